Background: an optimization exercise with open tools, aiming at small area and a short achievable clock period. Do not read the settings as production practice. At most, simulation tests tie the RTL to the original design; equivalence was not proved. Order is by start time. A run may have started before the one above it ended, and the first run may already hold edits. Not every run is shown, and edits may drop behaviour that the tests do not exercise. Function not checked in runs 3, 8, 10 to 15 and 20: the RTL went through the layout flow alone. The flow treats the clock pin as an ideal source. Dropping or thinning the clock tree relies on that and would not hold on a real chip.

==> design/flow/design.v <==
module fifo_sync(clk,rst,wen,ren,data_in,data_out,full,empty);
  input clk;
  input rst;
  input wen;
  input ren;
  input [31 : 0] data_in;
  output reg [31 : 0] data_out;
  output full, empty;
  reg [31:0] mem [7:0];
  reg [3:0] wptr;  
  reg [3:0] rptr;  
  always @(posedge clk) begin
    if(rst)
      wptr <= 0;
    else if(wen && ~full) begin
      mem[wptr[2:0]] <= data_in;
      wptr <= wptr + 1;
    end 
  end
  always @(posedge clk) begin
    if(rst) begin
      rptr <= 0;
      data_out <= 0;
    end
    else if(ren && ~empty) begin
      data_out <= mem[rptr[2:0]];
      rptr <= rptr + 1;
    end
  end
  assign full  = ({~wptr[3], wptr[2:0]} == rptr);
  assign empty = (wptr == rptr);
endmodule
==> design/flow/run.sh <==
#!/bin/bash
# synth_recipe.tcl (not shown) runs the flow's synth.tcl, then flattens the netlist and writes it again
# the make line also repeats each setting of config.mk as NAME=value (left out here)
make -C /OpenROAD-flow-scripts/flow DESIGN_CONFIG=/design/flow/config.mk WORK_HOME=/design/flow/orfs CLKGATE_MAP_FILE= SYNTH_SCRIPT=/design/flow/synth_recipe.tcl finish
==> design/flow/config.mk <==
export PLATFORM = sky130hd
export DESIGN_NAME = fifo_sync
export DESIGN_NICKNAME = fifo_sync
export VERILOG_FILES = /design/flow/design.v
export SDC_FILE = /design/flow/constraint.sdc
export NUM_CORES = 4
export LEC_CHECK = 0
export CAP_MARGIN = 20
export CORE_MARGIN = 2
export CORE_UTILIZATION = 40
export SLEW_MARGIN = 20
==> design/flow/constraint.sdc <==
create_clock -name core_clock -period 2.0 [get_ports {clk}]
set_input_delay 0.4000 -clock core_clock [delete_from_list [all_inputs] [get_ports {clk}]]
set_output_delay 0.4000 -clock core_clock [all_outputs]
set_load 0.01 [all_outputs]
==> results of run 1 <==
## layout make-up
type,instances,area (µm²),share of cell area (%)
sequential,296,8500,60.5
multi-input combinational,210,2720,19.4
timing repair buffer,111,1290,9.21
clock buffer,38,832,5.93
tap,378,473,3.37
clock inverter,18,216,1.54
inverter,1,3.75,0.0267
## per-stage QoR
stage | instances | hold slack [ns] | worst slack (ns) | setup TNS [ns]
final | 1052 | 0.326 | 0.0459 | 0
after global routing | 1052 | 0.326 | -0.0151 | -0.0606
after CTS | 1050 | 0.297 | -0.00831 | -0.0139
after detailed placement | 993 | 0.505 | -0.224 | -38.03
after global placement | 993 | 0.492 | -0.177 | -31.22
after floorplan | 542 | 0.495 | -0.541 | -57.57
## what timing repair did
action,in CTS,in global routing
endpoints found under the setup margin,17,135
cloned,0,2
pin swaps,2,1
gates resized for setup,17,10
hold buffers,0,0
buffers inserted,1,0
## sequential cells by signal, summed over array words and instances, names as in the netlist
signal	count
rptr	4
wptr	4
mem	256
data_out	32
## tightest hold or removal path: cells and delay by family
family          cells  cell delay (ns)
compound gates      1             0.04
buf+inv             2             0.38
## synth_stat cells (3+ instances only)
library cell / number / share of area (%)
buf_2: 12 / 0.53
a21oi_1: 4 / 0.18
nor3_1: 4 / 0.18
nand2_1: 4 / 0.13
buf_4: 7 / 0.47
xor2_1: 4 / 0.31
dfxtp_1: 40 / 7.1
edfxtp_1: 256 / 68
xnor2_1: 3 / 0.23
mux2i_1: 33 / 2.9
nor2_1: 43 / 1.4
nand2b_1: 3 / 0.17
mux4_2: 64 / 13
clkbuf_1: 11 / 0.37
buf_6: 3 / 0.30
a211oi_2: 30 / 3.3
## per-layer routing
| metal | vias up | track usage, % | share of wire (%) |
|---|---|---|---|
| li1 | 2425 | - | - |
| met1 | 2900 | 22.4 | 45 |
| met2 | 104 | 26.2 | 49 |
| met3 | 32 | 2.22 | 3.7 |
| met4 | 0 | 4.60 | 2.1 |
| met5 | - | 0 | 0 |
## cells by family after synthesis
logic type / after synthesis / synth area share [%]
mux: 98 / 15.8
fa+ha+maj: 2 / 0.222
buf+inv: 36 / 1.76
simple gates: 61 / 2.30
xor+xnor: 7 / 0.544
flops: 296 / 75.3
compound gates: 42 / 4.08
## path summary, 6_finish.rpt
check / from / end
min reg2reg: data_out[5] / data_out[5]
min: rst / data_out[20]
max reg2reg: rptr[1] / mem[6][12]
max: rptr[1] / empty
==> summary.txt, run 1 <==
Fillers - 2247
relative slew slack - 50.8%
DR vias - 5461
final core occ - 50.5%
Initial DRC Count - 446
placed inst area - 12900 µm²
IO buf count - 69
WP depth - 4
Die X - 172 µm
synth warn - 1
Avg Cell Area, Syn - 20.8 µm²
critical path fanouts, max - 2
final antenna-violating net count - 0
area delta synth->final - 24.5%
run status - finished clean
Worst-Margin Slew - 0.738 ns
crit-path leading delay family - simple AND/OR/NAND/NOR gates
TritonCTS Sinks - 296
Site Rows - 61
Initial Utilization - 40.6%
Top Ports - 70
cell area after synthesis - 11300 µm²
WP data arrival - 1.55 ns
post-synthesis cell count - 542
number of setup violations in the final report - 0
Reg2Reg Depth - 7
post-route cell area - 14000 µm²
first-pass GRT wire length - 34.9 mm
Worst Setup Start Kind - flop
total gr overflow - 0
Final Hold Vio Count - 0
WL per Instance - 22.0 µm
CP Class - flop to output port
CTS tree - built
Yosys reg bits - 296
ys async rst share - 0%
number of flops mapped to enable cells by yosys - 256
TritonCTS buffer count - 30
Tmin final - 1.95 ns
share of cells above drive strength 1 - 31.9%
clk root buf - clkbuf_16
Max clock buf depth - 3
Clk pin slew, worst setup/hold paths - 0.06 ns
commonest non-fill, non-tap cells in the layout - edfxtp_1 (256), clkdlybuf4s50_1 (66), mux4_2 (64)
ant diodes - 0
fin crit share - 97.7%
Hold Crit Depth - 3
number of max-cap violations - 0
crit path cell chain - xor2_2 > or2_4 > nor3_2 > buf_2
drt drc - 0
register area share after synthesis - 75.3%
Die Area - 29500 µm²
Final Skew - 0.0105 ns
CP max-delay cell - dfxtp_2
Buf/Inv on CP - 1
htree depth - 1
min-delay worst type - input port to flop
syn nets - 580
Yosys cell types - 31
Critical Path RT - 1.60 ns
count of final max-slew check failures - 0
chip height - 172 µm
clock latency (worst-skew pair) - 0.55 ns
crit-path max cell delay - 0.33 ns
Core Region - 27800 µm²
internal reg-to-reg setup slack - 0.06 ns
largest net degree at the start of global routing - 68
most common cell after layout, fill and taps aside - edfxtp_1
unrepaired setup endpoints after global routing - yes
dominant synthesized flop cell - edfxtp_1
crit path capture type - output port
routed vias/inst - 5.19
gr usage total - 15.9%
highest achievable clock rate - 512 MHz
drt total wl - 23.2 mm
routability cong. - 0.746
final net count - 688
initial antenna violation count - 0
vias in the first global route - 5715
dpl hpwl - 14.5 mm
drt pass-1 iters - 4
Power of run 1 is not shown: the default activity estimate is doubtful for this run.
==> run 2, diff against run 1 <==
==> design/flow/design.v (replaced) <==
module fifo_sync(clk,rst,wen,ren,data_in,data_out,full,empty);
  input clk;
  input rst;
  input wen;
  input ren;
  input [31 : 0] data_in;
  output reg [31 : 0] data_out;
  output reg full, empty;
  reg [31:0] mem [7:0];
  reg [3:0] wj;      
  reg [3:0] rj;      
  reg nfull;         
  reg nempty;        
  function automatic [7:0] jdec(input [3:0] j);
    begin
      jdec[0] = ~j[3] & ~j[0];
      jdec[1] =  j[0] & ~j[1];
      jdec[2] =  j[1] & ~j[2];
      jdec[3] =  j[2] & ~j[3];
      jdec[4] =  j[3] &  j[0];
      jdec[5] = ~j[0] &  j[1];
      jdec[6] = ~j[1] &  j[2];
      jdec[7] = ~j[2] &  j[3];
    end
  endfunction
  function automatic [3:0] jinc(input [3:0] j);
    jinc = {j[2:0], ~j[3]};
  endfunction
  wire [7:0] wsel = jdec(wj);
  wire [7:0] rsel = jdec(rj);
  wire wr = wen & nfull;
  wire rd = ren & nempty;
  integer i;
  always @(posedge clk)
    for (i = 0; i < 8; i = i + 1)
      if (nfull & wsel[i])
        mem[i] <= data_in;
  wire take = rd & ~rst;
  wire hold = ~rd & ~rst;
  reg [31:0] rdata;
  always @* begin
    rdata = {32{hold}} & data_out;
    for (i = 0; i < 8; i = i + 1)
      rdata = rdata | ({32{take & rsel[i]}} & mem[i]);
  end
  always @(posedge clk)
    data_out <= rdata;
  wire almost_full  = (jinc(wj) == rj);    
  wire almost_empty = (jinc(rj) == wj);    
  reg full_n, empty_n;
  always @* begin
    full_n  = ~nfull;
    empty_n = ~nempty;
    if (wr & ~rd) begin
      empty_n = 1'b0;
      full_n  = almost_full;
    end
    if (rd & ~wr) begin
      full_n  = 1'b0;
      empty_n = almost_empty;
    end
  end
  always @(posedge clk) begin
    if (rst) begin
      wj     <= 4'd0;
      rj     <= 4'd0;
      full   <= 1'b0;
      empty  <= 1'b1;
      nfull  <= 1'b1;
      nempty <= 1'b0;
    end else begin
      if (wr) wj <= jinc(wj);
      if (rd) rj <= jinc(rj);
      full   <= full_n;
      empty  <= empty_n;
      nfull  <= ~full_n;
      nempty <= ~empty_n;
    end
  end
endmodule
--- a/design/flow/config.mk
+++ b/design/flow/config.mk
@@ -9,3 +9,3 @@
 export CORE_MARGIN = 2
-export CORE_UTILIZATION = 40
+export CORE_UTILIZATION = 65
 export SLEW_MARGIN = 20
==> summary.txt, run 2 <==
run status - finished clean
final antenna-violating net count - 0 (unchanged)
CTS Hold Buffers Added - 0 (unchanged)
Synth area leaders - edfxtp_1 (69%), dfxtp_1 (7.9%), a22o_1 (2.8%), nand2_1 (2.8%), a222oi_1 (2.3%)
commonest non-fill, non-tap cells in the layout - edfxtp_1 (256), nand2_1 (84), clkdlybuf4s50_1 (69)
drt total wl - 26.5 mm (+14%)
post-route setup slack - 0.129 ns (+0.0833 ns)
CP Class - flop to output port
largest net degree at the start of global routing - 33 (-51%)
number of setup violations in the final report - 0 (unchanged)
dominant synthesized flop cell - edfxtp_1
Final Skew - 0.0231 ns (+0.0126 ns)
min-delay worst type - flop to flop
Worst-Margin Slew - 0.831 ns (+0.0925 ns)
crit-path max cell delay - 0.56 ns (+0.23 ns)
setup bufs post-CTS - 0 (-1)
placed inst area - 12400 µm² (-3.6%)
post-route cell area - 13300 µm² (-5.0%)
Yosys reg bits - 300 (+1.4%)
Commonest cells post-synth - edfxtp_1 (256), nand2_1 (84), dfxtp_1 (44)
first-pass GRT wire length - 40.1 mm (+15%)
synth warn - 2 (+1)
internal reg-to-reg setup slack - 0.16 ns (+0.10 ns)
gr usage total - 30.0% (+14 points)
TritonCTS Sinks - 300 (+1.4%)
cell area after synthesis - 11100 µm² (-1.7%)
crit-path leading delay family - buffers and inverters
routability cong. - 0.763 (+2.3%)
post-synth top area share - 69.3% (+1.1 points)
Die Area - 18100 µm² (-39%)
Clk pin slew, worst setup/hold paths - 0.06 ns (about the same)
Site Rows - 47 (-23%)
drt pass-1 iters - 6 (+2)
Hold Crit Depth - 2 (-1)
WP depth - 1 (-3)
leading area contributor after synthesis - edfxtp_1
count of final max-slew check failures - 0 (unchanged)
IO buf count - 69 (unchanged)
vias in the first global route - 6932 (+21%)
crit path cell chain - clkdlybuf4s50_1
area delta synth->final - 20.3%
post-synthesis cell count - 710 (+31%)
Largest register FFs - 256 (unchanged)
drt drc - 0 (unchanged)
WP data arrival - 1.47 ns (-0.08 ns)
Buf/Inv on CP - 1 (unchanged)
Yosys cell types - 38 (+23%)
Max clock buf depth - 3 (unchanged)
share of cells above drive strength 1 - 12.6% (-19 points)
Reg2Reg Depth - 4 (-3)
routed vias/inst - 6.58 (+27%)
fin crit share - 93.5% (-4.2 points)
Initial Utilization - 66.6% (+26 points)
highest achievable clock rate - 535 MHz (+4.5%)
CTS tree - built
Worst Setup Start Kind - flop
unrepaired setup endpoints after global routing - no
final net count - 842 (+22%)
number of flops mapped to enable cells by yosys - 256 (unchanged)
CTS resizes - 0 (-17)
ys async rst share - 0% (unchanged)
relative slew slack - 44.5% (-6.3 points)
DR vias - 6896 (+26%)
ant diodes - 0 (unchanged)
initial antenna violation count - 0 (unchanged)
chip height - 135 µm (-22%)
WL per Instance - 25.3 µm (+15%)
placed cell count - 996 (+0.30%)
hold worst-path end - data_out[5]
critical path fanouts, max - 2 (unchanged)
TritonCTS buffer count - 28 (-6.7%)
total gr overflow - 0 (unchanged)
Core Region - 16600 µm² (-40%)
worst r2r src - nempty
Initial DRC Count - 735 (+65%)
worst slack at placement - -0.231 ns (-0.00726 ns)
clk root buf - clkbuf_16
register area share after synthesis - 77.3% (+2.0 points)
final non-filler cell total - 1048 (-0.38%)
clock latency (worst-skew pair) - 0.55 ns (about the same)
most frequent cell after synthesis - edfxtp_1
Critical Path RT - 1.60 ns (about the same)
Top Ports - 70 (unchanged)
syn nets - 746 (+29%)
Final Hold Vio Count - 0 (unchanged)
htree depth - 1 (unchanged)
dpl hpwl - 14.2 mm (-1.8%)
number of max-cap violations - 0 (unchanged)
CP max-delay cell - clkdlybuf4s50_1
crit path capture type - output port
most common cell after layout, fill and taps aside - edfxtp_1
Die X - 135 µm (-22%)
RR Endpoint - data_out[0]
Tmin final - 1.87 ns (-0.0833 ns)
Avg Cell Area, Syn - 15.6 µm² (-25%)
HP Start - mem[7][5]
run 2: kinds of logic after synthesis:
group	count (synthesis)	share of synthesized area (%)
xor gates and xnor gates	8	0.632
AOI/OAI and AO/OA	162	11.3
DFF	300	77.3
buffers and inverters	50	1.88
and+or+nand+nor	190	8.88
run 2: worst max path at each step:
stage                 startpoint  slack [ns]      endpoint
CTS                 data_out[29]        0.12  data_out[29]
detailed placement           ren       -0.23  data_out[16]
global placement             ren       -0.16  data_out[16]
floorplan                  nfull       -0.45     mem[2][0]
finish              data_out[29]        0.13  data_out[29]
global route        data_out[27]        0.09  data_out[27]
run 2: final cells by class:
cell class	count	area [µm²]
multi-input cells	360	2350
clock buffers	37	774
inverters	3	11.3
repair buffers	113	1180
clock inverters	15	169
flip-flops and latches	300	8570
well taps	220	275
fillers	904	3310
run 2: per-layer routing:
layer,vias up,track usage [%],wire [µm],part of all wire (%)
met2,371,50.6,13400,51
met5,-,0,0,0
li1,2978,-,-,-
met4,0,10.4,689,2.6
met3,57,4.20,2190,8.3
met1,3490,40.8,10200,39
run 2: per-stage QoR:
stage / hold WS [ns] / util, % / TNS, ns
3_3_place_gp: 0.422 / 74.5 / -1.91
6_report: 0.455 / 80.1 / 0
4_1_cts: 0.457 / 80.1 / 0
2_1_floorplan: 0.421 / - / -39.45
5_1_grt: 0.470 / 80.1 / 0
3_5_place_dp: 0.429 / 74.5 / -3.76
Power of run 2 is not shown: the default activity estimate is doubtful for this run.
==> run 3, diff against run 2 <==
--- a/design/flow/design.v
+++ b/design/flow/design.v
@@ -37,12 +37,11 @@
         mem[i] <= data_in;
-  wire take = rd & ~rst;
-  wire hold = ~rd & ~rst;
   reg [31:0] rdata;
   always @* begin
-    rdata = {32{hold}} & data_out;
+    rdata = 32'd0;
     for (i = 0; i < 8; i = i + 1)
-      rdata = rdata | ({32{take & rsel[i]}} & mem[i]);
+      rdata = rdata | ({32{~rst & rsel[i]}} & mem[i]);
   end
   always @(posedge clk)
-    data_out <= rdata;
+    if (rd | rst)
+      data_out <= rdata;
   wire almost_full  = (jinc(wj) == rj);    
==> summary.txt, run 3 <==
run status - finished clean
Worst Setup Start Kind - flop
fin crit share - 94.8% (+1.2 points)
total gr overflow - 0 (unchanged)
drt drc - 0 (unchanged)
TritonCTS Sinks - 300 (unchanged)
initial antenna violation count - 2 (+2)
Core Region - 16500 µm² (-0.71%)
crit-path max cell delay - 0.58 ns (+0.02 ns)
Critical Path RT - 2.28 ns (+0.68 ns)
IO buf count - 69 (unchanged)
Site Rows - 47 (unchanged)
Top Ports - 70 (unchanged)
multi-input combinational cell area - 1890 µm² (-20%)
Initial Utilization - 66.2% (-0.43 points)
Fillers - 887 (-1.9%)
Commonest cells post-synth - edfxtp_1 (288), a22oi_1 (81), a21oi_1 (20)
Yosys reg bits - 300 (unchanged)
CP Class - flop to flop
Hold Crit Depth - 3 (+1)
drt pass-1 iters - 8 (+2)
relative slew slack - 50.2% (+5.7 points)
number of setup violations in the final report - 0 (unchanged)
register area share after synthesis - 81.2% (+4.0 points)
share of cells above drive strength 1 - 13.4% (+0.88 points)
syn nets - 643 (-14%)
worst slack at placement - 0.0415 ns (+0.273 ns)
leading area contributor after synthesis - edfxtp_1
CP max-delay cell - dfxtp_1
htree depth - 1 (unchanged)
TritonCTS buffer count - 29 (+3.6%)
Final Skew - 0.0133 ns (-0.00980 ns)
Clk pin slew, worst setup/hold paths - 0.06 ns (about the same)
final antenna-violating net count - 0 (unchanged)
chip height - 134 µm (-0.65%)
vias in the first global route - 6464 (-6.8%)
final non-filler cell total - 950 (-9.4%)
crit path cell chain - nor2b_1 > buf_4 > a222oi_1 > a31oi_1 > a21o_1
most frequent cell after synthesis - edfxtp_1
highest achievable clock rate - 528 MHz (-1.3%)
WP data arrival - 2.18 ns (+0.71 ns)
drt total wl - 24.5 mm (-7.5%)
Max clock buf depth - 3 (unchanged)
Yosys cell types - 41 (+7.9%)
clk root buf - clkbuf_16
area delta synth->final - 20.1%
cell area after synthesis - 10900 µm² (-1.3%)
routed vias/inst - 6.58 (about the same)
register area - 8890 µm² (+3.7%)
post-route setup slack - 0.105 ns (-0.0243 ns)
synth warn - 2 (unchanged)
Die X - 134 µm (-0.65%)
ys async rst share - 0% (unchanged)
Worst-Margin Slew - 0.746 ns (-0.0843 ns)
Largest register FFs - 256 (unchanged)
WL per Instance - 25.8 µm (+2.1%)
Die Area - 17900 µm² (-1.3%)
crit path capture type - flop
final net count - 745 (-12%)
Tmin final - 1.90 ns (+0.0243 ns)
dominant synthesized flop cell - edfxtp_1
number of flops mapped to enable cells by yosys - 288 (+13%)
Final Hold Vio Count - 0 (unchanged)
count of final max-slew check failures - 0 (unchanged)
Reg2Reg Depth - 5 (+1)
unrepaired setup endpoints after global routing - no
post-synth top area share - 79.0% (+9.7 points)
CTS tree - built
routability cong. - 0.751 (-1.5%)
first-pass GRT wire length - 37.0 mm (-7.8%)
CTS Hold Buffers Added - 0 (unchanged)
Initial DRC Count - 622 (-15%)
commonest non-fill, non-tap cells in the layout - edfxtp_1 (288), a22oi_1 (81), clkdlybuf4s50_1 (68)
number of max-cap violations - 0 (unchanged)
setup bufs post-CTS - 0 (unchanged)
placed cell count - 898 (-9.8%)
dpl hpwl - 13.7 mm (-4.1%)
DR vias - 6255 (-9.3%)
Synth area leaders - edfxtp_1 (79%), a22oi_1 (5.6%), dfxtp_1 (2.2%), a22o_1 (1.2%), a222oi_1 (1.0%)
min-delay worst type - input port to flop
gr usage total - 28.0% (-2.0 points)
clock latency (worst-skew pair) - 0.53 ns (-0.02 ns)
most common cell after layout, fill and taps aside - edfxtp_1
critical path fanouts, max - 14 (+12)
post-synthesis cell count - 607 (-15%)
Avg Cell Area, Syn - 18.0 µm² (+15%)
largest net degree at the start of global routing - 33 (unchanged)
-- run 3: through the flow --
stage	cell area [µm²]	TNS, ns	util, %	hold slack (ns)
final	13100	0	79.5	0.398
after global routing	13100	0	79.5	0.414
after CTS	13100	0	79.5	0.367
after detailed placement	12200	0	73.8	0.510
after global placement	12200	0	73.8	0.499
after floorplan	10900	-38.66	-	0.456
-- run 3: path summary, 6_finish.rpt --
| kind | start | slack, ns | to |
|---|---|---|---|
| worst min register to register | mem[2][1] | 0.52 | data_out[1] |
| worst max-delay path | rj[1] | 0.10 | data_out[5] |
| worst min-delay path | rst | 0.40 | rj[0] |
| worst max register to register | rj[1] | 0.10 | data_out[5] |
-- run 3: area by class of cell --
cell class	count	area share (%)
inverter	5	0.143
antenna	1	0.0190
sequential	300	67.6
multi-input combinational	262	14.4
timing repair buffer	111	8.60
clock buffer	34	5.67
tap	220	2.09
clock inverter	17	1.45
-- run 3: cell families (layout without fill, tap and decap cells) --
group / after synthesis / count (layout) / share of synthesized area [%]
AO/OA/AOI/OAI: 189 / 189 / 13.2
XOR/XNOR: 8 / 8 / 0.640
buffers and inverters: 45 / 167 / 1.82
flip-flops: 300 / 300 / 81.2
other: 0 / 1 / 0
AND/OR/NAND/NOR: 65 / 65 / 3.10
-- run 3: critical path, delay by kind of cell (launching register included) --
family,cells,cell delay (ns)
flops,1,0.58
simple gates,1,0.13
compound gates,3,0.70
buf+inv,1,0.23
-- run 3: routing by layer --
metal  vias up  track usage [%]  share of wire (%)
met2       304             47.3                 51
li1       2724                -                  -
met4         2             9.28                2.3
met1      3185             38.1                 39
met3        40             4.11                7.3
met5         -                0              0.053
-- run 3: timing repair --
action	4_1_cts	5_1_grt
setup endpoints to repair	1	12
resized for setup	1	2
endpoints found under the hold margin	0	0
Power of run 3 is not shown: the default activity estimate is doubtful for this run.
==> run 4, diff against run 3 <==
--- a/design/flow/design.v
+++ b/design/flow/design.v
@@ -37,11 +37,12 @@
         mem[i] <= data_in;
+  wire take = rd & ~rst;
+  wire hold = ~rd & ~rst;
   reg [31:0] rdata;
   always @* begin
-    rdata = 32'd0;
+    rdata = {32{hold}} & data_out;
     for (i = 0; i < 8; i = i + 1)
-      rdata = rdata | ({32{~rst & rsel[i]}} & mem[i]);
+      rdata = rdata | ({32{take & rsel[i]}} & mem[i]);
   end
   always @(posedge clk)
-    if (rd | rst)
-      data_out <= rdata;
+    data_out <= rdata;
   wire almost_full  = (jinc(wj) == rj);    
==> design/flow/flow/run.sh (new file) <==
#!/bin/bash
# Standard layout, with the output-port buffers made ordinary buffers after
# global placement (the standard port buffering picks a slow delay cell).
set -uo pipefail
here=$(pwd)
bash standard.sh finish POST_GLOBAL_PLACE_TCL="$here/flow/outbuf.tcl" > "$here/standard.log" 2>&1
==> design/flow/flow/outbuf.tcl (new file) <==
# Output-port buffers become buf_2.
foreach inst [get_cells output*] {
  replace_cell $inst sky130_fd_sc_hd__buf_2
}
puts "outbuf.tcl: resized [llength [get_cells output*]] output buffers"
==> design/flow/standard.sh (new file) <==
#!/bin/bash
# synth_recipe.tcl (not shown) runs the flow's synth.tcl, then flattens the netlist and writes it again
# the make line also repeats each setting of config.mk as NAME=value (left out here)
make -C /OpenROAD-flow-scripts/flow DESIGN_CONFIG=/design/flow/config.mk WORK_HOME=/design/flow/orfs CLKGATE_MAP_FILE= SYNTH_SCRIPT=/design/flow/synth_recipe.tcl "${@:-finish}"
removed: design/flow/run.sh
==> summary.txt, run 4 <==
run status - finished clean
total gr overflow - 0 (unchanged)
final net count - 844 (+13%)
syn nets - 746 (+16%)
Worst Setup Start Kind - flop
Buf/Inv on CP - 0 (-1)
multi-input combinational cell area - 2350 µm² (+24%)
post-synth top area share - 69.3% (-9.7 points)
CP max-delay cell - nor3_2
drt drc - 0 (unchanged)
Synth area leaders - edfxtp_1 (69%), dfxtp_1 (7.9%), a22o_1 (2.8%), nand2_1 (2.8%), a222oi_1 (2.3%)
Die Area - 18100 µm² (+1.3%)
DR vias - 6773 (+8.3%)
Tmin final - 1.79 ns (-0.106 ns)
crit path cell chain - nand3b_4 > nor3_2 > a222oi_1 > nand4_1
routed vias/inst - 6.44 (-2.1%)
critical path fanouts, max - 10 (-4)
Site Rows - 47 (unchanged)
Top Ports - 70 (unchanged)
CTS tree - built
count of final max-slew check failures - 0 (unchanged)
placed cell count - 996 (+11%)
Max clock buf depth - 3 (unchanged)
Clk pin slew, worst setup/hold paths - 0.06 ns (about the same)
number of flops mapped to enable cells by yosys - 256 (-11%)
WL per Instance - 24.2 µm (-6.2%)
most common cell after layout, fill and taps aside - edfxtp_1
drt pass-1 iters - 5 (-3)
TritonCTS buffer count - 30 (+3.4%)
Core Region - 16600 µm² (+0.71%)
IO buf count - 69 (unchanged)
Commonest cells post-synth - edfxtp_1 (256), nand2_1 (84), dfxtp_1 (44)
dominant synthesized flop cell - edfxtp_1
leading area contributor after synthesis - edfxtp_1
Fillers - 930 (+4.8%)
share of cells above drive strength 1 - 16.5% (+3.0 points)
highest achievable clock rate - 559 MHz (+5.9%)
final antenna-violating net count - 0 (unchanged)
number of setup violations in the final report - 0 (unchanged)
vias in the first global route - 6783 (+4.9%)
gr usage total - 28.5% (+0.57 points)
CTS Hold Buffers Added - 0 (unchanged)
Largest register FFs - 256 (unchanged)
min-delay worst type - flop to flop
unrepaired setup endpoints after global routing - no
commonest non-fill, non-tap cells in the layout - edfxtp_1 (256), nand2_1 (84), dfxtp_1 (44)
relative slew slack - 41.9% (-8.3 points)
register area - 8570 µm² (-3.6%)
CTS resizes - 0 (-1)
CP Class - flop to flop
TritonCTS Sinks - 300 (unchanged)
ant diodes - 0 (-1)
first-pass GRT wire length - 38.6 mm (+4.2%)
final non-filler cell total - 1051 (+11%)
most frequent cell after synthesis - edfxtp_1
register area share after synthesis - 77.3% (-4.0 points)
initial antenna violation count - 0 (-2)
number of max-cap violations - 0 (unchanged)
cell area after synthesis - 11100 µm² (+1.4%)
crit-path max cell delay - 0.59 ns (about the same)
synth warn - 2 (unchanged)
Initial DRC Count - 746 (+20%)
Yosys reg bits - 300 (unchanged)
clock latency (worst-skew pair) - 0.54 ns (about the same)
ys async rst share - 0% (unchanged)
htree depth - 1 (unchanged)
clk root buf - clkbuf_16
WP data arrival - 2.27 ns (+0.09 ns)
Worst-Margin Slew - 0.870 ns (+0.124 ns)
Final Hold Vio Count - 0 (unchanged)
crit-path leading delay family - simple AND/OR/NAND/NOR gates
post-synthesis cell count - 710 (+17%)
drt total wl - 25.4 mm (+3.8%)
Final Skew - 0.00839 ns (-0.00490 ns)
largest net degree at the start of global routing - 33 (unchanged)
Fin Hold WS - 0.451 ns (+0.0534 ns)
Critical Path RT - 2.48 ns (+0.20 ns)
Avg Cell Area, Syn - 15.6 µm² (-13%)
fin crit share - 89.5% (-5.3 points)
Yosys cell types - 38 (-7.3%)
Die X - 135 µm (+0.66%)
crit path capture type - flop
area delta synth->final - 19.6%
chip height - 135 µm (+0.66%)
setup bufs post-CTS - 0 (unchanged)
dpl hpwl - 14.1 mm (+3.2%)
Initial Utilization - 66.6% (+0.43 points)
-- run 4: cell types whose count changed after synthesis, moves of 12 or more --
cell,before,now
dfxtp_1,12,44
a21o_1,6,18
o21ai_0,0,25
a222oi_1,11,26
a22oi_1,81,15
nand2_1,15,84
nor2b_1,6,39
a31oi_1,13,0
edfxtp_1,288,256
a22o_1,15,36
nand4_1,0,22
-- run 4: worst paths after layout --
path	slack [ns]	to	startpoint	cells past startpoint
setup reg to reg	0.21	data_out[17]	nempty	4
hold / removal	0.45	data_out[24]	mem[7][24]	2
setup / recovery	0.21	data_out[17]	nempty	4
hold reg to reg	0.45	data_out[24]	mem[7][24]	2
-- run 4: layout make-up --
type,instances,area share (%)
clock inverters,19,1.74
flip-flops and latches,300,64.6
well taps,220,2.07
clock buffers,36,6.14
inverters,3,0.0849
repair buffers,113,7.64
multi-input cells,360,17.7
-- run 4: per-layer routing --
| metal | routed length [µm] | vias up | global-route usage (%) |
|---|---|---|---|
| met1 | 10000 | 3395 | 40.3 |
| li1 | - | 2980 | - |
| met5 | 0 | - | 0 |
| met2 | 12900 | 351 | 48.1 |
| met4 | 453 | 0 | 7.49 |
| met3 | 2090 | 47 | 3.57 |
-- run 4: through the flow --
step                      area (µm²)  setup TNS, ns  util [%]  setup slack, ns
final                          13300              0      79.7            0.211
after global routing           13300              0      79.7            0.111
after CTS                      13300              0      79.7            0.209
after global placement         12400          -1.91      74.5           -0.159
after detailed placement       12200          -3.70      73.4           -0.225
after floorplan                11100         -39.45         -           -0.449
-- run 4: kinds of logic after synthesis --
kind of cell	Yosys count	synth area share (%)
buffers and inverters	50	1.88
xor gates and xnor gates	8	0.632
and+or+nand+nor	190	8.88
AOI/OAI and AO/OA	162	11.3
DFF	300	77.3
-- run 4: worst reg2reg max path: cells and delay by family, from the launching register on --
kind            cells  cell delay, ns
simple gates        3            0.93
flops               1            0.57
compound gates      1            0.23
Power of run 4 is not shown: the default activity estimate is doubtful for this run.
==> run 5, diff against run 4 <==
--- a/design/flow/config.mk
+++ b/design/flow/config.mk
@@ -10,2 +10,3 @@
 export CORE_UTILIZATION = 65
+export SETUP_SLACK_MARGIN = 0.8
 export SLEW_MARGIN = 20
==> summary.txt, run 5 <==
relative slew slack - 31.0% (-11 points)
Tmin final - 2.13 ns (+0.337 ns)
Avg Cell Area, Syn - 15.6 µm² (unchanged)
CTS Hold Buffers Added - 0 (unchanged)
worst slack at placement - -0.0523 ns (+0.173 ns)
fin crit share - 106% (+17 points)
Yosys reg bits - 300 (unchanged)
CTS tree - built
htree depth - 1 (unchanged)
final core occ - 92.3% (+13 points)
simple logic cell fraction of the synthesized area - 8.88% (unchanged)
TritonCTS buffer count - 29 (-3.3%)
number of setup violations in the final report - 2 (+2)
DR vias - 8457 (+25%)
dpl hpwl - 14.3 mm (+1.8%)
IO buf count - 69 (unchanged)
Worst-Margin Slew - 1.04 ns (+0.165 ns)
unrepaired setup endpoints after global routing - yes
final antenna-violating net count - 0 (unchanged)
clock latency (worst-skew pair) - 0.56 ns (+0.02 ns)
Critical Path RT - 2.39 ns (-0.09 ns)
Max clock buf depth - 3 (unchanged)
post-synthesis mux area share - 0% (unchanged)
final net count - 946 (+12%)
largest net degree at the start of global routing - 35 (+6.1%)
CP max-delay cell - a222oi_1
Core Region - 16600 µm² (unchanged)
crit path capture type - flop
routed vias/inst - 7.33 (+14%)
Worst Setup Start Kind - flop
Yosys cell types - 38 (unchanged)
Metal-1 WL - 12.3 mm (+23%)
Top Ports - 70 (unchanged)
met3 WL - 6.44 mm (+210%)
chip height - 135 µm (unchanged)
Synth Area in Compound Gates - 11.3% (unchanged)
setup_tns - -0.149 ns (-0.149 ns)
worst r2r src - rj[1]
most common cell after layout, fill and taps aside - edfxtp_1
register area - 8650 µm² (+0.96%)
Die X - 135 µm (unchanged)
Initial DRC Count - 1637 (+120%)
syn nets - 746 (unchanged)
crit path cell chain - inv_8 > buf_16 > a22o_1 > a222oi_1 > o21ai_1
ys async rst share - 0% (unchanged)
post-route setup slack - -0.127 ns (-0.337 ns)
Site Rows - 47 (unchanged)
drt pass-1 iters - 9 (+4)
post-synthesis cell count - 710 (unchanged)
critical path fanouts, max - 7 (-3)
Commonest cells post-synth - edfxtp_1 (256), nand2_1 (84), dfxtp_1 (44)
commonest non-fill, non-tap cells in the layout - edfxtp_1 (256), nand2_1 (78), buf_6 (63)
highest achievable clock rate - 470 MHz (-16%)
cell area after synthesis - 11100 µm² (unchanged)
WP data arrival - 2.51 ns (+0.24 ns)
first-pass GRT wire length - 49.9 mm (+29%)
number of max-cap violations - 0 (unchanged)
drt drc - 0 (unchanged)
Largest register FFs - 256 (unchanged)
run status - finished with violations
post-synthesis xor/xnor area fraction - 0.632% (unchanged)
synth warn - 2 (unchanged)
WL per Instance - 35.1 µm (+45%)
Worst Setup SP - rj[1]
most frequent cell after synthesis - edfxtp_1
gr usage total - 38.3% (+9.8 points)
post-synth top area share - 69.3% (unchanged)
total gr overflow - 0 (unchanged)
clk root buf - clkbuf_16
number of flops mapped to enable cells by yosys - 256 (unchanged)
register area share after synthesis - 77.3% (unchanged)
initial antenna violation count - 3 (+3)
Adder-Cell Fraction of Synth Area - 0% (unchanged)
vias in the first global route - 7913 (+17%)
share of cells above drive strength 1 - 34.9% (+18 points)
drt total wl - 40.5 mm (+59%)
leading area contributor after synthesis - edfxtp_1
met2 WL post-DR - 18.7 mm (+45%)
HP Start - mem[7][22]
Fillers - 492 (-47%)
Initial Utilization - 66.6% (unchanged)
crit-path max cell delay - 0.86 ns (+0.27 ns)
count of final max-slew check failures - 0 (unchanged)
top layer in use - met5
area delta synth->final - 38.6%
Fin Hold WS - 0.459 ns (+0.00843 ns)
Synth area leaders - edfxtp_1 (69%), dfxtp_1 (7.9%), a22o_1 (2.8%), nand2_1 (2.8%), a222oi_1 (2.3%)
dominant synthesized flop cell - edfxtp_1
Final Hold Vio Count - 0 (unchanged)
CP Class - flop to flop
Clk pin slew, worst setup/hold paths - 0.08 ns (+0.02 ns)
main combinational cell family by area after synthesis - compound AO/OA/AOI/OAI gates
Failed Checks - negative setup slack
multi-input combinational cell area - 2620 µm² (+11%)
min-delay worst type - flop to flop
TritonCTS Sinks - 300 (unchanged)
Final Skew - 0.0188 ns (+0.0104 ns)
Die Area - 18100 µm² (unchanged)
==> run 5: cell counts after synthesis <==
No cell type changed its count.
==> run 5: cells by family after synthesis <==
group	after synthesis
DFF	300
and+or+nand+nor	190
AOI/OAI and AO/OA	162
buffers and inverters	50
xor gates and xnor gates	8
==> run 5: timing repair <==
item	4_1_cts	5_1_grt
gates cloned	15	6
pin swaps	31	34
setup buffers	52	22
setup endpoints to repair	330	313
gates resized for setup	176	57
==> run 5: final cells by class <==
class                           instances  area share, %
Sequential cell                       300           56.3
Antenna cell                            1         0.0163
Multi-Input combinational cell        361           17.1
Clock buffer                           39           5.23
Inverter                                3          0.204
Clock inverter                         15           1.35
Tap cell                              220           1.79
Timing Repair Buffer                  215           18.1
==> run 5: worst max-delay path, delay by kind of cell (launching register included) <==
family	cells	cell delay, ns
buf+inv	2	0.21
compound gates	3	1.31
flops	1	0.43
==> run 5: layer usage <==
metal | vias to the layer above | global-route usage [%]
li1 | 3199 | -
met1 | 4008 | 50.9
met2 | 960 | 61.1
met3 | 286 | 9.27
met4 | 4 | 17.5
met5 | - | 0
==> run 5: stage by stage <==
stage	area [µm²]	instances
floorplan	11300	710
global placement	12500	1004
detailed placement	12300	1004
CTS	14800	1125
global route	15400	1153
finish	15400	1154
==> run 5: path summary, 6_finish.rpt <==
path	endpoint	cells after the start	slack (ns)
hold / removal	data_out[22]	2	0.46
setup reg to reg	data_out[25]	5	-0.13
hold reg to reg	data_out[22]	2	0.46
setup / recovery	data_out[25]	5	-0.13
Power of run 5 is not shown: the default activity estimate is doubtful for this run.
==> run 6, diff against run 5 <==
==> design/flow/flow/run.sh (replaced) <==
#!/bin/bash
# The standard layout, with three changes:
#  - output-port buffers become buf_2 after global placement (outbuf.tcl);
#  - CTS without dummy loads, in clusters of at most 20 sinks;
#  - after CTS the clock port drives four branch buffers directly instead of
#    a root buffer and two branch buffers (post_cts.tcl, retree.tcl).
set -uo pipefail
here=$(pwd)
bash standard.sh finish \
  POST_GLOBAL_PLACE_TCL="$here/flow/outbuf.tcl" \
  POST_CTS_TCL="$here/flow/post_cts.tcl" \
  CTS_ARGS="-sink_clustering_enable -repair_clock_nets -sink_clustering_size 20 -sink_clustering_max_diameter 60 -dont_use_dummy_load" \
  > "$here/standard.log" 2>&1
==> design/flow/flow/post_cts.tcl (new file) <==
# After CTS: rebuild the top of the clock tree (retree.tcl), legalize, and
# repair timing again with the new clock arrival times.
source [file join [file dirname [info script]] retree.tcl]
detailed_placement
estimate_parasitics -placement
repair_timing -setup_margin $::env(SETUP_SLACK_MARGIN) -hold_margin $::env(HOLD_SLACK_MARGIN) -repair_tns 100 -verbose
detailed_placement
check_placement -verbose
estimate_parasitics -placement
report_clock_latency -clock core_clock
==> design/flow/flow/retree.tcl (new file) <==
# Rebuild the top of the clock tree: the clock port drives up to four
# clkbuf_16 branch buffers (one per quadrant of the leaf buffers), each placed
# at the centre of its leaves; CTS's root and branch buffers are removed.
set blk [ord::get_db_block]
set master [[ord::get_db] findMaster sky130_fd_sc_hd__clkbuf_16]
set clknet [$blk findNet clk]
set leaves {}
set old {}
foreach inst [$blk getInsts] {
  set n [$inst getName]
  if {[string match clkbuf_leaf_* $n]} { lappend leaves $inst }
  if {[string match clkbuf_0_* $n] || [string match clkbuf_1_* $n]} { lappend old $inst }
}
# centre of the leaves
set sx 0; set sy 0
foreach l $leaves { set b [$l getBBox]; set sx [expr {$sx + (([$b xMin]+[$b xMax])/2)}]; set sy [expr {$sy + (([$b yMin]+[$b yMax])/2)}] }
set cx [expr {$sx / [llength $leaves]}]
set cy [expr {$sy / [llength $leaves]}]
array set grp {0 {} 1 {} 2 {} 3 {}}
foreach l $leaves {
  set b [$l getBBox]
  set q [expr {((([$b xMin]+[$b xMax])/2) >= $cx ? 1 : 0) + ((([$b yMin]+[$b yMax])/2) >= $cy ? 2 : 0)}]
  lappend grp($q) $l
}
# remove old top of tree
foreach inst $old {
  set xn [[$inst findITerm X] getNet]
  [$inst findITerm A] disconnect
  [$inst findITerm X] disconnect
  odb::dbInst_destroy $inst
  if {$xn ne "NULL" && [llength [$xn getITerms]] == 0} { odb::dbNet_destroy $xn }
}
set k 0
foreach q {0 1 2 3} {
  if {[llength $grp($q)] == 0} continue
  set bx 0; set by 0
  foreach l $grp($q) { set b [$l getBBox]; set bx [expr {$bx + (([$b xMin]+[$b xMax])/2)}]; set by [expr {$by + (([$b yMin]+[$b yMax])/2)}] }
  set bx [expr {$bx / [llength $grp($q)]}]
  set by [expr {$by / [llength $grp($q)]}]
  set buf [odb::dbInst_create $blk $master clkbuf_top_$k]
  $buf setLocation $bx $by
  $buf setPlacementStatus PLACED
  set net [odb::dbNet_create $blk clknet_top_$k]
  $net setSigType CLOCK
  [$buf findITerm A] connect $clknet
  [$buf findITerm X] connect $net
  foreach l $grp($q) {
    set a [$l findITerm A]
    $a disconnect
    $a connect $net
  }
  incr k
}
puts "retree.tcl: clock port drives $k branch buffers over [llength $leaves] leaf buffers"
--- a/design/flow/config.mk
+++ b/design/flow/config.mk
@@ -10,3 +10,3 @@
 export CORE_UTILIZATION = 65
-export SETUP_SLACK_MARGIN = 0.8
+export SETUP_SLACK_MARGIN = 0.7
 export SLEW_MARGIN = 20
==> summary.txt, run 6 <==
run status - finished clean
area delta synth->final - 27.6%
number of setup violations in the final report - 0 (-2)
cell area after synthesis - 11100 µm² (unchanged)
most frequent cell after synthesis - edfxtp_1
final antenna-violating net count - 0 (unchanged)
post-synth top area share - 69.3% (unchanged)
share of cells above drive strength 1 - 30.0% (-5.0 points)
Core Region - 16600 µm² (unchanged)
Avg Cell Area, Syn - 15.6 µm² (unchanged)
Final Skew - 0.0234 ns (+0.00459 ns)
IO buf count - 69 (unchanged)
WP data arrival - 1.85 ns (-0.66 ns)
drt drc - 0 (unchanged)
ys async rst share - 0% (unchanged)
Die Area - 18100 µm² (unchanged)
Initial Utilization - 66.6% (unchanged)
crit path capture type - flop
syn nets - 746 (unchanged)
Fin Hold WS - 0.442 ns (-0.0170 ns)
Worst Setup Start Kind - flop
Initial DRC Count - 905 (-45%)
Synth area leaders - edfxtp_1 (69%), dfxtp_1 (7.9%), a22o_1 (2.8%), nand2_1 (2.8%), a222oi_1 (2.3%)
final non-filler cell total - 1078 (-6.6%)
Commonest cells post-synth - edfxtp_1 (256), nand2_1 (84), dfxtp_1 (44)
Largest register FFs - 256 (unchanged)
leading area contributor after synthesis - edfxtp_1
dpl hpwl - 14.4 mm (+0.35%)
Tmin final - 1.67 ns (-0.457 ns)
Top Ports - 70 (unchanged)
total gr overflow - 0 (unchanged)
routed vias/inst - 6.90 (-5.8%)
final net count - 899 (-5.0%)
number of flops mapped to enable cells by yosys - 256 (unchanged)
commonest non-fill, non-tap cells in the layout - edfxtp_1 (256), nand2_1 (70), buf_6 (56)
Fillers - 763 (+55%)
crit-path max cell delay - 0.46 ns (-0.40 ns)
placed cell count - 998 (-0.60%)
initial antenna violation count - 0 (-3)
synth warn - 2 (unchanged)
final core occ - 85.0% (-7.3 points)
gr usage total - 32.7% (-5.6 points)
number of max-cap violations - 0 (unchanged)
unrepaired setup endpoints after global routing - yes
register area share after synthesis - 77.3% (unchanged)
Clk pin slew, worst setup/hold paths - 0.08 ns (about the same)
clock latency (worst-skew pair) - 0.31 ns (-0.25 ns)
TritonCTS Sinks - 300 (unchanged)
Critical Path RT - 2.18 ns (-0.21 ns)
fin crit share - 83.5% (-23 points)
ant diodes - 0 (-1)
CP Class - flop to flop
most common cell after layout, fill and taps aside - edfxtp_1
relative slew slack - 66.2% (+35 points)
Worst-Margin Slew - 0.507 ns (-0.528 ns)
Yosys reg bits - 300 (unchanged)
Die X - 135 µm (unchanged)
drt total wl - 31.2 mm (-23%)
DR vias - 7439 (-12%)
CP max-delay cell - a222oi_1
crit path cell chain - buf_4 > clkbuf_16 > a22o_1 > a222oi_1 > o21ai_1
largest net degree at the start of global routing - 35 (unchanged)
WL per Instance - 29.0 µm (-17%)
drt pass-1 iters - 5 (-4)
first-pass GRT wire length - 43.2 mm (-13%)
min-delay worst type - flop to flop
critical path fanouts, max - 11 (+4)
Final Hold Vio Count - 0 (unchanged)
vias in the first global route - 7312 (-7.6%)
dominant synthesized flop cell - edfxtp_1
Site Rows - 47 (unchanged)
post-synthesis cell count - 710 (unchanged)
highest achievable clock rate - 599 MHz (+27%)
count of final max-slew check failures - 0 (unchanged)
Yosys cell types - 38 (unchanged)
chip height - 135 µm (unchanged)
-- run 6: changes by cell type in the layout (fill, tap and decap cells not counted), moves of 8 or more --
cell	change
buf_4	-17
buf_16	-12
buf_12	-9
a22oi_1	+8
a22oi_2	-8
nand2_1	-8
nand2_2	+8
-- run 6: final timing paths --
path              from           end  slack (ns)  depth (start not counted)
min reg2reg  mem[7][5]   data_out[5]        0.44                          2
max reg2reg      rj[3]  data_out[25]        0.33                          5
min          mem[7][5]   data_out[5]        0.44                          2
max              rj[3]  data_out[25]        0.33                          5
-- run 6: worst max-delay path: cells and delay by family, from the launching register on --
| family | cells | cell delay, ns |
|---|---|---|
| AOI/OAI and AO/OA | 3 | 0.81 |
| DFF | 1 | 0.41 |
| buffers and inverters | 2 | 0.33 |
-- run 6: layout make-up, clock buffers not listed --
cell class,count,area (µm²),share of cell area (%)
flip-flops and latches,300,8640,61.1
inverters,3,36.3,0.257
multi-input cells,360,2600,18.4
repair buffers,175,2090,14.8
plain buffers,4,100,0.708
well taps,220,275,1.95
-- run 6: logic make-up after synthesis --
group	Yosys count	share of synthesized area [%]
flip-flops	300	77.3
XOR/XNOR	8	0.632
AND/OR/NAND/NOR	190	8.88
AO/OA/AOI/OAI	162	11.3
buffers and inverters	50	1.88
-- run 6: layer usage --
metal  wire (µm)  track usage (%)  vias up
li1            -                -     3064
met1       11400             44.2     3768
met2       15300             53.5      524
met3        3290             6.04       83
met4        1190             13.5        0
met5           0                0        -
-- run 6: per-stage QoR --
| stage | setup slack [ns] | setup TNS (ns) | area [µm²] |
|---|---|---|---|
| 6_report | 0.331 | 0 | 14100 |
| 5_1_grt | 0.387 | 0 | 14100 |
| 3_5_place_dp | -0.0957 | -0.841 | 12300 |
| 3_3_place_gp | -0.0238 | -0.139 | 12500 |
| 2_1_floorplan | 0.241 | 0 | 11300 |
Power of run 6 is not shown: the default activity estimate is doubtful for this run.
==> run 7, diff against run 6 <==
==> design/flow/flow/run.sh (replaced) <==
#!/bin/bash
# Standard layout, with the output-port buffers made ordinary buffers after
# global placement (the standard port buffering picks a slow delay cell).
set -uo pipefail
here=$(pwd)
bash standard.sh finish POST_GLOBAL_PLACE_TCL="$here/flow/outbuf.tcl" > "$here/standard.log" 2>&1
--- a/design/flow/config.mk
+++ b/design/flow/config.mk
@@ -10,3 +10,3 @@
 export CORE_UTILIZATION = 65
-export SETUP_SLACK_MARGIN = 0.7
+export SETUP_SLACK_MARGIN = 0.5
 export SLEW_MARGIN = 20
removed: design/flow/flow/post_cts.tcl
removed: design/flow/flow/retree.tcl
==> summary.txt, run 7 <==
Critical Path RT - 2.40 ns (+0.22 ns)
crit path cell chain - clkinvlp_4 > buf_6 > a22o_1 > a222oi_1 > nand4_1
CTS tree - built
IO buf count - 69 (unchanged)
clk root buf - clkbuf_16
ant diodes - 0 (unchanged)
Yosys cell types - 38 (unchanged)
Synth Area in Compound Gates - 11.3% (unchanged)
clock latency (worst-skew pair) - 0.54 ns (+0.23 ns)
post-synthesis cell count - 710 (unchanged)
vias in the first global route - 6792 (-7.1%)
Worst Setup Start Kind - flop
commonest non-fill, non-tap cells in the layout - edfxtp_1 (256), nand2_1 (84), buf_4 (39)
largest net degree at the start of global routing - 35 (unchanged)
Yosys reg bits - 300 (unchanged)
number of setup violations in the final report - 0 (unchanged)
critical path fanouts, max - 14 (+3)
htree depth - 1
post-synthesis xor/xnor area fraction - 0.632% (unchanged)
area delta synth->final - 20.2%
highest achievable clock rate - 663 MHz (+11%)
post-synth top area share - 69.3% (unchanged)
number of flops mapped to enable cells by yosys - 256 (unchanged)
most frequent cell after synthesis - edfxtp_1
simple logic cell fraction of the synthesized area - 8.88% (unchanged)
DR vias - 6736 (-9.5%)
relative slew slack - 73.5% (+7.3 points)
initial antenna violation count - 0 (unchanged)
leading area contributor after synthesis - edfxtp_1
Avg Cell Area, Syn - 15.6 µm² (unchanged)
TritonCTS buffer count - 29
count of final max-slew check failures - 0 (unchanged)
register area share after synthesis - 77.3% (unchanged)
drt pass-1 iters - 6 (+1)
routed vias/inst - 6.34 (-8.2%)
Initial Utilization - 66.6% (unchanged)
Adder-Cell Fraction of Synth Area - 0% (unchanged)
Top Ports - 70 (unchanged)
Clk pin slew, worst setup/hold paths - 0.06 ns (-0.02 ns)
total gr overflow - 0 (unchanged)
dominant synthesized flop cell - edfxtp_1
Site Rows - 47 (unchanged)
dpl hpwl - 14.4 mm (+0.31%)
Final Skew - 0.0120 ns (-0.0114 ns)
final net count - 858 (-4.6%)
main combinational cell family by area after synthesis - compound AO/OA/AOI/OAI gates
post-route setup slack - 0.493 ns (+0.162 ns)
Initial DRC Count - 681 (-25%)
crit-path max cell delay - 0.37 ns (-0.09 ns)
crit-path leading delay family - compound AO/OA/AOI/OAI gates
Die X - 135 µm (unchanged)
WP data arrival - 1.91 ns (+0.06 ns)
CP Class - flop to flop
CTS Hold Buffers Added - 0
Die Area - 18100 µm² (unchanged)
Commonest cells post-synth - edfxtp_1 (256), nand2_1 (84), dfxtp_1 (44)
gr usage total - 27.8% (-5.0 points)
WL per Instance - 23.5 µm (-19%)
Buf/Inv on CP - 2 (unchanged)
most common cell after layout, fill and taps aside - edfxtp_1
run status - finished clean
synth warn - 2 (unchanged)
unrepaired setup endpoints after global routing - yes
Final Hold Vio Count - 0 (unchanged)
Max clock buf depth - 3
Synth area leaders - edfxtp_1 (69%), dfxtp_1 (7.9%), a22o_1 (2.8%), nand2_1 (2.8%), a222oi_1 (2.3%)
share of cells above drive strength 1 - 19.6% (-10 points)
number of max-cap violations - 0 (unchanged)
post-synthesis mux area share - 0% (unchanged)
chip height - 135 µm (unchanged)
syn nets - 746 (unchanged)
Core Region - 16600 µm² (unchanged)
TritonCTS Sinks - 300 (unchanged)
Fin Hold WS - 0.413 ns (-0.0298 ns)
drt total wl - 25.0 mm (-20%)
crit path capture type - flop
Largest register FFs - 256 (unchanged)
cell area after synthesis - 11100 µm² (unchanged)
drt drc - 0 (unchanged)
first-pass GRT wire length - 37.6 mm (-13%)
final antenna-violating net count - 0 (unchanged)
ys async rst share - 0% (unchanged)
fin crit share - 75.4% (-8.1 points)
min-delay worst type - input port to flop
Tmin final - 1.51 ns (-0.162 ns)
CP max-delay cell - dfxtp_4
worst slack at placement - -0.139 ns (-0.0433 ns)
Worst-Margin Slew - 0.393 ns (-0.115 ns)
[run 7: cell counts after synthesis]
Identical to the previous run, type by type.
[run 7: worst reg2reg max path, delay by kind of cell (launching register included)]
| kind | cells | cell delay, ns |
|---|---|---|
| buffers and inverters | 2 | 0.32 |
| and+or+nand+nor | 1 | 0.16 |
| DFF | 1 | 0.37 |
| AOI/OAI and AO/OA | 2 | 0.52 |
[run 7: worst paths after layout]
| kind | from | end | slack, ns | depth (start not counted) |
|---|---|---|---|---|
| worst min-delay path | rst | nempty | 0.41 | 3 |
| worst max register to register | rj[1] | data_out[29] | 0.49 | 5 |
| worst min register to register | mem[7][20] | data_out[20] | 0.44 | 2 |
| worst max-delay path | rj[1] | data_out[29] | 0.49 | 5 |
[run 7: per-layer routing]
metal	global-route usage, %	part of all wire, %	vias to the layer above
met3	3.83	7.4	54
met2	47.7	51	286
li1	-	-	3004
met5	0	0	-
met4	8.77	2.2	0
met1	37.5	39	3392
[run 7: cells by family (layout without fill, tap and decap cells)]
group                     Yosys count  in the layout
buffers and inverters              50            183
and+or+nand+nor                   190            190
AOI/OAI and AO/OA                 162            162
DFF                               300            300
xor gates and xnor gates            8              8
[run 7: repair_timing]
| action | CTS | global route |
|---|---|---|
| pin swaps | 3 | 4 |
| setup endpoints to repair | 124 | 31 |
| gates resized for setup | 32 | 16 |
| cloned | 0 | 1 |
| setup buffers | 5 | 2 |
[run 7: cell type report]
cell class	count	area, µm²
Clock inverter	8	70.1
Inverter	3	26.3
Multi-Input combinational cell	360	2410
Tap cell	220	275
Fill cell	936	3310
Timing Repair Buffer	128	1160
Sequential cell	300	8590
Clock buffer	44	802
[run 7: through the flow]
step           instance area (µm²)  instances  utilization (%)  TNS [ns]
3_3_place_gp                 12400       1003             74.6    -0.249
6_report                     13300       1063             80.1         0
5_1_grt                      13300       1063             80.1         0
2_1_floorplan                11200        710                -         0
3_5_place_dp                 12200       1003             73.6     -1.68
4_1_cts                      13200       1060             79.6         0
Power of run 7 is not shown: the default activity estimate is doubtful for this run.
==> run 8, diff against run 7 <==
--- a/design/flow/design.v
+++ b/design/flow/design.v
@@ -37,12 +37,11 @@
         mem[i] <= data_in;
-  wire take = rd & ~rst;
-  wire hold = ~rd & ~rst;
   reg [31:0] rdata;
   always @* begin
-    rdata = {32{hold}} & data_out;
+    rdata = 32'd0;
     for (i = 0; i < 8; i = i + 1)
-      rdata = rdata | ({32{take & rsel[i]}} & mem[i]);
+      rdata = rdata | ({32{~rst & rsel[i]}} & mem[i]);
   end
   always @(posedge clk)
-    data_out <= rdata;
+    if (rd | rst)
+      data_out <= rdata;
   wire almost_full  = (jinc(wj) == rj);    
==> design/flow/flow/run.sh (replaced) <==
#!/bin/bash
# The standard layout, with three changes:
#  - output-port buffers become buf_2 after global placement (outbuf.tcl);
#  - CTS without dummy loads, in clusters of at most 20 sinks;
#  - after CTS the clock port drives four branch buffers directly instead of
#    a root buffer and two branch buffers (post_cts.tcl, retree.tcl).
set -uo pipefail
here=$(pwd)
bash standard.sh finish \
  POST_GLOBAL_PLACE_TCL="$here/flow/outbuf.tcl" \
  POST_CTS_TCL="$here/flow/post_cts.tcl" \
  CTS_ARGS="-sink_clustering_enable -repair_clock_nets -sink_clustering_size 20 -sink_clustering_max_diameter 60 -dont_use_dummy_load" \
  > "$here/standard.log" 2>&1
==> design/flow/flow/post_cts.tcl (new file) <==
# After CTS: rebuild the top of the clock tree (retree.tcl), legalize, and
# repair timing again with the new clock arrival times.
source [file join [file dirname [info script]] retree.tcl]
detailed_placement
estimate_parasitics -placement
repair_timing -setup_margin $::env(SETUP_SLACK_MARGIN) -hold_margin $::env(HOLD_SLACK_MARGIN) -repair_tns 100 -verbose
detailed_placement
check_placement -verbose
estimate_parasitics -placement
report_clock_latency -clock core_clock
==> design/flow/flow/retree.tcl (new file) <==
# Rebuild the top of the clock tree: the clock port drives up to four
# clkbuf_16 branch buffers (one per quadrant of the leaf buffers), each placed
# at the centre of its leaves; CTS's root and branch buffers are removed.
set blk [ord::get_db_block]
set master [[ord::get_db] findMaster sky130_fd_sc_hd__clkbuf_16]
set clknet [$blk findNet clk]
set leaves {}
set old {}
foreach inst [$blk getInsts] {
  set n [$inst getName]
  if {[string match clkbuf_leaf_* $n]} { lappend leaves $inst }
  if {[string match clkbuf_0_* $n] || [string match clkbuf_1_* $n]} { lappend old $inst }
}
# centre of the leaves
set sx 0; set sy 0
foreach l $leaves { set b [$l getBBox]; set sx [expr {$sx + (([$b xMin]+[$b xMax])/2)}]; set sy [expr {$sy + (([$b yMin]+[$b yMax])/2)}] }
set cx [expr {$sx / [llength $leaves]}]
set cy [expr {$sy / [llength $leaves]}]
array set grp {0 {} 1 {} 2 {} 3 {}}
foreach l $leaves {
  set b [$l getBBox]
  set q [expr {((([$b xMin]+[$b xMax])/2) >= $cx ? 1 : 0) + ((([$b yMin]+[$b yMax])/2) >= $cy ? 2 : 0)}]
  lappend grp($q) $l
}
# remove old top of tree
foreach inst $old {
  set xn [[$inst findITerm X] getNet]
  [$inst findITerm A] disconnect
  [$inst findITerm X] disconnect
  odb::dbInst_destroy $inst
  if {$xn ne "NULL" && [llength [$xn getITerms]] == 0} { odb::dbNet_destroy $xn }
}
set k 0
foreach q {0 1 2 3} {
  if {[llength $grp($q)] == 0} continue
  set bx 0; set by 0
  foreach l $grp($q) { set b [$l getBBox]; set bx [expr {$bx + (([$b xMin]+[$b xMax])/2)}]; set by [expr {$by + (([$b yMin]+[$b yMax])/2)}] }
  set bx [expr {$bx / [llength $grp($q)]}]
  set by [expr {$by / [llength $grp($q)]}]
  set buf [odb::dbInst_create $blk $master clkbuf_top_$k]
  $buf setLocation $bx $by
  $buf setPlacementStatus PLACED
  set net [odb::dbNet_create $blk clknet_top_$k]
  $net setSigType CLOCK
  [$buf findITerm A] connect $clknet
  [$buf findITerm X] connect $net
  foreach l $grp($q) {
    set a [$l findITerm A]
    $a disconnect
    $a connect $net
  }
  incr k
}
puts "retree.tcl: clock port drives $k branch buffers over [llength $leaves] leaf buffers"
--- a/design/flow/config.mk
+++ b/design/flow/config.mk
@@ -7,2 +7,3 @@
 export LEC_CHECK = 0
+export ABC_CLOCK_PERIOD_IN_PS = 800
 export CAP_MARGIN = 20
@@ -10,3 +11,3 @@
 export CORE_UTILIZATION = 65
-export SETUP_SLACK_MARGIN = 0.5
+export SETUP_SLACK_MARGIN = 0.7
 export SLEW_MARGIN = 20
==> summary.txt, run 8 <==
drt total wl - 29.0 mm (+16%)
syn nets - 643 (-14%)
relative slew slack - 69.9% (-3.5 points)
leading area contributor after synthesis - edfxtp_1
Reg2Reg Depth - 9 (+4)
cell area after synthesis - 10900 µm² (-1.3%)
fin crit share - 85.8% (+10 points)
Yosys cell types - 41 (+7.9%)
ys async rst share - 0% (unchanged)
IO buf count - 69 (unchanged)
final net count - 827 (-3.6%)
register area share after synthesis - 81.2% (+4.0 points)
register area - 8920 µm² (+3.9%)
Avg Cell Area, Syn - 18.0 µm² (+15%)
Die Area - 17900 µm² (-1.3%)
Final Skew - 0.0264 ns (+0.0144 ns)
synth warn - 2 (unchanged)
Worst-Margin Slew - 0.449 ns (+0.0564 ns)
RR Endpoint - data_out[19]
Largest register FFs - 256 (unchanged)
first-pass GRT wire length - 41.1 mm (+9.3%)
clock latency (worst-skew pair) - 0.31 ns (-0.23 ns)
worst r2r src - rj[1]
DR vias - 6895 (+2.4%)
Yosys reg bits - 300 (unchanged)
post-synth top area share - 79.0% (+9.7 points)
Fin Hold WS - 0.524 ns (+0.112 ns)
Core Region - 16500 µm² (-0.71%)
Clk pin slew, worst setup/hold paths - 0.08 ns (+0.02 ns)
drt drc - 0 (unchanged)
hold worst-path end - data_out[17]
min-delay worst type - flop to flop
final antenna-violating net count - 0 (unchanged)
Tmin final - 1.72 ns (+0.209 ns)
share of cells above drive strength 1 - 37.7% (+18 points)
WL per Instance - 28.9 µm (+23%)
Commonest cells post-synth - edfxtp_1 (288), a22oi_1 (81), a21oi_1 (20)
Initial Utilization - 66.2% (-0.43 points)
multi-input combinational cell area - 2390 µm² (-0.83%)
Final Hold Vio Count - 0 (unchanged)
number of setup violations in the final report - 0 (unchanged)
Hold Crit Depth - 1 (-2)
HP Start - mem[2][17]
most common cell after layout, fill and taps aside - edfxtp_1
unrepaired setup endpoints after global routing - yes
ant diodes - 0 (unchanged)
chip height - 134 µm (-0.65%)
Critical Path RT - 2.03 ns (-0.37 ns)
dominant synthesized flop cell - edfxtp_1
crit path capture type - flop
dpl hpwl - 13.2 mm (-8.7%)
TritonCTS Sinks - 300 (unchanged)
post-synthesis cell count - 607 (-15%)
area delta synth->final - 31.0%
largest net degree at the start of global routing - 33 (-5.7%)
Site Rows - 47 (unchanged)
number of flops mapped to enable cells by yosys - 288 (+13%)
critical path fanouts, max - 6 (-8)
Worst Setup Start Kind - flop
number of max-cap violations - 0 (unchanged)
CP Class - flop to flop
setup_tns - 0 ns (unchanged)
total gr overflow - 0 (unchanged)
initial antenna violation count - 0 (unchanged)
Die X - 134 µm (-0.65%)
gr usage total - 31.7% (+4.0 points)
drt pass-1 iters - 8 (+2)
routed vias/inst - 6.85 (+8.2%)
highest achievable clock rate - 583 MHz (-12%)
Fillers - 679 (-27%)
commonest non-fill, non-tap cells in the layout - edfxtp_1 (288), buf_4 (54), a22oi_2 (43)
Top Ports - 70 (unchanged)
Initial DRC Count - 932 (+37%)
most frequent cell after synthesis - edfxtp_1
vias in the first global route - 6772 (-0.29%)
Synth area leaders - edfxtp_1 (79%), a22oi_1 (5.6%), dfxtp_1 (2.2%), a22o_1 (1.2%), a222oi_1 (1.0%)
run status - finished clean
WP data arrival - 1.75 ns (-0.16 ns)
internal reg-to-reg setup slack - 0.28 ns (-0.21 ns)
count of final max-slew check failures - 0 (unchanged)
final core occ - 86.7% (+6.6 points)
run 8: cell count changes after synthesis, moves of 22 or more:
| cell | previous run | this run |
|---|---|---|
| o21ai_0 | 25 | 0 |
| edfxtp_1 | 256 | 288 |
| nor2b_1 | 39 | 6 |
| nand2_1 | 84 | 15 |
| nand4_1 | 22 | 0 |
| a22oi_1 | 15 | 81 |
| dfxtp_1 | 44 | 12 |
run 8: per-stage QoR:
stage | std cells | worst slack (ns) | cell area [µm²]
3_3_place_gp | 888 | -0.00548 | 12300
6_report | 1006 | 0.283 | 14300
3_5_place_dp | 888 | 0.154 | 12100
2_1_floorplan | 607 | 0.242 | 11300
5_1_grt | 1006 | 0.272 | 14300
run 8: area by class of cell, clock buffers not listed:
type	count	share of cell area [%]
Sequential cell	300	62.3
Buffer	4	0.699
Tap cell	220	1.92
Multi-Input combinational cell	262	16.7
Inverter	5	0.332
Timing Repair Buffer	199	15.3
run 8: routing by layer:
metal	track usage (%)	share of wire (%)
met2	54.6	51
met4	10.6	3.7
met3	5.75	9.9
met1	41.5	36
met5	0	0
run 8: logic make-up after synthesis:
group                     Yosys count  share of synthesized area [%]
xor gates and xnor gates            8                          0.640
AOI/OAI and AO/OA                 189                           13.2
buffers and inverters              45                           1.82
DFF                               300                           81.2
and+or+nand+nor                    65                           3.10
run 8: how the worst max path moves through the flow:
stage               depth (start not counted)  startpoint            to  slack [ns]
floorplan                                   2       nfull     mem[0][0]        0.24
global placement                            4         rst   data_out[6]      -0.005
detailed placement                          4         ren  data_out[17]        0.15
global route                                7       rj[1]   data_out[7]        0.27
finish                                      9       rj[1]  data_out[19]        0.28
run 8: critical path, cell delays in order (launching register included):
cell	delay, ns
dfxtp_4	0.36
buf_6	0.09
buf_6	0.10
inv_8	0.04
buf_16	0.13
buf_4	0.13
buf_6	0.11
a22oi_2	0.21
a2bb2oi_2	0.16
nand3_1	0.11
Power of run 8 is not shown: the default activity estimate is doubtful for this run.
==> run 9, diff against run 8 <==
--- a/design/flow/design.v
+++ b/design/flow/design.v
@@ -37,11 +37,12 @@
         mem[i] <= data_in;
+  wire take = rd & ~rst;
+  wire hold = ~rd & ~rst;
   reg [31:0] rdata;
   always @* begin
-    rdata = 32'd0;
+    rdata = {32{hold}} & data_out;
     for (i = 0; i < 8; i = i + 1)
-      rdata = rdata | ({32{~rst & rsel[i]}} & mem[i]);
+      rdata = rdata | ({32{take & rsel[i]}} & mem[i]);
   end
   always @(posedge clk)
-    if (rd | rst)
-      data_out <= rdata;
+    data_out <= rdata;
   wire almost_full  = (jinc(wj) == rj);    
==> summary.txt, run 9 <==
routed vias/inst - 6.90 (+0.68%)
register area share after synthesis - 77.3% (-4.0 points)
Buf/Inv on CP - 2 (-4)
unrepaired setup endpoints after global routing - yes
relative slew slack - 66.2% (-3.8 points)
multi-input combinational cell area - 2600 µm² (+8.5%)
DR vias - 7439 (+7.9%)
Avg Cell Area, Syn - 15.6 µm² (-13%)
drt pass-1 iters - 5 (-3)
Clk pin slew, worst setup/hold paths - 0.08 ns (about the same)
syn nets - 746 (+16%)
gr usage total - 32.7% (+1.0 points)
post-synthesis cell count - 710 (+17%)
Fillers - 763 (+12%)
ys async rst share - 0% (unchanged)
drt total wl - 31.2 mm (+7.5%)
Worst Setup Start Kind - flop
Top Ports - 70 (unchanged)
initial antenna violation count - 0 (unchanged)
Fin Hold WS - 0.442 ns (-0.0820 ns)
Initial DRC Count - 905 (-2.9%)
worst slack at placement - -0.0957 ns (-0.250 ns)
Commonest cells post-synth - edfxtp_1 (256), nand2_1 (84), dfxtp_1 (44)
Site Rows - 47 (unchanged)
post-synth top area share - 69.3% (-9.7 points)
run status - finished clean
Initial Utilization - 66.6% (+0.43 points)
crit-path max cell delay - 0.46 ns (+0.10 ns)
area delta synth->final - 27.6%
Final Hold Vio Count - 0 (unchanged)
chip height - 135 µm (+0.66%)
synth warn - 2 (unchanged)
count of final max-slew check failures - 0 (unchanged)
Synth area leaders - edfxtp_1 (69%), dfxtp_1 (7.9%), a22o_1 (2.8%), nand2_1 (2.8%), a222oi_1 (2.3%)
HP Start - mem[7][5]
Final Skew - 0.0234 ns (-0.00303 ns)
ant diodes - 0 (unchanged)
worst r2r src - rj[3]
crit-path leading delay family - compound AO/OA/AOI/OAI gates
CP max-delay cell - a222oi_1
drt drc - 0 (unchanged)
total gr overflow - 0 (unchanged)
leading area contributor after synthesis - edfxtp_1
clock latency (worst-skew pair) - 0.31 ns (about the same)
Core Region - 16600 µm² (+0.71%)
crit path cell chain - buf_4 > clkbuf_16 > a22o_1 > a222oi_1 > o21ai_1
CP Class - flop to flop
highest achievable clock rate - 599 MHz (+2.8%)
vias in the first global route - 7312 (+8.0%)
commonest non-fill, non-tap cells in the layout - edfxtp_1 (256), nand2_1 (70), buf_6 (56)
WP data arrival - 1.85 ns (+0.10 ns)
dominant synthesized flop cell - edfxtp_1
WL per Instance - 29.0 µm (+0.36%)
TritonCTS Sinks - 300 (unchanged)
number of flops mapped to enable cells by yosys - 256 (-11%)
most frequent cell after synthesis - edfxtp_1
Worst Setup SP - rj[3]
Worst-Margin Slew - 0.507 ns (+0.0581 ns)
final antenna-violating net count - 0 (unchanged)
Yosys cell types - 38 (-7.3%)
crit path capture type - flop
number of max-cap violations - 0 (unchanged)
min-delay worst type - flop to flop
Die Area - 18100 µm² (+1.3%)
post-route setup slack - 0.331 ns (+0.0473 ns)
Largest register FFs - 256 (unchanged)
dpl hpwl - 14.4 mm (+9.2%)
register area - 8640 µm² (-3.2%)
Yosys reg bits - 300 (unchanged)
final net count - 899 (+8.7%)
most common cell after layout, fill and taps aside - edfxtp_1
number of setup violations in the final report - 0 (unchanged)
largest net degree at the start of global routing - 35 (+6.1%)
fin crit share - 83.5% (-2.4 points)
critical path fanouts, max - 11 (+5)
share of cells above drive strength 1 - 30.0% (-7.7 points)
Critical Path RT - 2.18 ns (+0.15 ns)
cell area after synthesis - 11100 µm² (+1.4%)
IO buf count - 69 (unchanged)
Tmin final - 1.67 ns (-0.0473 ns)
Die X - 135 µm (+0.66%)
first-pass GRT wire length - 43.2 mm (+5.1%)
-- run 9: changes by cell type in the layout (fill, tap and decap cells not counted), sizes merged, moves of 27 or more --
cell	change
nand2	+69
a22oi	-66
nor2b	+33
dfxtp	+32
edfxtp	-32
buf	-27
o21ai	+27
-- run 9: final timing paths --
path,end,slack (ns),cells after the start
min reg2reg,data_out[5],0.44,2
max reg2reg,data_out[25],0.33,5
max,data_out[25],0.33,5
min,data_out[5],0.44,2
-- run 9: cell type report, clock buffers not listed --
| cell class | instances | area share (%) |
|---|---|---|
| Inverter | 3 | 0.257 |
| Timing Repair Buffer | 175 | 14.8 |
| Sequential cell | 300 | 61.1 |
| Tap cell | 220 | 1.95 |
| Buffer | 4 | 0.708 |
| Multi-Input combinational cell | 360 | 18.4 |
-- run 9: stage by stage --
step	setup TNS (ns)	instance area, µm²	util (%)	cells
finish	0	14100	85.0	1078
global route	0	14100	85.0	1078
global placement	-0.139	12500	75.1	998
detailed placement	-0.841	12300	74.1	998
floorplan	0	11300	-	710
-- run 9: per-layer routing --
layer  wire length [µm]  global-route usage [%]  up-vias
li1                   -                       -     3064
met3               3290                    6.04       83
met2              15300                    53.5      524
met4               1190                    13.5        0
met5                  0                       0        -
met1              11400                    44.2     3768
-- run 9: cell families after synthesis --
| family | Yosys count | share of synthesized area, % |
|---|---|---|
| compound gates | 162 | 11.3 |
| xor+xnor | 8 | 0.632 |
| buf+inv | 50 | 1.88 |
| flops | 300 | 77.3 |
| simple gates | 190 | 8.88 |
-- run 9: worst register-to-register path: stages (launching register included) --
cell       delay, ns
dfxtp_4         0.41
buf_4           0.16
clkbuf_16       0.17
a22o_1          0.21
a222oi_1        0.46
o21ai_1         0.14
Power of run 9 is not shown: the default activity estimate is doubtful for this run.
==> run 10, diff against run 9 <==
--- a/design/flow/design.v
+++ b/design/flow/design.v
@@ -10,3 +10,3 @@
   reg [3:0] wj;      
-  reg [3:0] rj;      
+  reg [7:0] rsel;    
   reg nfull;         
@@ -29,3 +29,2 @@
   wire [7:0] wsel = jdec(wj);
-  wire [7:0] rsel = jdec(rj);
   wire wr = wen & nfull;
@@ -47,4 +46,6 @@
     data_out <= rdata;
-  wire almost_full  = (jinc(wj) == rj);    
-  wire almost_empty = (jinc(rj) == wj);    
+  wire [7:0] rnext = {rsel[6:0], rsel[7]};
+  wire [7:0] wnext = jdec(jinc(wj));
+  wire almost_full  = |(wnext & rsel);     
+  wire almost_empty = |(rnext & wsel);     
   reg full_n, empty_n;
@@ -65,3 +66,3 @@
       wj     <= 4'd0;
-      rj     <= 4'd0;
+      rsel   <= 8'd1;
       full   <= 1'b0;
@@ -72,3 +73,3 @@
       if (wr) wj <= jinc(wj);
-      if (rd) rj <= jinc(rj);
+      if (rd) rsel <= rnext;
       full   <= full_n;
--- a/design/flow/config.mk
+++ b/design/flow/config.mk
@@ -7,3 +7,2 @@
 export LEC_CHECK = 0
-export ABC_CLOCK_PERIOD_IN_PS = 800
 export CAP_MARGIN = 20
==> summary.txt, run 10 <==
run status - finished clean
relative slew slack - 68.8% (+2.6 points)
Critical Path RT - 2.17 ns (about the same)
TritonCTS Sinks - 304 (+1.3%)
IO buf count - 69 (unchanged)
Yosys reg bits - 304 (+1.3%)
internal reg-to-reg setup slack - 0.27 ns (-0.07 ns)
Synth Area in Compound Gates - 12.4% (+1.1 points)
WL per Instance - 36.1 µm (+24%)
ant diodes - 0 (unchanged)
drt pass-1 iters - 8 (+3)
crit path capture type - flop
initial antenna violation count - 0 (unchanged)
hold worst-path end - data_out[15]
CP Class - flop to flop
Tmin final - 1.73 ns (+0.0650 ns)
dpl hpwl - 13.4 mm (-6.9%)
area delta synth->final - 39.1%
main combinational cell family by area after synthesis - compound AO/OA/AOI/OAI gates
highest achievable clock rate - 577 MHz (-3.7%)
syn nets - 669 (-10%)
number of flops mapped to enable cells by yosys - 256 (unchanged)
fin crit share - 86.7% (+3.3 points)
Commonest cells post-synth - edfxtp_1 (256), dfxtp_1 (48), a221oi_1 (43)
Synth area leaders - edfxtp_1 (71%), dfxtp_1 (8.9%), a221oi_1 (3.5%), a222oi_1 (2.8%), a22o_1 (1.8%)
routed vias/inst - 7.47 (+8.3%)
dominant synthesized flop cell - edfxtp_1
WP data arrival - 1.90 ns (+0.05 ns)
most frequent cell after synthesis - edfxtp_1
drt total wl - 37.9 mm (+21%)
worst r2r src - rsel[0]
number of max-cap violations - 0 (unchanged)
clock latency (worst-skew pair) - 0.34 ns (+0.03 ns)
min-delay worst type - flop to flop
chip height - 133 µm (-1.2%)
DR vias - 7861 (+5.7%)
leading area contributor after synthesis - edfxtp_1
first-pass GRT wire length - 47.6 mm (+10%)
largest net degree at the start of global routing - 33 (-5.7%)
share of cells above drive strength 1 - 40.9% (+11 points)
Clk pin slew, worst setup/hold paths - 0.10 ns (+0.02 ns)
Reg2Reg Depth - 5 (unchanged)
Worst Setup Start Kind - flop
unrepaired setup endpoints after global routing - yes
Avg Cell Area, Syn - 17.1 µm² (+9.4%)
most common cell after layout, fill and taps aside - edfxtp_1
critical path fanouts, max - 3 (-8)
Die Area - 17700 µm² (-2.4%)
count of final max-slew check failures - 0 (unchanged)
Adder-Cell Fraction of Synth Area - 0% (unchanged)
setup_tns - 0 ns (unchanged)
post-synthesis mux area share - 0% (unchanged)
gr usage total - 37.6% (+4.8 points)
Final Hold Vio Count - 0 (unchanged)
Hold Crit Depth - 2 (unchanged)
Initial DRC Count - 1281 (+42%)
final antenna-violating net count - 0 (unchanged)
Final Skew - 0.0610 ns (+0.0376 ns)
synth warn - 2 (unchanged)
Fillers - 488 (-36%)
RR Endpoint - nempty
Initial Utilization - 65.9% (-0.73 points)
drt drc - 0 (unchanged)
cell area after synthesis - 10800 µm² (-2.5%)
Worst-Margin Slew - 0.465 ns (-0.0427 ns)
post-synth top area share - 71.1% (+1.8 points)
Core Region - 16400 µm² (-1.4%)
HP Start - mem[3][15]
register area share after synthesis - 80.0% (+2.7 points)
ys async rst share - 0% (unchanged)
post-synthesis cell count - 633 (-11%)
Die X - 133 µm (-1.2%)
Largest register FFs - 256 (unchanged)
vias in the first global route - 7569 (+3.5%)
post-synthesis xor/xnor area fraction - 0% (-0.63 points)
final net count - 873 (-2.9%)
Site Rows - 47 (unchanged)
number of setup violations in the final report - 0 (unchanged)
total gr overflow - 0 (unchanged)
commonest non-fill, non-tap cells in the layout - edfxtp_1 (256), buf_6 (71), buf_4 (44)
Yosys cell types - 35 (-7.9%)
simple logic cell fraction of the synthesized area - 5.45% (-3.4 points)
Top Ports - 70 (unchanged)
## run 10: changes by cell type after synthesis, sizes merged, moves of 12 or more
cell	previous run	this run
nand2	84	32
nor2b	39	0
a221oi	6	43
o21ai	27	2
nand4	22	0
nor2	15	36
a21o	18	0
or3	0	15
a22o	36	22
a311oi	0	12
nand3	7	19
## run 10: layout make-up, clock buffers not listed
type,instances,area [µm²],share of cell area (%)
buffer,4,100,0.666
inverter,4,22.5,0.150
multi-input combinational,279,2450,16.3
sequential,304,8730,58.0
tap,220,275,1.83
timing repair buffer,225,3070,20.4
## run 10: cell families (layout without fill, tap and decap cells)
family                 Yosys count  in the layout
and+or+nand+nor                118            118
DFF                            304            304
AOI/OAI and AO/OA              161            161
buffers and inverters           50            249
## run 10: routing by layer
metal | GRT usage, % | part of all wire, %
met2 | 62.3 | 48
met5 | 0 | 0
met3 | 9.04 | 13
met4 | 14.8 | 6.1
met1 | 48.7 | 33
## run 10: worst max path at each step
stage	from	end
2_1_floorplan	wj[2]	empty
6_report	rsel[0]	nempty
3_5_place_dp	ren	data_out[3]
5_1_grt	nempty	data_out[27]
3_3_place_gp	ren	data_out[1]
## run 10: critical path, cell delays in order, from the launching register on
cell,delay (ns)
dfxtp_4,0.37
buf_12,0.13
nand2b_1,0.10
a21oi_1,0.09
or4_4,0.44
a311oi_1,0.42
## run 10: stage by stage
stage | hold slack [ns] | util [%] | worst slack [ns] | area [µm²] | std cells
finish | 0.491 | 91.7 | 0.266 | 15000 | 1052
global route | 0.502 | 91.7 | 0.286 | 15000 | 1052
detailed placement | 0.455 | 73.0 | -0.359 | 12000 | 914
global placement | 0.446 | 74.0 | -0.295 | 12100 | 914
floorplan | 0.440 | - | 0.558 | 11000 | 633
Power of run 10 is not shown: the default activity estimate is doubtful for this run.
==> run 11, diff against run 10 <==
--- a/design/flow/design.v
+++ b/design/flow/design.v
@@ -9,3 +9,3 @@
   reg [31:0] mem [7:0];
-  reg [3:0] wj;      
+  reg [7:0] wsel;    
   reg [7:0] rsel;    
@@ -13,18 +13,2 @@
   reg nempty;        
-  function automatic [7:0] jdec(input [3:0] j);
-    begin
-      jdec[0] = ~j[3] & ~j[0];
-      jdec[1] =  j[0] & ~j[1];
-      jdec[2] =  j[1] & ~j[2];
-      jdec[3] =  j[2] & ~j[3];
-      jdec[4] =  j[3] &  j[0];
-      jdec[5] = ~j[0] &  j[1];
-      jdec[6] = ~j[1] &  j[2];
-      jdec[7] = ~j[2] &  j[3];
-    end
-  endfunction
-  function automatic [3:0] jinc(input [3:0] j);
-    jinc = {j[2:0], ~j[3]};
-  endfunction
-  wire [7:0] wsel = jdec(wj);
   wire wr = wen & nfull;
@@ -34,3 +18,3 @@
     for (i = 0; i < 8; i = i + 1)
-      if (nfull & wsel[i])
+      if (wsel[i])
         mem[i] <= data_in;
@@ -46,6 +30,7 @@
     data_out <= rdata;
+  wire [7:0] wpos  = wsel | ({8{~nfull}} & rsel);
+  wire [7:0] wnext = {wpos[6:0], wpos[7]};
   wire [7:0] rnext = {rsel[6:0], rsel[7]};
-  wire [7:0] wnext = jdec(jinc(wj));
   wire almost_full  = |(wnext & rsel);     
-  wire almost_empty = |(rnext & wsel);     
+  wire almost_empty = |(rnext & wpos);     
   reg full_n, empty_n;
@@ -65,3 +50,3 @@
     if (rst) begin
-      wj     <= 4'd0;
+      wsel   <= 8'd1;
       rsel   <= 8'd1;
@@ -72,3 +57,3 @@
     end else begin
-      if (wr) wj <= jinc(wj);
+      wsel   <= full_n ? 8'd0 : (wr ? wnext : wpos);
       if (rd) rsel <= rnext;
==> summary.txt, run 11 <==
initial antenna violation count - 1 (+1)
most common cell after layout, fill and taps aside - edfxtp_1
count of final max-slew check failures - 0 (unchanged)
crit path capture type - flop
Commonest cells post-synth - edfxtp_1 (256), a22oi_1 (85), dfxtp_1 (52)
number of flops mapped to enable cells by yosys - 256 (unchanged)
drt drc - 0 (unchanged)
TritonCTS Sinks - 308 (+1.3%)
drt total wl - 30.0 mm (-21%)
DR vias - 7356 (-6.4%)
Final Skew - 0.0149 ns (-0.0460 ns)
unrepaired setup endpoints after global routing - yes
worst slack at placement - -0.0861 ns (+0.273 ns)
final antenna-violating net count - 0 (unchanged)
synth warn - 2 (unchanged)
leading area contributor after synthesis - edfxtp_1
Worst Setup Start Kind - flop
drt pass-1 iters - 6 (-2)
chip height - 135 µm (+1.6%)
IO buf count - 69 (unchanged)
final non-filler cell total - 1053 (+0.095%)
clock latency (worst-skew pair) - 0.31 ns (-0.03 ns)
Initial Utilization - 66.9% (+1.0 points)
ant diodes - 0 (unchanged)
Synth area leaders - edfxtp_1 (69%), dfxtp_1 (9.3%), a22oi_1 (5.7%), a221oi_1 (3.1%), a311oi_1 (1.7%)
share of cells above drive strength 1 - 35.5% (-5.3 points)
critical path fanouts, max - 11 (+8)
post-synthesis cell count - 703 (+11%)
vias in the first global route - 7242 (-4.3%)
Die Area - 18300 µm² (+3.2%)
highest achievable clock rate - 652 MHz (+13%)
CP max-delay cell - dfxtp_4
Initial DRC Count - 757 (-41%)
dominant synthesized flop cell - edfxtp_1
M2 GR Usage - 52.6% (-9.7 points)
placed cell count - 995 (+8.9%)
first-pass GRT wire length - 42.5 mm (-11%)
WP data arrival - 1.73 ns (-0.17 ns)
area delta synth->final - 27.4%
Clk pin slew, worst setup/hold paths - 0.08 ns (-0.02 ns)
commonest non-fill, non-tap cells in the layout - edfxtp_1 (256), a22oi_1 (62), buf_6 (50)
Core Region - 16700 µm² (+1.8%)
Die X - 135 µm (+1.6%)
setup_tns - 0 ns (unchanged)
Yosys cell types - 40 (+14%)
Worst-Margin Slew - 0.413 ns (-0.0521 ns)
run status - finished clean
Site Rows - 47 (unchanged)
M1 GR Usage - 44.1% (-4.5 points)
post-synth top area share - 68.8% (-2.3 points)
GRT busiest layer - met2
relative slew slack - 72.5% (+3.7 points)
cell area after synthesis - 11200 µm² (+3.3%)
Tmin final - 1.53 ns (-0.202 ns)
largest net degree at the start of global routing - 23 (-30%)
fin crit share - 76.6% (-10 points)
ys async rst share - 0% (unchanged)
Largest register FFs - 256 (unchanged)
gr usage total - 32.0% (-5.6 points)
post-route setup slack - 0.467 ns (+0.202 ns)
Top Ports - 70 (unchanged)
dpl hpwl - 15.9 mm (+18%)
routed vias/inst - 6.99 (-6.5%)
number of max-cap violations - 0 (unchanged)
M3 GR Usage - 4.20% (-4.8 points)
crit path cell chain - and2b_1 > o21ai_1 > nand4_1 > or2_4 > a31o_1
Avg Cell Area, Syn - 15.9 µm² (-7.0%)
total gr overflow - 0 (unchanged)
syn nets - 739 (+10%)
Final Hold Vio Count - 0 (unchanged)
min-delay worst type - flop to flop
final net count - 874 (+0.11%)
register area share after synthesis - 78.1% (-1.9 points)
number of setup violations in the final report - 0 (unchanged)
most frequent cell after synthesis - edfxtp_1
WL per Instance - 28.5 µm (-21%)
crit-path max cell delay - 0.41 ns (-0.03 ns)
Yosys reg bits - 308 (+1.3%)
Critical Path RT - 2.19 ns (+0.02 ns)
CP Class - flop to flop
[run 11: path summary, 6_finish.rpt]
kind | from | endpoint | slack (ns) | cells past startpoint
worst max-delay path | nfull | full | 0.47 | 5
worst min register to register | mem[7][24] | data_out[24] | 0.48 | 2
worst max register to register | nfull | full | 0.47 | 5
worst min-delay path | mem[7][24] | data_out[24] | 0.48 | 2
[run 11: through the flow]
stage          hold WS (ns)  utilization (%)  cell area [µm²]
2_1_floorplan         0.432                -            11500
3_3_place_gp          0.437             75.7            12600
3_5_place_dp          0.451             74.7            12500
5_1_grt               0.491             85.2            14200
6_report              0.478             85.2            14200
[run 11: layout make-up, clock buffers not listed]
cell class	instances	area, µm²
Buffer	4	100
Sequential cell	308	8820
Timing Repair Buffer	159	1820
Fill cell	745	2470
Tap cell	220	275
Multi-Input combinational cell	346	2820
[run 11: cells by family (layout without fill, tap and decap cells)]
| group | after synthesis | in the layout | synth area share (%) |
|---|---|---|---|
| AO/OA/AOI/OAI | 204 | 204 | 13.5 |
| AND/OR/NAND/NOR | 133 | 135 | 5.60 |
| flip-flops | 308 | 308 | 78.1 |
| buffers and inverters | 51 | 179 | 2.14 |
| multiplexers | 7 | 7 | 0.638 |
[run 11: routing by layer]
metal | routed length, µm | vias up
li1 | - | 3076
met1 | 11100 | 3683
met2 | 14800 | 499
met3 | 3060 | 98
met4 | 1030 | 0
met5 | 0 | -
[run 11: critical path: cells and delay by family, from the launching register on]
kind | cells | cell delay, ns
AND/OR/NAND/NOR | 3 | 0.65
flip-flops | 1 | 0.41
AO/OA/AOI/OAI | 2 | 0.35
Power of run 11 is not shown: the default activity estimate is doubtful for this run.
==> run 12, diff against run 11 <==
--- a/design/flow/flow/run.sh
+++ b/design/flow/flow/run.sh
@@ -2,3 +2,3 @@
 # The standard layout, with three changes:
-#  - output-port buffers become buf_2 after global placement (outbuf.tcl);
+#  - port buffers become plain buffers after global placement (iobuf.tcl);
 #  - CTS without dummy loads, in clusters of at most 20 sinks;
@@ -9,3 +9,3 @@
 bash standard.sh finish \
-  POST_GLOBAL_PLACE_TCL="$here/flow/outbuf.tcl" \
+  POST_GLOBAL_PLACE_TCL="$here/flow/iobuf.tcl" \
   POST_CTS_TCL="$here/flow/post_cts.tcl" \
==> design/flow/flow/iobuf.tcl (new file) <==
# Port buffers become plain buffers (the standard port buffering picks a slow
# delay cell): buf_2 on the outputs, buf_1 on the inputs.
foreach inst [get_cells output*] {
  replace_cell $inst sky130_fd_sc_hd__buf_2
}
foreach inst [get_cells input*] {
  replace_cell $inst sky130_fd_sc_hd__buf_1
}
puts "iobuf.tcl: [llength [get_cells output*]] output and [llength [get_cells input*]] input buffers"
--- a/design/flow/flow/post_cts.tcl
+++ b/design/flow/flow/post_cts.tcl
@@ -5,3 +5,3 @@
 estimate_parasitics -placement
-repair_timing -setup_margin $::env(SETUP_SLACK_MARGIN) -hold_margin $::env(HOLD_SLACK_MARGIN) -repair_tns 100 -verbose
+repair_timing -setup_margin $::env(SETUP_SLACK_MARGIN) -hold_margin $::env(HOLD_SLACK_MARGIN) -repair_tns $::env(TNS_END_PERCENT) -verbose
 detailed_placement
--- a/design/flow/config.mk
+++ b/design/flow/config.mk
@@ -12 +12,2 @@
 export SLEW_MARGIN = 20
+export TNS_END_PERCENT = 5
removed: design/flow/flow/outbuf.tcl
==> summary.txt, run 12 <==
syn nets - 739 (unchanged)
GRT busiest layer - met2
post-synth top area share - 68.8% (unchanged)
count of final max-slew check failures - 0 (unchanged)
vias in the first global route - 6790 (-6.2%)
hold worst-path end - mem[5][23]
most common cell after layout, fill and taps aside - edfxtp_1
crit path capture type - flop
Initial DRC Count - 638 (-16%)
unrepaired setup endpoints after global routing - yes
ys async rst share - 0% (unchanged)
min-delay worst type - input port to flop
M3 GR Usage - 4.99% (+0.79 points)
internal reg-to-reg setup slack - 0.51 ns (+0.05 ns)
IO buf count - 69 (unchanged)
fin crit share - 74.4% (-2.3 points)
Site Rows - 47 (unchanged)
crit path cell chain - and2b_1 > o21ai_1 > nand4_1 > or2_4 > a31o_1
Hold Crit Depth - 1 (-1)
Worst Setup Start Kind - flop
Adder-Cell Fraction of Synth Area - 0% (unchanged)
TritonCTS Sinks - 308 (unchanged)
post-synthesis mux area share - 0.638% (unchanged)
register area share after synthesis - 78.1% (unchanged)
area delta synth->final - 15.8%
Final Hold Vio Count - 0 (unchanged)
CP max-delay cell - dfxtp_4
Yosys cell types - 40 (unchanged)
synth warn - 2 (unchanged)
most frequent cell after synthesis - edfxtp_1
Tmin final - 1.49 ns (-0.0452 ns)
Die X - 135 µm (unchanged)
Core Region - 16700 µm² (unchanged)
final antenna-violating net count - 0 (unchanged)
dpl hpwl - 15.8 mm (-0.66%)
M1 GR Usage - 42.8% (-1.4 points)
number of flops mapped to enable cells by yosys - 256 (unchanged)
ant diodes - 0 (unchanged)
share of cells above drive strength 1 - 21.3% (-14 points)
final net count - 843 (-3.5%)
post-synthesis xor/xnor area fraction - 0% (unchanged)
highest achievable clock rate - 672 MHz (+3.0%)
Clk pin slew, worst setup/hold paths - 0.07 ns (about the same)
Die Area - 18300 µm² (unchanged)
post-route cell area - 12900 µm² (-9.1%)
HP Start - data_in[23]
main combinational cell family by area after synthesis - compound AO/OA/AOI/OAI gates
Top Ports - 70 (unchanged)
Initial Utilization - 66.9% (unchanged)
WL per Instance - 25.3 µm (-11%)
post-route setup slack - 0.512 ns (+0.0452 ns)
routed vias/inst - 6.65 (-4.8%)
leading area contributor after synthesis - edfxtp_1
clock latency (worst-skew pair) - 0.31 ns (about the same)
worst slack at placement - 0.105 ns (+0.191 ns)
Reg2Reg Depth - 5 (unchanged)
crit-path max cell delay - 0.41 ns (about the same)
initial antenna violation count - 0 (-1)
drt pass-1 iters - 6 (unchanged)
Final Skew - 0.0162 ns (+0.00125 ns)
simple logic cell fraction of the synthesized area - 5.60% (unchanged)
Critical Path RT - 2.19 ns (about the same)
cell area after synthesis - 11200 µm² (unchanged)
critical path fanouts, max - 11 (unchanged)
Synth area leaders - edfxtp_1 (69%), dfxtp_1 (9.3%), a22oi_1 (5.7%), a221oi_1 (3.1%), a311oi_1 (1.7%)
relative slew slack - 73.2% (+0.75 points)
Yosys reg bits - 308 (unchanged)
total gr overflow - 0 (unchanged)
Synth Area in Compound Gates - 13.5% (unchanged)
drt total wl - 25.8 mm (-14%)
Commonest cells post-synth - edfxtp_1 (256), a22oi_1 (85), dfxtp_1 (52)
number of max-cap violations - 0 (unchanged)
drt drc - 0 (unchanged)
CP Class - flop to flop
first-pass GRT wire length - 39.4 mm (-7.3%)
placed inst area - 12200 µm² (-1.9%)
M2 GR Usage - 46.2% (-6.4 points)
Fin Hold WS - 0.430 ns (-0.0474 ns)
dominant synthesized flop cell - edfxtp_1
gr usage total - 29.3% (-2.7 points)
number of setup violations in the final report - 0 (unchanged)
run status - finished clean
chip height - 135 µm (unchanged)
commonest non-fill, non-tap cells in the layout - edfxtp_1 (256), a22oi_1 (83), nand2_1 (44)
post-synthesis cell count - 703 (unchanged)
Avg Cell Area, Syn - 15.9 µm² (unchanged)
WP data arrival - 1.68 ns (-0.05 ns)
DR vias - 6796 (-7.6%)
worst r2r src - nfull
RR Endpoint - full
Largest register FFs - 256 (unchanged)
Worst-Margin Slew - 0.401 ns (-0.0112 ns)
largest net degree at the start of global routing - 30 (+30%)
==> run 12: cell counts after synthesis <==
No cell type changed its count.
==> run 12: kinds of logic after synthesis <==
logic type | count (synthesis)
compound gates | 204
buf+inv | 51
flops | 308
mux | 7
simple gates | 133
==> run 12: metrics by stage <==
step / utilization, % / cells / TNS [ns]
floorplan: - / 703 / 0
global route: 77.5 / 1022 / 0
finish: 77.5 / 1022 / 0
global placement: 75.5 / 994 / -1.69
detailed placement: 73.2 / 994 / 0
==> run 12: worst max-delay path by stage <==
| stage | start | endpoint | cells after the start |
|---|---|---|---|
| finish | nfull | full | 5 |
| detailed placement | rst | data_out[26] | 6 |
| global placement | ren | data_out[18] | 7 |
| floorplan | rsel[3] | full | 7 |
| global route | nfull | full | 5 |
==> run 12: area by class of cell, clock buffers not listed <==
| cell class | instances | area [µm²] |
|---|---|---|
| buffer | 4 | 100 |
| fill | 984 | 3760 |
| multi-input combinational | 345 | 2410 |
| sequential | 308 | 8770 |
| tap | 220 | 275 |
| timing repair buffer | 129 | 977 |
==> run 12: worst max-delay path: cells and delay by family (launching register included) <==
kind	cells	cell delay, ns
and+or+nand+nor	3	0.65
AOI/OAI and AO/OA	2	0.32
DFF	1	0.41
==> run 12: per-layer routing <==
metal  up-vias  routed length, µm
met5         -                  0
met4         0                711
met3        68               2050
met2       319              12400
met1      3395              10700
li1       3014                  -
Power of run 12 is not shown: the default activity estimate is doubtful for this run.
==> run 13, diff against run 12 <==
--- a/design/flow/design.v
+++ b/design/flow/design.v
@@ -9,3 +9,3 @@
   reg [31:0] mem [7:0];
-  reg [7:0] wsel;    
+  reg [3:0] wj;      
   reg [7:0] rsel;    
@@ -13,2 +13,18 @@
   reg nempty;        
+  function automatic [7:0] jdec(input [3:0] j);
+    begin
+      jdec[0] = ~j[3] & ~j[0];
+      jdec[1] =  j[0] & ~j[1];
+      jdec[2] =  j[1] & ~j[2];
+      jdec[3] =  j[2] & ~j[3];
+      jdec[4] =  j[3] &  j[0];
+      jdec[5] = ~j[0] &  j[1];
+      jdec[6] = ~j[1] &  j[2];
+      jdec[7] = ~j[2] &  j[3];
+    end
+  endfunction
+  function automatic [3:0] jinc(input [3:0] j);
+    jinc = {j[2:0], ~j[3]};
+  endfunction
+  wire [7:0] wsel = jdec(wj);
   wire wr = wen & nfull;
@@ -18,3 +34,3 @@
     for (i = 0; i < 8; i = i + 1)
-      if (wsel[i])
+      if (nfull & wsel[i])
         mem[i] <= data_in;
@@ -30,7 +46,6 @@
     data_out <= rdata;
-  wire [7:0] wpos  = wsel | ({8{~nfull}} & rsel);
-  wire [7:0] wnext = {wpos[6:0], wpos[7]};
   wire [7:0] rnext = {rsel[6:0], rsel[7]};
+  wire [7:0] wnext = jdec(jinc(wj));
   wire almost_full  = |(wnext & rsel);     
-  wire almost_empty = |(rnext & wpos);     
+  wire almost_empty = |(rnext & wsel);     
   reg full_n, empty_n;
@@ -50,3 +65,3 @@
     if (rst) begin
-      wsel   <= 8'd1;
+      wj     <= 4'd0;
       rsel   <= 8'd1;
@@ -57,3 +72,3 @@
     end else begin
-      wsel   <= full_n ? 8'd0 : (wr ? wnext : wpos);
+      if (wr) wj <= jinc(wj);
       if (rd) rsel <= rnext;
==> summary.txt, run 13 <==
ys async rst share - 0% (unchanged)
Site Rows - 47 (unchanged)
crit-path max cell delay - 0.57 ns (+0.16 ns)
syn nets - 669 (-9.5%)
WP data arrival - 1.69 ns (about the same)
CP Class - flop to flop
Hold Crit Depth - 1 (unchanged)
gr usage total - 28.6% (-0.74 points)
clock latency (worst-skew pair) - 0.31 ns (about the same)
WP depth - 4 (-1)
post-synth top area share - 71.1% (+2.3 points)
drt pass-1 iters - 6 (unchanged)
final net count - 788 (-6.5%)
routed vias/inst - 6.84 (+2.9%)
WL per Instance - 26.5 µm (+4.9%)
dominant synthesized flop cell - edfxtp_1
Yosys cell types - 35 (-13%)
most common cell after layout, fill and taps aside - edfxtp_1
area delta synth->final - 18.3%
run status - finished clean
Worst Setup Start Kind - flop
crit-path leading delay family - simple AND/OR/NAND/NOR gates
first-pass GRT wire length - 37.6 mm (-4.5%)
chip height - 133 µm (-1.6%)
number of flops mapped to enable cells by yosys - 256 (unchanged)
leading area contributor after synthesis - edfxtp_1
Top Ports - 70 (unchanged)
Core Region - 16400 µm² (-1.8%)
Final Skew - 0.0229 ns (+0.00673 ns)
highest achievable clock rate - 666 MHz (-0.90%)
Die Area - 17700 µm² (-3.1%)
Buf/Inv on CP - 0 (unchanged)
CP max-delay cell - or4_4
Initial DRC Count - 799 (+25%)
critical path fanouts, max - 3 (-8)
number of max-cap violations - 0 (unchanged)
relative slew slack - 68.8% (-4.4 points)
vias in the first global route - 6572 (-3.2%)
initial antenna violation count - 0 (unchanged)
drt drc - 0 (unchanged)
most frequent cell after synthesis - edfxtp_1
crit path capture type - flop
TritonCTS Sinks - 304 (-1.3%)
Commonest cells post-synth - edfxtp_1 (256), dfxtp_1 (48), a221oi_1 (43)
Critical Path RT - 2.19 ns (about the same)
largest net degree at the start of global routing - 36 (+20%)
post-synthesis cell count - 633 (-10%)
register area share after synthesis - 80.0% (+1.9 points)
Avg Cell Area, Syn - 17.1 µm² (+7.5%)
Largest register FFs - 256 (unchanged)
ant diodes - 0 (unchanged)
count of final max-slew check failures - 0 (unchanged)
GRT busiest layer - met2
Yosys reg bits - 304 (-1.3%)
final antenna-violating net count - 0 (unchanged)
unrepaired setup endpoints after global routing - yes
Initial Utilization - 65.9% (-1.0 points)
Synth area leaders - edfxtp_1 (71%), dfxtp_1 (8.9%), a221oi_1 (3.5%), a222oi_1 (2.8%), a22o_1 (1.8%)
Final Hold Vio Count - 0 (unchanged)
number of setup violations in the final report - 0 (unchanged)
IO buf count - 69 (unchanged)
Tmin final - 1.50 ns (+0.0135 ns)
crit path cell chain - nand2_1 > o22ai_2 > or4_4 > a311oi_2
M2 GR Usage - 48.4% (+2.2 points)
Die X - 133 µm (-1.6%)
M3 GR Usage - 4.21% (-0.78 points)
total gr overflow - 0 (unchanged)
Worst-Margin Slew - 0.467 ns (+0.0660 ns)
share of cells above drive strength 1 - 24.5% (+3.2 points)
worst slack at placement - 0.177 ns (+0.0719 ns)
post-route setup slack - 0.499 ns (-0.0135 ns)
DR vias - 6616 (-2.6%)
dpl hpwl - 13.7 mm (-13%)
Clk pin slew, worst setup/hold paths - 0.08 ns (about the same)
synth warn - 2 (unchanged)
M1 GR Usage - 38.3% (-4.5 points)
drt total wl - 25.6 mm (-0.73%)
commonest non-fill, non-tap cells in the layout - edfxtp_1 (256), buf_4 (40), buf_2 (35)
min-delay worst type - input port to flop
Reg2Reg Depth - 4 (-1)
fin crit share - 75.1% (+0.67 points)
cell area after synthesis - 10800 µm² (-3.2%)
## run 13: changes by cell type in the layout (fill, tap and decap cells not counted), moves of 15 or more
cell / change
a22oi_1: -65
a222oi_1: +29
a22o_1: +22
nand2_1: -18
a221oi_1: +16
nor3_1: -15
o21ai_0: -15
or3_1: +15
## run 13: logic make-up (layout without fill, tap and decap cells)
kind of cell | after synthesis | count (layout) | synth area share [%]
AO/OA/AOI/OAI | 161 | 161 | 12.4
AND/OR/NAND/NOR | 118 | 119 | 5.45
buffers and inverters | 50 | 163 | 2.18
flip-flops | 304 | 304 | 80.0
## run 13: per-stage QoR
step	hold WS (ns)	cells	cell area, µm²	util, %	TNS, ns
after global routing	0.455	967	12800	78.0	0
final	0.430	967	12800	78.0	0
after global placement	0.442	920	12100	73.8	-0.776
after floorplan	0.440	633	10900	-	0
after detailed placement	0.449	920	11700	71.5	0
## run 13: worst register-to-register path, delay by kind of cell (launching register included)
family	cells	cell delay, ns
AND/OR/NAND/NOR	2	0.66
AO/OA/AOI/OAI	2	0.36
flip-flops	1	0.36
## run 13: final cells by class, clock buffers not listed
cell class | instances | area [µm²]
Buffer | 4 | 100
Fill cell | 912 | 3610
Inverter | 4 | 15.0
Multi-Input combinational cell | 280 | 2160
Sequential cell | 304 | 8700
Tap cell | 220 | 275
Timing Repair Buffer | 139 | 1150
## run 13: metal layers
| metal | vias to the layer above | share of wire, % |
|---|---|---|
| met4 | 0 | 3.2 |
| met5 | - | 0 |
| met1 | 3321 | 38 |
| met3 | 77 | 8.3 |
| li1 | 2835 | - |
| met2 | 383 | 50 |
## run 13: final timing paths
path	slack, ns	from	end
min reg2reg	0.45	data_out[20]	data_out[20]
min	0.43	data_in[22]	mem[0][22]
max reg2reg	0.50	rsel[5]	nempty
max	0.50	rsel[5]	nempty
Power of run 13 is not shown: the default activity estimate is doubtful for this run.
==> run 14, diff against run 13 <==
--- a/design/flow/design.v
+++ b/design/flow/design.v
@@ -9,3 +9,3 @@
   reg [31:0] mem [7:0];
-  reg [3:0] wj;      
+  reg [7:0] wsel;    
   reg [7:0] rsel;    
@@ -13,18 +13,2 @@
   reg nempty;        
-  function automatic [7:0] jdec(input [3:0] j);
-    begin
-      jdec[0] = ~j[3] & ~j[0];
-      jdec[1] =  j[0] & ~j[1];
-      jdec[2] =  j[1] & ~j[2];
-      jdec[3] =  j[2] & ~j[3];
-      jdec[4] =  j[3] &  j[0];
-      jdec[5] = ~j[0] &  j[1];
-      jdec[6] = ~j[1] &  j[2];
-      jdec[7] = ~j[2] &  j[3];
-    end
-  endfunction
-  function automatic [3:0] jinc(input [3:0] j);
-    jinc = {j[2:0], ~j[3]};
-  endfunction
-  wire [7:0] wsel = jdec(wj);
   wire wr = wen & nfull;
@@ -34,3 +18,3 @@
     for (i = 0; i < 8; i = i + 1)
-      if (nfull & wsel[i])
+      if (wsel[i])
         mem[i] <= data_in;
@@ -46,6 +30,7 @@
     data_out <= rdata;
+  wire [7:0] wpos  = wsel | ({8{~nfull}} & rsel);
+  wire [7:0] wnext = {wpos[6:0], wpos[7]};
   wire [7:0] rnext = {rsel[6:0], rsel[7]};
-  wire [7:0] wnext = jdec(jinc(wj));
   wire almost_full  = |(wnext & rsel);     
-  wire almost_empty = |(rnext & wsel);     
+  wire almost_empty = |(rnext & wpos);     
   reg full_n, empty_n;
@@ -65,3 +50,3 @@
     if (rst) begin
-      wj     <= 4'd0;
+      wsel   <= 8'd1;
       rsel   <= 8'd1;
@@ -72,3 +57,3 @@
     end else begin
-      if (wr) wj <= jinc(wj);
+      wsel   <= full_n ? 8'd0 : (wr ? wnext : wpos);
       if (rd) rsel <= rnext;
--- a/design/flow/config.mk
+++ b/design/flow/config.mk
@@ -9,3 +9,3 @@
 export CORE_MARGIN = 2
-export CORE_UTILIZATION = 65
+export CORE_UTILIZATION = 75
 export SETUP_SLACK_MARGIN = 0.7
==> summary.txt, run 14 <==
Worst-Margin Slew - 0.437 ns (-0.0302 ns)
WP depth - 5 (+1)
Yosys reg bits - 308 (+1.3%)
ys async rst share - 0% (unchanged)
Worst Setup Start Kind - flop
Initial DRC Count - 1074 (+34%)
Setup crit end - full
gr usage total - 36.1% (+7.6 points)
Tmin final - 1.52 ns (+0.0199 ns)
Clk pin slew, worst setup/hold paths - 0.08 ns (about the same)
main combinational cell family by area after synthesis - compound AO/OA/AOI/OAI gates
drt pass-1 iters - 7 (+1)
area delta synth->final - 17.4%
Core Region - 14500 µm² (-11%)
drt drc - 0 (unchanged)
most frequent cell after synthesis - edfxtp_1
Buf/Inv on CP - 0 (unchanged)
final antenna-violating net count - 0 (unchanged)
final net count - 855 (+8.5%)
leading area contributor after synthesis - edfxtp_1
chip height - 126 µm (-5.2%)
crit path capture type - flop
Top Ports - 70 (unchanged)
worst r2r src - rsel[6]
WP data arrival - 1.73 ns (+0.04 ns)
commonest non-fill, non-tap cells in the layout - edfxtp_1 (256), a22oi_1 (81), buf_4 (48)
fin crit share - 76.0% (+0.99 points)
TritonCTS Sinks - 308 (+1.3%)
post-synth top area share - 68.8% (-2.3 points)
cell area after synthesis - 11200 µm² (+3.3%)
Critical Path RT - 2.21 ns (+0.02 ns)
Avg Cell Area, Syn - 15.9 µm² (-7.0%)
post-synthesis cell count - 703 (+11%)
highest achievable clock rate - 657 MHz (-1.3%)
crit path cell chain - and2b_1 > o21ai_2 > nand4_1 > or2_4 > a31o_1
clock latency (worst-skew pair) - 0.32 ns (about the same)
count of final max-slew check failures - 0 (unchanged)
M2 GR Usage - 61.2% (+13 points)
dominant synthesized flop cell - edfxtp_1
vias in the first global route - 7528 (+15%)
dpl hpwl - 16.3 mm (+19%)
syn nets - 739 (+10%)
unrepaired setup endpoints after global routing - yes
Synth Area in Compound Gates - 13.5% (+1.1 points)
DR vias - 7369 (+11%)
Die Area - 15900 µm² (-10%)
largest net degree at the start of global routing - 29 (-19%)
internal reg-to-reg setup slack - 0.48 ns (-0.02 ns)
routed vias/inst - 7.38 (+7.9%)
HP Start - data_in[7]
Commonest cells post-synth - edfxtp_1 (256), a22oi_1 (85), dfxtp_1 (52)
Synth area leaders - edfxtp_1 (69%), dfxtp_1 (9.3%), a22oi_1 (5.7%), a221oi_1 (3.1%), a311oi_1 (1.7%)
relative slew slack - 70.8% (+2.0 points)
post-route cell area - 13100 µm² (+2.5%)
Die X - 126 µm (-5.2%)
total gr overflow - 0 (unchanged)
crit-path max cell delay - 0.44 ns (-0.13 ns)
number of max-cap violations - 0 (unchanged)
ant diodes - 0 (unchanged)
number of setup violations in the final report - 0 (unchanged)
crit-path leading delay family - simple AND/OR/NAND/NOR gates
Adder-Cell Fraction of Synth Area - 0% (unchanged)
synth warn - 2 (unchanged)
critical path fanouts, max - 10 (+7)
setup_tns - 0 ns (unchanged)
M3 GR Usage - 6.92% (+2.7 points)
share of cells above drive strength 1 - 23.8% (-0.67 points)
RR Endpoint - full
Yosys cell types - 40 (+14%)
Final Skew - 0.0462 ns (+0.0233 ns)
placed inst area - 12200 µm² (+3.7%)
post-synthesis xor/xnor area fraction - 0% (unchanged)
simple logic cell fraction of the synthesized area - 5.60% (+0.15 points)
Hold Crit Depth - 1 (unchanged)
IO buf count - 69 (unchanged)
CP Class - flop to flop
Initial Utilization - 76.9% (+11 points)
post-synthesis mux area share - 0.638% (+0.64 points)
GRT busiest layer - met2
worst slack at placement - 0.0891 ns (-0.0879 ns)
register area share after synthesis - 78.1% (-1.9 points)
first-pass GRT wire length - 42.4 mm (+13%)
Reg2Reg Depth - 5 (+1)
drt total wl - 29.0 mm (+13%)
CP max-delay cell - dfxtp_1
run status - finished clean
M1 GR Usage - 46.8% (+8.6 points)
number of flops mapped to enable cells by yosys - 256 (unchanged)
post-route setup slack - 0.479 ns (-0.0199 ns)
most common cell after layout, fill and taps aside - edfxtp_1
Worst Setup SP - rsel[6]
WL per Instance - 29.1 µm (+9.7%)
Final Hold Vio Count - 0 (unchanged)
Largest register FFs - 256 (unchanged)
Site Rows - 44 (-6.4%)
min-delay worst type - input port to flop
initial antenna violation count - 0 (unchanged)
[run 14: cell count changes after synthesis, sizes merged, moves of 7 or more]
cell	change
a22oi	+64
o21ai	+30
a222oi	-29
a22o	-22
nor3	+15
or3	-15
nand2	+13
a311oi	+10
buf	+9
nand3	-8
and2	+7
and2b	+7
[run 14: cell families after synthesis]
group	count (synthesis)
multiplexers	7
buffers and inverters	51
flip-flops	308
AO/OA/AOI/OAI	204
AND/OR/NAND/NOR	133
[run 14: cell type report, clock buffers not listed]
| class | count | area [µm²] |
|---|---|---|
| buffer | 4 | 100 |
| fill | 504 | 1420 |
| multi-input combinational | 344 | 2490 |
| timing repair buffer | 142 | 1120 |
| tap | 184 | 230 |
| sequential | 308 | 8780 |
[run 14: per-layer routing]
| layer | up-vias | wire [µm] |
|---|---|---|
| met5 | - | 0 |
| met1 | 3573 | 9830 |
| li1 | 3043 | - |
| met4 | 0 | 1260 |
| met3 | 123 | 3460 |
| met2 | 630 | 14500 |
[run 14: worst reg2reg max path, delay by kind of cell, from the launching register on]
| family | cells | cell delay (ns) |
|---|---|---|
| AO/OA/AOI/OAI | 2 | 0.35 |
| flip-flops | 1 | 0.44 |
| AND/OR/NAND/NOR | 3 | 0.67 |
[run 14: per-stage QoR]
stage,std cells,hold slack (ns),utilization (%)
finish,998,0.432,90.2
detailed placement,958,0.449,83.7
global placement,958,0.439,86.3
floorplan,703,0.432,-
global route,998,0.445,90.2
[run 14: worst min-delay path by stage]
stage                         endpoint  slack, ns
after floorplan            data_out[0]       0.43
after global placement    data_out[15]       0.44
after detailed placement  data_out[15]       0.45
after global routing        mem[2][31]       0.44
final                        mem[2][7]       0.43
Power of run 14 is not shown: the default activity estimate is doubtful for this run.
==> run 15, diff against run 14 <==
--- a/design/flow/config.mk
+++ b/design/flow/config.mk
@@ -9,4 +9,4 @@
 export CORE_MARGIN = 2
-export CORE_UTILIZATION = 75
-export SETUP_SLACK_MARGIN = 0.7
+export CORE_UTILIZATION = 65
+export SETUP_SLACK_MARGIN = 0.6
 export SLEW_MARGIN = 20
==> summary.txt, run 15 <==
clock latency (worst-skew pair) - 0.31 ns (about the same)
register area share after synthesis - 78.1% (unchanged)
cell area after synthesis - 11200 µm² (unchanged)
CP Class - flop to flop
critical path fanouts, max - 10 (unchanged)
total gr overflow - 0 (unchanged)
area delta synth->final - 14.5%
post-synth top area share - 68.8% (unchanged)
unrepaired setup endpoints after global routing - yes
Reg2Reg Depth - 6 (+1)
crit path cell chain - buf_4 > nor2b_2 > o21ai_1 > nand4_1 > or2_4 > a31o_1
Final Skew - 0.0323 ns (-0.0139 ns)
initial antenna violation count - 0 (unchanged)
drt total wl - 26.3 mm (-9.4%)
final core occ - 76.6% (-14 points)
commonest non-fill, non-tap cells in the layout - edfxtp_1 (256), a22oi_1 (85), nand2_1 (44)
WL per Instance - 25.9 µm (-11%)
chip height - 135 µm (+7.2%)
Initial Utilization - 66.9% (-10 points)
number of setup violations in the final report - 0 (unchanged)
Site Rows - 47 (+6.8%)
Commonest cells post-synth - edfxtp_1 (256), a22oi_1 (85), dfxtp_1 (52)
Critical Path RT - 2.20 ns (about the same)
count of final max-slew check failures - 0 (unchanged)
number of flops mapped to enable cells by yosys - 256 (unchanged)
Initial DRC Count - 769 (-28%)
Top Ports - 70 (unchanged)
drt drc - 0 (unchanged)
relative slew slack - 67.6% (-3.3 points)
fin crit share - 76.4% (+0.35 points)
setup_tns - 0 ns (unchanged)
largest net degree at the start of global routing - 32 (+10%)
DR vias - 6963 (-5.5%)
Hold Crit Depth - 1 (unchanged)
share of cells above drive strength 1 - 20.2% (-3.6 points)
final net count - 838 (-2.0%)
Buf/Inv on CP - 1 (+1)
final antenna-violating net count - 0 (unchanged)
Final Hold Vio Count - 0 (unchanged)
RR Endpoint - full
crit path capture type - flop
Worst-Margin Slew - 0.487 ns (+0.0495 ns)
most common cell after layout, fill and taps aside - edfxtp_1
min-delay worst type - input port to flop
crit-path leading delay family - simple AND/OR/NAND/NOR gates
number of max-cap violations - 0 (unchanged)
most frequent cell after synthesis - edfxtp_1
Die Area - 18300 µm² (+15%)
dominant synthesized flop cell - edfxtp_1
Worst Setup Start Kind - flop
Yosys cell types - 40 (unchanged)
CP max-delay cell - dfxtp_4
TritonCTS Sinks - 308 (unchanged)
WP data arrival - 1.73 ns (about the same)
routed vias/inst - 6.85 (-7.3%)
crit-path max cell delay - 0.40 ns (-0.04 ns)
first-pass GRT wire length - 39.4 mm (-7.2%)
Avg Cell Area, Syn - 15.9 µm² (unchanged)
Synth area leaders - edfxtp_1 (69%), dfxtp_1 (9.3%), a22oi_1 (5.7%), a221oi_1 (3.1%), a311oi_1 (1.7%)
IO buf count - 69 (unchanged)
ant diodes - 0 (unchanged)
highest achievable clock rate - 654 MHz (-0.46%)
Core Region - 16700 µm² (+15%)
hold worst-path end - mem[5][24]
run status - finished clean
internal reg-to-reg setup slack - 0.47 ns (about the same)
leading area contributor after synthesis - edfxtp_1
syn nets - 739 (unchanged)
Die X - 135 µm (+7.2%)
dpl hpwl - 15.2 mm (-6.5%)
worst r2r src - nfull
ys async rst share - 0% (unchanged)
Yosys reg bits - 308 (unchanged)
drt pass-1 iters - 5 (-2)
vias in the first global route - 6934 (-7.9%)
Tmin final - 1.53 ns (+0.00707 ns)
Clk pin slew, worst setup/hold paths - 0.08 ns (about the same)
synth warn - 2 (unchanged)
post-synthesis cell count - 703 (unchanged)
Largest register FFs - 256 (unchanged)
gr usage total - 29.4% (-6.8 points)
HP Start - data_in[24]
run 15: cell counts after synthesis:
Identical to the previous run, type by type.
run 15: layout make-up, clock buffers not listed:
type / count / area, µm²
Buffer: 4 / 100
Fill cell: 1015 / 3910
Multi-Input combinational cell: 344 / 2380
Sequential cell: 308 / 8770
Tap cell: 220 / 275
Timing Repair Buffer: 125 / 863
run 15: per-layer routing:
layer	global-route usage, %	part of all wire [%]
met5	0	0
met4	9.84	2.4
met3	3.87	7.5
met2	48.9	50
met1	40.9	40
run 15: worst max-delay path by stage:
stage	slack, ns	endpoint	depth (start not counted)	start
detailed placement	0.13	data_out[25]	8	rst
global route	0.44	full	6	nfull
finish	0.47	full	6	nfull
global placement	-0.12	data_out[18]	9	ren
floorplan	0.55	data_out[11]	7	rst
run 15: cells by family after synthesis:
family | after synthesis | synth area share, %
mux | 7 | 0.638
flops | 308 | 78.1
buf+inv | 51 | 2.14
simple gates | 133 | 5.60
compound gates | 204 | 13.5
run 15: stage by stage:
stage / setup WS [ns] / instance area [µm²] / instances / hold slack [ns]
floorplan: 0.547 / 11200 / 703 / 0.432
global placement: -0.124 / 12400 / 992 / 0.437
detailed placement: 0.130 / 12000 / 992 / 0.445
global route: 0.442 / 12800 / 1017 / 0.436
finish: 0.472 / 12800 / 1017 / 0.434
Power of run 15 is not shown: the default activity estimate is doubtful for this run.
==> run 16, diff against run 15 <==
==> design/flow/design.v (replaced) <==
module fifo_sync(clk,rst,wen,ren,data_in,data_out,full,empty);
  input clk;
  input rst;
  input wen;
  input ren;
  input [31 : 0] data_in;
  output reg [31 : 0] data_out;
  output reg full, empty;
  reg [31:0] mem [7:0];
  reg [3:0] wj;      
  reg [7:0] rsel;    
  reg nfull;         
  reg nempty;        
  function automatic [7:0] jdec(input [3:0] j);
    begin
      jdec[0] = ~j[3] & ~j[0];
      jdec[1] =  j[0] & ~j[1];
      jdec[2] =  j[1] & ~j[2];
      jdec[3] =  j[2] & ~j[3];
      jdec[4] =  j[3] &  j[0];
      jdec[5] = ~j[0] &  j[1];
      jdec[6] = ~j[1] &  j[2];
      jdec[7] = ~j[2] &  j[3];
    end
  endfunction
  function automatic [3:0] jinc(input [3:0] j);
    jinc = {j[2:0], ~j[3]};
  endfunction
  wire [7:0] wsel = jdec(wj);
  wire wr = wen & nfull;
  wire rd = ren & nempty;
  integer i;
  always @(posedge clk)
    for (i = 0; i < 8; i = i + 1)
      if (nfull & wsel[i])
        mem[i] <= data_in;
  wire take = rd & ~rst;
  wire hold = ~rd & ~rst;
  reg [31:0] head;
  always @* begin
    head = 32'd0;
    for (i = 0; i < 8; i = i + 1)
      head = head | ({32{rsel[i]}} & mem[i]);
  end
  wire [31:0] rdata = ({32{take}} & head) | ({32{hold}} & data_out);
  always @(posedge clk)
    data_out <= rdata;
  wire [7:0] rnext = {rsel[6:0], rsel[7]};
  wire [7:0] wnext = jdec(jinc(wj));
  wire almost_full  = |(wnext & rsel);     
  wire almost_empty = |(rnext & wsel);     
  wire full_n  = ~(ren & nempty) & (~nfull  | (wen & almost_full));
  wire empty_n = ~(wen & nfull)  & (~nempty | (ren & almost_empty));
  always @(posedge clk) begin
    if (rst) begin
      wj     <= 4'd0;
      rsel   <= 8'd1;
      full   <= 1'b0;
      empty  <= 1'b1;
      nfull  <= 1'b1;
      nempty <= 1'b0;
    end else begin
      if (wr) wj <= jinc(wj);
      if (rd) rsel <= rnext;
      full   <= full_n;
      empty  <= empty_n;
      nfull  <= ~full_n;
      nempty <= ~empty_n;
    end
  end
endmodule
--- a/design/flow/config.mk
+++ b/design/flow/config.mk
@@ -10,3 +10,3 @@
 export CORE_UTILIZATION = 65
-export SETUP_SLACK_MARGIN = 0.6
+export SETUP_SLACK_MARGIN = 0.7
 export SLEW_MARGIN = 20
==> summary.txt, run 16 <==
number of max-cap violations - 0 (unchanged)
number of flops mapped to enable cells by yosys - 256 (unchanged)
IO buf count - 69 (unchanged)
Final Hold Vio Count - 0 (unchanged)
Critical Path RT - 2.21 ns (about the same)
WL per Instance - 26.3 µm (+1.8%)
RR Endpoint - empty
internal reg-to-reg setup slack - 0.57 ns (+0.10 ns)
post-synthesis mux area share - 0% (-0.64 points)
final net count - 730 (-13%)
most frequent cell after synthesis - edfxtp_1
area delta synth->final - 13.3%
syn nets - 642 (-13%)
synth warn - 2 (unchanged)
Synth area leaders - edfxtp_1 (72%), dfxtp_1 (9.0%), a22oi_1 (9.0%), a22o_1 (3.1%), nand4_1 (1.9%)
min-delay worst type - input port to flop
ant diodes - 0 (unchanged)
dpl hpwl - 12.5 mm (-18%)
gr usage total - 27.5% (-1.9 points)
Commonest cells post-synth - edfxtp_1 (256), a22oi_1 (128), dfxtp_1 (48)
dominant synthesized flop cell - edfxtp_1
ys async rst share - 0% (unchanged)
Final Skew - 0.0440 ns (+0.0117 ns)
post-synthesis xor/xnor area fraction - 0% (unchanged)
share of cells above drive strength 1 - 18.3% (-1.9 points)
CP Class - flop to flop
Die X - 132 µm (-2.2%)
total gr overflow - 0 (unchanged)
TritonCTS Sinks - 304 (-1.3%)
most common cell after layout, fill and taps aside - edfxtp_1
commonest non-fill, non-tap cells in the layout - edfxtp_1 (256), a22oi_1 (127), a22o_1 (38)
Core Region - 15900 µm² (-4.5%)
cell area after synthesis - 10700 µm² (-4.4%)
Adder-Cell Fraction of Synth Area - 0% (unchanged)
Worst Setup Start Kind - flop
clock latency (worst-skew pair) - 0.31 ns (about the same)
hold worst-path end - mem[4][3]
Tmin final - 1.43 ns (-0.100 ns)
post-synth top area share - 72.0% (+3.2 points)
main combinational cell family by area after synthesis - compound AO/OA/AOI/OAI gates
unrepaired setup endpoints after global routing - yes
vias in the first global route - 6046 (-13%)
Clk pin slew, worst setup/hold paths - 0.08 ns (about the same)
chip height - 132 µm (-2.2%)
first-pass GRT wire length - 35.8 mm (-9.0%)
simple logic cell fraction of the synthesized area - 3.42% (-2.2 points)
Worst-Margin Slew - 0.506 ns (+0.0193 ns)
number of setup violations in the final report - 0 (unchanged)
routed vias/inst - 6.78 (-0.97%)
setup_tns - 0 ns (unchanged)
Yosys reg bits - 304 (-1.3%)
run status - finished clean
Initial DRC Count - 729 (-5.2%)
Synth Area in Compound Gates - 13.4% (-0.088 points)
DR vias - 6136 (-12%)
WP data arrival - 1.63 ns (-0.10 ns)
final core occ - 75.9% (-0.70 points)
drt drc - 0 (unchanged)
critical path fanouts, max - 6 (-4)
largest net degree at the start of global routing - 41 (+28%)
register area share after synthesis - 81.0% (+2.9 points)
crit path capture type - flop
Reg2Reg Depth - 4 (-2)
Hold Crit Depth - 1 (unchanged)
drt total wl - 23.8 mm (-9.4%)
count of final max-slew check failures - 0 (unchanged)
relative slew slack - 66.3% (-1.3 points)
Fillers - 926 (-8.8%)
Die Area - 17500 µm² (-4.3%)
initial antenna violation count - 0 (unchanged)
Top Ports - 70 (unchanged)
worst r2r src - rsel[2]
Largest register FFs - 256 (unchanged)
Avg Cell Area, Syn - 17.6 µm² (+11%)
post-synthesis cell count - 606 (-14%)
drt pass-1 iters - 5 (unchanged)
leading area contributor after synthesis - edfxtp_1
highest achievable clock rate - 700 MHz (+7.0%)
Yosys cell types - 26 (-35%)
final antenna-violating net count - 0 (unchanged)
Initial Utilization - 67.0% (+0.074 points)
HP Start - data_in[3]
Site Rows - 46 (-2.1%)
fin crit share - 71.4% (-5.0 points)
[run 16: how the worst max path moves through the flow]
stage | to | from | depth (start not counted)
final | empty | rsel[2] | 4
after global routing | empty | rsel[2] | 4
after detailed placement | empty | wj[0] | 4
after global placement | data_out[26] | rst | 4
after floorplan | mem[2][0] | nfull | 3
[run 16: through the flow]
stage	hold WS (ns)	area [µm²]	worst slack (ns)	instances
floorplan	0.499	10700	0.534	606
finish	0.425	12100	0.572	905
global placement	0.462	11800	0.283	876
detailed placement	0.465	11400	0.341	876
global route	0.421	12100	0.541	905
[run 16: cell families after synthesis]
group	after synthesis
flip-flops	304
AO/OA/AOI/OAI	187
AND/OR/NAND/NOR	65
buffers and inverters	50
[run 16: critical path: stages, from the launching register on]
cell and delay [ns]:
dfxtp_4 0.39, nand2_1 0.10, a21oi_2 0.06, or4_4 0.52, a311o_1 0.28
[run 16: routing by layer]
| layer | share of wire [%] | global-route usage, % | vias to the layer above |
|---|---|---|---|
| met3 | 9.7 | 6.00 | 46 |
| met1 | 40 | 38.8 | 3089 |
| met4 | 2.1 | 7.71 | 0 |
| met2 | 48 | 44.2 | 340 |
| li1 | - | - | 2661 |
| met5 | 0 | 0 | - |
[run 16: layout make-up, clock buffers not listed]
class                           instances  area (µm²)  share of cell area, %
Multi-Input combinational cell        252        1870                   15.4
Timing Repair Buffer                  108         757                   6.26
Sequential cell                       304        8680                   71.8
Buffer                                  4         100                  0.827
Tap cell                              216         270                   2.23
Inverter                                5        18.8                  0.155
Power of run 16 is not shown: the default activity estimate is doubtful for this run.
==> run 17, diff against run 16 <==
==> design/flow/design.v (replaced) <==
module fifo_sync(clk,rst,wen,ren,data_in,data_out,full,empty);
  input clk;
  input rst;
  input wen;
  input ren;
  input [31 : 0] data_in;
  output reg [31 : 0] data_out;
  output reg full, empty;
  reg [31:0] mem [7:0];
  reg [7:0] wsel;    
  reg [7:0] rsel;    
  reg [7:1] cnt;     
  reg nfull;         
  reg nempty;        
  wire wr = wen & nfull;
  wire rd = ren & nempty;
  wire up   = wr & ~rd;
  wire down = rd & ~wr;
  integer i;
  always @(posedge clk)
    for (i = 0; i < 8; i = i + 1)
      if (wsel[i])
        mem[i] <= data_in;
  reg [31:0] head;
  always @* begin
    head = 32'd0;
    for (i = 0; i < 8; i = i + 1)
      head = head | ({32{rsel[i]}} & mem[i]);
  end
  wire take = rd & ~rst;
  wire hold = ~rd & ~rst;
  always @(posedge clk)
    data_out <= ({32{take}} & head) | ({32{hold}} & data_out);
  wire [8:0] c = {~nfull, cnt, ~nempty};
  wire [8:0] c_n = up ? {c[7:0], 1'b0} : down ? {1'b0, c[8:1]} : c;
  wire [7:0] wpos  = wsel | ({8{~nfull}} & rsel);
  wire [7:0] wnext = {wpos[6:0], wpos[7]};
  wire [7:0] rnext = {rsel[6:0], rsel[7]};
  always @(posedge clk) begin
    if (rst) begin
      wsel   <= 8'd1;
      rsel   <= 8'd1;
      cnt    <= 7'd0;
      full   <= 1'b0;
      empty  <= 1'b1;
      nfull  <= 1'b1;
      nempty <= 1'b0;
    end else begin
      wsel   <= c_n[8] ? 8'd0 : (wr ? wnext : wpos);
      if (rd) rsel <= rnext;
      cnt    <= c_n[7:1];
      full   <= c_n[8];
      empty  <= c_n[0];
      nfull  <= ~c_n[8];
      nempty <= ~c_n[0];
    end
  end
endmodule
--- a/design/flow/config.mk
+++ b/design/flow/config.mk
@@ -10,3 +10,3 @@
 export CORE_UTILIZATION = 65
-export SETUP_SLACK_MARGIN = 0.7
+export SETUP_SLACK_MARGIN = 0.85
 export SLEW_MARGIN = 20
==> summary.txt, run 17 <==
Initial Utilization - 66.7% (-0.30 points)
WP data arrival - 1.54 ns (-0.09 ns)
cell area after synthesis - 11100 µm² (+3.9%)
Critical Path RT - 2.23 ns (+0.02 ns)
Largest register FFs - 256 (unchanged)
IO buf count - 69 (unchanged)
highest achievable clock rate - 763 MHz (+9.0%)
Yosys cell types - 29 (+12%)
number of max-cap violations - 0 (unchanged)
register area share after synthesis - 79.9% (-1.1 points)
post-synthesis cell count - 658 (+8.6%)
WL per Instance - 25.3 µm (-3.9%)
share of cells above drive strength 1 - 19.7% (+1.4 points)
gr usage total - 27.9% (+0.40 points)
Commonest cells post-synth - edfxtp_1 (256), a22oi_1 (128), dfxtp_1 (59)
Die Area - 18100 µm² (+3.8%)
post-route cell area - 12700 µm² (+5.2%)
unrepaired setup endpoints after global routing - yes
most common cell after layout, fill and taps aside - edfxtp_1
Yosys reg bits - 315 (+3.6%)
CP Class - flop to flop
placed inst area - 11900 µm² (+4.1%)
drt drc - 0 (unchanged)
synth warn - 2 (unchanged)
dominant synthesized flop cell - edfxtp_1
initial antenna violation count - 0 (unchanged)
dpl hpwl - 13.7 mm (+10%)
main combinational cell family by area after synthesis - compound AO/OA/AOI/OAI gates
Final Skew - 0.00969 ns (-0.0344 ns)
critical path fanouts, max - 7 (+1)
setup_tns - 0 ns (unchanged)
final antenna-violating net count - 0 (unchanged)
Synth area leaders - edfxtp_1 (69%), dfxtp_1 (11%), a22oi_1 (8.7%), a22o_1 (2.5%), nand4_1 (1.8%)
simple logic cell fraction of the synthesized area - 4.40% (+0.98 points)
Adder-Cell Fraction of Synth Area - 0.226% (+0.23 points)
drt pass-1 iters - 5 (unchanged)
ant diodes - 0 (unchanged)
syn nets - 696 (+8.4%)
Site Rows - 47 (+2.2%)
fin crit share - 65.5% (-5.9 points)
min-delay worst type - input port to flop
Clk pin slew, worst setup/hold paths - 0.08 ns (about the same)
vias in the first global route - 6476 (+7.1%)
crit path capture type - flop
count of final max-slew check failures - 0 (unchanged)
area delta synth->final - 14.7%
post-synthesis mux area share - 0.0902% (+0.090 points)
post-synthesis xor/xnor area fraction - 0% (unchanged)
Die X - 135 µm (+1.9%)
largest net degree at the start of global routing - 35 (-15%)
run status - finished clean
Synth Area in Compound Gates - 13.2% (-0.22 points)
routed vias/inst - 6.61 (-2.5%)
clock latency (worst-skew pair) - 0.30 ns (about the same)
relative slew slack - 61.7% (-4.5 points)
Final Hold Vio Count - 0 (unchanged)
Avg Cell Area, Syn - 16.9 µm² (-4.3%)
first-pass GRT wire length - 37.2 mm (+3.9%)
post-synth top area share - 69.3% (-2.7 points)
ys async rst share - 0% (unchanged)
final net count - 803 (+10%)
most frequent cell after synthesis - edfxtp_1
Tmin final - 1.31 ns (-0.118 ns)
Worst Setup Start Kind - flop
Core Region - 16600 µm² (+4.4%)
commonest non-fill, non-tap cells in the layout - edfxtp_1 (256), a22oi_1 (128), nand2_1 (45), dfxtp_1 (45), buf_4 (44)
Worst-Margin Slew - 0.574 ns (+0.0681 ns)
total gr overflow - 0 (unchanged)
leading area contributor after synthesis - edfxtp_1
Fin Hold WS - 0.434 ns (+0.00962 ns)
Initial DRC Count - 599 (-18%)
Top Ports - 70 (unchanged)
drt total wl - 24.8 mm (+4.0%)
number of flops mapped to enable cells by yosys - 256 (unchanged)
TritonCTS Sinks - 315 (+3.6%)
DR vias - 6478 (+5.6%)
chip height - 135 µm (+1.9%)
number of setup violations in the final report - 0 (unchanged)
==> run 17: cell count changes in the layout (fill, tap and decap cells not counted), sizes merged, moves of 8 or more <==
cell | before | now
a21oi | 10 | 18
buf | 106 | 125
dfxtp | 48 | 59
nand2 | 12 | 47
==> run 17: worst max-delay path, stage by stage, from the launching register on <==
cell and delay, ns:
dfxtp_4 0.37, nand2_4 0.07, inv_4 0.08, ha_4 0.18
nor3_4 0.05, a211o_4 0.32, a31oi_2 0.16
==> run 17: final cells by class, clock buffers not listed <==
class / instances / area, µm²
fill: 971 / 3920
tap: 220 / 275
inverter: 3 / 18.8
multi-input combinational: 295 / 2130
buffer: 4 / 100
sequential: 315 / 8890
timing repair buffer: 127 / 902
==> run 17: logic make-up (layout without fill, tap and decap cells) <==
kind of cell	Yosys count	in the layout
and+or+nand+nor	96	96
adders and majority gates	2	2
AOI/OAI and AO/OA	196	196
DFF	315	315
muxes	1	1
buffers and inverters	48	150
==> run 17: worst paths after layout <==
path / start / to / slack (ns) / cells after the start
min: data_in[23] / mem[5][23] / 0.43 / 1
min reg2reg: data_out[20] / data_out[20] / 0.48 / 1
max: nfull / wsel[1] / 0.69 / 6
max reg2reg: nfull / wsel[1] / 0.69 / 6
==> run 17: layer usage <==
metal / up-vias / track usage, % / share of wire, %
met2: 303 / 47.0 / 51
met3: 50 / 5.48 / 8.3
met4: 0 / 7.31 / 2.0
met1: 3280 / 38.0 / 39
met5: - / 0 / 0
li1: 2845 / - / -
==> run 17: stage by stage <==
step	setup WS (ns)	utilization (%)	std cells
6_report	0.690	76.4	980
3_5_place_dp	0.357	71.4	945
3_3_place_gp	0.0530	73.8	945
2_1_floorplan	0.594	-	658
5_1_grt	0.634	76.4	980
Power of run 17 is not shown: the default activity estimate is doubtful for this run.
==> run 18, diff against run 17 <==
--- a/design/flow/config.mk
+++ b/design/flow/config.mk
@@ -9,4 +9,4 @@
 export CORE_MARGIN = 2
-export CORE_UTILIZATION = 65
-export SETUP_SLACK_MARGIN = 0.85
+export CORE_UTILIZATION = 55
+export SETUP_SLACK_MARGIN = 0.7
 export SLEW_MARGIN = 20
==> summary.txt, run 18 <==
run status - finished clean
fin crit share - 67.7% (+2.2 points)
Worst Setup Start Kind - flop
relative slew slack - 68.0% (+6.3 points)
crit-path leading delay family - compound AO/OA/AOI/OAI gates
CP Class - flop to flop
number of max-cap violations - 0 (unchanged)
clock latency (worst-skew pair) - 0.32 ns (+0.02 ns)
vias in the first global route - 6461 (-0.23%)
Fillers - 1493 (+54%)
Die X - 146 µm (+8.5%)
Yosys cell types - 29 (unchanged)
drt pass-1 iters - 5 (unchanged)
total gr overflow - 0 (unchanged)
internal reg-to-reg setup slack - 0.65 ns (-0.04 ns)
synth warn - 2 (unchanged)
most common cell after layout, fill and taps aside - edfxtp_1
multi-input combinational cell area - 2060 µm² (-3.3%)
Commonest cells post-synth - edfxtp_1 (256), a22oi_1 (128), dfxtp_1 (59)
placed cell count - 983 (+4.0%)
crit-path max cell delay - 0.38 ns (about the same)
DR vias - 6229 (-3.8%)
initial antenna violation count - 0 (unchanged)
leading area contributor after synthesis - edfxtp_1
register area share after synthesis - 79.9% (unchanged)
Core Region - 19700 µm² (+18%)
Tmin final - 1.35 ns (+0.0443 ns)
Avg Cell Area, Syn - 16.9 µm² (unchanged)
drt drc - 0 (unchanged)
crit path capture type - flop
gr usage total - 23.3% (-4.5 points)
post-synthesis cell count - 658 (unchanged)
first-pass GRT wire length - 37.6 mm (+1.1%)
commonest non-fill, non-tap cells in the layout - edfxtp_1 (256), a22oi_1 (128), nand2_1 (45)
unrepaired setup endpoints after global routing - yes
cell area after synthesis - 11100 µm² (unchanged)
dominant synthesized flop cell - edfxtp_1
crit path cell chain - nand2_8 > inv_4 > ha_4 > nor3_4 > a211o_1 > a31oi_1
Die Area - 21300 µm² (+18%)
CP max-delay cell - dfxtp_4
chip height - 146 µm (+8.5%)
Clk pin slew, worst setup/hold paths - 0.08 ns (about the same)
Final Hold Vio Count - 0 (unchanged)
highest achievable clock rate - 738 MHz (-3.3%)
largest net degree at the start of global routing - 36 (+2.9%)
TritonCTS Sinks - 315 (unchanged)
register area - 8910 µm² (+0.20%)
final net count - 790 (-1.6%)
min-delay worst type - input port to flop
Initial DRC Count - 430 (-28%)
syn nets - 696 (unchanged)
IO buf count - 69 (unchanged)
Worst-Margin Slew - 0.479 ns (-0.0946 ns)
Yosys reg bits - 315 (unchanged)
Site Rows - 51 (+8.5%)
drt total wl - 24.4 mm (-1.6%)
final non-filler cell total - 1012 (+3.3%)
number of flops mapped to enable cells by yosys - 256 (unchanged)
critical path fanouts, max - 7 (unchanged)
setup_tns - 0 ns (unchanged)
routed vias/inst - 6.16 (-6.9%)
final core occ - 64.5% (-12 points)
Final Skew - 0.0294 ns (+0.0197 ns)
WP data arrival - 1.56 ns (+0.02 ns)
area delta synth->final - 14.2%
post-synth top area share - 69.3% (unchanged)
Synth area leaders - edfxtp_1 (69%), dfxtp_1 (11%), a22oi_1 (8.7%), a22o_1 (2.5%), nand4_1 (1.8%)
Critical Path RT - 2.21 ns (-0.02 ns)
most frequent cell after synthesis - edfxtp_1
number of setup violations in the final report - 0 (unchanged)
share of cells above drive strength 1 - 19.1% (-0.59 points)
Largest register FFs - 256 (unchanged)
final antenna-violating net count - 0 (unchanged)
Initial Utilization - 56.5% (-10 points)
WL per Instance - 24.1 µm (-4.7%)
ant diodes - 0 (unchanged)
Buf/Inv on CP - 1 (unchanged)
Top Ports - 70 (unchanged)
ys async rst share - 0% (unchanged)
count of final max-slew check failures - 0 (unchanged)
dpl hpwl - 13.3 mm (-3.0%)
==> run 18: cell counts after synthesis <==
No cell type changed its count.
==> run 18: path summary, 6_finish.rpt <==
kind	start	end	depth (start not counted)
worst min register to register	data_out[8]	data_out[8]	1
worst min-delay path	data_in[21]	mem[6][21]	1
worst max-delay path	nempty	wsel[7]	6
worst max register to register	nempty	wsel[7]	6
==> run 18: area by class of cell, clock buffers not listed <==
class | count | area share, %
sequential | 315 | 70.3
multi-input combinational | 295 | 16.3
timing repair buffer | 113 | 6.54
tap | 265 | 2.62
buffer | 4 | 0.790
inverter | 3 | 0.128
==> run 18: through the flow <==
stage / hold slack (ns) / setup WS, ns / cell area (µm²)
6_report: 0.429 / 0.645 / 12700
3_3_place_gp: 0.461 / 0.0284 / 12400
5_1_grt: 0.441 / 0.586 / 12700
2_1_floorplan: 0.458 / 0.594 / 11200
3_5_place_dp: 0.461 / 0.376 / 12000
==> run 18: logic make-up (layout without fill, tap and decap cells) <==
group,after synthesis,after routing,share of synthesized area [%]
adder cells (fa/ha/maj),2,2,0.225
flip-flops,315,315,79.9
AND/OR/NAND/NOR,96,96,4.40
AO/OA/AOI/OAI,196,196,13.2
multiplexers,1,1,0.0902
buffers and inverters,48,137,2.17
==> run 18: per-layer routing <==
metal	vias up	GRT usage, %	wire [µm]
met3	46	3.66	1540
met4	0	6.02	547
met5	-	0	0
met2	214	39.8	12300
li1	2823	-	-
met1	3146	31.8	9990
Power of run 18 is not shown: the default activity estimate is doubtful for this run.
==> run 19, diff against run 18 <==
--- a/design/flow/config.mk
+++ b/design/flow/config.mk
@@ -9,3 +9,3 @@
 export CORE_MARGIN = 2
-export CORE_UTILIZATION = 55
+export CORE_UTILIZATION = 65
 export SETUP_SLACK_MARGIN = 0.7
==> summary.txt, run 19 <==
run status - finished clean
largest net degree at the start of global routing - 35 (-2.8%)
Worst Setup SP - rsel[4]
GRT busiest layer - met2
Yosys cell types - 29 (unchanged)
setup_tns - 0 ns (unchanged)
Avg Cell Area, Syn - 16.9 µm² (unchanged)
dpl hpwl - 13.7 mm (+3.1%)
critical path fanouts, max - 22 (+15)
final antenna-violating net count - 0 (unchanged)
Final Hold Vio Count - 0 (unchanged)
crit path capture type - flop
Worst-Margin Slew - 0.583 ns (+0.104 ns)
ant diodes - 0 (unchanged)
Die X - 135 µm (-7.8%)
number of max-cap violations - 0 (unchanged)
Site Rows - 47 (-7.8%)
register area share after synthesis - 79.9% (unchanged)
total gr overflow - 0 (unchanged)
unrepaired setup endpoints after global routing - yes
relative slew slack - 61.1% (-6.9 points)
RR Endpoint - data_out[30]
leading area contributor after synthesis - edfxtp_1
Final Skew - 0.0125 ns (-0.0169 ns)
post-synth top area share - 69.3% (unchanged)
Reg2Reg Depth - 4 (-2)
cell area after synthesis - 11100 µm² (unchanged)
Die Area - 18100 µm² (-15%)
number of flops mapped to enable cells by yosys - 256 (unchanged)
most frequent cell after synthesis - edfxtp_1
M1 GR Usage - 37.2% (+5.4 points)
ys async rst share - 0% (unchanged)
WL per Instance - 25.0 µm (+3.5%)
highest achievable clock rate - 751 MHz (+1.7%)
Initial Utilization - 66.7% (+10 points)
synth warn - 2 (unchanged)
Worst Setup Start Kind - flop
fin crit share - 66.6% (-1.2 points)
share of cells above drive strength 1 - 18.2% (-0.93 points)
vias in the first global route - 6433 (-0.43%)
dominant synthesized flop cell - edfxtp_1
Top Ports - 70 (unchanged)
Clk pin slew, worst setup/hold paths - 0.08 ns (about the same)
Tmin final - 1.33 ns (-0.0232 ns)
area delta synth->final - 12.9%
drt drc - 0 (unchanged)
Synth area leaders - edfxtp_1 (69%), dfxtp_1 (11%), a22oi_1 (8.7%), a22o_1 (2.5%), nand4_1 (1.8%)
first-pass GRT wire length - 36.6 mm (-2.5%)
drt pass-1 iters - 5 (unchanged)
count of final max-slew check failures - 0 (unchanged)
gr usage total - 27.3% (+4.0 points)
worst r2r src - rsel[4]
Yosys reg bits - 315 (unchanged)
initial antenna violation count - 0 (unchanged)
Core Region - 16600 µm² (-15%)
internal reg-to-reg setup slack - 0.67 ns (+0.02 ns)
DR vias - 6432 (+3.3%)
TritonCTS Sinks - 315 (unchanged)
M3 GR Usage - 5.78% (+2.1 points)
clock latency (worst-skew pair) - 0.30 ns (-0.02 ns)
syn nets - 696 (unchanged)
Largest register FFs - 256 (unchanged)
Setup crit end - data_out[30]
WP data arrival - 1.53 ns (-0.03 ns)
most common cell after layout, fill and taps aside - edfxtp_1
number of setup violations in the final report - 0 (unchanged)
final net count - 795 (+0.63%)
commonest non-fill, non-tap cells in the layout - edfxtp_1 (256), a22oi_1 (128), nand2_1 (45), dfxtp_1 (45), buf_4 (42)
Fillers - 1001 (-33%)
IO buf count - 69 (unchanged)
min-delay worst type - input port to flop
chip height - 135 µm (-7.8%)
Commonest cells post-synth - edfxtp_1 (256), a22oi_1 (128), dfxtp_1 (59)
M2 GR Usage - 45.7% (+5.9 points)
Critical Path RT - 2.20 ns (about the same)
drt total wl - 24.3 mm (-0.55%)
routed vias/inst - 6.62 (+7.5%)
Initial DRC Count - 610 (+42%)
post-synthesis cell count - 658 (unchanged)
CP Class - flop to flop
-- run 19: logic make-up (layout without fill, tap and decap cells) --
| family | after synthesis | count (layout) | synth area share (%) |
|---|---|---|---|
| DFF | 315 | 315 | 79.9 |
| AOI/OAI and AO/OA | 196 | 196 | 13.2 |
| and+or+nand+nor | 96 | 96 | 4.40 |
| buffers and inverters | 48 | 142 | 2.17 |
| muxes | 1 | 1 | 0.0902 |
| adders and majority gates | 2 | 2 | 0.225 |
-- run 19: routing by layer --
layer | vias up | routed length [µm]
met1 | 3249 | 9650
met2 | 305 | 12100
met3 | 44 | 2030
li1 | 2834 | -
met5 | - | 0
met4 | 0 | 473
-- run 19: critical path, cell delays in order, from the launching register on --
cell	delay, ns
dfxtp_1	0.32
buf_4	0.25
a22oi_1	0.21
nand4_1	0.18
a22o_1	0.26
-- run 19: final cells by class, clock buffers not listed --
class / count / area (µm²) / share of cell area (%)
Buffer: 4 / 100 / 0.799
Inverter: 3 / 16.3 / 0.130
Multi-Input combinational cell: 295 / 2080 / 16.6
Sequential cell: 315 / 8890 / 71.0
Tap cell: 220 / 275 / 2.20
Timing Repair Buffer: 119 / 758 / 6.05
-- run 19: how the worst min path moves through the flow --
| stage | slack [ns] | endpoint | from | cells past startpoint |
|---|---|---|---|---|
| after global routing | 0.44 | mem[7][15] | data_in[15] | 1 |
| after detailed placement | 0.46 | data_out[22] | data_out[22] | 1 |
| after floorplan | 0.46 | cnt[3] | cnt[3] | 2 |
| final | 0.43 | mem[3][28] | data_in[28] | 1 |
| after global placement | 0.46 | data_out[30] | data_out[30] | 1 |
-- run 19: metrics by stage --
step / util, % / cells / worst slack [ns] / area, µm² / hold WS [ns]
after floorplan: - / 658 / 0.594 / 11200 / 0.458
after global placement: 73.8 / 945 / 0.0530 / 12300 / 0.463
after detailed placement: 71.4 / 945 / 0.357 / 11900 / 0.459
after global routing: 75.3 / 972 / 0.609 / 12500 / 0.438
final: 75.3 / 972 / 0.669 / 12500 / 0.428
Power of run 19 is not shown: the default activity estimate is doubtful for this run.
==> run 20, diff against run 19 <==
--- a/design/flow/design.v
+++ b/design/flow/design.v
@@ -29,6 +29,11 @@
   end
-  wire take = rd & ~rst;
-  wire hold = ~rd & ~rst;
-  always @(posedge clk)
-    data_out <= ({32{take}} & head) | ({32{hold}} & data_out);
+  wire rd_hi = ren & ~empty;
+  wire take_lo = rd & ~rst;
+  wire hold_lo = ~rd & ~rst;
+  wire take_hi = rd_hi & ~rst;
+  wire hold_hi = ~rd_hi & ~rst;
+  always @(posedge clk) begin
+    data_out[15:0]  <= ({16{take_lo}} & head[15:0])  | ({16{hold_lo}} & data_out[15:0]);
+    data_out[31:16] <= ({16{take_hi}} & head[31:16]) | ({16{hold_hi}} & data_out[31:16]);
+  end
   wire [8:0] c = {~nfull, cnt, ~nempty};
==> summary.txt, run 20 <==
run status - finished clean
register area - 8900 µm² (about the same)
TritonCTS Sinks - 315 (unchanged)
DR vias - 6396 (-0.56%)
Yosys reg bits - 315 (unchanged)
number of setup violations in the final report - 0 (unchanged)
number of max-cap violations - 0 (unchanged)
dpl hpwl - 13.5 mm (-1.5%)
WP data arrival - 1.60 ns (+0.07 ns)
Reg2Reg Depth - 7 (+3)
internal reg-to-reg setup slack - 0.60 ns (-0.07 ns)
commonest non-fill, non-tap cells in the layout - edfxtp_1 (256), a22oi_1 (128), nand2_1 (45)
WL per Instance - 24.7 µm (-0.90%)
Core Region - 17100 µm² (+2.8%)
final net count - 799 (+0.50%)
Fillers - 1049 (+4.8%)
Synth area leaders - edfxtp_1 (68%), dfxtp_1 (10%), a22oi_1 (8.5%), a22o_1 (2.5%), nand4_1 (1.8%)
IO buf count - 69 (unchanged)
Clk pin slew, worst setup/hold paths - 0.08 ns (about the same)
ys async rst share - 0% (unchanged)
crit path capture type - flop
Critical Path RT - 2.20 ns (about the same)
count of final max-slew check failures - 0 (unchanged)
critical path fanouts, max - 7 (-68%)
Tmin final - 1.40 ns (+0.0693 ns)
post-route cell area - 12700 µm² (+1.0%)
Hold Crit Depth - 1 (unchanged)
Top Ports - 70 (unchanged)
clock latency (worst-skew pair) - 0.32 ns (+0.02 ns)
Avg Cell Area, Syn - 17.1 µm² (+1.4%)
CP Class - flop to flop
fin crit share - 70.0% (+3.5 points)
highest achievable clock rate - 714 MHz (-4.9%)
share of cells above drive strength 1 - 18.8% (+0.56 points)
number of flops mapped to enable cells by yosys - 256 (unchanged)
Final Hold Vio Count - 0 (unchanged)
Commonest cells post-synth - edfxtp_1 (256), a22oi_1 (128), dfxtp_1 (59)
final antenna-violating net count - 0 (unchanged)
Largest register FFs - 256 (unchanged)
placed inst area - 12000 µm² (+0.74%)
crit path cell chain - nand2_8 > inv_4 > ha_4 > buf_6 > nor3_4 > a211o_4 > a31oi_1
HP Start - data_in[3]
total gr overflow - 0 (unchanged)
largest net degree at the start of global routing - 36 (+2.9%)
drt drc - 0 (unchanged)
Yosys cell types - 36 (+24%)
initial antenna violation count - 0 (unchanged)
Initial DRC Count - 519 (-15%)
Die Area - 18400 µm² (+1.7%)
gr usage total - 27.2% (-0.11 points)
post-synth top area share - 68.1% (-1.2 points)
leading area contributor after synthesis - edfxtp_1
crit-path max cell delay - 0.37 ns (+0.05 ns)
first-pass GRT wire length - 36.8 mm (+0.49%)
routed vias/inst - 6.52 (-1.5%)
hold worst-path end - mem[4][3]
synth warn - 2 (unchanged)
register area share after synthesis - 78.6% (-1.3 points)
dominant synthesized flop cell - edfxtp_1
CP max-delay cell - dfxtp_4
most common cell after layout, fill and taps aside - edfxtp_1
vias in the first global route - 6535 (+1.6%)
Die X - 136 µm (+0.83%)
most frequent cell after synthesis - edfxtp_1
drt total wl - 24.3 mm (about the same)
post-synthesis cell count - 660 (+0.30%)
Initial Utilization - 65.9% (-0.74 points)
unrepaired setup endpoints after global routing - yes
Final Skew - 0.0412 ns (+0.0287 ns)
Worst Setup Start Kind - flop
syn nets - 698 (+0.29%)
area delta synth->final - 12.2%
worst r2r src - nempty
ant diodes - 0 (unchanged)
relative slew slack - 59.4% (-1.7 points)
Site Rows - 48 (+2.1%)
drt pass-1 iters - 5 (unchanged)
chip height - 136 µm (+0.83%)
Worst-Margin Slew - 0.608 ns (+0.0253 ns)
cell area after synthesis - 11300 µm² (+1.7%)
multi-input combinational cell area - 2130 µm² (+2.4%)
min-delay worst type - input port to flop
RR Endpoint - wsel[7]
## run 20: cell types whose count changed in the layout (fill, tap and decap cells not counted), moves of 2 or more
cell	delta
dfxtp_1	-2
buf_6	+3
a31oi_1	-2
buf_12	+4
buf_4	-4
a21oi_1	+2
## run 20: worst max-delay path by stage
stage | start | endpoint | slack [ns]
after floorplan | ren | nfull | 0.57
after global placement | ren | wsel[6] | -0.008
after detailed placement | ren | wsel[7] | 0.31
after global routing | nempty | wsel[7] | 0.56
final | nempty | wsel[7] | 0.60
## run 20: routing by layer
layer	track usage, %	wire, µm
met5	0	0
met4	9.32	494
met3	3.55	1630
met2	45.7	12200
met1	37.4	9970
## run 20: critical path, delay by kind of cell, from the launching register on
kind | cells | cell delay (ns)
simple gates | 2 | 0.11
buf+inv | 2 | 0.18
compound gates | 2 | 0.54
fa+ha+maj | 1 | 0.12
flops | 1 | 0.37
## run 20: area by class of cell, clock buffers not listed
cell class | count | area share, %
inverter | 4 | 0.158
sequential | 315 | 70.3
buffer | 4 | 0.791
timing repair buffer | 120 | 6.50
tap | 225 | 2.22
multi-input combinational | 297 | 16.9
## run 20: metrics by stage
stage,worst slack (ns),util (%),hold slack [ns],instances,TNS [ns]
after global routing,0.557,74.0,0.429,981,0
after floorplan,0.565,-,0.454,660,0
after detailed placement,0.314,70.0,0.458,952,0
final,0.599,74.0,0.424,981,0
after global placement,-0.00796,72.2,0.460,952,-0.0133
## run 20: cell families after synthesis
kind of cell / synth area share [%]
compound gates: 13.2
fa+ha+maj: 0.222
buf+inv: 3.22
flops: 78.6
mux: 0.0887
simple gates: 4.72
Power of run 20 is not shown: the default activity estimate is doubtful for this run.
==> run 21, diff against run 20 <==
--- a/design/flow/design.v
+++ b/design/flow/design.v
@@ -29,11 +29,6 @@
   end
-  wire rd_hi = ren & ~empty;
-  wire take_lo = rd & ~rst;
-  wire hold_lo = ~rd & ~rst;
-  wire take_hi = rd_hi & ~rst;
-  wire hold_hi = ~rd_hi & ~rst;
-  always @(posedge clk) begin
-    data_out[15:0]  <= ({16{take_lo}} & head[15:0])  | ({16{hold_lo}} & data_out[15:0]);
-    data_out[31:16] <= ({16{take_hi}} & head[31:16]) | ({16{hold_hi}} & data_out[31:16]);
-  end
+  wire take = rd & ~rst;
+  wire hold = ~rd & ~rst;
+  always @(posedge clk)
+    data_out <= ({32{take}} & head) | ({32{hold}} & data_out);
   wire [8:0] c = {~nfull, cnt, ~nempty};
--- a/design/flow/config.mk
+++ b/design/flow/config.mk
@@ -10,2 +10,4 @@
 export CORE_UTILIZATION = 65
+export GPL_ROUTABILITY_DRIVEN = 0
+export PLACE_DENSITY = 0.7
 export SETUP_SLACK_MARGIN = 0.7
==> summary.txt, run 21 <==
Yosys cell types - 29 (-19%)
HP Start - data_in[8]
Initial Utilization - 66.7% (+0.74 points)
critical path fanouts, max - 8 (+1)
DR vias - 6401 (+0.078%)
chip height - 135 µm (-0.82%)
placed cell count - 943 (-0.95%)
Initial DRC Count - 557 (+7.3%)
Top Ports - 70 (unchanged)
relative slew slack - 62.3% (+2.9 points)
CP max-delay cell - dfxtp_4
RR Endpoint - cnt[5]
Clk pin slew, worst setup/hold paths - 0.08 ns (about the same)
TritonCTS Sinks - 315 (unchanged)
register area - 8910 µm² (+0.18%)
largest net degree at the start of global routing - 28 (-22%)
dpl hpwl - 14.1 mm (+4.0%)
Final Hold Vio Count - 0 (unchanged)
multi-input combinational cell area - 2080 µm² (-2.7%)
Yosys reg bits - 315 (unchanged)
commonest non-fill, non-tap cells in the layout - edfxtp_1 (256), a22oi_1 (128), nand2_1 (45)
most common cell after layout, fill and taps aside - edfxtp_1
post-synth top area share - 69.3% (+1.2 points)
first-pass GRT wire length - 37.3 mm (+1.2%)
CP Class - flop to flop
crit-path max cell delay - 0.36 ns (about the same)
leading area contributor after synthesis - edfxtp_1
routed vias/inst - 6.57 (+0.69%)
Core Region - 16600 µm² (-2.8%)
number of flops mapped to enable cells by yosys - 256 (unchanged)
count of final max-slew check failures - 0 (unchanged)
drt total wl - 24.5 mm (+0.99%)
Final Skew - 0.0300 ns (-0.0112 ns)
synth warn - 2 (unchanged)
drt pass-1 iters - 5 (unchanged)
final net count - 798 (-0.13%)
clock latency (worst-skew pair) - 0.31 ns (about the same)
final antenna-violating net count - 0 (unchanged)
initial antenna violation count - 0 (unchanged)
syn nets - 696 (-0.29%)
Synth area leaders - edfxtp_1 (69%), dfxtp_1 (11%), a22oi_1 (8.7%), a22o_1 (2.5%), nand4_1 (1.8%)
vias in the first global route - 6535 (unchanged)
Critical Path RT - 2.23 ns (+0.03 ns)
number of max-cap violations - 0 (unchanged)
Fillers - 995 (-5.1%)
Largest register FFs - 256 (unchanged)
Worst Setup Start Kind - flop
WL per Instance - 25.1 µm (+1.6%)
drt drc - 0 (unchanged)
fin crit share - 67.1% (-2.9 points)
register area share after synthesis - 79.9% (+1.3 points)
Site Rows - 47 (-2.1%)
area delta synth->final - 13.8%
Reg2Reg Depth - 7 (unchanged)
total gr overflow - 0 (unchanged)
ant diodes - 0 (unchanged)
Avg Cell Area, Syn - 16.9 µm² (-1.4%)
IO buf count - 69 (unchanged)
internal reg-to-reg setup slack - 0.66 ns (+0.06 ns)
Die Area - 18100 µm² (-1.6%)
run status - finished clean
Die X - 135 µm (-0.82%)
Commonest cells post-synth - edfxtp_1 (256), a22oi_1 (128), dfxtp_1 (59)
worst r2r src - nfull
final non-filler cell total - 975 (-0.61%)
hold worst-path end - mem[4][8]
number of setup violations in the final report - 0 (unchanged)
crit path capture type - flop
Tmin final - 1.34 ns (-0.0587 ns)
min-delay worst type - input port to flop
dominant synthesized flop cell - edfxtp_1
cell area after synthesis - 11100 µm² (-1.7%)
WP data arrival - 1.57 ns (-0.03 ns)
share of cells above drive strength 1 - 19.7% (+0.95 points)
unrepaired setup endpoints after global routing - yes
Worst-Margin Slew - 0.565 ns (-0.0430 ns)
post-synthesis cell count - 658 (-0.30%)
ys async rst share - 0% (unchanged)
Hold Crit Depth - 1 (unchanged)
highest achievable clock rate - 745 MHz (+4.4%)
setup_tns - 0 ns (unchanged)
gr usage total - 27.6% (+0.35 points)
crit path cell chain - nand2_4 > inv_4 > ha_4 > buf_6 > nand3b_1 > a21o_1 > a21oi_2
final core occ - 75.9% (+1.9 points)
most frequent cell after synthesis - edfxtp_1
## run 21: changes by cell type after synthesis, sizes merged
cell,delta
inv,-1
clkbuf,+1
a21oi,-1
nor3b,-1
## run 21: worst max-delay path by stage
stage,from,to,slack (ns),cells past startpoint
3_3_place_gp,ren,wsel[6],0.07,7
5_1_grt,nfull,cnt[3],0.59,7
3_5_place_dp,ren,wsel[6],0.35,7
2_1_floorplan,ren,nfull,0.59,7
6_report,nfull,cnt[5],0.66,7
## run 21: cells by family after synthesis
| group | share of synthesized area [%] |
|---|---|
| flip-flops | 79.9 |
| AO/OA/AOI/OAI | 13.2 |
| AND/OR/NAND/NOR | 4.40 |
| buffers and inverters | 2.17 |
| adder cells (fa/ha/maj) | 0.225 |
| multiplexers | 0.0902 |
## run 21: cell type report, clock buffers not listed
cell class,count,share of cell area (%)
buffer,4,0.793
inverter,3,0.129
timing repair buffer,122,6.66
tap,220,2.18
sequential,315,70.6
multi-input combinational,295,16.5
## run 21: critical path, delay by kind of cell (launching register included)
family                     cells  cell delay [ns]
AOI/OAI and AO/OA              2             0.31
adders and majority gates      1             0.19
buffers and inverters          2             0.17
DFF                            1             0.36
and+or+nand+nor                2             0.24
## run 21: metrics by stage
stage | area (µm²) | setup WS, ns | hold WS [ns]
global placement | 12300 | 0.0745 | 0.462
floorplan | 11200 | 0.594 | 0.458
finish | 12600 | 0.658 | 0.434
global route | 12600 | 0.590 | 0.448
detailed placement | 11900 | 0.345 | 0.462
## run 21: routing by layer
layer | GRT usage (%) | part of all wire, % | vias up
met5 | 0 | 0 | -
met4 | 7.08 | 2.1 | 0
met3 | 4.47 | 6.4 | 41
met2 | 46.3 | 51 | 268
met1 | 38.5 | 41 | 3244
li1 | - | - | 2848
Power of run 21 is not shown: the default activity estimate is doubtful for this run.
==> run 22, diff against run 21 <==
==> design/flow/flow/run.sh (replaced) <==
#!/bin/bash
# The standard layout, with three changes:
#  - port buffers become plain buffers after global placement (iobuf.tcl);
#  - CTS without dummy loads, in clusters of at most 28 sinks;
#  - after CTS the clock port drives four branch buffers directly instead of
#    a root buffer and two branch buffers (post_cts.tcl, retree.tcl).
set -uo pipefail
here=$(pwd)
bash standard.sh finish \
  POST_GLOBAL_PLACE_TCL="$here/flow/iobuf.tcl" \
  POST_CTS_TCL="$here/flow/post_cts.tcl" \
  CTS_ARGS="-sink_clustering_enable -repair_clock_nets -sink_clustering_size 28 -sink_clustering_max_diameter 80 -dont_use_dummy_load" \
  > "$here/standard.log" 2>&1
--- a/design/flow/config.mk
+++ b/design/flow/config.mk
@@ -10,4 +10,2 @@
 export CORE_UTILIZATION = 65
-export GPL_ROUTABILITY_DRIVEN = 0
-export PLACE_DENSITY = 0.7
 export SETUP_SLACK_MARGIN = 0.7
==> summary.txt, run 22 <==
run status - finished clean
WP data arrival - 1.55 ns (-0.02 ns)
unrepaired setup endpoints after global routing - yes
setup_tns - 0 ns (unchanged)
gr usage total - 27.2% (-0.40 points)
vias in the first global route - 6422 (-1.7%)
Yosys reg bits - 315 (unchanged)
Synth area leaders - edfxtp_1 (69%), dfxtp_1 (11%), a22oi_1 (8.7%), a22o_1 (2.5%), nand4_1 (1.8%)
Clk pin slew, worst setup/hold paths - 0.11 ns (+0.03 ns)
Commonest cells post-synth - edfxtp_1 (256), a22oi_1 (128), dfxtp_1 (59)
CP Class - flop to flop
Die X - 135 µm (unchanged)
Setup crit end - data_out[30]
relative slew slack - 61.2% (-1.1 points)
total gr overflow - 0 (unchanged)
first-pass GRT wire length - 36.6 mm (-1.9%)
most common cell after layout, fill and taps aside - edfxtp_1
Final Skew - 0.0541 ns (+0.0240 ns)
syn nets - 696 (unchanged)
register area share after synthesis - 79.9% (unchanged)
largest net degree at the start of global routing - 35 (+25%)
cell area after synthesis - 11100 µm² (unchanged)
share of cells above drive strength 1 - 17.4% (-2.4 points)
commonest non-fill, non-tap cells in the layout - edfxtp_1 (256), a22oi_1 (128), dfxtp_1 (47)
Worst-Margin Slew - 0.582 ns (+0.0167 ns)
Largest register FFs - 256 (unchanged)
area delta synth->final - 11.9%
clock latency (worst-skew pair) - 0.33 ns (+0.02 ns)
highest achievable clock rate - 745 MHz (about the same)
final antenna-violating net count - 0 (unchanged)
Site Rows - 47 (unchanged)
most frequent cell after synthesis - edfxtp_1
Core Region - 16600 µm² (unchanged)
Worst Setup Start Kind - flop
Die Area - 18100 µm² (unchanged)
min-delay worst type - input port to flop
drt pass-1 iters - 5 (unchanged)
ant diodes - 0 (unchanged)
TritonCTS Sinks - 315 (unchanged)
post-route setup slack - 0.658 ns (+0.000306 ns)
Initial DRC Count - 595 (+6.8%)
drt drc - 0 (unchanged)
internal reg-to-reg setup slack - 0.66 ns (about the same)
routed vias/inst - 6.61 (+0.64%)
Reg2Reg Depth - 4 (-3)
Final Hold Vio Count - 0 (unchanged)
Top Ports - 70 (unchanged)
synth warn - 2 (unchanged)
Fillers - 1013 (+1.8%)
initial antenna violation count - 0 (unchanged)
dominant synthesized flop cell - edfxtp_1
IO buf count - 69 (unchanged)
crit path capture type - flop
chip height - 135 µm (unchanged)
WL per Instance - 24.7 µm (-1.6%)
number of max-cap violations - 0 (unchanged)
final net count - 791 (-0.88%)
leading area contributor after synthesis - edfxtp_1
DR vias - 6396 (-0.078%)
final non-filler cell total - 968 (-0.72%)
drt total wl - 23.9 mm (-2.3%)
ys async rst share - 0% (unchanged)
Yosys cell types - 29 (unchanged)
Tmin final - 1.34 ns (-0.000306 ns)
post-synth top area share - 69.3% (unchanged)
dpl hpwl - 13.7 mm (-2.4%)
Worst Setup SP - rsel[4]
Critical Path RT - 2.21 ns (-0.02 ns)
worst slack at placement - 0.357 ns (+0.0122 ns)
RR Endpoint - data_out[30]
worst r2r src - rsel[4]
placed cell count - 945 (+0.21%)
count of final max-slew check failures - 0 (unchanged)
Initial Utilization - 66.7% (unchanged)
Fin Hold WS - 0.411 ns (-0.0225 ns)
critical path fanouts, max - 22 (+14)
fin crit share - 67.1% (about the same)
number of flops mapped to enable cells by yosys - 256 (unchanged)
number of setup violations in the final report - 0 (unchanged)
Avg Cell Area, Syn - 16.9 µm² (unchanged)
post-synthesis cell count - 658 (unchanged)
run 22: metal layers:
layer | share of wire, % | up-vias | GRT usage [%]
met3 | 8.2 | 32 | 4.54
li1 | - | 2822 | -
met5 | 0 | - | 0
met1 | 40 | 3236 | 38.0
met2 | 50 | 306 | 45.2
met4 | 1.6 | 0 | 7.49
run 22: stage by stage:
step | util [%] | area, µm²
global route | 74.6 | 12400
finish | 74.6 | 12400
floorplan | - | 11200
detailed placement | 71.4 | 11900
global placement | 73.8 | 12300
run 22: final cells by class, clock buffers not listed:
| class | instances | area (µm²) | area share [%] |
|---|---|---|---|
| Timing Repair Buffer | 119 | 757 | 6.10 |
| Inverter | 3 | 16.3 | 0.131 |
| Buffer | 4 | 100 | 0.806 |
| Tap cell | 220 | 275 | 2.22 |
| Multi-Input combinational cell | 295 | 2080 | 16.7 |
| Sequential cell | 315 | 8890 | 71.6 |
run 22: cell families after synthesis:
kind of cell	count (synthesis)	synth area share (%)
compound gates	196	13.2
flops	315	79.9
mux	1	0.0902
buf+inv	48	2.17
fa+ha+maj	2	0.225
simple gates	96	4.40
run 22: worst min path at each step:
stage                    to    startpoint  cells after the start
5_1_grt           mem[7][1]    data_in[1]                      1
3_5_place_dp   data_out[22]  data_out[22]                      1
2_1_floorplan        cnt[3]        cnt[3]                      2
3_3_place_gp   data_out[30]  data_out[30]                      1
6_report         mem[2][26]   data_in[26]                      1
run 22: worst max-delay path, cell delays in order (launching register included):
cell,delay (ns)
dfxtp_1,0.33
buf_4,0.24
a22oi_1,0.20
nand4_1,0.18
a22o_1,0.26
Power of run 22 is not shown: the default activity estimate is doubtful for this run.
==> run 23, diff against run 22 <==
--- a/design/flow/design.v
+++ b/design/flow/design.v
@@ -14,6 +14,2 @@
   reg nempty;        
-  wire wr = wen & nfull;
-  wire rd = ren & nempty;
-  wire up   = wr & ~rd;
-  wire down = rd & ~wr;
   integer i;
@@ -29,4 +25,4 @@
   end
-  wire take = rd & ~rst;
-  wire hold = ~rd & ~rst;
+  wire take = ~rst & ren & nempty;
+  wire hold = ~rst & (~ren | ~nempty);
   always @(posedge clk)
@@ -34,6 +30,19 @@
   wire [8:0] c = {~nfull, cnt, ~nempty};
-  wire [8:0] c_n = up ? {c[7:0], 1'b0} : down ? {1'b0, c[8:1]} : c;
-  wire [7:0] wpos  = wsel | ({8{~nfull}} & rsel);
-  wire [7:0] wnext = {wpos[6:0], wpos[7]};
+  wire inc  = wen & ~ren;         
+  wire dec  = ren & ~wen;         
+  wire same = ~(wen ^ ren);       
+  reg [8:0] c_n;
+  always @* begin
+    c_n[0] = (c[1] & dec) | (c[0] & ~wen);
+    for (i = 1; i < 8; i = i + 1)
+      c_n[i] = (c[i-1] & (i == 1 ? wen : inc)) |
+               (c[i+1] & (i == 7 ? ren : dec)) |
+               (c[i] & same);
+    c_n[8] = (c[7] & inc) | (c[8] & ~ren);
+  end
+  wire [7:0] wprev = {wsel[6:0], wsel[7]};
   wire [7:0] rnext = {rsel[6:0], rsel[7]};
+  wire [7:0] wsel_n = ({8{wen & ~(c[7] & ~ren)}} & wprev) |
+                      ({8{~wen}} & wsel) |
+                      ({8{c[8] & ren}} & rsel);
   always @(posedge clk) begin
@@ -48,4 +57,4 @@
     end else begin
-      wsel   <= c_n[8] ? 8'd0 : (wr ? wnext : wpos);
-      if (rd) rsel <= rnext;
+      wsel   <= wsel_n;
+      if (ren & nempty) rsel <= rnext;
       cnt    <= c_n[7:1];
==> design/flow/flow/run.sh (replaced) <==
#!/bin/bash
# The standard layout, with three changes:
#  - port buffers become plain buffers after global placement (iobuf.tcl);
#  - CTS without dummy loads, in clusters of at most 20 sinks;
#  - after CTS the clock port drives four branch buffers directly instead of
#    a root buffer and two branch buffers (post_cts.tcl, retree.tcl).
set -uo pipefail
here=$(pwd)
bash standard.sh finish \
  POST_GLOBAL_PLACE_TCL="$here/flow/iobuf.tcl" \
  POST_CTS_TCL="$here/flow/post_cts.tcl" \
  CTS_ARGS="-sink_clustering_enable -repair_clock_nets -sink_clustering_size 20 -sink_clustering_max_diameter 60 -dont_use_dummy_load" \
  > "$here/standard.log" 2>&1
==> summary.txt, run 23 <==
final net count - 760 (-3.9%)
dpl hpwl - 13.4 mm (-2.2%)
crit path capture type - flop
dominant synthesized flop cell - edfxtp_1
vias in the first global route - 6208 (-3.3%)
met2 WL post-DR - 12.3 mm (+1.8%)
CP Class - flop to flop
initial antenna violation count - 1 (+1)
crit path cell chain - buf_4 > a22oi_1 > nand4_1 > a22o_1
internal reg-to-reg setup slack - 0.71 ns (+0.05 ns)
min-delay worst type - input port to flop
Die X - 134 µm (-0.25%)
unrepaired setup endpoints after global routing - yes
largest net degree at the start of global routing - 33 (-5.7%)
Top Ports - 70 (unchanged)
commonest non-fill, non-tap cells in the layout - edfxtp_1 (256), a22oi_1 (135), buf_1 (34)
Commonest cells post-synth - edfxtp_1 (256), a22oi_1 (135), dfxtp_1 (59)
Clk pin slew, worst setup/hold paths - 0.08 ns (-0.03 ns)
Tmin final - 1.29 ns (-0.0482 ns)
register area share after synthesis - 80.3% (+0.41 points)
routed vias/inst - 6.67 (+0.91%)
crit-path leading delay family - compound AO/OA/AOI/OAI gates
Buf/Inv on CP - 1 (unchanged)
ys async rst share - 0% (unchanged)
WL per Instance - 25.4 µm (+2.6%)
IO buf count - 69 (unchanged)
gr usage total - 27.0% (-0.17 points)
met3 WL - 1.71 mm (-13%)
drt total wl - 23.8 mm (-0.60%)
CP max-delay cell - dfxtp_1
Metal-1 WL - 9.47 mm (-0.76%)
syn nets - 670 (-3.7%)
clock latency (worst-skew pair) - 0.31 ns (-0.02 ns)
Yosys reg bits - 315 (unchanged)
final antenna-violating net count - 0 (unchanged)
top layer in use - met4
Site Rows - 47 (unchanged)
drt drc - 0 (unchanged)
post-synth top area share - 69.6% (+0.35 points)
cell area after synthesis - 11000 µm² (-0.51%)
most frequent cell after synthesis - edfxtp_1
count of final max-slew check failures - 0 (unchanged)
number of max-cap violations - 0 (unchanged)
Die Area - 18000 µm² (-0.50%)
Fin Hold WS - 0.437 ns (+0.0261 ns)
share of cells above drive strength 1 - 19.1% (+1.7 points)
most common cell after layout, fill and taps aside - edfxtp_1
Core Region - 16600 µm² (-0.35%)
DR vias - 6254 (-2.2%)
area delta synth->final - 12.7%
Worst-Margin Slew - 0.528 ns (-0.0541 ns)
WP data arrival - 1.48 ns (-0.07 ns)
Largest register FFs - 256 (unchanged)
critical path fanouts, max - 21 (-4.5%)
Final Hold Vio Count - 0 (unchanged)
first-pass GRT wire length - 35.9 mm (-1.9%)
Initial DRC Count - 664 (+12%)
run status - finished clean
Final Skew - 0.0174 ns (-0.0366 ns)
crit-path max cell delay - 0.32 ns (about the same)
TritonCTS Sinks - 315 (unchanged)
total gr overflow - 0 (unchanged)
number of flops mapped to enable cells by yosys - 256 (unchanged)
setup_tns - 0 ns (unchanged)
drt pass-1 iters - 7 (+2)
Initial Utilization - 66.6% (-0.10 points)
Synth area leaders - edfxtp_1 (70%), dfxtp_1 (11%), a22oi_1 (9.2%), a22o_1 (2.5%), nand4_1 (1.8%)
synth warn - 2 (unchanged)
fin crit share - 64.7% (-2.4 points)
Critical Path RT - 2.19 ns (-0.02 ns)
Yosys cell types - 27 (-6.9%)
Avg Cell Area, Syn - 17.5 µm² (+3.6%)
post-synthesis cell count - 632 (-4.0%)
highest achievable clock rate - 773 MHz (+3.7%)
number of setup violations in the final report - 0 (unchanged)
leading area contributor after synthesis - edfxtp_1
Worst Setup Start Kind - flop
relative slew slack - 64.8% (+3.6 points)
chip height - 134 µm (-0.25%)
run 23: cell types whose count changed after synthesis, moves of 3 or more:
cell / delta
nand2_1: -28
o211ai_1: +8
a22oi_1: +7
a21o_1: -6
a222oi_1: +6
a31oi_1: -6
nand3b_1: -5
nor2_1: +5
a21oi_1: -4
buf_6: +4
clkbuf_1: -3
nor3_1: -3
run 23: area by class of cell, clock buffers not listed:
type / count / area (µm²)
Tap cell: 220 / 275
Antenna cell: 1 / 2.50
Inverter: 5 / 20.0
Fill cell: 1031 / 4150
Multi-Input combinational cell: 267 / 1910
Timing Repair Buffer: 110 / 803
Buffer: 4 / 100
Sequential cell: 315 / 8920
run 23: routing by layer:
metal	global-route usage (%)	vias up
li1	-	2767
met1	36.8	3168
met2	47.2	280
met3	3.85	39
met4	5.91	0
met5	0	-
run 23: per-stage QoR:
step / util, % / area (µm²) / std cells / setup slack, ns
6_report: 75.0 / 12400 / 938 / 0.707
5_1_grt: 75.0 / 12400 / 937 / 0.673
3_5_place_dp: 71.1 / 11800 / 913 / 0.404
3_3_place_gp: 73.5 / 12200 / 913 / 0.161
2_1_floorplan: - / 11100 / 632 / 0.655
run 23: worst paths after layout:
path,from,end,cells after the start
max,rsel[7],data_out[30],4
min,data_in[9],mem[1][9],1
max reg2reg,rsel[7],data_out[30],4
min reg2reg,data_out[27],data_out[27],1
run 23: worst reg2reg max path: cells and delay by family, from the launching register on:
kind | cells | cell delay, ns
simple gates | 1 | 0.14
flops | 1 | 0.32
compound gates | 2 | 0.48
buf+inv | 1 | 0.24
run 23: kinds of logic (layout without fill, tap and decap cells):
| logic type | count (synthesis) | after routing | share of synthesized area [%] |
|---|---|---|---|
| simple gates | 66 | 66 | 3.29 |
| buf+inv | 50 | 135 | 2.44 |
| fa+ha+maj | 2 | 2 | 0.227 |
| compound gates | 199 | 199 | 13.7 |
| flops | 315 | 315 | 80.3 |
| other cells | 0 | 1 | 0 |
Power of run 23 is not shown: the default activity estimate is doubtful for this run.
==> run 24, diff against run 23 <==
==> design/flow/flow/run.sh (replaced) <==
#!/bin/bash
# The standard layout, with three changes:
#  - port buffers become plain buffers after global placement (iobuf.tcl);
#  - CTS without dummy loads, in clusters of at most 28 sinks;
#  - after CTS the clock port drives four branch buffers directly instead of
#    a root buffer and two branch buffers (post_cts.tcl, retree.tcl).
set -uo pipefail
here=$(pwd)
bash standard.sh finish \
  POST_GLOBAL_PLACE_TCL="$here/flow/iobuf.tcl" \
  POST_CTS_TCL="$here/flow/post_cts.tcl" \
  CTS_ARGS="-sink_clustering_enable -repair_clock_nets -sink_clustering_size 28 -sink_clustering_max_diameter 80 -dont_use_dummy_load" \
  > "$here/standard.log" 2>&1
==> summary.txt, run 24 <==
Largest register FFs - 256 (unchanged)
ys async rst share - 0% (unchanged)
crit-path leading delay family - compound AO/OA/AOI/OAI gates
number of flops mapped to enable cells by yosys - 256 (unchanged)
internal reg-to-reg setup slack - 0.71 ns (about the same)
first-pass GRT wire length - 35.5 mm (-1.1%)
clock latency (worst-skew pair) - 0.31 ns (about the same)
Synth area leaders - edfxtp_1 (70%), dfxtp_1 (11%), a22oi_1 (9.2%), a22o_1 (2.5%), nand4_1 (1.8%)
syn nets - 670 (unchanged)
synth warn - 2 (unchanged)
Initial DRC Count - 681 (+2.6%)
Yosys cell types - 27 (unchanged)
TritonCTS Sinks - 315 (unchanged)
chip height - 134 µm (unchanged)
number of max-cap violations - 0 (unchanged)
Final Skew - 0.0448 ns (+0.0273 ns)
placed cell count - 913 (unchanged)
dominant synthesized flop cell - edfxtp_1
crit path capture type - flop
drt drc - 0 (unchanged)
final non-filler cell total - 933 (-0.53%)
relative slew slack - 65.5% (+0.68 points)
unrepaired setup endpoints after global routing - yes
worst slack at placement - 0.404 ns (unchanged)
Hold Crit Depth - 1 (unchanged)
share of cells above drive strength 1 - 18.0% (-1.1 points)
Die X - 134 µm (unchanged)
gr usage total - 26.8% (-0.25 points)
DR vias - 6166 (-1.4%)
Critical Path RT - 2.21 ns (+0.02 ns)
total gr overflow - 0 (unchanged)
final antenna-violating net count - 0 (unchanged)
fin crit share - 64.6% (about the same)
HP Start - data_in[17]
CP Class - flop to flop
Reg2Reg Depth - 4 (unchanged)
routed vias/inst - 6.61 (-0.88%)
area delta synth->final - 11.4%
post-synthesis cell count - 632 (unchanged)
cell area after synthesis - 11000 µm² (unchanged)
min-delay worst type - input port to flop
most frequent cell after synthesis - edfxtp_1
post-synth top area share - 69.6% (unchanged)
post-route setup slack - 0.707 ns (+0.000856 ns)
final net count - 755 (-0.66%)
setup_tns - 0 ns (unchanged)
most common cell after layout, fill and taps aside - edfxtp_1
Die Area - 18000 µm² (unchanged)
Commonest cells post-synth - edfxtp_1 (256), a22oi_1 (135), dfxtp_1 (59)
leading area contributor after synthesis - edfxtp_1
initial antenna violation count - 1 (unchanged)
RR Endpoint - data_out[30]
dpl hpwl - 13.4 mm (unchanged)
Initial Utilization - 66.6% (unchanged)
IO buf count - 69 (unchanged)
vias in the first global route - 6243 (+0.56%)
Yosys reg bits - 315 (unchanged)
critical path fanouts, max - 26 (+24%)
Worst Setup Start Kind - flop
highest achievable clock rate - 774 MHz (about the same)
Site Rows - 47 (unchanged)
WP data arrival - 1.50 ns (+0.02 ns)
largest net degree at the start of global routing - 33 (unchanged)
WL per Instance - 25.3 µm (-0.31%)
Top Ports - 70 (unchanged)
drt total wl - 23.6 mm (-0.84%)
run status - finished clean
crit-path max cell delay - 0.33 ns (about the same)
Avg Cell Area, Syn - 17.5 µm² (unchanged)
Worst-Margin Slew - 0.518 ns (-0.0103 ns)
count of final max-slew check failures - 0 (unchanged)
crit path cell chain - buf_4 > a22oi_1 > nand4_1 > a22o_1
commonest non-fill, non-tap cells in the layout - edfxtp_1 (256), a22oi_1 (135), buf_1 (35)
hold worst-path end - mem[0][17]
Buf/Inv on CP - 1 (unchanged)
worst r2r src - rsel[3]
Core Region - 16600 µm² (unchanged)
Tmin final - 1.29 ns (-0.000856 ns)
CP max-delay cell - dfxtp_1
number of setup violations in the final report - 0 (unchanged)
Final Hold Vio Count - 0 (unchanged)
register area share after synthesis - 80.3% (unchanged)
Clk pin slew, worst setup/hold paths - 0.10 ns (+0.02 ns)
drt pass-1 iters - 6 (-1)
-- run 24: how the worst max path moves through the flow --
stage                 start            to  cells past startpoint
global placement        wen        cnt[2]                      5
detailed placement      wen        cnt[2]                      5
finish              rsel[3]  data_out[30]                      4
global route        rsel[4]   data_out[6]                      4
floorplan               ren        cnt[3]                      5
-- run 24: kinds of logic (layout without fill, tap and decap cells) --
group                      after synthesis  in the layout  share of synthesized area, %
DFF                                    315            315                          80.3
AOI/OAI and AO/OA                      199            199                          13.7
and+or+nand+nor                         66             66                          3.29
buffers and inverters                   50            130                          2.44
adders and majority gates                2              2                         0.227
other                                    0              1                             0
-- run 24: area by class of cell, clock buffers not listed --
class                   instances  area, µm²
diodes                          1       2.50
plain buffers                   4        100
fillers                      1049       4280
inverters                       5       20.0
multi-input cells             267       1920
flip-flops and latches        315       8920
well taps                     220        275
repair buffers                109        769
-- run 24: routing by layer --
layer,vias to the layer above,share of wire [%],global-route usage (%)
met1,3119,40,36.4
met2,255,52,46.6
li1,2747,-,-
met5,-,0,0
met3,45,6.3,3.78
met4,0,2.0,6.43
-- run 24: per-stage QoR --
step | utilization, % | hold WS (ns) | area [µm²]
after floorplan | - | 0.454 | 11100
after global placement | 73.5 | 0.462 | 12200
after detailed placement | 71.1 | 0.458 | 11800
after global routing | 74.2 | 0.441 | 12300
final | 74.2 | 0.434 | 12300
Power of run 24 is not shown: the default activity estimate is doubtful for this run.
==> run 25, diff against run 24 <==
--- a/design/flow/config.mk
+++ b/design/flow/config.mk
@@ -10,3 +10,3 @@
 export CORE_UTILIZATION = 65
-export SETUP_SLACK_MARGIN = 0.7
+export SETUP_SLACK_MARGIN = 0.85
 export SLEW_MARGIN = 20
==> summary.txt, run 25 <==
drt pass-1 iters - 6 (unchanged)
setup_tns - 0 ns (unchanged)
chip height - 134 µm (unchanged)
relative slew slack - 62.6% (-2.9 points)
dpl hpwl - 13.8 mm (+2.5%)
initial antenna violation count - 0 (-1)
drt total wl - 25.3 mm (+7.1%)
Synth area leaders - edfxtp_1 (70%), dfxtp_1 (11%), a22oi_1 (9.2%), a22o_1 (2.5%), nand4_1 (1.8%)
fin crit share - 63.0% (-1.6 points)
Yosys cell types - 27 (unchanged)
register area - 8950 µm² (+0.34%)
most frequent cell after synthesis - edfxtp_1
total gr overflow - 0 (unchanged)
met3 WL - 1.82 mm (+21%)
IO buf count - 69 (unchanged)
post-synthesis cell count - 632 (unchanged)
Die X - 134 µm (unchanged)
gr usage total - 28.3% (+1.5 points)
register area share after synthesis - 80.3% (unchanged)
Clk pin slew, worst setup/hold paths - 0.10 ns (about the same)
routed vias/inst - 6.71 (+1.5%)
final net count - 779 (+3.2%)
top layer in use - met4
multi-input combinational cell area - 2030 µm² (+5.9%)
Tmin final - 1.26 ns (-0.0322 ns)
synth warn - 2 (unchanged)
crit path capture type - flop
ys async rst share - 0% (unchanged)
clock latency (worst-skew pair) - 0.32 ns (about the same)
crit-path leading delay family - flip-flops
DR vias - 6415 (+4.0%)
vias in the first global route - 6565 (+5.2%)
crit path cell chain - buf_4
count of final max-slew check failures - 0 (unchanged)
met2 WL post-DR - 12.6 mm (+3.5%)
number of setup violations in the final report - 0 (unchanged)
min-delay worst type - input port to flop
CP Class - flop to flop
Avg Cell Area, Syn - 17.5 µm² (unchanged)
Critical Path RT - 2.01 ns (-0.20 ns)
most common cell after layout, fill and taps aside - edfxtp_1
Die Area - 18000 µm² (unchanged)
Buf/Inv on CP - 1 (unchanged)
Final Hold Vio Count - 0 (unchanged)
leading area contributor after synthesis - edfxtp_1
Core Region - 16600 µm² (unchanged)
WL per Instance - 26.4 µm (+4.6%)
drt drc - 0 (unchanged)
ant diodes - 0 (-1)
crit-path max cell delay - 0.64 ns (+0.31 ns)
dominant synthesized flop cell - edfxtp_1
cell area after synthesis - 11000 µm² (unchanged)
Metal-1 WL - 10.1 mm (+7.5%)
area delta synth->final - 16.7%
Fillers - 975 (-7.1%)
Commonest cells post-synth - edfxtp_1 (256), a22oi_1 (135), dfxtp_1 (59)
critical path fanouts, max - 13 (-50%)
first-pass GRT wire length - 37.2 mm (+4.9%)
Largest register FFs - 256 (unchanged)
largest net degree at the start of global routing - 29 (-12%)
WP data arrival - 1.27 ns (-0.23 ns)
post-synth top area share - 69.6% (unchanged)
share of cells above drive strength 1 - 26.0% (+8.0 points)
Worst-Margin Slew - 0.561 ns (+0.0432 ns)
Initial DRC Count - 715 (+5.0%)
Site Rows - 47 (unchanged)
unrepaired setup endpoints after global routing - yes
Worst Setup Start Kind - flop
run status - finished clean
Initial Utilization - 66.6% (unchanged)
CP max-delay cell - dfxtp_2
Yosys reg bits - 315 (unchanged)
highest achievable clock rate - 793 MHz (+2.6%)
commonest non-fill, non-tap cells in the layout - edfxtp_1 (256), a22oi_1 (114), dfxtp_2 (38)
syn nets - 670 (unchanged)
number of max-cap violations - 0 (unchanged)
number of flops mapped to enable cells by yosys - 256 (unchanged)
TritonCTS Sinks - 315 (unchanged)
Final Skew - 0.0727 ns (+0.0279 ns)
Top Ports - 70 (unchanged)
final antenna-violating net count - 0 (unchanged)
run 25: cell counts after synthesis:
Identical to the previous run, type by type.
run 25: cell families (layout without fill, tap and decap cells):
family	count (synthesis)	count (layout)	synth area share (%)
adder cells (fa/ha/maj)	2	2	0.227
AO/OA/AOI/OAI	199	199	13.7
buffers and inverters	50	154	2.44
AND/OR/NAND/NOR	66	66	3.29
flip-flops	315	315	80.3
run 25: final cells by class, clock buffers not listed:
| cell class | count | share of cell area, % |
|---|---|---|
| plain buffers | 4 | 0.777 |
| repair buffers | 133 | 9.21 |
| well taps | 220 | 2.14 |
| multi-input cells | 267 | 15.8 |
| flip-flops and latches | 315 | 69.4 |
| inverters | 5 | 0.350 |
run 25: worst paths after layout:
check | startpoint | endpoint | slack (ns) | cells after the start
setup / recovery | wsel[7] | mem[7][18] | 0.74 | 1
hold / removal | data_in[22] | mem[1][22] | 0.41 | 1
setup reg to reg | wsel[7] | mem[7][18] | 0.74 | 1
hold reg to reg | data_out[11] | data_out[11] | 0.47 | 1
run 25: per-layer routing:
metal	global-route usage (%)	vias up
met1	38.0	3252
met5	0	-
li1	-	2799
met2	47.2	310
met4	9.77	0
met3	5.48	54
run 25: metrics by stage:
stage | cell area, µm² | hold WS (ns) | worst slack (ns) | utilization (%) | instances
3_3_place_gp | 12300 | 0.462 | 0.0767 | 74.0 | 918
2_1_floorplan | 11100 | 0.454 | 0.742 | - | 632
6_report | 12900 | 0.410 | 0.740 | 77.7 | 956
3_5_place_dp | 11900 | 0.460 | 0.381 | 71.7 | 918
5_1_grt | 12900 | 0.429 | 0.718 | 77.7 | 956
Power of run 25 is not shown: the default activity estimate is doubtful for this run.
==> run 26, diff against run 25 <==
--- a/design/flow/config.mk
+++ b/design/flow/config.mk
@@ -10,3 +10,3 @@
 export CORE_UTILIZATION = 65
-export SETUP_SLACK_MARGIN = 0.85
+export SETUP_SLACK_MARGIN = 1.0
 export SLEW_MARGIN = 20
==> summary.txt, run 26 <==
crit-path leading delay family - flip-flops
unrepaired setup endpoints after global routing - yes
commonest non-fill, non-tap cells in the layout - edfxtp_1 (256), a22oi_1 (90), a22oi_2 (45)
min-delay worst type - input port to flop
ant diodes - 0 (unchanged)
crit path cell chain - buf_2
clock latency (worst-skew pair) - 0.31 ns (about the same)
final antenna-violating net count - 0 (unchanged)
placed cell count - 902 (-1.7%)
Adder-Cell Fraction of Synth Area - 0.227% (unchanged)
Fin Hold WS - 0.426 ns (+0.0159 ns)
post-synthesis xor/xnor area fraction - 0% (unchanged)
final core occ - 79.3% (+1.6 points)
Critical Path RT - 1.60 ns (-0.41 ns)
post-synth top area share - 69.6% (unchanged)
hold worst-path end - mem[2][20]
gr usage total - 29.7% (+1.4 points)
Initial Utilization - 66.6% (unchanged)
Yosys cell types - 27 (unchanged)
dominant synthesized flop cell - edfxtp_1
number of max-cap violations - 0 (unchanged)
setup_tns - 0 ns (unchanged)
Worst Setup Start Kind - flop
CP max-delay cell - dfxtp_1
Clk pin slew, worst setup/hold paths - 0.10 ns (about the same)
first-pass GRT wire length - 39.0 mm (+4.7%)
HP Start - data_in[20]
critical path fanouts, max - 2 (-11)
most common cell after layout, fill and taps aside - edfxtp_1
highest achievable clock rate - 823 MHz (+3.8%)
WL per Instance - 27.9 µm (+5.6%)
post-synthesis cell count - 632 (unchanged)
initial antenna violation count - 0 (unchanged)
internal reg-to-reg setup slack - 0.81 ns (+0.07 ns)
final net count - 782 (+0.39%)
Final Skew - 0.0267 ns (-0.0459 ns)
Worst-Margin Slew - 0.401 ns (-0.160 ns)
Synth Area in Compound Gates - 13.7% (unchanged)
TritonCTS Sinks - 315 (unchanged)
DR vias - 6557 (+2.2%)
chip height - 134 µm (unchanged)
leading area contributor after synthesis - edfxtp_1
crit-path max cell delay - 0.37 ns (-0.27 ns)
area delta synth->final - 19.1%
CP Class - flop to output port
count of final max-slew check failures - 0 (unchanged)
Commonest cells post-synth - edfxtp_1 (256), a22oi_1 (135), dfxtp_1 (59)
WP data arrival - 0.81 ns (-0.46 ns)
drt total wl - 26.8 mm (+5.9%)
Die X - 134 µm (unchanged)
cell area after synthesis - 11000 µm² (unchanged)
share of cells above drive strength 1 - 28.3% (+2.3 points)
crit path capture type - output port
RR Endpoint - data_out[25]
drt drc - 0 (unchanged)
synth warn - 2 (unchanged)
post-synthesis mux area share - 0% (unchanged)
worst r2r src - rsel[5]
Hold Crit Depth - 1 (unchanged)
Top Ports - 70 (unchanged)
Tmin final - 1.21 ns (-0.0461 ns)
register area share after synthesis - 80.3% (unchanged)
Initial DRC Count - 708 (-0.98%)
most frequent cell after synthesis - edfxtp_1
routed vias/inst - 6.84 (+1.9%)
final non-filler cell total - 959 (+0.31%)
largest net degree at the start of global routing - 35 (+21%)
ys async rst share - 0% (unchanged)
syn nets - 670 (unchanged)
Buf/Inv on CP - 1 (unchanged)
run status - finished clean
drt pass-1 iters - 5 (-1)
relative slew slack - 73.3% (+11 points)
number of setup violations in the final report - 0 (unchanged)
number of flops mapped to enable cells by yosys - 256 (unchanged)
Largest register FFs - 256 (unchanged)
IO buf count - 69 (unchanged)
Final Hold Vio Count - 0 (unchanged)
dpl hpwl - 12.7 mm (-8.0%)
Core Region - 16600 µm² (unchanged)
simple logic cell fraction of the synthesized area - 3.29% (unchanged)
main combinational cell family by area after synthesis - compound AO/OA/AOI/OAI gates
total gr overflow - 0 (unchanged)
Yosys reg bits - 315 (unchanged)
vias in the first global route - 6457 (-1.6%)
Synth area leaders - edfxtp_1 (70%), dfxtp_1 (11%), a22oi_1 (9.2%), a22o_1 (2.5%), nand4_1 (1.8%)
Reg2Reg Depth - 4 (+3)
fin crit share - 60.7% (-2.3 points)
Die Area - 18000 µm² (unchanged)
Site Rows - 47 (unchanged)
Avg Cell Area, Syn - 17.5 µm² (unchanged)
==> run 26: cell count changes in the layout (fill, tap and decap cells not counted), moves of 4 or more <==
| cell | previous run | this run |
|---|---|---|
| dfxtp_2 | 38 | 23 |
| dfxtp_1 | 13 | 23 |
| dfxtp_4 | 8 | 13 |
| buf_6 | 19 | 29 |
| buf_2 | 22 | 17 |
| a22oi_2 | 21 | 45 |
| a22oi_1 | 114 | 90 |
| buf_12 | 15 | 19 |
| buf_4 | 35 | 29 |
==> run 26: worst max-delay path by stage <==
stage               slack (ns)  cells past startpoint     endpoint        start
floorplan                 0.84                      5       cnt[3]          ren
global placement          0.07                      5       cnt[2]          ren
detailed placement        0.35                      5       cnt[6]          ren
global route              0.74                      4  data_out[2]      rsel[2]
finish                    0.79                      1  data_out[2]  data_out[2]
==> run 26: per-stage QoR <==
| stage | cell area (µm²) | setup WS (ns) |
|---|---|---|
| 2_1_floorplan | 11100 | 0.840 |
| 3_3_place_gp | 12000 | 0.0723 |
| 3_5_place_dp | 11700 | 0.348 |
| 5_1_grt | 13100 | 0.741 |
| 6_report | 13100 | 0.786 |
==> run 26: final cells by class, clock buffers not listed <==
type / count / area [µm²]
repair buffers: 136 / 1330
flip-flops and latches: 315 / 8950
plain buffers: 4 / 100
well taps: 220 / 275
multi-input cells: 267 / 2150
fillers: 914 / 3440
inverters: 5 / 33.8
==> run 26: cell families (layout without fill, tap and decap cells) <==
| logic type | Yosys count | in the layout |
|---|---|---|
| DFF | 315 | 315 |
| AOI/OAI and AO/OA | 199 | 199 |
| and+or+nand+nor | 66 | 66 |
| buffers and inverters | 50 | 157 |
| adders and majority gates | 2 | 2 |
==> run 26: routing by layer <==
| layer | vias up | track usage (%) | wire length, µm |
|---|---|---|---|
| met1 | 3327 | 42.4 | 10300 |
| met5 | - | 0 | 0 |
| met2 | 380 | 49.5 | 13700 |
| met4 | 0 | 7.31 | 465 |
| met3 | 39 | 4.31 | 2310 |
| li1 | 2811 | - | - |
Power of run 26 is not shown: the default activity estimate is doubtful for this run.
==> run 27, diff against run 26 <==
--- a/design/flow/config.mk
+++ b/design/flow/config.mk
@@ -9,4 +9,4 @@
 export CORE_MARGIN = 2
-export CORE_UTILIZATION = 65
-export SETUP_SLACK_MARGIN = 1.0
+export CORE_UTILIZATION = 70
+export SETUP_SLACK_MARGIN = 0.7
 export SLEW_MARGIN = 20
==> summary.txt, run 27 <==
placed cell count - 902 (unchanged)
cell area after synthesis - 11000 µm² (unchanged)
first-pass GRT wire length - 35.5 mm (-8.8%)
total gr overflow - 0 (unchanged)
routed vias/inst - 6.79 (-0.66%)
Yosys reg bits - 315 (unchanged)
worst slack at placement - 0.299 ns (-0.0499 ns)
Fillers - 802 (-12%)
area delta synth->final - 11.6%
register area - 8900 µm² (-0.46%)
count of final max-slew check failures - 0 (unchanged)
Final Hold Vio Count - 0 (unchanged)
gr usage total - 28.7% (-1.1 points)
Tmin final - 1.30 ns (+0.0836 ns)
final non-filler cell total - 923 (-3.8%)
commonest non-fill, non-tap cells in the layout - edfxtp_1 (256), a22oi_1 (133), buf_1 (35)
number of setup violations in the final report - 0 (unchanged)
min-delay worst type - input port to flop
ys async rst share - 0% (unchanged)
Core Region - 15300 µm² (-7.7%)
Clk pin slew, worst setup/hold paths - 0.10 ns (about the same)
leading area contributor after synthesis - edfxtp_1
final antenna-violating net count - 0 (unchanged)
unrepaired setup endpoints after global routing - yes
critical path fanouts, max - 14 (+12)
initial antenna violation count - 0 (unchanged)
Largest register FFs - 256 (unchanged)
highest achievable clock rate - 770 MHz (-6.4%)
ant diodes - 0 (unchanged)
CP Class - flop to flop
number of flops mapped to enable cells by yosys - 256 (unchanged)
DR vias - 6269 (-4.4%)
drt drc - 0 (unchanged)
Final Skew - 0.0498 ns (+0.0231 ns)
drt pass-1 iters - 6 (+1)
Worst-Margin Slew - 0.420 ns (+0.0189 ns)
WL per Instance - 25.4 µm (-9.0%)
Worst Setup Start Kind - flop
Yosys cell types - 27 (unchanged)
most frequent cell after synthesis - edfxtp_1
dominant synthesized flop cell - edfxtp_1
run status - finished clean
Avg Cell Area, Syn - 17.5 µm² (unchanged)
clock latency (worst-skew pair) - 0.32 ns (about the same)
Site Rows - 45 (-4.3%)
Die Area - 16800 µm² (-6.9%)
share of cells above drive strength 1 - 17.7% (-11 points)
largest net degree at the start of global routing - 35 (unchanged)
fin crit share - 64.9% (+4.2 points)
vias in the first global route - 6375 (-1.3%)
chip height - 130 µm (-3.5%)
syn nets - 670 (unchanged)
synth warn - 2 (unchanged)
TritonCTS Sinks - 315 (unchanged)
IO buf count - 69 (unchanged)
post-route setup slack - 0.702 ns (-0.0836 ns)
WP data arrival - 1.48 ns (+0.67 ns)
post-synthesis cell count - 632 (unchanged)
most common cell after layout, fill and taps aside - edfxtp_1
internal reg-to-reg setup slack - 0.70 ns (-0.11 ns)
dpl hpwl - 13.6 mm (+7.4%)
final net count - 755 (-3.5%)
register area share after synthesis - 80.3% (unchanged)
Synth area leaders - edfxtp_1 (70%), dfxtp_1 (11%), a22oi_1 (9.2%), a22o_1 (2.5%), nand4_1 (1.8%)
drt total wl - 23.5 mm (-12%)
Critical Path RT - 2.19 ns (+0.59 ns)
Top Ports - 70 (unchanged)
Initial DRC Count - 653 (-7.8%)
multi-input combinational cell area - 1930 µm² (-10%)
Commonest cells post-synth - edfxtp_1 (256), a22oi_1 (135), dfxtp_1 (59)
post-synth top area share - 69.6% (unchanged)
crit path capture type - flop
final core occ - 80.4% (+1.2 points)
number of max-cap violations - 0 (unchanged)
relative slew slack - 72.0% (-1.3 points)
Initial Utilization - 72.1% (+5.5 points)
Die X - 130 µm (-3.5%)
run 27: cell types whose count changed in the layout (fill, tap and decap cells not counted), sizes merged:
cell / delta
clkbuf: -6
buf: -21
run 27: path summary, 6_finish.rpt:
path	from	endpoint	cells after the start
worst min-delay path	data_in[0]	mem[4][0]	1
worst max register to register	rsel[2]	data_out[22]	4
worst max-delay path	rsel[2]	data_out[22]	4
worst min register to register	data_out[23]	data_out[23]	1
run 27: cells by family after synthesis:
group / share of synthesized area, %
AOI/OAI and AO/OA: 13.7
adders and majority gates: 0.227
buffers and inverters: 2.44
DFF: 80.3
and+or+nand+nor: 3.29
run 27: area by class of cell, clock buffers not listed:
cell class / instances / area share, %
sequential: 315 / 72.3
tap: 211 / 2.14
timing repair buffer: 109 / 6.44
buffer: 4 / 0.813
multi-input combinational: 267 / 15.7
inverter: 5 / 0.163
run 27: stage by stage:
stage	cell area [µm²]	hold slack, ns	TNS (ns)
global route	12300	0.427	0
finish	12300	0.419	0
global placement	12200	0.464	-0.334
detailed placement	11800	0.463	0
floorplan	11100	0.454	0
run 27: worst max-delay path: stages (launching register included):
cell	delay, ns
dfxtp_1	0.35
buf_4	0.22
a22oi_1	0.24
nand4_1	0.14
a22o_1	0.20
run 27: per-layer routing:
metal / global-route usage [%] / wire length [µm]
met1: 39.3 / 9020
met2: 49.4 / 12200
met3: 3.72 / 1890
met4: 8.03 / 344
met5: 0 / 0
Power of run 27 is not shown: the default activity estimate is doubtful for this run.
==> run 28, diff against run 27 <==
--- a/design/flow/config.mk
+++ b/design/flow/config.mk
@@ -9,4 +9,4 @@
 export CORE_MARGIN = 2
-export CORE_UTILIZATION = 70
-export SETUP_SLACK_MARGIN = 0.7
+export CORE_UTILIZATION = 65
+export SETUP_SLACK_MARGIN = 0.75
 export SLEW_MARGIN = 20
==> summary.txt, run 28 <==
crit path cell chain - buf_4
Worst Setup Start Kind - flop
min-delay worst type - input port to flop
post-synthesis mux area share - 0% (unchanged)
vias in the first global route - 6245 (-2.0%)
internal reg-to-reg setup slack - 0.74 ns (+0.04 ns)
Clk pin slew, worst setup/hold paths - 0.10 ns (about the same)
Top Ports - 70 (unchanged)
Final Hold Vio Count - 0 (unchanged)
drt total wl - 23.6 mm (+0.43%)
run status - finished clean
Largest register FFs - 256 (unchanged)
crit-path max cell delay - 0.67 ns (+0.32 ns)
total gr overflow - 0 (unchanged)
area delta synth->final - 11.9%
post-synthesis xor/xnor area fraction - 0% (unchanged)
worst r2r src - wsel[1]
DR vias - 6202 (-1.1%)
most common cell after layout, fill and taps aside - edfxtp_1
unrepaired setup endpoints after global routing - yes
most frequent cell after synthesis - edfxtp_1
register area share after synthesis - 80.3% (unchanged)
main combinational cell family by area after synthesis - compound AO/OA/AOI/OAI gates
final core occ - 74.5% (-5.9 points)
post-route setup slack - 0.744 ns (+0.0423 ns)
Critical Path RT - 2.01 ns (-0.18 ns)
setup_tns - 0 ns (unchanged)
CP Class - flop to flop
final antenna-violating net count - 0 (unchanged)
count of final max-slew check failures - 0 (unchanged)
number of flops mapped to enable cells by yosys - 256 (unchanged)
Die Area - 18000 µm² (+7.4%)
RR Endpoint - mem[1][6]
crit path capture type - flop
Avg Cell Area, Syn - 17.5 µm² (unchanged)
Site Rows - 47 (+4.4%)
crit-path leading delay family - flip-flops
dominant synthesized flop cell - edfxtp_1
chip height - 134 µm (+3.7%)
WP data arrival - 1.27 ns (-0.21 ns)
highest achievable clock rate - 796 MHz (+3.4%)
cell area after synthesis - 11000 µm² (unchanged)
synth warn - 2 (unchanged)
Setup crit end - mem[1][6]
largest net degree at the start of global routing - 33 (-5.7%)
syn nets - 670 (unchanged)
WP depth - 1 (-3)
Tmin final - 1.26 ns (-0.0423 ns)
share of cells above drive strength 1 - 18.9% (+1.2 points)
Final Skew - 0.0444 ns (-0.00543 ns)
number of setup violations in the final report - 0 (unchanged)
Yosys reg bits - 315 (unchanged)
Worst Setup SP - wsel[1]
Buf/Inv on CP - 1 (unchanged)
Synth Area in Compound Gates - 13.7% (unchanged)
simple logic cell fraction of the synthesized area - 3.29% (unchanged)
first-pass GRT wire length - 35.5 mm (about the same)
gr usage total - 26.8% (-1.9 points)
ys async rst share - 0% (unchanged)
critical path fanouts, max - 14 (unchanged)
drt drc - 0 (unchanged)
IO buf count - 69 (unchanged)
leading area contributor after synthesis - edfxtp_1
fin crit share - 62.8% (-2.1 points)
drt pass-1 iters - 5 (-1)
placed inst area - 11800 µm² (+0.22%)
Core Region - 16600 µm² (+8.3%)
relative slew slack - 65.9% (-6.1 points)
Die X - 134 µm (+3.7%)
initial antenna violation count - 1 (+1)
Initial Utilization - 66.6% (-5.5 points)
routed vias/inst - 6.64 (-2.2%)
clock latency (worst-skew pair) - 0.31 ns (about the same)
Worst-Margin Slew - 0.512 ns (+0.0918 ns)
post-synth top area share - 69.6% (unchanged)
Yosys cell types - 27 (unchanged)
post-synthesis cell count - 632 (unchanged)
Initial DRC Count - 674 (+3.2%)
Commonest cells post-synth - edfxtp_1 (256), a22oi_1 (135), dfxtp_1 (59)
Synth area leaders - edfxtp_1 (70%), dfxtp_1 (11%), a22oi_1 (9.2%), a22o_1 (2.5%), nand4_1 (1.8%)
TritonCTS Sinks - 315 (unchanged)
dpl hpwl - 13.4 mm (-1.4%)
CP max-delay cell - dfxtp_2
post-route cell area - 12400 µm² (+0.34%)
Reg2Reg Depth - 1 (-3)
worst slack at placement - 0.404 ns (+0.106 ns)
number of max-cap violations - 0 (unchanged)
WL per Instance - 25.2 µm (-0.76%)
commonest non-fill, non-tap cells in the layout - edfxtp_1 (256), a22oi_1 (132), buf_1 (34)
Adder-Cell Fraction of Synth Area - 0.227% (unchanged)
final net count - 756 (+0.13%)
## run 28: cell count changes in the layout (fill, tap and decap cells not counted), moves of 2 or more
cell and delta:
buf_2 +3, buf_4 -4, buf_6 +2, dfxtp_1 -7
dfxtp_2 +4, dfxtp_4 +3
## run 28: layer usage
layer  share of wire, %  track usage [%]  vias to the layer above
li1                   -                -                     2748
met1                 40             36.4                     3155
met2                 52             46.7                      259
met3                6.6             3.78                       40
met4                1.7             6.43                        0
met5                  0                0                        -
## run 28: through the flow
stage | instances | hold slack [ns]
6_report | 934 | 0.435
3_3_place_gp | 913 | 0.462
2_1_floorplan | 632 | 0.454
5_1_grt | 933 | 0.441
3_5_place_dp | 913 | 0.458
## run 28: cell type report, clock buffers not listed
type                       count  area (µm²)
sequential                   315        8920
fill                        1041        4230
multi-input combinational    267        1940
timing repair buffer         110         802
tap                          220         275
buffer                         4         100
inverter                       5        20.0
antenna                        1        2.50
## run 28: cell families after synthesis
group / Yosys count
buffers and inverters: 50
AOI/OAI and AO/OA: 199
DFF: 315
and+or+nand+nor: 66
adders and majority gates: 2
## run 28: how the worst min path moves through the flow
stage	start	to	cells past startpoint
floorplan	cnt[1]	nempty	1
global placement	data_out[16]	data_out[16]	1
detailed placement	data_out[29]	data_out[29]	1
global route	data_in[1]	mem[0][1]	1
finish	data_in[17]	mem[0][17]	1
Power of run 28 is not shown: the default activity estimate is doubtful for this run.
==> run 29, diff against run 28 <==
--- a/design/flow/config.mk
+++ b/design/flow/config.mk
@@ -10,3 +10,3 @@
 export CORE_UTILIZATION = 65
-export SETUP_SLACK_MARGIN = 0.75
+export SETUP_SLACK_MARGIN = 0.8
 export SLEW_MARGIN = 20
==> summary.txt, run 29 <==
critical path fanouts, max - 10 (-4)
routed vias/inst - 6.74 (+1.5%)
most common cell after layout, fill and taps aside - edfxtp_1
setup_tns - 0 ns (unchanged)
Worst Setup Start Kind - flop
total gr overflow - 0 (unchanged)
post-synth top area share - 69.6% (unchanged)
DR vias - 6356 (+2.5%)
Final Hold Vio Count - 0 (unchanged)
min-delay worst type - input port to flop
Synth area leaders - edfxtp_1 (70%), dfxtp_1 (11%), a22oi_1 (9.2%), a22o_1 (2.5%), nand4_1 (1.8%)
dpl hpwl - 13.4 mm (+0.13%)
ant diodes - 0 (-1)
Top Ports - 70 (unchanged)
fin crit share - 61.5% (-1.2 points)
drt total wl - 24.2 mm (+2.8%)
unrepaired setup endpoints after global routing - yes
leading area contributor after synthesis - edfxtp_1
Site Rows - 47 (unchanged)
Initial DRC Count - 667 (-1.0%)
TritonCTS Sinks - 315 (unchanged)
largest net degree at the start of global routing - 30 (-9.1%)
drt drc - 0 (unchanged)
Critical Path RT - 2.20 ns (+0.19 ns)
vias in the first global route - 6370 (+2.0%)
number of flops mapped to enable cells by yosys - 256 (unchanged)
Final Skew - 0.0355 ns (-0.00893 ns)
area delta synth->final - 13.6%
Commonest cells post-synth - edfxtp_1 (256), a22oi_1 (135), dfxtp_1 (59)
highest achievable clock rate - 813 MHz (+2.0%)
Die Area - 18000 µm² (unchanged)
number of max-cap violations - 0 (unchanged)
gr usage total - 27.5% (+0.70 points)
CP max-delay cell - dfxtp_4
crit path capture type - flop
CP Class - flop to flop
Buf/Inv on CP - 1 (unchanged)
Yosys reg bits - 315 (unchanged)
register area - 8930 µm² (about the same)
WL per Instance - 25.7 µm (+1.8%)
Largest register FFs - 256 (unchanged)
share of cells above drive strength 1 - 21.3% (+2.4 points)
run status - finished clean
initial antenna violation count - 0 (-1)
Initial Utilization - 66.6% (unchanged)
Avg Cell Area, Syn - 17.5 µm² (unchanged)
register area share after synthesis - 80.3% (unchanged)
final antenna-violating net count - 0 (unchanged)
count of final max-slew check failures - 0 (unchanged)
Clk pin slew, worst setup/hold paths - 0.10 ns (about the same)
relative slew slack - 65.3% (-0.56 points)
crit-path leading delay family - compound AO/OA/AOI/OAI gates
syn nets - 670 (unchanged)
Yosys cell types - 27 (unchanged)
crit path cell chain - buf_4 > a22oi_1 > nand4_1 > a22o_1
IO buf count - 69 (unchanged)
multi-input combinational cell area - 1970 µm² (+2.0%)
dominant synthesized flop cell - edfxtp_1
Fillers - 971 (-6.7%)
synth warn - 2 (unchanged)
Worst-Margin Slew - 0.520 ns (+0.00842 ns)
WP data arrival - 1.43 ns (+0.16 ns)
number of setup violations in the final report - 0 (unchanged)
commonest non-fill, non-tap cells in the layout - edfxtp_1 (256), a22oi_1 (124), buf_1 (33)
Die X - 134 µm (unchanged)
drt pass-1 iters - 5 (unchanged)
clock latency (worst-skew pair) - 0.31 ns (about the same)
final net count - 766 (+1.3%)
Core Region - 16600 µm² (unchanged)
crit-path max cell delay - 0.38 ns (-0.29 ns)
ys async rst share - 0% (unchanged)
most frequent cell after synthesis - edfxtp_1
post-synthesis cell count - 632 (unchanged)
Tmin final - 1.23 ns (-0.0249 ns)
cell area after synthesis - 11000 µm² (unchanged)
first-pass GRT wire length - 36.6 mm (+3.1%)
chip height - 134 µm (unchanged)
run 29: cell counts after synthesis:
Identical to the previous run, type by type.
run 29: routing by layer:
metal | GRT usage [%] | vias up | wire (µm)
met1 | 38.5 | 3243 | 9510
met5 | 0 | - | 0
met4 | 5.85 | 0 | 333
met3 | 4.84 | 34 | 2010
li1 | - | 2769 | -
met2 | 46.3 | 310 | 12400
run 29: worst paths after layout:
| path | start | to | slack [ns] | cells after the start |
|---|---|---|---|---|
| hold reg to reg | data_out[9] | data_out[9] | 0.48 | 1 |
| setup reg to reg | rsel[5] | data_out[19] | 0.77 | 4 |
| hold / removal | data_in[17] | mem[0][17] | 0.43 | 1 |
| setup / recovery | rsel[5] | data_out[19] | 0.77 | 4 |
run 29: area by class of cell, clock buffers not listed:
type                    count  area share [%]
repair buffers            120            7.51
well taps                 220            2.19
plain buffers               4           0.798
multi-input cells         267            15.7
inverters                   5           0.189
flip-flops and latches    315            71.2
run 29: worst reg2reg max path: cells and delay by family, from the launching register on:
family,cells,cell delay [ns]
simple gates,1,0.15
flops,1,0.38
compound gates,2,0.41
buf+inv,1,0.19
run 29: logic make-up (layout without fill, tap and decap cells):
logic type	count (synthesis)	in the layout	share of synthesized area, %
flops	315	315	80.3
compound gates	199	199	13.7
simple gates	66	66	3.29
buf+inv	50	141	2.44
fa+ha+maj	2	2	0.227
run 29: stage by stage:
stage | std cells | setup WS (ns) | util (%) | hold WS [ns] | area, µm²
after floorplan | 632 | 0.700 | - | 0.454 | 11100
after global placement | 911 | 0.0848 | 73.7 | 0.463 | 12200
after detailed placement | 911 | 0.410 | 71.4 | 0.462 | 11800
after global routing | 943 | 0.731 | 75.7 | 0.434 | 12500
final | 943 | 0.769 | 75.7 | 0.426 | 12500
Power of run 29 is not shown: the default activity estimate is doubtful for this run.
==> run 30, diff against run 29 <==
--- a/design/flow/config.mk
+++ b/design/flow/config.mk
@@ -10,4 +10,4 @@
 export CORE_UTILIZATION = 65
-export SETUP_SLACK_MARGIN = 0.8
+export SETUP_SLACK_MARGIN = 0.75
 export SLEW_MARGIN = 20
-export TNS_END_PERCENT = 5
+export TNS_END_PERCENT = 0
==> summary.txt, run 30 <==
Initial Utilization - 66.6% (unchanged)
Reg2Reg Depth - 4 (unchanged)
dominant synthesized flop cell - edfxtp_1
Setup crit end - data_out[14]
Critical Path RT - 2.20 ns (about the same)
Yosys reg bits - 315 (unchanged)
Final Skew - 0.0541 ns (+0.0187 ns)
commonest non-fill, non-tap cells in the layout - edfxtp_1 (256), a22oi_1 (127), dfxtp_2 (34), buf_1 (34)
most frequent cell after synthesis - edfxtp_1
first-pass GRT wire length - 35.5 mm (-3.0%)
min-delay worst type - input port to flop
setup_tns - 0 ns (unchanged)
WP data arrival - 1.45 ns (+0.02 ns)
critical path fanouts, max - 23 (+13)
Avg Cell Area, Syn - 17.5 µm² (unchanged)
cell area after synthesis - 11000 µm² (unchanged)
worst r2r src - rsel[0]
synth warn - 2 (unchanged)
relative slew slack - 69.0% (+3.6 points)
ant diodes - 0 (unchanged)
syn nets - 670 (unchanged)
area delta synth->final - 12.1%
routed vias/inst - 6.61 (-1.9%)
Die Area - 18000 µm² (unchanged)
Yosys cell types - 27 (unchanged)
ys async rst share - 0% (unchanged)
Fin Hold WS - 0.430 ns (+0.00390 ns)
vias in the first global route - 6217 (-2.4%)
Worst Setup Start Kind - flop
Initial DRC Count - 626 (-6.1%)
WL per Instance - 24.8 µm (-3.3%)
DR vias - 6198 (-2.5%)
Final Hold Vio Count - 0 (unchanged)
internal reg-to-reg setup slack - 0.76 ns (about the same)
most common cell after layout, fill and taps aside - edfxtp_1
initial antenna violation count - 0 (unchanged)
number of flops mapped to enable cells by yosys - 256 (unchanged)
clock latency (worst-skew pair) - 0.31 ns (about the same)
Fillers - 1034 (+6.5%)
RR Endpoint - data_out[14]
drt drc - 0 (unchanged)
fin crit share - 62.1% (+0.57 points)
post-synth top area share - 69.6% (unchanged)
Synth area leaders - edfxtp_1 (70%), dfxtp_1 (11%), a22oi_1 (9.2%), a22o_1 (2.5%), nand4_1 (1.8%)
CP Class - flop to flop
Worst-Margin Slew - 0.466 ns (-0.0546 ns)
highest achievable clock rate - 805 MHz (-0.92%)
run status - finished clean
Tmin final - 1.24 ns (+0.0115 ns)
Commonest cells post-synth - edfxtp_1 (256), a22oi_1 (135), dfxtp_1 (59)
IO buf count - 69 (unchanged)
crit path capture type - flop
Core Region - 16600 µm² (unchanged)
unrepaired setup endpoints after global routing - yes
final net count - 760 (-0.78%)
number of setup violations in the final report - 0 (unchanged)
number of max-cap violations - 0 (unchanged)
Die X - 134 µm (unchanged)
final antenna-violating net count - 0 (unchanged)
Largest register FFs - 256 (unchanged)
register area share after synthesis - 80.3% (unchanged)
leading area contributor after synthesis - edfxtp_1
TritonCTS Sinks - 315 (unchanged)
share of cells above drive strength 1 - 19.9% (-1.4 points)
largest net degree at the start of global routing - 34 (+13%)
post-synthesis cell count - 632 (unchanged)
chip height - 134 µm (unchanged)
drt pass-1 iters - 7 (+2)
Worst Setup SP - rsel[0]
gr usage total - 26.7% (-0.81 points)
Top Ports - 70 (unchanged)
drt total wl - 23.3 mm (-3.9%)
dpl hpwl - 13.3 mm (-0.66%)
total gr overflow - 0 (unchanged)
Clk pin slew, worst setup/hold paths - 0.10 ns (about the same)
count of final max-slew check failures - 0 (unchanged)
Site Rows - 47 (unchanged)
run 30: cell counts after synthesis:
Identical to the previous run, type by type.
run 30: area by class of cell, clock buffers not listed:
type                    instances  area (µm²)  share of cell area (%)
repair buffers                114         811                    6.55
plain buffers                   4         100                   0.809
inverters                       5        18.8                   0.152
flip-flops and latches        315        8910                    72.0
multi-input cells             267        1960                    15.8
well taps                     220         275                    2.22
run 30: cells by family (layout without fill, tap and decap cells):
logic type                 count (synthesis)  in the layout  share of synthesized area, %
DFF                                      315            315                          80.3
buffers and inverters                     50            135                          2.44
AOI/OAI and AO/OA                        199            199                          13.7
adders and majority gates                  2              2                         0.227
and+or+nand+nor                           66             66                          3.29
run 30: worst max-delay path, cell delays in order, from the launching register on:
cell and delay (ns):
dfxtp_2 0.35, buf_12 0.17, a22oi_2 0.16, nand4_1 0.20, a22o_1 0.25
run 30: worst min path at each step:
stage,startpoint,to,depth (start not counted)
global route,data_in[0],mem[6][0],1
detailed placement,data_out[22],data_out[22],1
floorplan,cnt[1],nempty,1
finish,data_in[5],mem[7][5],1
global placement,data_out[8],data_out[8],1
run 30: stage by stage:
stage,setup WS [ns],utilization (%),std cells,cell area [µm²]
finish,0.758,74.6,937,12400
floorplan,0.569,-,632,11100
detailed placement,0.336,70.8,919,11700
global route,0.724,74.6,937,12400
global placement,0.0254,73.1,919,12100
run 30: routing by layer:
metal | GRT usage [%] | vias to the layer above | wire [µm]
met2 | 45.9 | 270 | 11900
met3 | 3.17 | 38 | 1570
met5 | 0 | - | 0
met1 | 36.6 | 3128 | 9370
li1 | - | 2762 | -
met4 | 7.60 | 0 | 434
Power of run 30 is not shown: the default activity estimate is doubtful for this run.
==> run 31, diff against run 30 <==
==> design/flow/flow/run.sh (replaced) <==
#!/bin/bash
# The standard layout, with three changes:
#  - port buffers become plain buffers after global placement (iobuf.tcl);
#  - CTS without dummy loads, in clusters of at most 34 sinks;
#  - after CTS the clock port drives four branch buffers directly instead of
#    a root buffer and two branch buffers (post_cts.tcl, retree.tcl).
set -uo pipefail
here=$(pwd)
bash standard.sh finish \
  POST_GLOBAL_PLACE_TCL="$here/flow/iobuf.tcl" \
  POST_CTS_TCL="$here/flow/post_cts.tcl" \
  CTS_ARGS="-sink_clustering_enable -repair_clock_nets -sink_clustering_size 34 -sink_clustering_max_diameter 90 -dont_use_dummy_load" \
  > "$here/standard.log" 2>&1
--- a/design/flow/config.mk
+++ b/design/flow/config.mk
@@ -12,2 +12,2 @@
 export SLEW_MARGIN = 20
-export TNS_END_PERCENT = 0
+export TNS_END_PERCENT = 5
==> summary.txt, run 31 <==
run status - finished clean
M3 GR Usage - 4.35% (+1.2 points)
most frequent cell after synthesis - edfxtp_1
IO buf count - 69 (unchanged)
Worst Setup Start Kind - flop
Synth area leaders - edfxtp_1 (70%), dfxtp_1 (11%), a22oi_1 (9.2%), a22o_1 (2.5%), nand4_1 (1.8%)
Tmin final - 1.27 ns (+0.0254 ns)
fin crit share - 63.4% (+1.3 points)
vias in the first global route - 6258 (+0.66%)
chip height - 134 µm (unchanged)
Commonest cells post-synth - edfxtp_1 (256), a22oi_1 (135), dfxtp_1 (59)
number of flops mapped to enable cells by yosys - 256 (unchanged)
DR vias - 6153 (-0.73%)
dominant synthesized flop cell - edfxtp_1
drt drc - 0 (unchanged)
main combinational cell family by area after synthesis - compound AO/OA/AOI/OAI gates
gr usage total - 26.9% (+0.20 points)
min-delay worst type - input port to flop
Adder-Cell Fraction of Synth Area - 0.227% (unchanged)
highest achievable clock rate - 789 MHz (-2.0%)
number of max-cap violations - 0 (unchanged)
Avg Cell Area, Syn - 17.5 µm² (unchanged)
first-pass GRT wire length - 35.6 mm (+0.25%)
Buf/Inv on CP - 1 (unchanged)
most common cell after layout, fill and taps aside - edfxtp_1
synth warn - 2 (unchanged)
Synth Area in Compound Gates - 13.7% (unchanged)
simple logic cell fraction of the synthesized area - 3.29% (unchanged)
crit-path leading delay family - flip-flops
post-synth top area share - 69.6% (unchanged)
ys async rst share - 0% (unchanged)
Fin Hold WS - 0.415 ns (-0.0152 ns)
post-route cell area - 12300 µm² (-0.37%)
post-synthesis cell count - 632 (unchanged)
Site Rows - 47 (unchanged)
share of cells above drive strength 1 - 19.1% (-0.87 points)
WP data arrival - 1.29 ns (-0.16 ns)
Final Hold Vio Count - 0 (unchanged)
dpl hpwl - 13.4 mm (+0.53%)
Clk pin slew, worst setup/hold paths - 0.12 ns (+0.02 ns)
Die X - 134 µm (unchanged)
post-synthesis mux area share - 0% (unchanged)
crit path capture type - flop
largest net degree at the start of global routing - 35 (+2.9%)
commonest non-fill, non-tap cells in the layout - edfxtp_1 (256), a22oi_1 (131), buf_1 (34)
WL per Instance - 25.5 µm (+2.5%)
register area share after synthesis - 80.3% (unchanged)
M2 GR Usage - 46.4% (+0.43 points)
drt pass-1 iters - 5 (-2)
crit-path max cell delay - 0.69 ns (+0.34 ns)
count of final max-slew check failures - 0 (unchanged)
GRT busiest layer - met2
syn nets - 670 (unchanged)
Critical Path RT - 2.02 ns (-0.18 ns)
Final Skew - 0.0711 ns (+0.0170 ns)
post-synthesis xor/xnor area fraction - 0% (unchanged)
total gr overflow - 0 (unchanged)
Initial Utilization - 66.6% (unchanged)
area delta synth->final - 11.7%
TritonCTS Sinks - 315 (unchanged)
CP max-delay cell - dfxtp_2
Initial DRC Count - 577 (-7.8%)
M1 GR Usage - 36.6% (about the same)
routed vias/inst - 6.59 (-0.41%)
clock latency (worst-skew pair) - 0.32 ns (about the same)
number of setup violations in the final report - 0 (unchanged)
Die Area - 18000 µm² (unchanged)
Top Ports - 70 (unchanged)
drt total wl - 23.8 mm (+2.2%)
setup_tns - 0 ns (unchanged)
critical path fanouts, max - 14 (-39%)
crit path cell chain - buf_4
relative slew slack - 64.7% (-4.3 points)
Yosys cell types - 27 (unchanged)
initial antenna violation count - 1 (+1)
Worst-Margin Slew - 0.530 ns (+0.0645 ns)
Largest register FFs - 256 (unchanged)
leading area contributor after synthesis - edfxtp_1
cell area after synthesis - 11000 µm² (unchanged)
placed inst area - 11800 µm² (+0.44%)
Yosys reg bits - 315 (unchanged)
CP Class - flop to flop
final antenna-violating net count - 0 (unchanged)
unrepaired setup endpoints after global routing - yes
final net count - 756 (-0.53%)
Core Region - 16600 µm² (unchanged)
[run 31: cell counts after synthesis]
No cell type changed its count.
[run 31: path summary, 6_finish.rpt]
path,from,endpoint,slack (ns),cells past startpoint
setup / recovery,wsel[1],mem[1][12],0.73,1
hold reg to reg,data_out[11],data_out[11],0.48,1
setup reg to reg,wsel[1],mem[1][12],0.73,1
hold / removal,data_in[25],mem[5][25],0.41,1
[run 31: final cells by class, clock buffers not listed]
class	count	area, µm²
fillers	1040	4260
flip-flops and latches	315	8920
inverters	5	20.0
well taps	220	275
repair buffers	112	815
multi-input cells	267	1940
diodes	1	2.50
plain buffers	4	100
[run 31: layer usage]
| layer | routed length [µm] | part of all wire [%] | up-vias |
|---|---|---|---|
| met3 | 1530 | 6.4 | 35 |
| li1 | - | - | 2743 |
| met4 | 423 | 1.8 | 0 |
| met2 | 12100 | 51 | 247 |
| met5 | 0 | 0 | - |
| met1 | 9730 | 41 | 3128 |
[run 31: per-stage QoR]
| step | cells | setup slack, ns | util (%) |
|---|---|---|---|
| floorplan | 632 | 0.655 | - |
| global placement | 913 | 0.161 | 73.5 |
| detailed placement | 913 | 0.404 | 71.1 |
| global route | 933 | 0.699 | 74.3 |
| finish | 934 | 0.732 | 74.3 |
[run 31: cell families after synthesis]
family,after synthesis
and+or+nand+nor,66
DFF,315
adders and majority gates,2
buffers and inverters,50
AOI/OAI and AO/OA,199
Power of run 31 is not shown: the default activity estimate is doubtful for this run.

[separate check: timing with driven ports]
The flow's constraints put no driver on any port. The routed layouts listed below were extracted and timed again, unchanged, in two steps.
Step 1 assumes that a clkbuf_16 drives the clock port and a buf_2 every other input.
Step 2, shift: input delay + t, output delay - t, t = (earliest + latest rising clock arrival at the registers) / 2. This alone moves slack from input paths to output paths.
a / b / c = ideal ports / drivers / drivers and shift; a / b = the first two.
run	t (ns)	setup WS [ns]	latest minus earliest clock arrival (ns)	worst data-port slew with drivers (ns)	pins driven straight from the clock port
run 1	0.593	0.046 / -0.001 / -0.222	0.016 / 0.016	0.04	1
run 2	0.582	0.129 / 0.083 / -0.424	0.026 / 0.026	0.06	1
run 3	0.569	0.105 / 0.064 / 0.105	0.015 / 0.016	0.07	1
run 4	0.583	0.211 / 0.211 / -0.365	0.011 / 0.011	0.06	1
run 5	0.595	-0.127 / -0.127 / -0.138	0.022 / 0.022	0.19	1
run 6	0.393	0.331 / 0.331 / 0.223	0.029 / 0.028	0.08	4
run 7	0.572	0.493 / 0.488 / 0.130	0.018 / 0.018	0.05	1
run 8	0.399	0.283 / 0.283 / 0.231	0.027 / 0.026	0.05	4
run 9	0.393	0.331 / 0.331 / 0.223	0.029 / 0.028	0.08	4
run 10	0.409	0.266 / 0.266 / 0.093	0.061 / 0.062	0.06	4
run 11	0.393	0.467 / 0.467 / 0.239	0.016 / 0.017	0.05	4
run 12	0.394	0.512 / 0.512 / 0.280	0.021 / 0.021	0.04	4
run 13	0.389	0.499 / 0.499 / 0.330	0.024 / 0.023	0.06	4
run 14	0.389	0.479 / 0.479 / 0.282	0.046 / 0.047	0.08	4
run 15	0.390	0.472 / 0.472 / 0.195	0.034 / 0.034	0.05	4
run 16	0.386	0.572 / 0.572 / 0.535	0.046 / 0.046	0.06	4
run 17	0.394	0.690 / 0.690 / 0.431	0.015 / 0.014	0.05	4
run 18	0.393	0.645 / 0.645 / 0.382	0.032 / 0.032	0.06	4
run 19	0.395	0.669 / 0.669 / 0.417	0.014 / 0.014	0.06	4
run 20	0.392	0.599 / 0.599 / 0.333	0.042 / 0.041	0.06	4
run 21	0.395	0.658 / 0.658 / 0.412	0.033 / 0.033	0.05	4
run 22	0.398	0.658 / 0.658 / 0.426	0.054 / 0.054	0.05	4
run 23	0.391	0.707 / 0.707 / 0.455	0.019 / 0.019	0.08	4
run 24	0.382	0.707 / 0.708 / 0.446	0.045 / 0.045	0.07	4
run 25	0.381	0.740 / 0.705 / 0.488	0.073 / 0.072	0.06	4
run 26	0.390	0.786 / 0.692 / 0.506	0.027 / 0.026	0.07	4
run 27	0.381	0.702 / 0.702 / 0.428	0.050 / 0.051	0.06	4
run 28	0.380	0.744 / 0.710 / 0.479	0.044 / 0.044	0.07	4
run 29	0.381	0.769 / 0.713 / 0.561	0.036 / 0.036	0.06	4
run 30	0.381	0.758 / 0.716 / 0.476	0.054 / 0.054	0.06	4
run 31	0.379	0.732 / 0.696 / 0.465	0.071 / 0.071	0.08	4
Met with ideal ports but missed after step 2: setup timing in run 1, run 2 and run 4. The setup slack of run 4, which loses most, moves by 0.000 ns with the drivers and by -0.576 ns with both steps.
